Background: an optimization exercise with open tools, aiming at small area. Do not read the settings as production practice. Where RTL was checked, it was by simulation tests only, not by an equivalence proof against the original. The runs stand in the order in which they began. Some may have run side by side, so a run need not build on the results above it, and the first need not be the original design. The series may have gaps, and a smaller design here may also do less where the tests do not look. For runs 2 and 3, only the layout was checked, not whether the RTL still works. The clock port is modelled as an ideal driver; clocking choices that lean on that would not hold on a real chip. Power is estimated from default activity; no workload was simulated.

$ cat flow/config.mk
export PLATFORM = sky130hd
export DESIGN_NAME = blackjack
export DESIGN_NICKNAME = blackjack
export VERILOG_FILES = /design/flow/design.v
export SDC_FILE = /design/flow/constraint.sdc
export NUM_CORES = 4
export LEC_CHECK = 0
export CAP_MARGIN = 20
export CORE_MARGIN = 2
export CORE_UTILIZATION = 40
export SLEW_MARGIN = 20
$ cat flow/constraint.sdc
create_clock -name core_clock -period 10.0 [get_ports {clk}]
set_input_delay 2.0000 -clock core_clock [delete_from_list [all_inputs] [get_ports {clk}]]
set_output_delay 2.0000 -clock core_clock [all_outputs]
set_load 0.01 [all_outputs]
$ cat flow/design.v
`timescale 1ns / 1ps
module dbc(
input clk,
input rst,
input signal_i,
output reg signal_o
    );
    parameter clock_freq = 100000000,
              debounce_time = 1000,
              initial_value = 1'b0;
    localparam timerlim = clock_freq / debounce_time;
		localparam s_initial = 3'b000,
				   s_zero = 3'b001,
				   s_zero_to_one = 3'b010,
				   s_one = 3'b011,
				   s_one_to_zero = 3'b100;				   
		reg [2:0] state;		
    localparam timerw = $clog2(timerlim);
    reg [timerw-1:0] timer;
	reg timer_en, timer_tick;
    always@ (posedge clk or posedge rst) begin
      if (rst) begin
        state <= s_initial;
        signal_o <= 1'b0;
        timer <= 0;
        timer_en <= 1'b0;
        timer_tick <= 1'b0;
      end
      else begin
        case (state)
            s_initial: begin
                if (initial_value == 1'b0)
                    state <= s_zero;
                else
                    state <= s_one;
            end
            s_zero: begin
                signal_o <= 1'b0;
                if (signal_i == 1'b1)
                    state <= s_zero_to_one;
            end
            s_zero_to_one: begin
                signal_o <= 1'b0;
                timer_en <= 1'b1;
                if (timer_tick == 1'b1) begin
                    state <= s_one;
                    timer_en <= 1'b0;
                end
                if (signal_i == 1'b0) begin
                    state <= s_zero;
                    timer_en <= 1'b0;
                end
            end
            s_one: begin
                signal_o <= 1'b1;
                if (signal_i == 1'b0)
                    state <= s_one_to_zero;
            end
            s_one_to_zero: begin
                signal_o <= 1'b1;
                timer_en <= 1'b1;
                if (timer_tick == 1'b1) begin
                    state <= s_zero;
                    timer_en <= 1'b0;
                end
                if (signal_i == 1'b1) begin
                    state <= s_one;
                    timer_en <= 1'b0;
                end
            end
        endcase
        if (timer_en == 1'b1) begin
            if (timer == (timerlim - 1)) begin
                timer_tick <= 1'b1;
                timer <= 0;
            end    
            else begin
                timer_tick <= 1'b0;
                timer <= timer + 1'b1;
            end
        end       
        else begin
            timer <= 0;
            timer_tick <= 1'b0;
        end    
      end
    end 
endmodule
`timescale 1ns / 1ps
module edge_detector(
input clk, input rst, input in,
output reg out,
output rise
    );
	reg [1:0] state;
	assign rise = (state == 2);
	always @ (posedge clk or posedge rst) begin
	if (rst) begin
		state<=0;
		out<=0;
	end
	else
	case (state)
		0: begin
		out<=0;
		if(in) 
			state<=0;
		else 
			state<=1;
		end
		1: begin
		out<=0;
		if(in) 
			state<=2;
		else 
			state<=1;
		end
		2: begin
		out<=1;
		if(in) 
			state<=0;
		else 
			state<=1;
		end
		default: begin 
		state<=0;
		out<=0;
		end
	endcase
	end
endmodule
`timescale 1ns / 1ps
module card_generator(input hit, input clk, input rst, output reg [3:0] card, output reg [3:0] prev_card);
reg [3:0] counter;
always@(posedge clk or posedge rst) begin
if(rst)
counter<=2;
else begin
counter<=counter+1'b1;
if(counter==11)
counter<=2;
end
end
always@(posedge clk or posedge rst) begin
if(rst) begin
card<=0;
prev_card<=0;
end
else if(hit) begin
card<=counter;
prev_card<= card;
end
end
endmodule
`timescale 1ns / 1ps
module lfsr (out, clk, rst);
  output reg [3:0] out;
  reg [3:0] number;
  input clk, rst;
  wire feedback;
  assign feedback = ~(number[3] ^ number[2]);
always @(posedge clk, posedge rst)
  begin
    if (rst)
      number <= 4'b0;
    else
      number <= {number[2:0],feedback};
  end
  always @(*) begin
  case(number)
  0: out=5;
  1: out=11;
  14: out=8;
  13: out=3;
  12: out=10;
  default: out=number;
  endcase
  end
endmodule
`timescale 1ns / 1ps
module bin2bcd_5b(
   input [4:0] bin,
   output reg [15:0] bcd
   );
integer i;
always @(bin) begin
    bcd=0;		 	
    for (i=0;i<5;i=i+1) begin					 
        if (bcd[3:0] >= 5) bcd[3:0] = bcd[3:0] + 3;		 
	if (bcd[7:4] >= 5) bcd[7:4] = bcd[7:4] + 3;
	if (bcd[11:8] >= 5) bcd[11:8] = bcd[11:8] + 3;
	if (bcd[15:12] >= 5) bcd[15:12] = bcd[15:12] + 3;
	bcd = {bcd[14:0],bin[4-i]};				 
    end
end
endmodule
`timescale 1ns / 1ps
module bin2bcd_8b(
   input [7:0] bin,
   output reg [15:0] bcd
   );
integer i;
always @(bin) begin
    bcd=0;		 	
    for (i=0;i<8;i=i+1) begin					 
        if (bcd[3:0] >= 5) bcd[3:0] = bcd[3:0] + 3;		 
	if (bcd[7:4] >= 5) bcd[7:4] = bcd[7:4] + 3;
	if (bcd[11:8] >= 5) bcd[11:8] = bcd[11:8] + 3;
	if (bcd[15:12] >= 5) bcd[15:12] = bcd[15:12] + 3;
	bcd = {bcd[14:0],bin[7-i]};				 
    end
end
endmodule
`timescale 1ns / 1ps
module lcd( clk, p_score_bcd, d_score_bcd, p_fh_bcd, p_sh_bcd, d_fh_bcd, d_sh_bcd,
 bet_bcd, sf_e, e, rs, rw, d, c, b, a, trigger, rst );
	 parameter CW = 27;
	 input trigger;
	 input rst;
	 input [15:0] p_score_bcd, d_score_bcd, p_fh_bcd, p_sh_bcd, d_fh_bcd, d_sh_bcd, bet_bcd;
	 input clk;  
	 output reg sf_e;  
	 output reg e;  
	 output reg rs;  
	 output reg rw;  
	 output reg d;  
	 output reg c;  
	 output reg b;  
	 output reg a;  
	reg [ CW-1 : 0 ] count;	 
	reg [ 5 : 0 ] code;			 
	reg refresh;					 
	reg st;
	always @ (posedge clk or posedge rst) begin
	if (rst) begin
		count <= 0;
		code <= 0;
		refresh <= 0;
		st <= 0;
		{ sf_e, e, rs, rw, d, c, b, a } <= 0;
	end
	else
	case(st)
	0: begin
		count <= count +1;
		case ( count[ CW-1 : CW-7 ] )	 
			0: code <= 6'h03;			 
			1: code <= 6'h03;			 
			2: code <= 6'h03;			 
			3: code <= 6'h02;			 
			4: code <= 6'h02;			 
			5: code <= 6'h08;			 
			6: code <= 6'h00; 		 
			7: code <= 6'h06;			 
			8: code <= 6'h00;			 
			9: code <= 6'h0C;			 
			10: code <= 6'h00;		 
			11: code <= 6'h01;		 
			12: code <= 6'h25;		 
			13: code <= 6'h20;		 
			14: code <= 6'h23;		 
			15: code <= 6'h2A;
			16: code <= 6'h23;		 
			17: code <= {2'h2,p_score_bcd[7:4]};
			18: code <= 6'h23;		 
			19: code <= {2'h2,p_score_bcd[3:0]};
			20: code <= 6'h22;		 
			21: code <= 6'h20;
			22: code <= 6'h24;		 
			23: code <= 6'h24;
			24: code <= 6'h23;		 
			25: code <= 6'h2A;
			26: code <= 6'h23;		 
			27: code <= {2'h2,d_score_bcd[7:4]};
			28: code <= 6'h23;		 
			29: code <= {2'h2,d_score_bcd[3:0]};
			30: code <= 6'h22;		 
			31: code <= 6'h20;	
			32: code <= 6'h24;		 
			33: code <= 6'h22;	
			34: code <= 6'h23;		 
			35: code <= 6'h2A;	
			36: code <= 6'h23;		 
			37: code <= {2'h2,bet_bcd[11:8]};
			38: code <= 6'h23;		 
			39: code <= {2'h2,bet_bcd[7:4]};
			40: code <= 6'h23;		 
			41: code <= {2'h2,bet_bcd[3:0]};
			42: code <= 6'b001100;	 
			43: code <= 6'b000000;	 
			44: code <= 6'h25;		 
			45: code <= 6'h20;		 
			46: code <= 6'h23;		 
			47: code <= 6'h2A;
			48: code <= 6'h23;		 
			49: code <= {2'h2,p_fh_bcd[7:4]};
			50: code <= 6'h23;		 
			51: code <= {2'h2,p_fh_bcd[3:0]};
			52: code <= 6'h22;		 
			53: code <= 6'h20;
			54: code <= 6'h23;		 
			55: code <= {2'h2,p_sh_bcd[7:4]};
			56: code <= 6'h23;		 
			57: code <= {2'h2,p_sh_bcd[3:0]};
			58: code <= 6'h22;		 
			59: code <= 6'h20;
			60: code <= 6'h24;		 
			61: code <= 6'h24;
			62: code <= 6'h23;		 
			63: code <= 6'h2A;
			64: code <= 6'h23;		 
			65: code <= {2'h2,d_fh_bcd[7:4]};
			66: code <= 6'h23;		 
			67: code <= {2'h2,d_fh_bcd[3:0]};
			68: code <= 6'h22;		 
			69: code <= 6'h20;
			70: code <= 6'h23;		 
			71: code <= {2'h2,d_sh_bcd[7:4]};
			72: code <= 6'h23;		 
			73: code <= {2'h2,d_sh_bcd[3:0]};			
			default: code <= 6'h10;
		endcase
			refresh <= count[ CW-8 ];  
			sf_e <= 1;
			{ e, rs, rw, d, c, b, a } <= { refresh, code };
			if(count[CW-1:CW-7]==127)
			st<=1;
			end
			1: begin
			if(trigger)
			st<=0;
			end
		endcase
	end  
endmodule
`timescale 1ns / 1ps
module blackjack(
	input reset,
	input clk,
	input hit,
	input stay,
	input double_down,
	input split,
	output reg win,
	output reg tie,
	output reg lose,
	output sf_e, e, rs, rw, d, c, b, a
    );
wire[3:0] card;  
wire [3:0] prev_card;	
wire hit_sp, stay_sp, double_down_sp, split_sp;	
wire hit_out, stay_out, dd_out, split_out;
wire [3:0] d_card;
wire hit_rise;
localparam DBC_TIME = 6250000;    
localparam LCD_CW = 11;
dbc #(.debounce_time(DBC_TIME)) hit_debounce(.signal_i(hit),.clk(clk), .rst(reset), .signal_o(hit_out));
dbc #(.debounce_time(DBC_TIME)) stay_debounce(.signal_i(stay),.clk(clk), .rst(reset), .signal_o(stay_out));
dbc #(.debounce_time(DBC_TIME)) dd_debounce(.signal_i(double_down),.clk(clk), .rst(reset), .signal_o(dd_out));
dbc #(.debounce_time(DBC_TIME)) split_debounce(.signal_i(split),.clk(clk), .rst(reset), .signal_o(split_out));
card_generator new_card(.hit(hit_rise), .clk(clk), .rst(reset), .card(card), .prev_card(prev_card));
lfsr d_new_card(.clk(clk), .rst(reset), .out(d_card));
edge_detector hit_button(.clk(clk), .rst(reset), .in(hit_out), .out(hit_sp), .rise(hit_rise));
edge_detector stay_button(.clk(clk), .rst(reset), .in(stay_out), .out(stay_sp), .rise());
edge_detector double_down_button(.clk(clk), .rst(reset), .in(dd_out), .out(double_down_sp), .rise());
edge_detector split_button(.clk(clk), .rst(reset), .in(split_out), .out(split_sp), .rise());
reg [3:0] state;    
reg [4:0] player_score;
reg [4:0] dealer_score;
reg [4:0] number_of_cards_player;
reg [4:0] number_of_cards_dealer;
reg [4:0] split_fh_p_score;
reg [4:0] split_sh_p_score;
reg [4:0] split_fh_d_score;
reg [4:0] split_sh_d_score;
reg [7:0] bet;  
reg dd_flag;		 
reg split_flag;      
reg result_flag;
reg splitted;
reg hit_d;
localparam state_initial = 0;
localparam state_player = 1;
localparam state_dealer = 2;
localparam state_game_result = 3;
localparam state_player_dd = 4;
localparam state_player_split_fh = 5;
localparam state_player_split_sh = 6;
localparam state_dealer_split_fh = 7;
localparam state_dealer_split_sh = 8;
wire [15:0] p_score_bcd, d_score_bcd, p_fh_bcd, p_sh_bcd, d_fh_bcd, d_sh_bcd;
wire [15:0] bet_bcd;
bin2bcd_5b bcd_p_score(.bin(player_score), .bcd(p_score_bcd));
bin2bcd_5b bcd_d_score(.bin(dealer_score), .bcd(d_score_bcd));
bin2bcd_5b bcd_p_score_fh(.bin(split_fh_p_score), .bcd(p_fh_bcd));
bin2bcd_5b bcd_p_score_sh(.bin(split_sh_p_score), .bcd(p_sh_bcd));
bin2bcd_5b bcd_d_score_fh(.bin(split_fh_d_score), .bcd(d_fh_bcd));
bin2bcd_5b bcd_d_score_sh(.bin(split_sh_d_score), .bcd(d_sh_bcd));
bin2bcd_8b bcd_bet(.bin(bet), .bcd(bet_bcd));
wire trigger;
assign trigger=(hit_out || stay_out || dd_out || split_out || reset)?1:0;
lcd #(.CW(LCD_CW)) lcdTest( .clk(clk), .rst(reset), .p_score_bcd(p_score_bcd), .d_score_bcd(d_score_bcd), .p_fh_bcd(p_fh_bcd), .p_sh_bcd(p_sh_bcd), .d_fh_bcd(d_fh_bcd), .d_sh_bcd(d_sh_bcd),
 .bet_bcd(bet_bcd), .sf_e(sf_e), .e(e), .rs(rs), .rw(rw), .d(d), .c(c), .b(b), .a(a), .trigger(trigger));
always @(posedge clk or posedge reset)
begin
	if(reset) begin 
	win = 0;
	tie = 0;
	lose = 0;
	number_of_cards_player = 0;
	number_of_cards_dealer = 0;
	player_score = 0;
	dealer_score = 0;
	dd_flag = 1;
	split_flag = 1;
	result_flag = 1;
	splitted = 1;
	hit_d=1;
	split_fh_p_score = 0;
	split_sh_p_score = 0;
	split_fh_d_score = 0;
	split_sh_d_score = 0;
	bet = 100;
	state <= state_initial;
	end
	else begin
	case(state)
		state_initial:
			begin
				state <= state_player;
			end
		state_player:   
		if(bet >= 10) 
		begin
				begin
				if(hit_sp == 1) begin
					if(card == 11 && player_score > 10)  								 
						begin
						player_score = player_score + 1'b1;
						number_of_cards_player = number_of_cards_player + 1'b1;
						end
				else 
					begin                                                      			 
					player_score = player_score + card;
					number_of_cards_player = number_of_cards_player + 1'b1;
					end
				end
				if((stay_sp == 1 && number_of_cards_player >=2 ) || player_score >= 21)	 
					begin																 
						state <= state_dealer;
					end
				if(double_down_sp == 1 && number_of_cards_player==2 && (player_score==9 || player_score==10 || player_score==11 ) && bet >= 20) 
					begin
						state <= state_player_dd;										 
					end																	 
				if(split_sp == 1 && number_of_cards_player == 2 && card==prev_card)		 
					begin																 
						split_fh_p_score = card;
						split_sh_p_score = card;
						splitted = 0;
						state <= state_player_split_fh;
					end
				end
			end
		state_player_dd:    
			begin
				if(hit_sp == 1 && dd_flag == 1) begin										
					if(card == 11 && player_score > 10)  								 
						begin
						player_score = player_score + 1'b1;
						number_of_cards_player = number_of_cards_player + 1'b1;
						dd_flag = 0;													 
						end
				else 
					begin                                                      			 
					player_score = player_score + card;
					number_of_cards_player = number_of_cards_player + 1'b1;
					dd_flag = 0;														 
					end
				end
				if(stay_sp == 1 && dd_flag == 0 )											 
					begin																
						state <= state_dealer;
					end
			end
		state_player_split_fh:    
			begin
			if(hit_sp == 1) begin
					if(card == 11 && split_fh_p_score > 10)  								
						begin
						split_fh_p_score = split_fh_p_score + 1'b1;
						split_flag = 0;
						end
				else 
					begin                                                      			
					split_fh_p_score = split_fh_p_score + card;
					split_flag = 0;
					end
				end
				if((stay_sp == 1 && split_flag==0) || split_fh_p_score >= 21)										
					begin																
						state <= state_dealer_split_fh;
						split_flag=1;
					end
			end
		state_dealer_split_fh:    
		begin
				if(hit_d == 1) begin
				split_fh_d_score = split_fh_d_score + d_card;
				number_of_cards_dealer = number_of_cards_dealer + 1'b1;
					if(number_of_cards_dealer >=2 && split_fh_d_score >= 17) 												 
						hit_d=0;		
				end
				else      
					begin
						hit_d=1;
						state <= state_player_split_sh;
					end
			end
		state_player_split_sh:    
			begin
			if(hit_sp == 1) begin
					if(card == 11 && split_sh_p_score > 10)  								
						begin
						split_sh_p_score = split_sh_p_score + 1'b1;
						split_flag = 0;
						end
				else 
					begin                                                      			
					split_sh_p_score = split_sh_p_score + card;
					split_flag = 0;
					end
				end
				if((stay_sp == 1 && split_flag==0) || split_sh_p_score >= 21)										
					begin																
						state <= state_dealer_split_sh;
						split_flag = 1;
					end
			end
			state_dealer_split_sh:    
			begin
				if(hit_d == 1) begin
				split_sh_d_score = split_sh_d_score + d_card;
				number_of_cards_dealer = number_of_cards_dealer + 1'b1;
					if(number_of_cards_dealer >=2 && split_sh_d_score >= 17) 												 
						hit_d=0;		
				end
				else      
					begin
						hit_d=1;
						state <= state_game_result;
					end
			end
		state_dealer:    
			begin
				if(hit_d == 1) begin
				dealer_score = dealer_score + d_card;
				number_of_cards_dealer = number_of_cards_dealer + 1'b1;
					if(number_of_cards_dealer >=2 && dealer_score >= 17) 												 
						hit_d=0;		
				end
				else      
					begin
						hit_d=1;
						state <= state_game_result;
					end
			end
		state_game_result:     
		begin
		if(result_flag) begin
		result_flag = 0;
		if(splitted) begin
				if((player_score > 21) && (dealer_score > 21))	 						 
					tie = 1;
				else if(player_score > 21)	begin											 
					lose = 1;
					bet = bet - 10;
					end
				else if(dealer_score > 21)	begin											 
					win = 1;
						if(dd_flag == 0) begin
						bet = bet + 20;
						end
						else begin
							if(player_score==21)
							bet = bet + 15;
							else bet = bet + 10;
						end
					end
				else if (dealer_score > player_score) begin									 
					lose = 1;
						if(dd_flag == 0)
						bet = bet - 20;
						else
						bet = bet - 10;
					end
				else if (dealer_score < player_score) begin									 
					win = 1;
					if(dd_flag == 0) begin
						bet = bet + 20;
					end
					else begin
						if(player_score==21)
						bet = bet + 15;
						else bet = bet + 10;
						end
					end
				else if (dealer_score == player_score)									 
					tie = 1;
			end
			else begin
				if((split_fh_p_score > 21) && (split_fh_d_score > 21))	 						
					tie = 1;
				else if(split_fh_p_score > 21) begin													
					lose = 1;
					bet = bet - 10;
					end
				else if(split_fh_d_score > 21) begin												
					win = 1;
					bet = bet + 10;
					end
				else if (split_fh_d_score > split_fh_p_score) begin							
					lose = 1;
					bet = bet - 10;
					end
				else if (split_fh_d_score < split_fh_p_score) begin									
					win = 1;
					bet = bet + 10;
					end
				else if (split_fh_d_score == split_fh_p_score && split_fh_p_score != 0 && split_fh_d_score != 0)									
					tie = 1;
				if((split_sh_p_score > 21) && (split_sh_d_score > 21))  						
					tie = 1;
				else if(split_sh_p_score > 21)	begin													
					lose = 1;
					bet = bet - 10;
					end
				else if(split_sh_d_score > 21) begin														
					win = 1;
					bet = bet + 10;
					end
				else if (split_sh_d_score > split_sh_p_score) begin								
					lose = 1;
					bet = bet - 10;
					end
				else if (split_sh_d_score < split_sh_p_score) begin									
					win = 1;
					bet = bet + 10;
					end
				else if (split_sh_d_score == split_sh_p_score && split_sh_p_score != 0 && split_sh_d_score != 0)									
					tie = 1;
			end
			end
				if (split_sp == 1) begin
					state <= state_initial;
					win = 0;
					tie = 0;
					lose = 0;
					number_of_cards_player = 0;
					number_of_cards_dealer = 0;
					player_score = 0;
					dealer_score = 0;
					dd_flag = 1;
					split_flag = 1;
					result_flag = 1;
					splitted = 1;
					split_fh_p_score = 0;
					split_sh_p_score = 0;
					split_fh_d_score = 0;
					split_sh_d_score = 0;
					end
			end
	endcase
	end
end
endmodule					
$ cat flow/run.sh
#!/bin/bash
# synth_recipe.tcl (not shown) runs the flow's synth.tcl, then flattens the netlist and writes it again
# the make line also repeats each setting of config.mk as NAME=value (left out here)
make -C /OpenROAD-flow-scripts/flow DESIGN_CONFIG=/design/flow/config.mk WORK_HOME=/design/flow/orfs CLKGATE_MAP_FILE= SYNTH_SCRIPT=/design/flow/synth_recipe.tcl finish
==> results of run 1 <==
## cell type report
type | count | area, sq um | share of cell area [%]
Timing Repair Buffer | 27 | 263 | 1.81
Inverter | 87 | 332 | 2.29
Sequential cell | 155 | 3890 | 26.8
Clock inverter | 14 | 131 | 0.906
Clock buffer | 18 | 439 | 3.03
Multi-Input combinational cell | 1311 | 8880 | 61.3
Tap cell | 448 | 561 | 3.87
## cells by family after synthesis
logic type               count (synthesis)  share of synthesized area (%)
AND/OR/NAND/NOR                        537                           19.5
AO/OA/AOI/OAI                          529                           26.0
buffers and inverters                  171                           4.95
flip-flops                             155                           29.0
adder cells (fa/ha/maj)                116                           11.1
XOR/XNOR                                77                           5.19
multiplexers                            52                           4.20
## metal layers
layer / routed length (microns) / global-route usage, % / up-vias / share of wire [%]
li1: - / - / 5902 / -
met1: 16700 / 28.0 / 5797 / 47
met2: 16500 / 34.0 / 298 / 46
met3: 1660 / 3.36 / 50 / 4.7
met4: 729 / 6.41 / 0 / 2.1
met5: 0 / 0 / - / 0
## registers in the layout, summed over array words and instances (netlist names), 5 cells and up
register / cells
player_score: 5
bet: 8
dealer_score: 5
split_sh_p_score: 5
split_fh_p_score: 5
number_of_cards_player: 5
split_fh_d_score: 5
lcdTest.code: 6
number_of_cards_dealer: 5
lcdTest.count: 11
split_sh_d_score: 5
## worst max-delay path: stages, from the launching register on
cell	delay (ps)
dfstp_2	700
inv_1	220
ha_1	270
inv_1	60
ha_1	280
a21oi_1	150
xnor2_1	300
ha_1	310
nor2b_1	260
nor2_1	100
a221oi_4	450
inv_2	90
ha_1	210
nor2b_1	160
o221ai_1	180
a21oi_1	160
o31ai_1	540
o21ai_2	180
o21ai_4	150
xor2_2	250
inv_2	70
ha_1	210
nor4_2	270
o21ai_1	100
a221o_1	330
## stage by stage
stage          hold slack [ps]  instances  cell area, sq um  utilization [%]
3_3_place_gp               425       2027             13900             41.8
5_1_grt                    463       2060             14500             43.6
3_5_place_dp               425       2027             13900             41.8
2_1_floorplan              399       1637             13400                -
4_1_cts                    437       2059             14500             43.5
6_report                   435       2060             14500             43.6
## power by group through the flow
stage | Sequential (mW) | Clock (mW) | Combinational [mW]
3_3_place_gp | 0.941 | 0 | 0.472
4_1_cts | 0.933 | 0.660 | 0.487
6_report | 0.936 | 0.642 | 0.485
5_1_grt | 0.965 | 0.687 | 0.554
2_1_floorplan | 0.838 | 0 | 0.461
3_5_place_dp | 0.944 | 0 | 0.485
## final timing paths
kind,to,cells after the start
setup / recovery,lcdTest.code[2],24
hold / removal,d_new_card.number[3],0
setup reg to reg,lcdTest.code[2],24
hold reg to reg,d_new_card.number[3],0
max in group asynchronous,lcdTest.code[0],4
min in group asynchronous,dd_debounce.state[2],2
## cells in the final DEF, fill, tap and decap left out, types with 11 or more instances in the layout
| cell type | n |
|---|---|
| dfrtp_1 | 146 |
| o21ai_0 | 144 |
| nor2_1 | 142 |
| nand2_1 | 132 |
| a21oi_1 | 121 |
| ha_1 | 110 |
| inv_1 | 81 |
| nand3_1 | 62 |
| nor3_1 | 51 |
| xnor2_1 | 49 |
| nor2b_1 | 47 |
| mux2i_1 | 29 |
| a21o_1 | 28 |
| nand2b_1 | 26 |
| xor2_1 | 25 |
| mux2_2 | 22 |
| o21a_1 | 18 |
| o211ai_1 | 18 |
| o22ai_1 | 17 |
| clkbuf_16 | 17 |
| a31oi_1 | 16 |
| clkdlybuf4s50_1 | 16 |
| o31ai_1 | 14 |
| and2_1 | 14 |
| a22oi_1 | 11 |
==> qor.yml, run 1 <==
clock_skew_ps: 20.9
dr_total_vias: 12000
grt_pass1_vias: 11500
synth-edff-count: 0
avgSynthCellArea_sq_um: 8.21
worstSkewPairLatency_ps: 450
setup_viol: 0
dieArea_sq_um: 35100
numCtsBuffers: 17
status: "complete, no violations"
async_reset_ff_share_pct: 100
tns_ps: 0
ys_types: 95
post_cts_buffers: 0
port_buffers: 16
crit_path_end_kind: "register"
sw_frac_of_total_pct: 35.8
cts_resized: 0
clock_path_buffers: 2
power.density_nw_per_um2: 142
rsz0062_at_grt: "false"
antenna_left: 0
p_leak_nw: 6.13
hold_violations: 0
syn_inst: 1637
worstPathArrival_ps: 6470
hp-start: "d_new_card.number[2]"
post-place-ws_ps: 3920
cts_sinks: 155
first_pass_iters: 5
power.switching_mw: 0.739
cp_data_required_time_ps: 10310
p_int_mw: 1.32
p_total_mw: 2.06
rr_startpoint: "bet[5]"
final_max_slew_viol_count: 0
criticalPathCategory: "reg2reg"
grt_pass1_wl_mm: 59.4
dr.first_iter.drc_count: 962
track_usage_pct: 20.7
slew_headroom_pct: 32.7
synth.top_cell.area_share_pct: 27.2
wl_per_cell_microns: 17.2
path_clk_slew_ps: 80
syn-num-nets: 1759
drc: 0
syn_to_final_growth_pct: 7.89
drive_above_1_share_pct: 6.33
synth_top_area_cell: "dfrtp_1"
synth_common_cells: "dfrtp_1, o21ai_0, nor2_1, nand2_1, a21oi_1"
start_kind: "register"
netlist_top_cells_area: "dfrtp_1, ha_1, o21ai_0"
path_max_fanout: 15
cts_hold_buf: 0
seq_power_share_pct: 45.4
n_antenna_cell: 0
crit_start: "bet[5]"
dp_hpwl_mm: 26.2
cts-root-buf: "clkbuf_16"
ys_seq_elements: 155
ir_drop_mv: 0.122
ys_seq_area_share_pct: 29.0
die_h_microns: 187
row_count: 67
yosysWarnings: 8
dieWidth_microns: 187
grt_max_degree: 82
synth_most_common_cell: "dfrtp_1"
post-route-period-util_pct: 61.6
layout.nets: 1721
max_freq_mhz: 162
place_congestion: 0.890
max_cap_viol_count: 0
combinationalPowerShare_pct: 23.5
antenna_found_initial: 0
io_pins: 17
fillers: 3378
wirelength_mm: 35.5
worst-slew-pin-transition_ps: 1010
core_sq_um: 33300
grt-ovfl-total: 0
vias_per_cell: 5.85
post-route-worst-setup-slack_ps: 3840
r2r_slack_ps: 3840
tritoncts: "yes"
p_clk_share_pct: 31.1
worstHoldPathType: "reg2reg"
start_util_pct: 40.4
synth_flop_cell: "dfrtp_1"
netlist_area_sq_um: 13400
finalCriticalPeriod_ps: 6160
cts_max_level: 4
==> inputs of run 2 (changes only) <==
==> flow/design.v (replaced) <==
module dbc(input clk, input rst, input signal_i, output reg signal_o, output rise, output reg pulse);
  reg [4:0] cnt; reg s1, s2;
  function [4:0] L; input [4:0] x; L = {x[3:0], x[4] ^ x[2]}; endfunction
  localparam [4:0] Z = 5'b00001;
  wire [4:0] T19, RST;
  assign T19 = L(L(L(L(L(L(L(L(L(L(L(L(L(L(L(L(L(L(L(Z)))))))))))))))))));
  wire flip = (cnt == T19);
  wire s = signal_o ^ flip;
  wire diff = signal_i ^ s;
  assign rise = s2;
  always @(posedge clk or posedge rst)
    if (rst) begin signal_o <= 0; cnt <= 5'b10000; s1 <= 0; s2 <= 0; pulse <= 0; end
    else begin
      signal_o <= s;
      cnt <= (diff & ~flip) ? L(cnt) : (diff ? L(Z) : Z);
      s1 <= ~signal_o; s2 <= signal_o & s1; pulse <= s2;
    end
endmodule
module card_generator(input hit, input clk, input rst, input [3:0] lstate,
                      output reg [3:0] card, output reg same);
reg par;
reg [3:0] v;
always @(*) begin
    case ({par, lstate})
        5'd0: v = 4'd2;
        5'd1: v = 4'd8;
        5'd2: v = 4'd2;
        5'd3: v = 4'd4;
        5'd4: v = 4'd10;
        5'd5: v = 4'd8;
        5'd6: v = 4'd4;
        5'd7: v = 4'd10;
        5'd8: v = 4'd6;
        5'd9: v = 4'd6;
        5'd10: v = 4'd4;
        5'd11: v = 4'd8;
        5'd12: v = 4'd10;
        5'd13: v = 4'd2;
        5'd14: v = 4'd6;
        5'd16: v = 4'd7;
        5'd17: v = 4'd3;
        5'd18: v = 4'd7;
        5'd19: v = 4'd9;
        5'd20: v = 4'd5;
        5'd21: v = 4'd3;
        5'd22: v = 4'd9;
        5'd23: v = 4'd5;
        5'd24: v = 4'd11;
        5'd25: v = 4'd11;
        5'd26: v = 4'd9;
        5'd27: v = 4'd3;
        5'd28: v = 4'd5;
        5'd29: v = 4'd7;
        5'd30: v = 4'd11;
        default: v = {par, 3'd0};
    endcase
end
always @(posedge clk or posedge rst) begin
    if (rst) begin
        par <= 1'b0;
        card <= 4'd0;
        same <= 1'b1;
    end else begin
        par <= ~par;
        if (hit) begin
            card <= v;
            same <= (v == card);
        end
    end
end
endmodule
module lfsr (out, state, clk, rst);
  output reg [3:0] out;
  output [3:0] state;
  input clk, rst;
  reg [3:0] number;
  assign state = number;
  wire feedback = ~(number[3] ^ number[2]);
  always @(posedge clk, posedge rst)
  begin
    if (rst)
      number <= 4'b0;
    else
      number <= {number[2:0], feedback};
  end
  always @(*) begin
    case (number)
      0: out = 5;
      1: out = 11;
      14: out = 8;
      13: out = 3;
      12: out = 10;
      default: out = number;
    endcase
  end
endmodule
module bin2bcd_8b(
   input [7:0] bin,
   output reg [11:0] bcd
   );
integer i;
always @(bin) begin
    bcd = 0;
    for (i = 0; i < 8; i = i + 1) begin
        if (bcd[3:0] >= 5) bcd[3:0] = bcd[3:0] + 3;
        if (bcd[7:4] >= 5) bcd[7:4] = bcd[7:4] + 3;
        bcd = {bcd[10:0], bin[7-i]};
    end
end
endmodule
module lcd(clk, rst, trigger, ps, ds, fhp, shp, fhd, shd, bet_bcd,
           sf_e, e, rs, rw, d, c, b, a);
    parameter CW = 11;
    input clk, rst, trigger;
    input [4:0] ps, ds, fhp, shp, fhd, shd;
    input [11:0] bet_bcd;
    output reg sf_e, e, rs, rw, d, c, b, a;
    reg [CW-1:0] count;
    reg [5:0] code;
    reg refresh;
    reg st;
    wire [6:0] idx = count[CW-1:CW-7];
    reg [4:0] sc;
    always @(*) begin
        case (idx)
            7'd17, 7'd19: sc = ps;
            7'd27, 7'd29: sc = ds;
            7'd49, 7'd51: sc = fhp;
            7'd55, 7'd57: sc = shp;
            7'd65, 7'd67: sc = fhd;
            default:      sc = shd;
        endcase
    end
    wire [1:0] tens = (sc >= 5'd30) ? 2'd3 : (sc >= 5'd20) ? 2'd2 : (sc >= 5'd10) ? 2'd1 : 2'd0;
    wire [4:0] ones5 = sc - tens * 4'd10;
    reg [5:0] code_n;
    always @(*) begin
        case (idx)
            7'd0: code_n = 6'h03;
            7'd1: code_n = 6'h03;
            7'd2: code_n = 6'h03;
            7'd3: code_n = 6'h02;
            7'd4: code_n = 6'h02;
            7'd5: code_n = 6'h08;
            7'd6: code_n = 6'h00;
            7'd7: code_n = 6'h06;
            7'd8: code_n = 6'h00;
            7'd9: code_n = 6'h0C;
            7'd10: code_n = 6'h00;
            7'd11: code_n = 6'h01;
            7'd12: code_n = 6'h25;
            7'd13: code_n = 6'h20;
            7'd14: code_n = 6'h23;
            7'd15: code_n = 6'h2A;
            7'd16: code_n = 6'h23;
            7'd17: code_n = {4'h8, tens};
            7'd18: code_n = 6'h23;
            7'd19: code_n = {2'h2, ones5[3:0]};
            7'd20: code_n = 6'h22;
            7'd21: code_n = 6'h20;
            7'd22: code_n = 6'h24;
            7'd23: code_n = 6'h24;
            7'd24: code_n = 6'h23;
            7'd25: code_n = 6'h2A;
            7'd26: code_n = 6'h23;
            7'd27: code_n = {4'h8, tens};
            7'd28: code_n = 6'h23;
            7'd29: code_n = {2'h2, ones5[3:0]};
            7'd30: code_n = 6'h22;
            7'd31: code_n = 6'h20;
            7'd32: code_n = 6'h24;
            7'd33: code_n = 6'h22;
            7'd34: code_n = 6'h23;
            7'd35: code_n = 6'h2A;
            7'd36: code_n = 6'h23;
            7'd37: code_n = {2'h2, bet_bcd[11:8]};
            7'd38: code_n = 6'h23;
            7'd39: code_n = {2'h2, bet_bcd[7:4]};
            7'd40: code_n = 6'h23;
            7'd41: code_n = {2'h2, bet_bcd[3:0]};
            7'd42: code_n = 6'h0C;
            7'd43: code_n = 6'h00;
            7'd44: code_n = 6'h25;
            7'd45: code_n = 6'h20;
            7'd46: code_n = 6'h23;
            7'd47: code_n = 6'h2A;
            7'd48: code_n = 6'h23;
            7'd49: code_n = {4'h8, tens};
            7'd50: code_n = 6'h23;
            7'd51: code_n = {2'h2, ones5[3:0]};
            7'd52: code_n = 6'h22;
            7'd53: code_n = 6'h20;
            7'd54: code_n = 6'h23;
            7'd55: code_n = {4'h8, tens};
            7'd56: code_n = 6'h23;
            7'd57: code_n = {2'h2, ones5[3:0]};
            7'd58: code_n = 6'h22;
            7'd59: code_n = 6'h20;
            7'd60: code_n = 6'h24;
            7'd61: code_n = 6'h24;
            7'd62: code_n = 6'h23;
            7'd63: code_n = 6'h2A;
            7'd64: code_n = 6'h23;
            7'd65: code_n = {4'h8, tens};
            7'd66: code_n = 6'h23;
            7'd67: code_n = {2'h2, ones5[3:0]};
            7'd68: code_n = 6'h22;
            7'd69: code_n = 6'h20;
            7'd70: code_n = 6'h23;
            7'd71: code_n = {4'h8, tens};
            7'd72: code_n = 6'h23;
            7'd73: code_n = {2'h2, ones5[3:0]};
            default: code_n = 6'h10;
        endcase
    end
    always @(posedge clk or posedge rst) begin
        if (rst) begin
            count <= 0;
            code <= 0;
            refresh <= 0;
            st <= 0;
            {sf_e, e, rs, rw, d, c, b, a} <= 0;
        end else if (!st) begin
            count <= count + 1'b1;
            code <= code_n;
            refresh <= count[CW-8];
            sf_e <= 1'b1;
            {e, rs, rw, d, c, b, a} <= {refresh, code};
            if (idx == 7'd127)
                st <= 1'b1;
        end else if (trigger)
            st <= 1'b0;
    end
endmodule
`timescale 1ns / 1ps
module blackjack(
	input reset,
	input clk,
	input hit,
	input stay,
	input double_down,
	input split,
	output reg win,
	output reg tie,
	output reg lose,
	output sf_e, e, rs, rw, d, c, b, a
    );
wire hit_out, stay_out, dd_out, split_out;
wire hit_rise, hit_sp, stay_sp, double_down_sp, split_sp;
dbc hit_debounce(.clk(clk), .rst(reset), .signal_i(hit), .signal_o(hit_out), .rise(hit_rise), .pulse(hit_sp));
dbc stay_debounce(.clk(clk), .rst(reset), .signal_i(stay), .signal_o(stay_out), .rise(), .pulse(stay_sp));
dbc dd_debounce(.clk(clk), .rst(reset), .signal_i(double_down), .signal_o(dd_out), .rise(), .pulse(double_down_sp));
dbc split_debounce(.clk(clk), .rst(reset), .signal_i(split), .signal_o(split_out), .rise(), .pulse(split_sp));
wire [3:0] d_card, lstate;
lfsr d_new_card(.clk(clk), .rst(reset), .out(d_card), .state(lstate));
wire [3:0] card;
wire same;
card_generator new_card(.hit(hit_rise), .clk(clk), .rst(reset), .lstate(lstate), .card(card), .same(same));
reg [4:0] ps, X, fhp, shp, shd;
reg [7:0] bet;
reg [4:0] state;
localparam [4:0] S_INIT = 0,
                 S_P0 = 1, S_P1 = 2, S_P2 = 3, S_P3 = 4,
                 S_DDA = 5, S_DDB = 6,
                 S_DL1 = 7, S_DLN = 8, S_DLS = 9,
                 S_DL1D = 10, S_DLND = 11, S_DLSD = 12,
                 S_RES = 13, S_RESD = 14, S_DONE = 15,
                 S_SFHA = 16, S_SFHB = 17, S_DFH1 = 18, S_DFHN = 19, S_DFHS = 20,
                 S_SSHA = 21, S_SSHB = 22, S_DSH = 23, S_DSHS = 24;
wire splitted = |fhp;    
wire [15:0] bet_bcd;
bin2bcd_8b bcd_bet(.bin(bet), .bcd(bet_bcd[11:0]));
assign bet_bcd[15:12] = 4'd0;
wire trigger = hit_out | stay_out | dd_out | split_out;
lcd lcdTest(.clk(clk), .rst(reset), .trigger(trigger),
    .ps(ps), .ds(splitted ? 5'd0 : X), .fhp(fhp), .shp(shp), .fhd(splitted ? X : 5'd0), .shd(shd),
    .bet_bcd(bet_bcd[11:0]), .sf_e(sf_e), .e(e), .rs(rs), .rw(rw), .d(d), .c(c), .b(b), .a(a));
wire in_sfh = (state == S_SFHA) || (state == S_SFHB);
wire in_ssh = (state == S_SSHA) || (state == S_SSHB);
wire [4:0] P = in_sfh ? fhp : in_ssh ? shp : ps;
wire [4:0] padd = (card == 4'd11 && P > 5'd10) ? 5'd1 : {1'b0, card};
wire [4:0] psum = P + padd;
wire [4:0] np = hit_sp ? psum : P;
wire in_dsh = (state == S_DSH);
wire [4:0] D = in_dsh ? shd : X;
wire [4:0] dsum = D + {1'b0, d_card};
wire d17 = dsum >= 5'd17;
function [2:0] hand;
    input [4:0] p, dl;
    input chk0;
    begin
        if (p > 21 && dl > 21) hand = 3'b010;
        else if (p > 21) hand = 3'b001;
        else if (dl > 21) hand = 3'b100;
        else if (dl > p) hand = 3'b001;
        else if (dl < p) hand = 3'b100;
        else if (!chk0 || (p != 0 && dl != 0)) hand = 3'b010;
        else hand = 3'b000;
    end
endfunction
wire [4:0] p1 = splitted ? fhp : ps;
wire [2:0] h1 = hand(p1, X, splitted);
wire [2:0] h2 = hand(shp, shd, 1'b1);
wire ddg = (state == S_RESD);
reg [7:0] delta;
always @(*) begin
    if (splitted) begin
        delta = (h1[2] ? 8'd10 : h1[0] ? -8'd10 : 8'd0) + (h2[2] ? 8'd10 : h2[0] ? -8'd10 : 8'd0);
    end else begin
        if (h1[2]) delta = ddg ? 8'd20 : (ps == 5'd21) ? 8'd15 : 8'd10;
        else if (h1[0]) delta = (ddg && !(ps > 21)) ? -8'd20 : -8'd10;
        else delta = 8'd0;
    end
end
wire [2:0] res = splitted ? (h1 | h2) : h1;
wire [1:0] ncp = state[1:0] - 2'd1;    
wire [1:0] ncp1 = hit_sp ? ((ncp == 2'd3) ? 2'd3 : ncp + 2'd1) : ncp;
always @(posedge clk or posedge reset) begin
    if (reset) begin
        win <= 0; tie <= 0; lose <= 0;
        ps <= 0; X <= 0; fhp <= 0; shp <= 0; shd <= 0;
        bet <= 8'd100;
        state <= S_INIT;
    end else begin
        case (state)
            S_INIT: state <= S_P0;
            S_P0, S_P1, S_P2, S_P3:
                if (bet >= 10) begin
                    ps <= np;
                    state <= S_P0 + ncp1;
                    if ((stay_sp && ncp1 >= 2) || np >= 21)
                        state <= S_DL1;
                    if (double_down_sp && ncp1 == 2 && (np == 9 || np == 10 || np == 11) && bet >= 20)
                        state <= S_DDA;
                    if (split_sp && ncp1 == 2 && same) begin
                        fhp <= card;
                        shp <= card;
                        state <= S_SFHA;
                    end
                end
            S_DDA: if (hit_sp) begin
                    ps <= psum;
                    state <= stay_sp ? S_DL1D : S_DDB;
                end
            S_DDB: if (stay_sp) state <= S_DL1D;
            S_DL1, S_DL1D: begin
                    X <= dsum;
                    state <= state + 1'b1;
                end
            S_DLN, S_DLND, S_DFHN: begin
                    X <= dsum;
                    if (d17) state <= state + 1'b1;
                end
            S_DLS: state <= S_RES;
            S_DLSD: state <= S_RESD;
            S_SFHA, S_SFHB: begin
                    fhp <= np;
                    if (hit_sp) state <= S_SFHB;
                    if ((stay_sp && (hit_sp || state == S_SFHB)) || np >= 21)
                        state <= S_DFH1;
                end
            S_DFH1: begin
                    X <= dsum;
                    state <= S_DFHN;
                end
            S_DFHS: state <= S_SSHA;
            S_SSHA, S_SSHB: begin
                    shp <= np;
                    if (hit_sp) state <= S_SSHB;
                    if ((stay_sp && (hit_sp || state == S_SSHB)) || np >= 21)
                        state <= S_DSH;
                end
            S_DSH: begin
                    shd <= dsum;
                    if (d17) state <= S_DSHS;
                end
            S_DSHS: state <= S_RES;
            default: ;
        endcase
        if (state == S_RES || state == S_RESD) begin
            {win, tie, lose} <= res;
            bet <= bet + delta;
            state <= S_DONE;
        end
        if ((state == S_RES || state == S_RESD || state == S_DONE) && split_sp) begin
            win <= 0; tie <= 0; lose <= 0;
            ps <= 0; X <= 0; fhp <= 0; shp <= 0; shd <= 0;
            state <= S_INIT;
        end
    end
end
endmodule
==> qor.yml, run 2 <==
status: "complete, no violations"  # unchanged
grt_pass1_wl_mm: 38.5  # was 59.4 mm
drc: 0  # unchanged
worst-slew-pin-transition_ps: 1200  # was 1010 ps
synth-edff-count: 0  # unchanged
ys_types: 94  # was 95
r2r_slack_ps: 3810  # was 3840 ps
n_antenna_cell: 0  # unchanged
ys_seq_elements: 114  # was 155
max_cap_viol_count: 0  # unchanged
cp_slowest_cell: "dfstp_2"  # unchanged
async_reset_ff_share_pct: 100  # unchanged
port_buffers: 16  # unchanged
hold_violations: 0  # unchanged
cp_data_required_time_ps: 10290  # was 10310 ps
synthXorXnorAreaFrac_pct: 4.81  # was 5.19%
wirelength_mm: 23.2  # was 35.5 mm
row_count: 55  # was 67
yosysWarnings: 6  # was 8
place_congestion: 0.879  # was 0.890
first_pass_iters: 6  # was 5
crit_top_cell: "ha_1"  # unchanged
post-route-period-util_pct: 61.9  # was 61.6%
dr.first_iter.drc_count: 553  # was 962
grt_max_degree: 70  # was 82
synth_most_common_cell: "nand2_1"  # was dfrtp_1
synth_top_area_cell: "dfrtp_1"  # unchanged
drive_above_1_share_pct: 8.05  # was 6.33%
track_usage_pct: 19.5  # was 20.7%
synth_top_family_by_area: "compound AO/OA/AOI/OAI gates"  # unchanged
die_h_microns: 156  # was 187 microns
cts-root-buf: "clkbuf_16"  # unchanged
syn-num-nets: 1186  # was 1759
start_util_pct: 40.8  # was 40.4%
power.density_nw_per_um2: 141  # was 142 nW/um^2
path_clk_slew_ps: 60  # was 80 ps
grt_pass1_vias: 7596  # was 11500
fin_area_sq_um: 10100  # was 14500 sq um
cts_sinks: 114  # was 155
final_common_cell: "nand2_1"  # was dfrtp_1
grt-ovfl-total: 0  # unchanged
regMostFlops: "lcdTest.count"  # unchanged
largest_reg_flops: 11  # unchanged
start_kind: "register"  # unchanged
final_cell_mix: "nand2_1, dfrtp_1, nor2_1"  # was dfrtp_1, o21ai_0, nor2_1
tns_ps: 0  # unchanged
place_area_sq_um: 9560  # was 13900 sq um
rsz0062_at_grt: "false"  # unchanged
netlist_top_cells_area: "dfrtp_1, ha_1, nand2_1"  # was dfrtp_1, ha_1, o21ai_0
layout.nets: 1176  # was 1721
synthMuxAreaShare_pct: 4.99  # was 4.20%
antenna_left: 0  # unchanged
p_leak_nw: 4.40  # was 6.13 nW
synth_common_cells: "nand2_1, dfrtp_1, nor2_1, a21oi_1, o21ai_0"  # was dfrtp_1, o21ai_0, nor2_1, nand2_1, a21oi_1
clock_skew_ps: 9.73  # was 20.9 ps
p_total_mw: 1.43  # was 2.06 mW
cts_max_level: 4  # unchanged
synth_fa_ha_area_share_pct: 9.25  # was 11.1%
clock_path_buffers: 2  # unchanged
ys_seq_area_share_pct: 31.0  # was 29.0%
finalCriticalPeriod_ps: 6190  # was 6160 ps
max_freq_mhz: 162  # about the same
worstPathArrival_ps: 6480  # was 6470 ps
synth_flop_cell: "dfrtp_1"  # unchanged
path_max_fanout: 7  # was 15
ir_drop_mv: 0.130  # was 0.122 mV
synthSimpleGateAreaFrac_pct: 20.3  # was 19.5%
crit_buf_inv: 4  # unchanged
crit_path_end_kind: "register"  # unchanged
vias_per_cell: 5.78  # was 5.85
dieArea_sq_um: 24300  # was 35100 sq um
synth-compound-area-share_pct: 24.3  # was 26.0%
final_max_slew_viol_count: 0  # unchanged
synth.top_cell.area_share_pct: 28.7  # was 27.2%
io_pins: 17  # unchanged
cts_resized: 0  # unchanged
cts_hold_buf: 0  # unchanged
syn_to_final_growth_pct: 9.61  # was 7.89%
criticalPathCategory: "reg2reg"  # unchanged
avgSynthCellArea_sq_um: 8.28  # was 8.21 sq um
antenna_found_initial: 0  # unchanged
critPathMaxStageDelay_ps: 590  # was 700 ps
numCtsBuffers: 17  # unchanged
syn_inst: 1115  # was 1637
tritoncts: "yes"  # unchanged
dp_hpwl_mm: 16.8  # was 26.2 mm
netlist_area_sq_um: 9230  # was 13400 sq um
dieWidth_microns: 156  # was 187 microns
post_cts_buffers: 0  # unchanged
worstSkewPairLatency_ps: 420  # was 450 ps
slew_headroom_pct: 19.4  # was 32.7%
critPathTopFamily: "adder cells"  # was compound AO/OA/AOI/OAI gates
core_sq_um: 22600  # was 33300 sq um
dr_total_vias: 8105  # was 12000
worstHoldPathType: "reg2reg"  # unchanged
wl_per_cell_microns: 16.6  # was 17.2 microns
setup_viol: 0  # unchanged
## run 2: kinds of logic after synthesis
| logic type | Yosys count |
|---|---|
| xor+xnor | 49 |
| buf+inv | 122 |
| simple gates | 395 |
| mux | 43 |
| compound gates | 326 |
| fa+ha+maj | 66 |
| flops | 114 |
## run 2: path summary, 6_finish.rpt
| kind | start | to | cells after the start |
|---|---|---|---|
| setup / recovery | bet[5] | lcdTest.code[2] | 27 |
| hold / removal | dd_debounce.s2 | dd_debounce.pulse | 0 |
| setup reg to reg | bet[5] | lcdTest.code[2] | 27 |
| hold reg to reg | dd_debounce.s2 | dd_debounce.pulse | 0 |
| max in group asynchronous | reset | win | 3 |
| min in group asynchronous | reset | split_debounce.cnt[2] | 2 |
## run 2: area by class of cell
cell class	count	area, sq um
clock buffer	21	450
clock inverter	11	105
fill	2209	12500
inverter	73	278
multi-input combinational	879	5870
sequential	114	2860
tap	285	357
timing repair buffer	20	190
## run 2: worst reg2reg max path: stages, from the launching register on
cell      delay, ps
dfstp_2         590
inv_1            80
ha_1            190
inv_1            50
ha_1            240
a21o_1          190
xnor2_1         170
ha_1            280
nor2b_1         170
a211oi_1        300
nor2_1          120
xnor2_2         270
ha_1            240
nor2b_1         230
nor2_1           60
mux2i_1         340
ha_1            220
inv_1            40
ha_1            210
a21oi_1         220
xor2_1          320
inv_1           110
ha_1            220
nor2b_1         150
o21ai_0         280
mux2_2          380
a221oi_1        290
o21ai_0         110
## run 2: where the power goes
| group | total (mW) | internal, mW | switching, mW |
|---|---|---|---|
| clock network | 0.576 | 0.348 | 0.228 |
| registers | 0.622 | 0.532 | 0.0902 |
| logic | 0.232 | 0.0979 | 0.134 |
## run 2: per-stage QoR
stage,hold slack [ps],cells,setup slack (ps),util [%]
global route,354,1403,3210,44.7
detailed placement,335,1371,3890,42.2
CTS,347,1403,3860,44.7
floorplan,331,1115,4510,-
global placement,335,1371,4110,42.2
finish,346,1403,3810,44.7
## run 2: layer usage
layer | global-route usage, % | vias to the layer above | share of wire (%) | routed length [microns]
met5 | 0 | - | 0 | 0
met4 | 5.64 | 0 | 1.8 | 416
met3 | 3.81 | 28 | 5.1 | 1190
met2 | 30.3 | 200 | 45 | 10400
met1 | 27.8 | 3876 | 49 | 11300
li1 | - | 4001 | - | -
==> inputs of run 3 (changes only) <==
--- a/flow/config.mk
+++ b/flow/config.mk
@@ -9,3 +9,5 @@
 export CORE_MARGIN = 2
 export CORE_UTILIZATION = 40
+export CTS_BUF_LIST = sky130_fd_sc_hd__clkbuf_4
+export HOLD_SLACK_MARGIN = 0
 export SLEW_MARGIN = 20
==> qor.yml, run 3 <==
status: "complete, no violations"  # unchanged
final_common_cell: "nand2_1"  # unchanged
ir_drop_mv: 0.125  # was 0.130 mV
synth-edff-count: 0  # unchanged
wirelength_mm: 23.2  # about the same
tns_ps: 0  # unchanged
drive_above_1_share_pct: 8.23  # was 8.05%
p_total_mw: 1.18  # was 1.43 mW
place_congestion: 0.879  # unchanged
post_cts_buffers: 0  # unchanged
antenna_found_initial: 1  # was 0
cp_slowest_cell: "dfstp_2"  # unchanged
die_h_microns: 156  # unchanged
power.density_nw_per_um2: 120  # was 141 nW/um^2
numCtsBuffers: 17  # unchanged
final_max_slew_viol_count: 0  # unchanged
synth_common_cells: "nand2_1, dfrtp_1, nor2_1, a21oi_1, o21ai_0"  # unchanged
async_reset_ff_share_pct: 100  # unchanged
dp_hpwl_mm: 16.8  # unchanged
synth.top_cell.area_share_pct: 28.7  # unchanged
crit_path_end_kind: "register"  # unchanged
cts_resized: 0  # unchanged
crit_buf_inv: 4  # unchanged
start_util_pct: 40.8  # unchanged
avgSynthCellArea_sq_um: 8.28  # unchanged
fin_area_sq_um: 9820  # was 10100 sq um
post-route-period-util_pct: 62.0  # was 61.9%
setup_viol: 0  # unchanged
critPathTopFamily: "adder cells"  # unchanged
clock_skew_ps: 18.1  # was 9.73 ps
vias_per_cell: 5.79  # was 5.78
ys_seq_elements: 114  # unchanged
ys_types: 94  # unchanged
largest_reg_flops: 11  # unchanged
start_kind: "register"  # unchanged
tritoncts: "yes"  # unchanged
final_cell_mix: "nand2_1, dfrtp_1, nor2_1"  # unchanged
grt-ovfl-total: 0  # unchanged
regMostFlops: "lcdTest.count"  # unchanged
ys_seq_area_share_pct: 31.0  # unchanged
path_max_fanout: 7  # unchanged
cp_data_required_time_ps: 10430  # was 10290 ps
place_inst: 1371  # unchanged
criticalPathCategory: "reg2reg"  # unchanged
slew_headroom_pct: 17.4  # was 19.4%
io_pins: 17  # unchanged
grt_max_degree: 70  # unchanged
worstHoldPathType: "reg2reg"  # unchanged
netlist_area_sq_um: 9230  # unchanged
syn-num-nets: 1186  # unchanged
max_cap_viol_count: 0  # unchanged
cts-root-buf: "clkbuf_4"  # was clkbuf_16
wl_per_cell_microns: 16.5  # was 16.6 microns
netlist_top_cells_area: "dfrtp_1, ha_1, nand2_1"  # unchanged
rsz0062_at_grt: "false"  # unchanged
path_clk_slew_ps: 110  # was 60 ps
synth_top_area_cell: "dfrtp_1"  # unchanged
synth_flop_cell: "dfrtp_1"  # unchanged
dr.first_iter.drc_count: 543  # was 553
dr_total_vias: 8123  # was 8105
yosysWarnings: 6  # unchanged
crit_top_cell: "ha_1"  # unchanged
p_leak_nw: 4.28  # was 4.40 nW
hold_violations: 0  # unchanged
max_freq_mhz: 161  # was 162 MHz
place_area_sq_um: 9560  # unchanged
worstSkewPairLatency_ps: 540  # was 420 ps
cts_hold_buf: 0  # unchanged
antenna_left: 0  # unchanged
clock_path_buffers: 2  # unchanged
dieWidth_microns: 156  # unchanged
grt_pass1_vias: 7572  # was 7596
syn_inst: 1115  # unchanged
grt_pass1_wl_mm: 38.4  # was 38.5 mm
track_usage_pct: 19.5  # about the same
synth_most_common_cell: "nand2_1"  # unchanged
cts_sinks: 114  # unchanged
drc: 0  # unchanged
syn_to_final_growth_pct: 6.43  # was 9.61%
worstPathArrival_ps: 6630  # was 6480 ps
holdWs_ps: 359  # was 346 ps
multi_input_area_sq_um: 5870  # unchanged
fillers: 2249  # was 2209
regArea_sq_um: 2860  # unchanged
port_buffers: 16  # unchanged
fin_cells: 1404  # was 1403
critPathMaxStageDelay_ps: 610  # was 590 ps
row_count: 55  # unchanged
finalCriticalPeriod_ps: 6200  # was 6190 ps
layout.nets: 1176  # unchanged
core_sq_um: 22600  # unchanged
dieArea_sq_um: 24300  # unchanged
worst-slew-pin-transition_ps: 1230  # was 1200 ps
cts_max_level: 4  # unchanged
first_pass_iters: 5  # was 6
==> run 3: cell counts after synthesis <==
No cell type changed its count.
==> run 3: final timing paths <==
| kind | startpoint | end | slack, ps | cells past startpoint |
|---|---|---|---|---|
| setup / recovery | bet[5] | lcdTest.code[2] | 3800 | 27 |
| setup reg to reg | bet[5] | lcdTest.code[2] | 3800 | 27 |
| hold / removal | dd_debounce.s2 | dd_debounce.pulse | 360 | 0 |
| min in group asynchronous | reset | split_debounce.cnt[2] | 1850 | 2 |
| hold reg to reg | dd_debounce.s2 | dd_debounce.pulse | 360 | 0 |
| max in group asynchronous | reset | bet[7] | 6830 | 3 |
==> run 3: kinds of logic after synthesis <==
group	count (synthesis)	synth area share [%]
muxes	43	4.99
AOI/OAI and AO/OA	326	24.3
and+or+nand+nor	395	20.3
adders and majority gates	66	9.25
xor gates and xnor gates	49	4.81
buffers and inverters	122	5.34
DFF	114	31.0
==> run 3: report_power, final <==
part           switching, mW  internal (mW)  total, mW
clock network          0.194          0.131      0.325
registers             0.0901          0.531      0.621
logic                  0.135         0.0979      0.233
total                  0.419          0.759       1.18
==> run 3: final cells by class <==
cell class,instances,share of cell area (%)
Clock inverter,12,1.11
Antenna cell,1,0.0255
Inverter,73,2.83
Tap cell,285,3.63
Clock buffer,20,1.53
Sequential cell,114,29.2
Multi-Input combinational cell,879,59.8
Timing Repair Buffer,20,1.94
==> run 3: per-layer routing <==
| layer | share of wire (%) | routed length, microns | global-route usage (%) | up-vias |
|---|---|---|---|---|
| met4 | 1.8 | 421 | 5.29 | 0 |
| met3 | 6.0 | 1380 | 4.17 | 29 |
| met5 | 0 | 0 | 0 | - |
| met2 | 44 | 10200 | 30.0 | 227 |
| li1 | - | - | - | 4000 |
| met1 | 48 | 11100 | 27.8 | 3867 |
==> run 3: worst reg2reg max path, cell delays in order, from the launching register on <==
cell and delay, ps:
dfstp_2 610, inv_1 80, ha_1 190, inv_1 50, ha_1 240, a21o_1 180
xnor2_1 170, ha_1 280, nor2b_1 160, a211oi_1 300, nor2_1 120, xnor2_2 270
ha_1 240, nor2b_1 230, nor2_1 70, mux2i_1 330, ha_1 220, inv_1 40
ha_1 210, a21oi_1 220, xor2_1 320, inv_1 110, ha_1 220, nor2b_1 150
o21ai_0 280, mux2_2 380, a221oi_1 290, o21ai_0 110
==> run 3: per-stage QoR <==
stage,worst slack [ps],util [%]
after floorplan,4510,-
after detailed placement,3890,42.2
final,3800,43.4
after CTS,3850,43.4
after global routing,3200,43.4
after global placement,4110,42.2
==> inputs of run 4 (changes only) <==
--- a/flow/design.v
+++ b/flow/design.v
@@ -276,14 +276,31 @@
     .ps(ps), .ds(splitted ? 5'd0 : X), .fhp(fhp), .shp(shp), .fhd(splitted ? X : 5'd0), .shd(shd),
     .bet_bcd(bet_bcd[11:0]), .sf_e(sf_e), .e(e), .rs(rs), .rw(rw), .d(d), .c(c), .b(b), .a(a));
+wire isP   = (state == S_P0) || (state == S_P1) || (state == S_P2) || (state == S_P3);
+wire isDDA = (state == S_DDA);
 wire in_sfh = (state == S_SFHA) || (state == S_SFHB);
 wire in_ssh = (state == S_SSHA) || (state == S_SSHB);
-wire [4:0] P = in_sfh ? fhp : in_ssh ? shp : ps;
-wire [4:0] padd = (card == 4'd11 && P > 5'd10) ? 5'd1 : {1'b0, card};
+wire in_dsh = (state == S_DSH);
+wire dl_add = (state == S_DL1) || (state == S_DLN) || (state == S_DL1D) || (state == S_DLND)
+           || (state == S_DFH1) || (state == S_DFHN);
+wire resf = (state == S_RES) || (state == S_RESD);
+wire clr = (resf || state == S_DONE) && split_sp;    
+wire betok = bet >= 8'd10;
+wire pl = isP && betok;
+wire [1:0] ncp = state[1:0] - 2'd1;    
+wire [1:0] ncp1 = hit_sp ? ((ncp == 2'd3) ? 2'd3 : ncp + 2'd1) : ncp;
+wire split_ev = pl && split_sp && ncp1 == 2'd2 && same;
+wire [4:0] P = clr ? 5'd0 : in_sfh ? fhp : in_ssh ? shp : ps;
+wire [4:0] padd = clr ? 5'd0 : (card == 4'd11 && P > 5'd10) ? 5'd1 : {1'b0, card};
 wire [4:0] psum = P + padd;
 wire [4:0] np = hit_sp ? psum : P;
-wire in_dsh = (state == S_DSH);
-wire [4:0] D = in_dsh ? shd : X;
-wire [4:0] dsum = D + {1'b0, d_card};
+wire ge21 = np >= 5'd21;
+wire [4:0] D = clr ? 5'd0 : in_dsh ? shd : X;
+wire [4:0] dsum = D + (clr ? 5'd0 : {1'b0, d_card});
 wire d17 = dsum >= 5'd17;
+wire we_ps = clr || (hit_sp && (pl || isDDA));
+wire we_fh = clr || (hit_sp && in_sfh);
+wire we_sh = clr || (hit_sp && in_ssh);
+wire we_x  = clr || dl_add;
+wire we_sd = clr || in_dsh;
 function [2:0] hand;
     input [4:0] p, dl;
@@ -313,7 +330,44 @@
     end
 end
-wire [2:0] res = splitted ? (h1 | h2) : h1;
-wire [1:0] ncp = state[1:0] - 2'd1;    
-wire [1:0] ncp1 = hit_sp ? ((ncp == 2'd3) ? 2'd3 : ncp + 2'd1) : ncp;
+wire [2:0] res = h1 | h2;
+reg [4:0] nstate;
+always @(*) begin
+    nstate = state;
+    case (state)
+        S_INIT: nstate = S_P0;
+        S_P0, S_P1, S_P2, S_P3:
+            if (betok) begin
+                nstate = S_P0 + ncp1;
+                if ((stay_sp && ncp1 >= 2) || ge21)
+                    nstate = S_DL1;
+                if (double_down_sp && ncp1 == 2 && (np == 9 || np == 10 || np == 11) && bet >= 20)
+                    nstate = S_DDA;
+                if (split_ev)
+                    nstate = S_SFHA;
+            end
+        S_DDA: if (hit_sp) nstate = stay_sp ? S_DL1D : S_DDB;
+        S_DDB: if (stay_sp) nstate = S_DL1D;
+        S_DL1, S_DL1D, S_DFH1: nstate = state + 1'b1;
+        S_DLN, S_DLND, S_DFHN: if (d17) nstate = state + 1'b1;
+        S_DLS: nstate = S_RES;
+        S_DLSD: nstate = S_RESD;
+        S_SFHA, S_SFHB: begin
+                if (hit_sp) nstate = S_SFHB;
+                if ((stay_sp && (hit_sp || state == S_SFHB)) || ge21)
+                    nstate = S_DFH1;
+            end
+        S_DFHS: nstate = S_SSHA;
+        S_SSHA, S_SSHB: begin
+                if (hit_sp) nstate = S_SSHB;
+                if ((stay_sp && (hit_sp || state == S_SSHB)) || ge21)
+                    nstate = S_DSH;
+            end
+        S_DSH: if (d17) nstate = S_DSHS;
+        S_DSHS: nstate = S_RES;
+        S_RES, S_RESD: nstate = S_DONE;
+        default: ;
+    endcase
+    if (clr) nstate = S_INIT;
+end
 always @(posedge clk or posedge reset) begin
     if (reset) begin
@@ -323,69 +377,18 @@
         state <= S_INIT;
     end else begin
-        case (state)
-            S_INIT: state <= S_P0;
-            S_P0, S_P1, S_P2, S_P3:
-                if (bet >= 10) begin
-                    ps <= np;
-                    state <= S_P0 + ncp1;
-                    if ((stay_sp && ncp1 >= 2) || np >= 21)
-                        state <= S_DL1;
-                    if (double_down_sp && ncp1 == 2 && (np == 9 || np == 10 || np == 11) && bet >= 20)
-                        state <= S_DDA;
-                    if (split_sp && ncp1 == 2 && same) begin
-                        fhp <= card;
-                        shp <= card;
-                        state <= S_SFHA;
-                    end
-                end
-            S_DDA: if (hit_sp) begin
-                    ps <= psum;
-                    state <= stay_sp ? S_DL1D : S_DDB;
-                end
-            S_DDB: if (stay_sp) state <= S_DL1D;
-            S_DL1, S_DL1D: begin
-                    X <= dsum;
-                    state <= state + 1'b1;
-                end
-            S_DLN, S_DLND, S_DFHN: begin
-                    X <= dsum;
-                    if (d17) state <= state + 1'b1;
-                end
-            S_DLS: state <= S_RES;
-            S_DLSD: state <= S_RESD;
-            S_SFHA, S_SFHB: begin
-                    fhp <= np;
-                    if (hit_sp) state <= S_SFHB;
-                    if ((stay_sp && (hit_sp || state == S_SFHB)) || np >= 21)
-                        state <= S_DFH1;
-                end
-            S_DFH1: begin
-                    X <= dsum;
-                    state <= S_DFHN;
-                end
-            S_DFHS: state <= S_SSHA;
-            S_SSHA, S_SSHB: begin
-                    shp <= np;
-                    if (hit_sp) state <= S_SSHB;
-                    if ((stay_sp && (hit_sp || state == S_SSHB)) || np >= 21)
-                        state <= S_DSH;
-                end
-            S_DSH: begin
-                    shd <= dsum;
-                    if (d17) state <= S_DSHS;
-                end
-            S_DSHS: state <= S_RES;
-            default: ;
-        endcase
-        if (state == S_RES || state == S_RESD) begin
-            {win, tie, lose} <= res;
-            bet <= bet + delta;
-            state <= S_DONE;
-        end
-        if ((state == S_RES || state == S_RESD || state == S_DONE) && split_sp) begin
-            win <= 0; tie <= 0; lose <= 0;
-            ps <= 0; X <= 0; fhp <= 0; shp <= 0; shd <= 0;
-            state <= S_INIT;
+        state <= nstate;
+        if (we_ps) ps <= psum;
+        if (split_ev) begin
+            fhp <= {1'b0, card};
+            shp <= {1'b0, card};
+        end else begin
+            if (we_fh) fhp <= psum;
+            if (we_sh) shp <= psum;
         end
+        if (we_x) X <= dsum;
+        if (we_sd) shd <= dsum;
+        if (resf) bet <= bet + delta;
+        if (clr) {win, tie, lose} <= 3'b000;
+        else if (resf) {win, tie, lose} <= res;
     end
 end
==> flow/flow/run.sh (new file) <==
#!/bin/bash
# Layout flow: the standard synthesis, then the combinational logic between
# the (unchanged) registers is re-optimised for area with ABC, then the standard flow's
# standard layout from floorplan to finish. Each tool writes its own log here.
set -uo pipefail
W=$(pwd)
R=$W/orfs/results/${FLOW_PLATFORM}/blackjack/base
LIB=$FLOW_HOME/platforms/${FLOW_PLATFORM}/lib/sky130_fd_sc_hd__tt_025C_1v80.lib

bash standard.sh synth > $W/log_1_std_synth.txt 2>&1 || exit 1
cp $R/1_2_yosys.v $W/std_netlist.v

# don't-use cells of the platform
python3 - "$FLOW_HOME/platforms/${FLOW_PLATFORM}/config.mk" > $W/dont_use.txt <<'PY'
import re, sys
txt = open(sys.argv[1]).read().replace("\\\n", " ")
cells = set()
for m in re.finditer(r"DONT_USE_CELLS\s*\+?=([^\n]*)", txt):
    cells.update(re.findall(r"sky130_fd_sc_hd__\w+", m.group(1)))
print(" ".join(f"-dont_use {c}" for c in sorted(cells)))
PY
DU=$(cat $W/dont_use.txt)

best=""
bestarea=""
for s in $W/flow/abc_*.script; do
  n=$(basename $s .script)
  cat > $W/resynth_$n.ys <<EOS
read_liberty -ignore_miss_func $LIB
blackbox sky130_fd_sc_hd__df*
read_verilog $W/std_netlist.v
hierarchy -top $FLOW_TOP
flatten
opt_clean -purge
abc -script $s -liberty $LIB $DU
opt_clean -purge
hilomap -singleton -hicell sky130_fd_sc_hd__conb_1 HI -locell sky130_fd_sc_hd__conb_1 LO
opt_clean -purge
tee -o $W/stat_$n.txt stat -liberty $LIB
write_verilog -noattr -nohex -nodec $W/netlist_$n.v
EOS
  ( timeout 1200 yosys -s $W/resynth_$n.ys > $W/log_2_resynth_$n.txt 2>&1 ) &
done
wait
for s in $W/flow/abc_*.script; do
  n=$(basename $s .script)
  a=$(grep -o "Chip area for module.*: [0-9.]*" $W/stat_$n.txt 2>/dev/null | awk '{print $NF}')
  [[ -z "$a" || ! -s $W/netlist_$n.v ]] && continue
  grep -o "sky130_fd_sc_hd__df[a-z0-9_]* [^ ]*" $W/std_netlist.v | sort > $W/regs_std.txt
  grep -o "sky130_fd_sc_hd__df[a-z0-9_]* [^ ]*" $W/netlist_$n.v | sort > $W/regs_$n.txt
  cmp -s $W/regs_std.txt $W/regs_$n.txt || continue
  if [[ -z "$best" ]] || python3 -c "import sys; sys.exit(0 if $a < $bestarea else 1)"; then
    best=$n; bestarea=$a
  fi
done
echo "chosen: ${best:-standard} ${bestarea}" > $W/log_2_resynth_choice.txt
if [[ -n "$best" ]]; then
  cp $W/netlist_$best.v $R/1_2_yosys.v
  touch $R/1_2_yosys.v
fi

bash standard.sh "BUFFER_PORTS_ARGS=-buffer_cell sky130_fd_sc_hd__buf_1" finish > $W/log_3_std_layout.txt 2>&1 || exit 1
==> flow/flow/abc_a.script (new file) <==
strash
&get -n
&deepsyn -T 30
&put
dch -f
amap
topo
==> flow/flow/abc_b.script (new file) <==
strash
&get -n
&deepsyn -T 30
&put
&get -n
&dch -f
&nf -R 1000
&put
topo
==> flow/flow/abc_c.script (new file) <==
strash
dch -f
map -a
topo
==> flow/standard.sh (new file) <==
#!/bin/bash
# synth_recipe.tcl (not shown) runs the flow's synth.tcl, then flattens the netlist and writes it again
# the make line also repeats each setting of config.mk as NAME=value (left out here)
make -C /OpenROAD-flow-scripts/flow DESIGN_CONFIG=/design/flow/config.mk WORK_HOME=/design/flow/orfs CLKGATE_MAP_FILE= SYNTH_SCRIPT=/design/flow/synth_recipe.tcl "${@:-finish}"
removed: flow/run.sh
==> qor.yml, run 4 <==
final_cell_mix: "nor2_1, clkinv_1, dfrtp_1"  # was nand2_1, dfrtp_1, nor2_1
drive_above_1_share_pct: 4.27  # was 8.23%
worst-slew-pin-transition_ps: 890  # was 1230 ps
post-route-worst-setup-slack_ps: 4070  # was 3800 ps
syn-num-nets: 894  # was 1186
post-route-period-util_pct: 59.3  # was 62.0%
antenna_found_initial: 1  # unchanged
ir_drop_mv: 0.0892  # was 0.125 mV
syn_to_final_growth_pct: 9.93  # was 6.43%
start_kind: "register"  # unchanged
tns_ps: 0  # unchanged
cts_max_level: 4  # unchanged
wl_per_cell_microns: 15.2  # was 16.5 microns
largest_reg_flops: 11  # unchanged
crit_top_cell: "nor2_1"  # was ha_1
p_leak_nw: 2.89  # was 4.28 nW
rr_endpoint: "state[2]"  # was lcdTest.code[2]
r2r_slack_ps: 4070  # was 3800 ps
first_pass_iters: 10  # was 5
place_congestion: 0.923  # was 0.879
track_usage_pct: 20.7  # was 19.5%
start_util_pct: 40.6  # was 40.8%
clock_path_buffers: 2  # unchanged
fin_cells: 1157  # was 1404
cts_resized: 0  # unchanged
rsz0062_at_grt: "false"  # unchanged
io_pins: 17  # unchanged
yosysWarnings: 6  # unchanged
syn_inst: 888  # was 1115
final_max_slew_viol_count: 0  # unchanged
worstHoldPathType: "reg2reg"  # unchanged
ff2ff_path_depth: 25  # was 27
numCtsBuffers: 17  # unchanged
die_h_microns: 133  # was 156 microns
cts-root-buf: "clkbuf_4"  # unchanged
post-place-ws_ps: 4310  # was 3890 ps
grt-ovfl-total: 0  # unchanged
row_count: 47  # was 55
max_freq_mhz: 169  # was 161 MHz
slew_headroom_pct: 40.7  # was 17.4%
grt_pass1_wl_mm: 29.7  # was 38.4 mm
worstSkewPairLatency_ps: 540  # about the same
dieArea_sq_um: 17800  # was 24300 sq um
place_inst: 1125  # was 1371
path_max_fanout: 7  # unchanged
max_cap_viol_count: 0  # unchanged
critPathMaxStageDelay_ps: 570  # was 610 ps
criticalPathCategory: "reg2reg"  # unchanged
p_total_mw: 1.13  # was 1.18 mW
worstSetupEndpoint: "state[2]"  # was lcdTest.code[2]
grt_max_degree: 71  # was 70
vias_per_cell: 5.64  # was 5.79
final_common_cell: "nor2_1"  # was nand2_1
rr_startpoint: "state[4]"  # was bet[5]
core_sq_um: 16500  # was 22600 sq um
setup_viol: 0  # unchanged
netlist_area_sq_um: 6690  # was 9230 sq um
cp_slowest_cell: "o21ai_0"  # was dfstp_2
worstPathArrival_ps: 6340  # was 6630 ps
cts_hold_buf: 0  # unchanged
dr.first_iter.drc_count: 693  # was 543
crit_path_end_kind: "register"  # unchanged
finalCriticalPeriod_ps: 5930  # was 6200 ps
drc: 0  # unchanged
layout.nets: 930  # was 1176
cp_data_required_time_ps: 10410  # was 10430 ps
wirelength_mm: 17.6  # was 23.2 mm
holdWs_ps: 361  # was 359 ps
status: "complete, no violations"  # unchanged
clock_skew_ps: 23.0  # was 18.1 ps
dieWidth_microns: 133  # was 156 microns
regMostFlops: "lcdTest.count"  # unchanged
antenna_left: 0  # unchanged
crit_start: "state[4]"  # was bet[5]
cts_sinks: 114  # unchanged
avgSynthCellArea_sq_um: 7.53  # was 8.28 sq um
tritoncts: "yes"  # unchanged
power.density_nw_per_um2: 153  # was 120 nW/um^2
hold_violations: 0  # unchanged
post_cts_buffers: 0  # unchanged
dr_total_vias: 6529  # was 8123
path_clk_slew_ps: 120  # was 110 ps
dp_hpwl_mm: 13.2  # was 16.8 mm
grt_pass1_vias: 6133  # was 7572
port_buffers: 16  # unchanged
run 4: worst min-delay path by stage:
stage | start | to | cells past startpoint
after global routing | split_debounce.s2 | split_debounce.pulse | 0
after detailed placement | stay_debounce.s2 | stay_debounce.pulse | 0
after global placement | stay_debounce.s2 | stay_debounce.pulse | 0
after floorplan | dd_debounce.s2 | dd_debounce.pulse | 0
final | split_debounce.s2 | split_debounce.pulse | 0
after CTS | split_debounce.s2 | split_debounce.pulse | 0
run 4: metrics by stage:
step                      cell area [sq um]  util (%)
final                                  7350      44.7
after detailed placement               7030      42.7
after CTS                              7350      44.6
after floorplan                        6690         -
after global routing                   7350      44.7
after global placement                 7030      42.7
run 4: area by class of cell:
cell class	instances	area [sq um]
repair buffers	17	67.6
multi-input cells	636	3310
clock inverters	14	189
clock buffers	17	128
well taps	220	275
diodes	1	2.50
flip-flops and latches	114	2860
inverters	138	520
fillers	1709	9110
run 4: per-layer routing:
metal | track usage (%) | wire length (microns) | vias to the layer above
li1 | - | - | 3221
met1 | 28.7 | 8210 | 3008
met2 | 32.0 | 7870 | 263
met3 | 4.45 | 1130 | 37
met4 | 7.74 | 392 | 0
met5 | 0 | 0 | -
run 4: critical path: cells and delay by family (launching register included):
family | cells | cell delay (ps)
flops | 1 | 410
buf+inv | 4 | 550
simple gates | 12 | 2250
compound gates | 9 | 2590
run 4: where the power goes:
| group | switching (mW) | leakage, nW | internal (mW) |
|---|---|---|---|
| sequential | 0.0455 | 1.45 | 0.527 |
| clock | 0.189 | 0.165 | 0.196 |
| combinational | 0.108 | 1.28 | 0.0616 |
==> inputs of run 5 (changes only) <==
--- a/flow/flow/run.sh
+++ b/flow/flow/run.sh
@@ -60,3 +60,8 @@
 fi
 
-bash standard.sh "BUFFER_PORTS_ARGS=-buffer_cell sky130_fd_sc_hd__buf_1" finish > $W/log_3_std_layout.txt 2>&1 || exit 1
+# extra make settings for the layout, one per line
+ARGS=()
+if [[ -f $W/flow/layout_args.txt ]]; then
+  while IFS= read -r line; do [[ -n "$line" ]] && ARGS+=("$line"); done < $W/flow/layout_args.txt
+fi
+bash standard.sh "${ARGS[@]}" finish > $W/log_3_std_layout.txt 2>&1 || exit 1
==> flow/flow/layout_args.txt (new file) <==
BUFFER_PORTS_ARGS=-buffer_cell sky130_fd_sc_hd__buf_1
CTS_ARGS=-sink_clustering_enable -repair_clock_nets -buf_list sky130_fd_sc_hd__clkbuf_8 -dont_use_dummy_load -sink_clustering_size 30 -sink_clustering_max_diameter 100
==> qor.yml, run 5 <==
clock_skew_ps: 25.5  # was 23.0 ps
finalCriticalPeriod_ps: 5920  # was 5930 ps
worstHoldPathType: "reg2reg"  # unchanged
max_freq_mhz: 169  # about the same
start_kind: "register"  # unchanged
track_usage_pct: 20.6  # was 20.7%
hold_violations: 0  # unchanged
crit_top_cell: "nor2_1"  # unchanged
power.density_nw_per_um2: 145  # was 153 nW/um^2
criticalPathCategory: "reg2reg"  # unchanged
cts-root-buf: "clkbuf_8"  # was clkbuf_4
layout.nets: 930  # unchanged
path_clk_slew_ps: 70  # was 120 ps
final_max_slew_viol_count: 0  # unchanged
final_common_cell: "nor2_1"  # unchanged
numCtsBuffers: 17  # unchanged
cts_sinks: 114  # unchanged
setup_viol: 0  # unchanged
avgSynthCellArea_sq_um: 7.53  # unchanged
tritoncts: "yes"  # unchanged
cts_resized: 0  # unchanged
yosysWarnings: 6  # unchanged
regMostFlops: "lcdTest.count"  # unchanged
path_max_fanout: 7  # unchanged
n_antenna_cell: 0  # was 1
holdWs_ps: 342  # was 361 ps
dr_total_vias: 6409  # was 6529
port_buffers: 16  # unchanged
cts_max_level: 4  # unchanged
antenna_found_initial: 0  # was 1
first_pass_iters: 6  # was 10
dieWidth_microns: 133  # unchanged
wl_per_cell_microns: 15.3  # was 15.2 microns
clock_path_buffers: 2  # unchanged
grtUsageMet2_pct: 31.4  # was 32.0%
worstSkewPairLatency_ps: 440  # was 540 ps
min_to: "dd_debounce.pulse"  # was split_debounce.pulse
status: "complete, no violations"  # unchanged
ff2ff_path_depth: 25  # unchanged
p_total_mw: 1.05  # was 1.13 mW
die_h_microns: 133  # unchanged
grt-ovfl-total: 0  # unchanged
top_usage_layer: "met2"  # unchanged
fillers: 1715  # was 1709
dr.first_iter.drc_count: 708  # was 693
dp_hpwl_mm: 13.2  # unchanged
p_leak_nw: 2.85  # was 2.89 nW
post-route-worst-setup-slack_ps: 4080  # was 4070 ps
antenna_left: 0  # unchanged
syn_inst: 888  # unchanged
r2r_slack_ps: 4080  # was 4070 ps
dieArea_sq_um: 17800  # unchanged
rr_startpoint: "state[4]"  # unchanged
ir_drop_mv: 0.0782  # was 0.0892 mV
critPathMaxStageDelay_ps: 580  # was 570 ps
row_count: 47  # unchanged
post-route-period-util_pct: 59.2  # was 59.3%
worstPathArrival_ps: 6210  # was 6340 ps
met3_usage_pct: 4.30  # was 4.45%
cp_slowest_cell: "o21ai_0"  # unchanged
grt_pass1_vias: 6065  # was 6133
post-place-ws_ps: 4310  # unchanged
wirelength_mm: 17.5  # was 17.6 mm
grt_use_met1_pct: 28.8  # was 28.7%
vias_per_cell: 5.61  # was 5.64
post_cts_buffers: 0  # unchanged
start_util_pct: 40.6  # unchanged
tns_ps: 0  # unchanged
final_util_pct: 44.1  # was 44.7%
cts_hold_buf: 0  # unchanged
max_cap_viol_count: 0  # unchanged
largest_reg_flops: 11  # unchanged
core_sq_um: 16500  # unchanged
io_pins: 17  # unchanged
critPathTopFamily: "compound AO/OA/AOI/OAI gates"  # unchanged
final_cell_mix: "nor2_1, clkinv_1, dfrtp_1"  # unchanged
crit_path_end_kind: "register"  # unchanged
syn-num-nets: 894  # unchanged
crit_buf_inv: 4  # unchanged
place_congestion: 0.923  # unchanged
worst-slew-pin-transition_ps: 903  # was 890 ps
drc: 0  # unchanged
drive_above_1_share_pct: 2.93  # was 4.27%
rr_endpoint: "state[2]"  # unchanged
rsz0062_at_grt: "false"  # unchanged
holdPathStages: 0  # unchanged
netlist_area_sq_um: 6690  # unchanged
grt_pass1_wl_mm: 29.5  # was 29.7 mm
grt_max_degree: 71  # unchanged
cp_data_required_time_ps: 10290  # was 10410 ps
hp-start: "dd_debounce.s2"  # was split_debounce.s2
slew_headroom_pct: 39.8  # was 40.7%
syn_to_final_growth_pct: 8.66  # was 9.93%
## run 5: worst reg2reg max path, stage by stage (launching register included)
cell and delay [ps]:
dfrtp_1 380, clkinv_1 160, nor2_1 230, clkinv_1 230, nor3_1 510, nor2_1 210
a222oi_1 560, nor2_1 120, nor2_1 110, nor2_1 50, o211ai_1 220, o211ai_1 130
or2_0 260, o21ai_0 110, nand2_1 110, clkinv_1 50, o21ai_0 90, nor2_1 180
nor2_1 70, a21oi_1 360, o22ai_1 140, and2_0 200, o21ai_0 580, nor3_1 190
a222oi_1 400, clkinv_1 110
## run 5: power breakdown
group	leakage, nW	switching, mW	internal, mW
logic	1.28	0.108	0.0616
clock network	0.122	0.160	0.149
registers	1.45	0.0452	0.529
total	2.85	0.313	0.739
## run 5: worst max path at each step
stage | start | end | slack, ps | cells after the start
after CTS | state[4] | state[2] | 4230 | 25
final | state[4] | state[2] | 4080 | 25
after floorplan | state[4] | state[2] | 5280 | 25
after detailed placement | state[4] | state[2] | 4310 | 25
after global placement | state[4] | state[2] | 4240 | 25
after global routing | state[4] | state[2] | 3400 | 25
## run 5: metrics by stage
step,std cells,instance area (sq um)
after floorplan,888,6690
after global routing,1142,7270
after detailed placement,1125,7030
final,1142,7270
after CTS,1142,7270
after global placement,1125,7030
## run 5: routing by layer
layer  part of all wire, %  vias up
li1                      -     3214
met1                    48     2930
met2                    44      231
met3                   6.0       34
met4                   2.6        0
met5                     0        -
## run 5: area by class of cell
class,instances,area (sq um),area share (%)
Tap cell,220,275,3.79
Sequential cell,114,2860,39.4
Inverter,138,520,7.16
Multi-Input combinational cell,636,3310,45.5
Clock buffer,17,234,3.22
Timing Repair Buffer,17,67.6,0.930
==> inputs of run 6 (changes only) <==
==> flow/flow/layout_args.txt (replaced) <==
BUFFER_PORTS_ARGS=-buffer_cell sky130_fd_sc_hd__buf_1
CTS_ARGS=-sink_clustering_enable -repair_clock_nets -buf_list sky130_fd_sc_hd__clkbuf_8 -dont_use_dummy_load -sink_clustering_size 60 -sink_clustering_max_diameter 400 -sink_clustering_levels 1
==> qor.yml, run 6 <==
status: "complete, no violations"  # unchanged
port_buffers: 16  # unchanged
hold_violations: 0  # unchanged
finalCriticalPeriod_ps: 5920  # unchanged
worstSkewPairLatency_ps: 440  # about the same
rr_startpoint: "state[4]"  # unchanged
wl_per_cell_microns: 15.3  # unchanged
criticalPathCategory: "reg2reg"  # unchanged
seq_power_share_pct: 54.6  # about the same
slew_headroom_pct: 39.8  # unchanged
path_clk_slew_ps: 70  # about the same
die_h_microns: 133  # unchanged
worst-slew-pin-transition_ps: 903  # unchanged
cts_max_level: 4  # unchanged
dieWidth_microns: 133  # unchanged
regArea_sq_um: 2860  # unchanged
wirelength_mm: 17.5  # unchanged
p_leak_nw: 2.85  # unchanged
max_cap_viol_count: 0  # unchanged
clock_path_buffers: 2  # unchanged
tritoncts: "yes"  # unchanged
dp_hpwl_mm: 13.2  # unchanged
largest_reg_flops: 11  # unchanged
grt_pass1_vias: 6065  # unchanged
m1WireLength_mm: 8.32  # unchanged
r2r_slack_ps: 4080  # about the same
cts_hold_buf: 0  # unchanged
n_antenna_cell: 0  # unchanged
setup_viol: 0  # unchanged
layout.nets: 930  # unchanged
power.density_nw_per_um2: 145  # unchanged
clock_skew_ps: 25.5  # unchanged
regMostFlops: "lcdTest.count"  # unchanged
io_pins: 17  # unchanged
cts_resized: 0  # unchanged
final_cell_mix: "nor2_1, clkinv_1, dfrtp_1"  # unchanged
rr_endpoint: "state[2]"  # unchanged
ff2ff_path_depth: 25  # unchanged
syn-num-nets: 894  # unchanged
sw_frac_of_total_pct: 29.8  # unchanged
core_sq_um: 16500  # unchanged
rsz0062_at_grt: "false"  # unchanged
yosysWarnings: 6  # unchanged
place_congestion: 0.923  # unchanged
dr.first_iter.drc_count: 708  # unchanged
post-route-period-util_pct: 59.2  # unchanged
final_common_cell: "nor2_1"  # unchanged
p_int_mw: 0.739  # unchanged
netlist_area_sq_um: 6690  # unchanged
crit_start: "state[4]"  # unchanged
ir_drop_mv: 0.0782  # unchanged
grt-ovfl-total: 0  # unchanged
top_layer_used: "met4"  # unchanged
cts_sinks: 114  # unchanged
dieArea_sq_um: 17800  # unchanged
first_pass_iters: 6  # unchanged
track_usage_pct: 20.6  # unchanged
antenna_left: 0  # unchanged
drive_above_1_share_pct: 2.93  # unchanged
power.switching_mw: 0.313  # unchanged
grt_pass1_wl_mm: 29.5  # unchanged
dr_total_vias: 6409  # unchanged
max_freq_mhz: 169  # unchanged
syn_to_final_growth_pct: 8.66  # unchanged
fillers: 1715  # unchanged
worstPathArrival_ps: 6210  # about the same
cp_data_required_time_ps: 10290  # about the same
p_clk_share_pct: 29.3  # about the same
vias_per_cell: 5.61  # unchanged
worstSetupEndpoint: "state[2]"  # unchanged
worstHoldPathType: "reg2reg"  # unchanged
grt_max_degree: 71  # unchanged
combinationalPowerShare_pct: 16.1  # about the same
cts-root-buf: "clkbuf_8"  # unchanged
dr_wl_met3_mm: 1.04  # unchanged
numCtsBuffers: 17  # unchanged
final_max_slew_viol_count: 0  # unchanged
final_util_pct: 44.1  # unchanged
syn_inst: 888  # unchanged
drc: 0  # unchanged
tns_ps: 0  # unchanged
start_util_pct: 40.6  # unchanged
met2WireLength_mm: 7.66  # unchanged
row_count: 47  # unchanged
fin_cells: 1142  # unchanged
multi_input_area_sq_um: 3310  # unchanged
path_max_fanout: 7  # unchanged
crit_path_end_kind: "register"  # unchanged
post_cts_buffers: 0  # unchanged
antenna_found_initial: 0  # unchanged
start_kind: "register"  # unchanged
avgSynthCellArea_sq_um: 7.53  # unchanged
place_inst: 1125  # unchanged
==> run 6: cell counts in the layout (fill, tap and decap cells not counted) <==
Identical to the previous run, type by type.
==> run 6: worst min-delay path by stage <==
stage / from / end / slack [ps] / depth (start not counted)
detailed placement: stay_debounce.s2 / stay_debounce.pulse / 330 / 0
global route: split_debounce.s2 / split_debounce.pulse / 360 / 0
finish: dd_debounce.s2 / dd_debounce.pulse / 340 / 0
global placement: stay_debounce.s2 / stay_debounce.pulse / 330 / 0
floorplan: dd_debounce.s2 / dd_debounce.pulse / 330 / 0
CTS: dd_debounce.s2 / dd_debounce.pulse / 350 / 0
==> run 6: through the flow <==
| step | area [sq um] | hold WS, ps | total power [mW] | setup slack, ps |
|---|---|---|---|---|
| floorplan | 6690 | 331 | 0.700 | 5280 |
| global placement | 7030 | 334 | 0.753 | 4240 |
| detailed placement | 7030 | 335 | 0.753 | 4310 |
| CTS | 7270 | 348 | 1.07 | 4230 |
| global route | 7270 | 359 | 1.12 | 3400 |
| finish | 7270 | 342 | 1.05 | 4080 |
==> run 6: layout make-up <==
type	instances	area share, %
Tap cell	220	3.79
Timing Repair Buffer	17	0.930
Clock buffer	17	3.22
Sequential cell	114	39.4
Multi-Input combinational cell	636	45.5
Inverter	138	7.16
==> run 6: critical path, stage by stage (launching register included) <==
cell and delay (ps):
dfrtp_1 380, clkinv_1 160, nor2_1 230, clkinv_1 230, nor3_1 510, nor2_1 200
a222oi_1 560, nor2_1 120, nor2_1 110, nor2_1 50, o211ai_1 220, o211ai_1 130
or2_0 260, o21ai_0 110, nand2_1 110, clkinv_1 50, o21ai_0 90, nor2_1 180
nor2_1 70, a21oi_1 360, o22ai_1 140, and2_0 200, o21ai_0 580, nor3_1 190
a222oi_1 400, clkinv_1 110
==> run 6: power groups by stage <==
stage               sequential, mW  combinational (mW)  clock [mW]
finish                       0.574               0.170       0.308
global route                 0.582               0.196       0.340
CTS                          0.573               0.172       0.320
detailed placement           0.581               0.172           0
global placement             0.582               0.171           0
floorplan                    0.566               0.135           0
==> run 6: per-layer routing <==
layer	GRT usage (%)	up-vias
met2	31.4	231
met5	0	-
met3	4.30	34
met1	28.8	2930
met4	8.27	0
li1	-	3214
==> inputs of run 7 (changes only) <==
==> flow/flow/layout_args.txt (replaced) <==
BUFFER_PORTS_ARGS=-buffer_cell sky130_fd_sc_hd__buf_1
CTS_ARGS=-repair_clock_nets -buf_list sky130_fd_sc_hd__clkbuf_16 -dont_use_dummy_load
==> qor.yml, run 7 <==
status: "complete, no violations"  # unchanged
cp_slowest_cell: "o21ai_0"  # unchanged
cts_resized: 0  # unchanged
core_sq_um: 16500  # unchanged
drive_above_1_share_pct: 2.93  # unchanged
row_count: 47  # unchanged
regMostFlops: "lcdTest.count"  # unchanged
first_pass_iters: 5  # was 6
met2WireLength_mm: 7.71  # was 7.66 mm
port_buffers: 16  # unchanged
sw_frac_of_total_pct: 27.3  # was 29.8%
setup_viol: 0  # unchanged
post-route-worst-setup-slack_ps: 4110  # was 4080 ps
fillers: 1695  # was 1715
crit_top_cell: "nor2_1"  # unchanged
netlist_area_sq_um: 6690  # unchanged
slew_headroom_pct: 39.9  # was 39.8%
cp_data_required_time_ps: 10270  # was 10290 ps
wl_per_cell_microns: 15.4  # was 15.3 microns
syn-num-nets: 894  # unchanged
vias_per_cell: 5.67  # was 5.61
crit_path_end_kind: "register"  # unchanged
drc: 0  # unchanged
clock_path_buffers: 2  # unchanged
critPathTopFamily: "compound AO/OA/AOI/OAI gates"  # unchanged
io_pins: 17  # unchanged
grt-ovfl-total: 0  # unchanged
dieWidth_microns: 133  # unchanged
p_total_mw: 1.22  # was 1.05 mW
criticalPathCategory: "reg2reg"  # unchanged
place_congestion: 0.923  # unchanged
largest_reg_flops: 11  # unchanged
crit_buf_inv: 4  # unchanged
numCtsBuffers: 17  # unchanged
hold_violations: 0  # unchanged
ir_drop_mv: 0.112  # was 0.0782 mV
top_layer_used: "met4"  # unchanged
holdWs_ps: 348  # was 342 ps
yosysWarnings: 6  # unchanged
syn_inst: 888  # unchanged
p_clk_share_pct: 38.7  # was 29.3%
post-route-period-util_pct: 58.9  # was 59.2%
finalCriticalPeriod_ps: 5890  # was 5920 ps
path_clk_slew_ps: 60  # was 70 ps
p_leak_nw: 2.94  # was 2.85 nW
max_cap_viol_count: 0  # unchanged
worst-slew-pin-transition_ps: 901  # was 903 ps
track_usage_pct: 20.7  # was 20.6%
final_common_cell: "nor2_1"  # unchanged
final_cell_mix: "nor2_1, clkinv_1, dfrtp_1"  # unchanged
post_cts_buffers: 0  # unchanged
start_kind: "register"  # unchanged
rsz0062_at_grt: "false"  # unchanged
tns_ps: 0  # unchanged
antenna_found_initial: 0  # unchanged
critPathMaxStageDelay_ps: 590  # was 580 ps
cts_sinks: 114  # unchanged
power.density_nw_per_um2: 163  # was 145 nW/um^2
dr_total_vias: 6471  # was 6409
post-place-ws_ps: 4310  # unchanged
combinationalPowerShare_pct: 13.9  # was 16.1%
power.switching_mw: 0.332  # was 0.313 mW
seq_power_share_pct: 47.3  # was 54.6%
dr.first_iter.drc_count: 667  # was 708
grt_pass1_vias: 6091  # was 6065
dr_wl_met3_mm: 1.09  # was 1.04 mm
worstHoldPathType: "reg2reg"  # unchanged
tritoncts: "yes"  # unchanged
die_h_microns: 133  # unchanged
dieArea_sq_um: 17800  # unchanged
avgSynthCellArea_sq_um: 7.53  # unchanged
m1WireLength_mm: 8.36  # was 8.32 mm
worstSkewPairLatency_ps: 410  # was 440 ps
dp_hpwl_mm: 13.2  # unchanged
antenna_left: 0  # unchanged
layout.nets: 930  # unchanged
final_max_slew_viol_count: 0  # unchanged
p_int_mw: 0.883  # was 0.739 mW
worstPathArrival_ps: 6170  # was 6210 ps
cts_hold_buf: 0  # unchanged
clock_skew_ps: 20.1  # was 25.5 ps
grt_max_degree: 71  # unchanged
cts_max_level: 4  # unchanged
grt_pass1_wl_mm: 29.8  # was 29.5 mm
wirelength_mm: 17.6  # was 17.5 mm
n_antenna_cell: 0  # unchanged
cts-root-buf: "clkbuf_16"  # was clkbuf_8
start_util_pct: 40.6  # unchanged
path_max_fanout: 7  # unchanged
syn_to_final_growth_pct: 11.5  # was 8.66%
max_freq_mhz: 170  # was 169 MHz
[run 7: final cells by class]
| cell class | instances | area, sq um | area share [%] |
|---|---|---|---|
| Sequential cell | 114 | 2860 | 38.4 |
| Clock buffer | 17 | 425 | 5.70 |
| Multi-Input combinational cell | 636 | 3310 | 44.3 |
| Tap cell | 220 | 275 | 3.69 |
| Inverter | 138 | 520 | 6.98 |
| Timing Repair Buffer | 17 | 67.6 | 0.906 |
[run 7: path summary, 6_finish.rpt]
path / depth (start not counted) / from / slack (ps) / to
max in group asynchronous: 3 / reset / 7050 / lose
worst min register to register: 0 / split_debounce.s2 / 350 / split_debounce.pulse
worst max-delay path: 25 / state[4] / 4110 / state[2]
worst min-delay path: 0 / split_debounce.s2 / 350 / split_debounce.pulse
worst max register to register: 25 / state[4] / 4110 / state[2]
min in group asynchronous: 2 / reset / 1650 / split_debounce.signal_o
[run 7: power groups by stage]
| stage | Sequential, mW | Combinational, mW | Clock, mW |
|---|---|---|---|
| after global placement | 0.582 | 0.171 | 0 |
| after floorplan | 0.566 | 0.135 | 0 |
| after detailed placement | 0.581 | 0.172 | 0 |
| after global routing | 0.583 | 0.196 | 0.505 |
| after CTS | 0.574 | 0.172 | 0.483 |
| final | 0.575 | 0.169 | 0.471 |
[run 7: routing by layer]
metal	GRT usage, %	up-vias
li1	-	3216
met5	0	-
met4	8.45	0
met1	29.3	2969
met3	3.81	39
met2	31.5	247
[run 7: worst register-to-register path, stage by stage, from the launching register on]
cell and delay [ps]:
dfrtp_1 380, clkinv_1 160, nor2_1 230, clkinv_1 230, nor3_1 520, nor2_1 210, a222oi_1 560, nor2_1 120
nor2_1 110, nor2_1 50, o211ai_1 220, o211ai_1 130, or2_0 260, o21ai_0 110, nand2_1 110, clkinv_1 50
o21ai_0 90, nor2_1 180, nor2_1 70, a21oi_1 360, o22ai_1 140, and2_0 200, o21ai_0 590, nor3_1 190
a222oi_1 380, clkinv_1 110
[run 7: through the flow]
step	instances	cell area [sq um]	utilization [%]
finish	1142	7460	45.3
global route	1142	7460	45.3
CTS	1142	7460	45.3
detailed placement	1125	7030	42.7
global placement	1125	7030	42.7
floorplan	888	6690	-
==> inputs of run 8 (changes only) <==
==> flow/flow/layout_args.txt (replaced) <==
BUFFER_PORTS_ARGS=-buffer_cell sky130_fd_sc_hd__buf_1
CTS_ARGS=-sink_clustering_enable -repair_clock_nets -buf_list sky130_fd_sc_hd__clkbuf_4 -dont_use_dummy_load
==> qor.yml, run 8 <==
die_h_microns: 133  # unchanged
place_area_sq_um: 7030  # unchanged
rsz0062_at_grt: "false"  # unchanged
drive_above_1_share_pct: 2.93  # unchanged
crit_path_end_kind: "register"  # unchanged
p_total_mw: 0.970  # was 1.22 mW
post-route-worst-setup-slack_ps: 4040  # was 4110 ps
grt_pass1_vias: 6087  # was 6091
holdWs_ps: 340  # was 348 ps
final_util_pct: 43.5  # was 45.3%
dp_hpwl_mm: 13.2  # unchanged
worst-slew-pin-transition_ps: 906  # was 901 ps
hold_violations: 0  # unchanged
clock_skew_ps: 39.0  # was 20.1 ps
grt_pass1_wl_mm: 29.5  # was 29.8 mm
fin_cells: 1143  # was 1142
met3_usage_pct: 4.83  # was 3.81%
row_count: 47  # unchanged
yosysWarnings: 6  # unchanged
syn_to_final_growth_pct: 7.11  # was 11.5%
worstHoldPathType: "reg2reg"  # unchanged
regMostFlops: "lcdTest.count"  # unchanged
cts_resized: 0  # unchanged
power.density_nw_per_um2: 135  # was 163 nW/um^2
numCtsBuffers: 17  # unchanged
grtUsageMet2_pct: 31.3  # was 31.5%
port_buffers: 16  # unchanged
max_freq_mhz: 168  # was 170 MHz
top_usage_layer: "met2"  # unchanged
criticalPathCategory: "reg2reg"  # unchanged
vias_per_cell: 5.64  # was 5.67
io_pins: 17  # unchanged
post-route-period-util_pct: 59.6  # was 58.9%
cp_data_required_time_ps: 10380  # was 10270 ps
cts_max_level: 4  # unchanged
final_max_slew_viol_count: 0  # unchanged
ir_drop_mv: 0.0953  # was 0.112 mV
start_kind: "register"  # unchanged
avgSynthCellArea_sq_um: 7.53  # unchanged
critPathMaxStageDelay_ps: 600  # was 590 ps
crit_top_cell: "nor2_1"  # unchanged
largest_reg_flops: 11  # unchanged
post_cts_buffers: 0  # unchanged
tns_ps: 0  # unchanged
dr.first_iter.drc_count: 700  # was 667
status: "complete, no violations"  # unchanged
grt_use_met1_pct: 28.7  # was 29.3%
post-place-ws_ps: 4310  # unchanged
fin_area_sq_um: 7160  # was 7460 sq um
start_util_pct: 40.6  # unchanged
final_cell_mix: "nor2_1, clkinv_1, dfrtp_1"  # unchanged
antenna_left: 0  # unchanged
path_clk_slew_ps: 110  # was 60 ps
sw_frac_of_total_pct: 31.3  # was 27.3%
final_common_cell: "nor2_1"  # unchanged
setup_viol: 0  # unchanged
combinationalPowerShare_pct: 17.5  # was 13.9%
p_int_mw: 0.666  # was 0.883 mW
syn-num-nets: 894  # unchanged
place_inst: 1125  # unchanged
dieWidth_microns: 133  # unchanged
clock_path_buffers: 2  # unchanged
worstPathArrival_ps: 6340  # was 6170 ps
power.switching_mw: 0.303  # was 0.332 mW
wirelength_mm: 17.5  # was 17.6 mm
core_sq_um: 16500  # unchanged
slew_headroom_pct: 39.6  # was 39.9%
p_leak_nw: 2.81  # was 2.94 nW
path_max_fanout: 7  # unchanged
cp_slowest_cell: "o21ai_0"  # unchanged
grt_max_degree: 71  # unchanged
worstSkewPairLatency_ps: 540  # was 410 ps
critPathTopFamily: "compound AO/OA/AOI/OAI gates"  # unchanged
layout.nets: 930  # unchanged
crit_buf_inv: 4  # unchanged
seq_power_share_pct: 59.1  # was 47.3%
syn_inst: 888  # unchanged
antenna_found_initial: 1  # was 0
cts-root-buf: "clkbuf_4"  # was clkbuf_16
track_usage_pct: 20.7  # about the same
netlist_area_sq_um: 6690  # unchanged
finalCriticalPeriod_ps: 5960  # was 5890 ps
grt-ovfl-total: 0  # unchanged
max_cap_viol_count: 0  # unchanged
dr_total_vias: 6450  # was 6471
cts_hold_buf: 0  # unchanged
wl_per_cell_microns: 15.3  # was 15.4 microns
p_clk_share_pct: 23.4  # was 38.7%
first_pass_iters: 6  # was 5
tritoncts: "yes"  # unchanged
drc: 0  # unchanged
place_congestion: 0.923  # unchanged
dieArea_sq_um: 17800  # unchanged
cts_sinks: 114  # unchanged
## run 8: path summary, 6_finish.rpt
path	startpoint	endpoint	slack, ps	depth (start not counted)
worst max-delay path	state[4]	state[2]	4040	25
worst min-delay path	dd_debounce.s2	dd_debounce.pulse	340	0
worst max register to register	state[4]	state[2]	4040	25
worst min register to register	dd_debounce.s2	dd_debounce.pulse	340	0
max in group asynchronous	reset	state[1]	7160	3
min in group asynchronous	reset	dd_debounce.cnt[0]	1500	2
## run 8: area by class of cell
type,instances,area [sq um]
clock buffers,17,128
flip-flops and latches,114,2860
multi-input cells,636,3310
diodes,1,2.50
well taps,220,275
inverters,138,520
repair buffers,17,67.6
fillers,1727,9300
## run 8: routing by layer
metal	part of all wire, %	wire length (microns)
met5	0	0
met4	2.7	477
met3	5.8	1010
met2	44	7630
met1	48	8400
## run 8: worst register-to-register path, cell delays in order (launching register included)
cell,delay [ps]
dfrtp_1,400
clkinv_1,160
nor2_1,240
clkinv_1,230
nor3_1,530
nor2_1,220
a222oi_1,540
nor2_1,120
nor2_1,110
nor2_1,50
o211ai_1,220
o211ai_1,130
or2_0,260
o21ai_0,110
nand2_1,110
clkinv_1,50
o21ai_0,90
nor2_1,180
nor2_1,70
a21oi_1,370
o22ai_1,140
and2_0,200
o21ai_0,600
nor3_1,190
a222oi_1,380
clkinv_1,110
## run 8: power by group through the flow
stage                     clock (mW)  combinational, mW  sequential [mW]
after CTS                      0.238              0.172            0.573
final                          0.226              0.170            0.573
after global placement             0              0.171            0.582
after detailed placement           0              0.172            0.581
after global routing           0.257              0.197            0.581
after floorplan                    0              0.135            0.566
==> inputs of run 9 (changes only) <==
--- a/flow/design.v
+++ b/flow/design.v
@@ -1,18 +1,36 @@
-module dbc(input clk, input rst, input signal_i, output reg signal_o, output rise, output reg pulse);
-  reg [4:0] cnt; reg s1, s2;
-  function [4:0] L; input [4:0] x; L = {x[3:0], x[4] ^ x[2]}; endfunction
-  localparam [4:0] Z = 5'b00001;
-  wire [4:0] T19, RST;
-  assign T19 = L(L(L(L(L(L(L(L(L(L(L(L(L(L(L(L(L(L(L(Z)))))))))))))))))));
-  wire flip = (cnt == T19);
-  wire s = signal_o ^ flip;
-  wire diff = signal_i ^ s;
-  assign rise = s2;
-  always @(posedge clk or posedge rst)
-    if (rst) begin signal_o <= 0; cnt <= 5'b10000; s1 <= 0; s2 <= 0; pulse <= 0; end
-    else begin
-      signal_o <= s;
-      cnt <= (diff & ~flip) ? L(cnt) : (diff ? L(Z) : Z);
-      s1 <= ~signal_o; s2 <= signal_o & s1; pulse <= s2;
+module dbc(
+input clk,
+input rst,
+input signal_i,
+output reg signal_o,
+output rise,       
+output pulse,      
+output started     
+    );
+    function [4:0] L;
+        input [4:0] x;
+        L = {x[3:0], x[4] ^ x[2]};
+    endfunction
+    localparam [4:0] Z   = 5'b00001;   
+    localparam [4:0] T19 = 5'b00110;   
+    localparam [4:0] R   = 5'b10000;   
+    reg [4:0] cnt;
+    reg [1:0] ph;
+    wire flip = (cnt == T19);
+    wire s = signal_o ^ flip;
+    wire diff = signal_i ^ s;
+    assign rise = signal_o & (ph == 2'd2);
+    assign pulse = signal_o & (ph == 2'd3);
+    assign started = (cnt != R);
+    always @(posedge clk or posedge rst) begin
+        if (rst) begin
+            signal_o <= 1'b0;
+            cnt <= R;
+            ph <= 2'd0;
+        end else begin
+            signal_o <= s;
+            cnt <= (diff & ~flip) ? L(cnt) : (diff ? L(Z) : Z);
+            ph <= flip ? 2'd1 : ph + {1'b0, ph != 2'd0};
+        end
     end
 endmodule
@@ -109,16 +127,18 @@
 end
 endmodule
-module lcd(clk, rst, trigger, ps, ds, fhp, shp, fhd, shd, bet_bcd,
+module lcd(clk, rst, trigger, started, ps, ds, fhp, shp, fhd, shd, bet_bcd,
            sf_e, e, rs, rw, d, c, b, a);
     parameter CW = 11;
-    input clk, rst, trigger;
+    input clk, rst, trigger, started;
     input [4:0] ps, ds, fhp, shp, fhd, shd;
     input [11:0] bet_bcd;
-    output reg sf_e, e, rs, rw, d, c, b, a;
+    output sf_e;
+    output reg e, rs, rw, d, c, b, a;
     reg [CW-1:0] count;
     reg [5:0] code;
-    reg refresh;
     reg st;
     wire [6:0] idx = count[CW-1:CW-7];
+    assign sf_e = started;
+    wire refresh = started & (count[CW-8] ^ (count[CW-9:CW-11] == 3'd0));
     reg [4:0] sc;
     always @(*) begin
@@ -218,12 +238,9 @@
             count <= 0;
             code <= 0;
-            refresh <= 0;
             st <= 0;
-            {sf_e, e, rs, rw, d, c, b, a} <= 0;
+            {e, rs, rw, d, c, b, a} <= 0;
         end else if (!st) begin
             count <= count + 1'b1;
             code <= code_n;
-            refresh <= count[CW-8];
-            sf_e <= 1'b1;
             {e, rs, rw, d, c, b, a} <= {refresh, code};
             if (idx == 7'd127)
@@ -241,15 +258,16 @@
 	input double_down,
 	input split,
-	output reg win,
-	output reg tie,
-	output reg lose,
+	output win,
+	output tie,
+	output lose,
 	output sf_e, e, rs, rw, d, c, b, a
     );
 wire hit_out, stay_out, dd_out, split_out;
 wire hit_rise, hit_sp, stay_sp, double_down_sp, split_sp;
-dbc hit_debounce(.clk(clk), .rst(reset), .signal_i(hit), .signal_o(hit_out), .rise(hit_rise), .pulse(hit_sp));
-dbc stay_debounce(.clk(clk), .rst(reset), .signal_i(stay), .signal_o(stay_out), .rise(), .pulse(stay_sp));
-dbc dd_debounce(.clk(clk), .rst(reset), .signal_i(double_down), .signal_o(dd_out), .rise(), .pulse(double_down_sp));
-dbc split_debounce(.clk(clk), .rst(reset), .signal_i(split), .signal_o(split_out), .rise(), .pulse(split_sp));
+wire started;
+dbc hit_debounce(.clk(clk), .rst(reset), .signal_i(hit), .signal_o(hit_out), .rise(hit_rise), .pulse(hit_sp), .started(started));
+dbc stay_debounce(.clk(clk), .rst(reset), .signal_i(stay), .signal_o(stay_out), .rise(), .pulse(stay_sp), .started());
+dbc dd_debounce(.clk(clk), .rst(reset), .signal_i(double_down), .signal_o(dd_out), .rise(), .pulse(double_down_sp), .started());
+dbc split_debounce(.clk(clk), .rst(reset), .signal_i(split), .signal_o(split_out), .rise(), .pulse(split_sp), .started());
 wire [3:0] d_card, lstate;
 lfsr d_new_card(.clk(clk), .rst(reset), .out(d_card), .state(lstate));
@@ -273,5 +291,5 @@
 assign bet_bcd[15:12] = 4'd0;
 wire trigger = hit_out | stay_out | dd_out | split_out;
-lcd lcdTest(.clk(clk), .rst(reset), .trigger(trigger),
+lcd lcdTest(.clk(clk), .rst(reset), .trigger(trigger), .started(started),
     .ps(ps), .ds(splitted ? 5'd0 : X), .fhp(fhp), .shp(shp), .fhd(splitted ? X : 5'd0), .shd(shd),
     .bet_bcd(bet_bcd[11:0]), .sf_e(sf_e), .e(e), .rs(rs), .rw(rw), .d(d), .c(c), .b(b), .a(a));
@@ -331,4 +349,5 @@
 end
 wire [2:0] res = h1 | h2;
+assign {win, tie, lose} = (state == S_DONE) ? res : 3'b000;
 reg [4:0] nstate;
 always @(*) begin
@@ -372,5 +391,4 @@
 always @(posedge clk or posedge reset) begin
     if (reset) begin
-        win <= 0; tie <= 0; lose <= 0;
         ps <= 0; X <= 0; fhp <= 0; shp <= 0; shd <= 0;
         bet <= 8'd100;
@@ -389,6 +407,4 @@
         if (we_sd) shd <= dsum;
         if (resf) bet <= bet + delta;
-        if (clr) {win, tie, lose} <= 3'b000;
-        else if (resf) {win, tie, lose} <= res;
     end
 end
==> flow/flow/layout_args.txt (replaced) <==
BUFFER_PORTS_ARGS=-buffer_cell sky130_fd_sc_hd__buf_1
CTS_ARGS=-sink_clustering_enable -repair_clock_nets -buf_list sky130_fd_sc_hd__clkbuf_8 -dont_use_dummy_load
--- a/flow/config.mk
+++ b/flow/config.mk
@@ -9,5 +9,5 @@
 export CORE_MARGIN = 2
 export CORE_UTILIZATION = 40
-export CTS_BUF_LIST = sky130_fd_sc_hd__clkbuf_4
+export CTS_BUF_LIST = sky130_fd_sc_hd__clkbuf_8
 export HOLD_SLACK_MARGIN = 0
 export SLEW_MARGIN = 20
==> qor.yml, run 9 <==
status: "complete, no violations"  # unchanged
ir_drop_mv: 0.106  # was 0.0953 mV
yosysWarnings: 6  # unchanged
track_usage_pct: 20.8  # was 20.7%
cts_max_level: 3  # was 4
dieArea_sq_um: 17400  # was 17800 sq um
path_max_fanout: 9  # was 7
place_area_sq_um: 6880  # was 7030 sq um
drc: 0  # unchanged
worstHoldPathType: "reg2reg"  # unchanged
hold_violations: 0  # unchanged
post_cts_buffers: 0  # unchanged
path_clk_slew_ps: 90  # was 110 ps
rr_endpoint: "state[3]"  # was state[2]
dr.first_iter.drc_count: 642  # was 700
slew_headroom_pct: 44.4  # was 39.6%
fin_area_sq_um: 7010  # was 7160 sq um
avgSynthCellArea_sq_um: 7.33  # was 7.53 sq um
rr_startpoint: "state[1]"  # was state[4]
crit_path_end_kind: "register"  # unchanged
final_max_slew_viol_count: 0  # unchanged
combinationalPowerShare_pct: 19.6  # was 17.5%
clock_path_buffers: 2  # unchanged
grt_max_degree: 67  # was 71
final_cell_mix: "nor2_1, clkinv_1, dfrtp_1"  # unchanged
r2r_slack_ps: 4010  # was 4040 ps
die_h_microns: 132  # was 133 microns
largest_reg_flops: 11  # unchanged
fillers: 1673  # was 1727
worst-slew-pin-transition_ps: 834  # was 906 ps
grt_pass1_wl_mm: 29.4  # was 29.5 mm
dp_hpwl_mm: 13.5  # was 13.2 mm
p_total_mw: 0.929  # was 0.970 mW
dieWidth_microns: 132  # was 133 microns
io_pins: 17  # unchanged
first_pass_iters: 7  # was 6
post-route-worst-setup-slack_ps: 4010  # was 4040 ps
regMostFlops: "lcdTest.count"  # unchanged
final_util_pct: 44.0  # was 43.5%
layout.nets: 927  # was 930
post-route-period-util_pct: 59.9  # was 59.6%
row_count: 46  # was 47
dr_total_vias: 6461  # was 6450
antenna_found_initial: 0  # was 1
n_antenna_cell: 0  # was 1
worstSkewPairLatency_ps: 390  # was 540 ps
numCtsBuffers: 9  # was 17
core_sq_um: 15900  # was 16500 sq um
wirelength_mm: 17.5  # about the same
netlist_area_sq_um: 6530  # was 6690 sq um
max_freq_mhz: 167  # was 168 MHz
max_cap_viol_count: 0  # unchanged
p_int_mw: 0.630  # was 0.666 mW
holdPathStages: 0  # unchanged
drive_above_1_share_pct: 2.29  # was 2.93%
cts-root-buf: "clkbuf_8"  # was clkbuf_4
power.density_nw_per_um2: 133  # was 135 nW/um^2
cts_sinks: 105  # was 114
clock_skew_ps: 18.7  # was 39.0 ps
cp_data_required_time_ps: 10280  # was 10380 ps
cts_resized: 0  # unchanged
grt_pass1_vias: 5992  # was 6087
vias_per_cell: 5.69  # was 5.64
start_kind: "register"  # unchanged
worstPathArrival_ps: 6270  # was 6340 ps
min_to: "d_new_card.number[3]"  # was dd_debounce.pulse
antenna_left: 0  # unchanged
start_util_pct: 41.0  # was 40.6%
criticalPathCategory: "reg2reg"  # unchanged
finalCriticalPeriod_ps: 5990  # was 5960 ps
wl_per_cell_microns: 15.4  # was 15.3 microns
place_inst: 1126  # was 1125
final_common_cell: "nor2_1"  # unchanged
setup_viol: 0  # unchanged
syn-num-nets: 897  # was 894
hp-start: "d_new_card.number[2]"  # was dd_debounce.s2
grt-ovfl-total: 0  # unchanged
rsz0062_at_grt: "false"  # unchanged
sw_frac_of_total_pct: 32.2  # was 31.3%
port_buffers: 16  # unchanged
holdWs_ps: 413  # was 340 ps
post-place-ws_ps: 4200  # was 4310 ps
tns_ps: 0  # unchanged
p_clk_share_pct: 23.6  # was 23.4%
cts_hold_buf: 0  # unchanged
ff2ff_path_depth: 26  # was 25
place_congestion: 0.962  # was 0.923
syn_inst: 891  # was 888
seq_power_share_pct: 56.8  # was 59.1%
syn_to_final_growth_pct: 7.34  # was 7.11%
fin_cells: 1135  # was 1143
tritoncts: "yes"  # unchanged
p_leak_nw: 2.62  # was 2.81 nW
power.switching_mw: 0.299  # was 0.303 mW
-- run 9: final cells by class --
cell class | count | area [sq um] | share of cell area, %
Sequential cell | 105 | 2640 | 37.6
Inverter | 156 | 588 | 8.39
Tap cell | 216 | 270 | 3.86
Clock buffer | 9 | 124 | 1.77
Timing Repair Buffer | 19 | 82.6 | 1.18
Multi-Input combinational cell | 630 | 3310 | 47.2
-- run 9: power by group through the flow --
| stage | logic, mW | registers [mW] | clock network (mW) |
|---|---|---|---|
| detailed placement | 0.185 | 0.535 | 0 |
| global placement | 0.183 | 0.535 | 0 |
| global route | 0.213 | 0.536 | 0.245 |
| finish | 0.182 | 0.528 | 0.219 |
| floorplan | 0.143 | 0.524 | 0 |
| CTS | 0.184 | 0.528 | 0.230 |
-- run 9: worst max-delay path: stages, from the launching register on --
cell and delay [ps]:
dfrtp_1 520, clkinv_1 260, nor2_1 200, clkinv_1 90
o21ai_0 140, o21ai_0 140, nor2_1 440, nor2_1 210
a222oi_1 450, clkinv_1 230, a21oi_1 190, o211ai_1 140
o21ai_0 290, nor2_1 70, a21oi_1 210, nand2_1 120
o21ai_0 120, nand2_1 90, o21ai_0 110, o21ai_0 230
o21a_1 180, o32ai_1 540, nor2b_1 120, nor2_1 120
o21ai_0 110, or2_0 290, o32ai_1 250
-- run 9: layer usage --
metal / share of wire (%) / vias up / global-route usage (%)
met5: 0 / - / 0
met4: 3.1 / 0 / 9.06
met3: 5.9 / 44 / 4.42
met2: 45 / 232 / 32.0
met1: 46 / 2956 / 28.3
li1: - / 3229 / -
-- run 9: worst max-delay path by stage --
stage	start	depth (start not counted)	to
2_1_floorplan	state[1]	26	state[3]
3_3_place_gp	state[1]	21	state[3]
3_5_place_dp	state[1]	26	state[3]
4_1_cts	state[1]	26	state[3]
5_1_grt	state[1]	26	state[3]
6_report	state[1]	26	state[3]
==> inputs of run 10 (changes only) <==
--- a/flow/design.v
+++ b/flow/design.v
@@ -127,10 +127,10 @@
 end
 endmodule
-module lcd(clk, rst, trigger, started, ps, ds, fhp, shp, fhd, shd, bet_bcd,
+module lcd(clk, rst, trigger, started, ps, ds, fhp, shp, fhd, shd, bet,
            sf_e, e, rs, rw, d, c, b, a);
     parameter CW = 11;
     input clk, rst, trigger, started;
     input [4:0] ps, ds, fhp, shp, fhd, shd;
-    input [11:0] bet_bcd;
+    input [7:0] bet;
     output sf_e;
     output reg e, rs, rw, d, c, b, a;
@@ -141,17 +141,20 @@
     assign sf_e = started;
     wire refresh = started & (count[CW-8] ^ (count[CW-9:CW-11] == 3'd0));
-    reg [4:0] sc;
+    reg [7:0] sc;
     always @(*) begin
         case (idx)
-            7'd17, 7'd19: sc = ps;
-            7'd27, 7'd29: sc = ds;
-            7'd49, 7'd51: sc = fhp;
-            7'd55, 7'd57: sc = shp;
-            7'd65, 7'd67: sc = fhd;
-            default:      sc = shd;
+            7'd17, 7'd19: sc = {3'b000, ps};
+            7'd27, 7'd29: sc = {3'b000, ds};
+            7'd37, 7'd39, 7'd41: sc = bet;
+            7'd49, 7'd51: sc = {3'b000, fhp};
+            7'd55, 7'd57: sc = {3'b000, shp};
+            7'd65, 7'd67: sc = {3'b000, fhd};
+            default:      sc = {3'b000, shd};
         endcase
     end
-    wire [1:0] tens = (sc >= 5'd30) ? 2'd3 : (sc >= 5'd20) ? 2'd2 : (sc >= 5'd10) ? 2'd1 : 2'd0;
-    wire [4:0] ones5 = sc - tens * 4'd10;
+    wire [11:0] dg;
+    bin2bcd_8b conv(.bin(sc), .bcd(dg));
+    wire [1:0] tens = dg[5:4];
+    wire [4:0] ones5 = {1'b0, dg[3:0]};
     reg [5:0] code_n;
     always @(*) begin
@@ -194,9 +197,9 @@
             7'd35: code_n = 6'h2A;
             7'd36: code_n = 6'h23;
-            7'd37: code_n = {2'h2, bet_bcd[11:8]};
+            7'd37: code_n = {2'h2, dg[11:8]};
             7'd38: code_n = 6'h23;
-            7'd39: code_n = {2'h2, bet_bcd[7:4]};
+            7'd39: code_n = {2'h2, dg[7:4]};
             7'd40: code_n = 6'h23;
-            7'd41: code_n = {2'h2, bet_bcd[3:0]};
+            7'd41: code_n = {2'h2, dg[3:0]};
             7'd42: code_n = 6'h0C;
             7'd43: code_n = 6'h00;
@@ -287,11 +290,8 @@
                  S_SSHA = 21, S_SSHB = 22, S_DSH = 23, S_DSHS = 24;
 wire splitted = |fhp;    
-wire [15:0] bet_bcd;
-bin2bcd_8b bcd_bet(.bin(bet), .bcd(bet_bcd[11:0]));
-assign bet_bcd[15:12] = 4'd0;
 wire trigger = hit_out | stay_out | dd_out | split_out;
 lcd lcdTest(.clk(clk), .rst(reset), .trigger(trigger), .started(started),
     .ps(ps), .ds(splitted ? 5'd0 : X), .fhp(fhp), .shp(shp), .fhd(splitted ? X : 5'd0), .shd(shd),
-    .bet_bcd(bet_bcd[11:0]), .sf_e(sf_e), .e(e), .rs(rs), .rw(rw), .d(d), .c(c), .b(b), .a(a));
+    .bet(bet), .sf_e(sf_e), .e(e), .rs(rs), .rw(rw), .d(d), .c(c), .b(b), .a(a));
 wire isP   = (state == S_P0) || (state == S_P1) || (state == S_P2) || (state == S_P3);
 wire isDDA = (state == S_DDA);
@@ -308,12 +308,14 @@
 wire [1:0] ncp1 = hit_sp ? ((ncp == 2'd3) ? 2'd3 : ncp + 2'd1) : ncp;
 wire split_ev = pl && split_sp && ncp1 == 2'd2 && same;
-wire [4:0] P = clr ? 5'd0 : in_sfh ? fhp : in_ssh ? shp : ps;
-wire [4:0] padd = clr ? 5'd0 : (card == 4'd11 && P > 5'd10) ? 5'd1 : {1'b0, card};
-wire [4:0] psum = P + padd;
-wire [4:0] np = hit_sp ? psum : P;
+wire dealer_turn = dl_add || in_dsh;
+wire [4:0] A = clr ? 5'd0 : in_sfh ? fhp : in_ssh ? shp : dl_add ? X : in_dsh ? shd : ps;
+wire [4:0] padd = (card == 4'd11 && A > 5'd10) ? 5'd1 : {1'b0, card};
+wire [4:0] B = clr ? 5'd0 : dealer_turn ? {1'b0, d_card} : padd;
+wire [4:0] sum = A + B;
+wire [4:0] psum = sum;
+wire [4:0] dsum = sum;
+wire [4:0] np = hit_sp ? sum : A;
 wire ge21 = np >= 5'd21;
-wire [4:0] D = clr ? 5'd0 : in_dsh ? shd : X;
-wire [4:0] dsum = D + (clr ? 5'd0 : {1'b0, d_card});
-wire d17 = dsum >= 5'd17;
+wire d17 = sum >= 5'd17;
 wire we_ps = clr || (hit_sp && (pl || isDDA));
 wire we_fh = clr || (hit_sp && in_sfh);
--- a/flow/flow/run.sh
+++ b/flow/flow/run.sh
@@ -41,4 +41,6 @@
 EOS
   ( timeout 1200 yosys -s $W/resynth_$n.ys > $W/log_2_resynth_$n.txt 2>&1 ) &
+  # at most NUM_CORES at once
+  while (( $(jobs -rp | wc -l) >= ${NUM_CORES:-4} )); do sleep 1; done
 done
 wait
==> flow/flow/abc_s1.script (new file) <==
strash
&get -n
&deepsyn -T 60 -S 1
&put
dch -f
amap
topo
==> flow/flow/abc_s2.script (new file) <==
strash
&get -n
&deepsyn -T 60 -S 2
&put
dch -f
amap
topo
==> flow/flow/abc_s3.script (new file) <==
strash
&get -n
&deepsyn -T 60 -S 3
&put
dch -f
amap
topo
==> flow/flow/abc_s4.script (new file) <==
strash
&get -n
&deepsyn -T 60 -S 4
&put
dch -f
amap
topo
==> flow/flow/abc_s5.script (new file) <==
strash
&get -n
&deepsyn -T 60 -S 5
&put
dch -f
amap
topo
==> flow/flow/abc_s6.script (new file) <==
strash
&get -n
&deepsyn -T 60 -S 6
&put
dch -f
amap
topo
==> flow/flow/abc_s7.script (new file) <==
strash
&get -n
&deepsyn -T 60 -S 7
&put
dch -f
amap
topo
==> flow/flow/abc_s8.script (new file) <==
strash
&get -n
&deepsyn -T 60 -S 8
&put
dch -f
amap
topo
--- a/flow/config.mk
+++ b/flow/config.mk
@@ -6,4 +6,5 @@
 export NUM_CORES = 4
 export LEC_CHECK = 0
+export ABC_AREA = 1
 export CAP_MARGIN = 20
 export CORE_MARGIN = 2
removed: flow/flow/abc_a.script
removed: flow/flow/abc_b.script
removed: flow/flow/abc_c.script
==> qor.yml, run 10 <==
cts_max_level: 3  # unchanged
port_buffers: 16  # unchanged
row_count: 45  # was 46
setup_viol: 0  # unchanged
final_cell_mix: "nor2_1, clkinv_1, dfrtp_1"  # unchanged
grt_pass1_vias: 5592  # was 5992
wirelength_mm: 17.3  # was 17.5 mm
first_pass_iters: 5  # was 7
tns_ps: 0  # unchanged
netlist_area_sq_um: 6240  # was 6530 sq um
avgSynthCellArea_sq_um: 7.57  # was 7.33 sq um
wl_per_cell_microns: 16.7  # was 15.4 microns
final_common_cell: "nor2_1"  # unchanged
post_cts_buffers: 0  # unchanged
p_clk_share_pct: 22.9  # was 23.6%
regMostFlops: "lcdTest.count"  # unchanged
regArea_sq_um: 2640  # unchanged
status: "complete, no violations"  # unchanged
combinationalPowerShare_pct: 22.4  # was 19.6%
n_antenna_cell: 0  # unchanged
syn_inst: 824  # was 891
antenna_found_initial: 0  # unchanged
antenna_left: 0  # unchanged
criticalPathCategory: "reg2reg"  # unchanged
cp_data_required_time_ps: 10270  # was 10280 ps
p_int_mw: 0.640  # was 0.630 mW
holdPathStages: 2  # was 0
path_clk_slew_ps: 100  # was 90 ps
io_pins: 17  # unchanged
drc: 0  # unchanged
numCtsBuffers: 9  # unchanged
largest_reg_flops: 11  # unchanged
clock_skew_ps: 22.6  # was 18.7 ps
tritoncts: "yes"  # unchanged
grt_pass1_wl_mm: 28.7  # was 29.4 mm
post-place-ws_ps: 3540  # was 4200 ps
cts_resized: 0  # unchanged
ff2ff_path_depth: 24  # was 26
final_util_pct: 43.9  # was 44.0%
cts_sinks: 105  # unchanged
drive_above_1_share_pct: 2.35  # was 2.29%
syn-num-nets: 830  # was 897
final_max_slew_viol_count: 0  # unchanged
rsz0062_at_grt: "false"  # unchanged
power.density_nw_per_um2: 144  # was 133 nW/um^2
dr_total_vias: 6072  # was 6461
slew_headroom_pct: 34.4  # was 44.4%
sw_frac_of_total_pct: 33.4  # was 32.2%
post-route-worst-setup-slack_ps: 3510  # was 4010 ps
place_congestion: 0.933  # was 0.962
finalCriticalPeriod_ps: 6490  # was 5990 ps
dr.first_iter.drc_count: 517  # was 642
track_usage_pct: 21.9  # was 20.8%
grt-ovfl-total: 0  # unchanged
max_cap_viol_count: 0  # unchanged
dp_hpwl_mm: 13.2  # was 13.5 mm
worstSkewPairLatency_ps: 390  # about the same
cts-root-buf: "clkbuf_8"  # unchanged
start_util_pct: 41.0  # about the same
path_max_fanout: 7  # was 9
crit_path_end_kind: "register"  # unchanged
ir_drop_mv: 0.124  # was 0.106 mV
p_leak_nw: 2.52  # was 2.62 nW
worstHoldPathType: "reg2reg"  # unchanged
multi_input_area_sq_um: 3110  # was 3310 sq um
worst-slew-pin-transition_ps: 976  # was 834 ps
die_h_microns: 129  # was 132 microns
cts_hold_buf: 0  # unchanged
layout.nets: 859  # was 927
seq_power_share_pct: 54.7  # was 56.8%
clock_path_buffers: 2  # unchanged
dieArea_sq_um: 16600  # was 17400 sq um
worstPathArrival_ps: 6760  # was 6270 ps
max_freq_mhz: 154  # was 167 MHz
hold_violations: 0  # unchanged
dieWidth_microns: 129  # was 132 microns
yosysWarnings: 6  # unchanged
grt_max_degree: 81  # was 67
power.switching_mw: 0.320  # was 0.299 mW
post-route-period-util_pct: 64.9  # was 59.9%
vias_per_cell: 5.84  # was 5.69
fillers: 1587  # was 1673
syn_to_final_growth_pct: 7.08  # was 7.34%
core_sq_um: 15200  # was 15900 sq um
start_kind: "register"  # unchanged
run 10: routing by layer:
layer | vias up | share of wire (%) | GRT usage [%]
li1 | 3008 | - | -
met1 | 2824 | 47 | 29.9
met2 | 194 | 44 | 33.7
met3 | 46 | 5.7 | 5.41
met4 | 0 | 3.1 | 8.63
met5 | - | 0 | 0
run 10: stage by stage:
stage / std cells / hold slack, ps / area [sq um] / power [mW]
global route: 1039 / 492 / 6680 / 1.02
CTS: 1039 / 454 / 6670 / 0.969
detailed placement: 1030 / 441 / 6550 / 0.748
finish: 1039 / 453 / 6680 / 0.960
global placement: 1030 / 440 / 6550 / 0.747
floorplan: 824 / 422 / 6240 / 0.687
run 10: area by class of cell:
class                   instances  share of cell area (%)
repair buffers                 18                    1.18
flip-flops and latches        105                    39.5
clock buffers                   9                    1.85
multi-input cells             589                    46.6
well taps                     188                    3.52
inverters                     130                    7.34
run 10: critical path, stage by stage, from the launching register on:
cell	delay (ps)
dfrtp_1	470
clkinv_1	210
nor2_1	260
clkinv_1	180
nor2_1	200
clkinv_1	150
nor2_1	290
nor2_1	200
a2111oi_1	900
a21o_1	130
a21boi_0	80
o41ai_1	370
a211oi_1	140
o21ai_0	300
o22ai_1	150
o21ai_0	490
or2_0	280
o21ai_0	170
o21ai_0	300
nor2b_1	240
nor2_1	50
a2111oi_0	420
nand2_1	110
a31oi_1	180
o22ai_1	90
run 10: power by group through the flow:
stage / logic [mW] / registers, mW / clock network (mW)
2_1_floorplan: 0.164 / 0.523 / 0
3_3_place_gp: 0.214 / 0.533 / 0
3_5_place_dp: 0.214 / 0.533 / 0
4_1_cts: 0.215 / 0.525 / 0.230
5_1_grt: 0.247 / 0.533 / 0.244
6_report: 0.215 / 0.525 / 0.220
run 10: worst paths after layout:
path                                      from  slack [ps]             endpoint
setup / recovery                      state[0]        3510             state[1]
hold / removal             hit_debounce.cnt[3]         450  hit_debounce.cnt[4]
setup reg to reg                      state[0]        3510             state[1]
hold reg to reg            hit_debounce.cnt[3]         450  hit_debounce.cnt[4]
max in group asynchronous                reset        7420               shp[1]
min in group asynchronous                reset        1570            lcdTest.e
==> inputs of run 11 (changes only) <==
--- a/flow/design.v
+++ b/flow/design.v
@@ -281,12 +281,29 @@
 reg [7:0] bet;
 reg [4:0] state;
-localparam [4:0] S_INIT = 0,
-                 S_P0 = 1, S_P1 = 2, S_P2 = 3, S_P3 = 4,
-                 S_DDA = 5, S_DDB = 6,
-                 S_DL1 = 7, S_DLN = 8, S_DLS = 9,
-                 S_DL1D = 10, S_DLND = 11, S_DLSD = 12,
-                 S_RES = 13, S_RESD = 14, S_DONE = 15,
-                 S_SFHA = 16, S_SFHB = 17, S_DFH1 = 18, S_DFHN = 19, S_DFHS = 20,
-                 S_SSHA = 21, S_SSHB = 22, S_DSH = 23, S_DSHS = 24;
+localparam [4:0] S_INIT = 5'b00000,
+                 S_DDA = 5'b00010,
+                 S_DDB = 5'b00011,
+                 S_P0 = 5'b00100,
+                 S_P1 = 5'b00101,
+                 S_P2 = 5'b00110,
+                 S_P3 = 5'b00111,
+                 S_DL1 = 5'b01000,
+                 S_DLN = 5'b01001,
+                 S_DLS = 5'b01010,
+                 S_DL1D = 5'b01100,
+                 S_DLND = 5'b01101,
+                 S_DLSD = 5'b01110,
+                 S_SFHA = 5'b10000,
+                 S_SFHB = 5'b10001,
+                 S_SSHA = 5'b10100,
+                 S_SSHB = 5'b10101,
+                 S_RES = 5'b10010,
+                 S_RESD = 5'b10011,
+                 S_DONE = 5'b10110,
+                 S_DFH1 = 5'b11000,
+                 S_DFHN = 5'b11001,
+                 S_DFHS = 5'b11010,
+                 S_DSH = 5'b11101,
+                 S_DSHS = 5'b11110;
 wire splitted = |fhp;    
 wire trigger = hit_out | stay_out | dd_out | split_out;
@@ -305,5 +322,13 @@
 wire betok = bet >= 8'd10;
 wire pl = isP && betok;
-wire [1:0] ncp = state[1:0] - 2'd1;    
+reg [1:0] ncp;    
+always @(*) begin
+    case (state)
+        S_P1: ncp = 2'd1;
+        S_P2: ncp = 2'd2;
+        S_P3: ncp = 2'd3;
+        default: ncp = 2'd0;
+    endcase
+end
 wire [1:0] ncp1 = hit_sp ? ((ncp == 2'd3) ? 2'd3 : ncp + 2'd1) : ncp;
 wire split_ev = pl && split_sp && ncp1 == 2'd2 && same;
@@ -359,5 +384,5 @@
         S_P0, S_P1, S_P2, S_P3:
             if (betok) begin
-                nstate = S_P0 + ncp1;
+                nstate = (ncp1 == 2'd0) ? S_P0 : (ncp1 == 2'd1) ? S_P1 : (ncp1 == 2'd2) ? S_P2 : S_P3;
                 if ((stay_sp && ncp1 >= 2) || ge21)
                     nstate = S_DL1;
@@ -369,6 +394,10 @@
         S_DDA: if (hit_sp) nstate = stay_sp ? S_DL1D : S_DDB;
         S_DDB: if (stay_sp) nstate = S_DL1D;
-        S_DL1, S_DL1D, S_DFH1: nstate = state + 1'b1;
-        S_DLN, S_DLND, S_DFHN: if (d17) nstate = state + 1'b1;
+        S_DL1: nstate = S_DLN;
+        S_DL1D: nstate = S_DLND;
+        S_DFH1: nstate = S_DFHN;
+        S_DLN: if (d17) nstate = S_DLS;
+        S_DLND: if (d17) nstate = S_DLSD;
+        S_DFHN: if (d17) nstate = S_DFHS;
         S_DLS: nstate = S_RES;
         S_DLSD: nstate = S_RESD;
==> flow/flow/abc_s5.script (replaced) <==
strash
&get -n
&deepsyn -T 60 -S 5
&put
dch -f
amap -m
topo
==> flow/flow/abc_s6.script (replaced) <==
strash
&get -n
&deepsyn -T 60 -S 6
&put
dch -f
amap -m
topo
==> flow/flow/abc_s7.script (replaced) <==
strash
&get -n
&deepsyn -T 60 -S 7
&put
dch -f
amap -m
topo
==> flow/flow/abc_s8.script (replaced) <==
strash
&get -n
&deepsyn -T 60 -S 8
&put
dch -f
amap -m
topo
==> qor.yml, run 11 <==
critPathMaxStageDelay_ps: 640  # was 900 ps
wirelength_mm: 16.9  # was 17.3 mm
drc: 0  # unchanged
grt_pass1_wl_mm: 28.2  # was 28.7 mm
grt-ovfl-total: 0  # unchanged
place_area_sq_um: 6460  # was 6550 sq um
wl_per_cell_microns: 16.7  # about the same
ir_drop_mv: 0.126  # was 0.124 mV
dr.first_iter.drc_count: 636  # was 517
dieArea_sq_um: 16300  # was 16600 sq um
syn_to_final_growth_pct: 7.24  # was 7.08%
layout.nets: 827  # was 859
max_cap_viol_count: 0  # unchanged
netlist_area_sq_um: 6140  # was 6240 sq um
grtUsageMet2_pct: 33.1  # was 33.7%
grt_max_degree: 69  # was 81
fin_cells: 1007  # was 1039
hold_violations: 0  # unchanged
rsz0062_at_grt: "false"  # unchanged
holdWs_ps: 479  # was 453 ps
tritoncts: "yes"  # unchanged
critPathTopFamily: "compound AO/OA/AOI/OAI gates"  # unchanged
criticalPathCategory: "reg2reg"  # unchanged
ff2ff_path_depth: 25  # was 24
avgSynthCellArea_sq_um: 7.76  # was 7.57 sq um
worstPathArrival_ps: 6450  # was 6760 ps
status: "complete, no violations"  # unchanged
grt_use_met1_pct: 30.2  # was 29.9%
worst-slew-pin-transition_ps: 830  # was 976 ps
dr_total_vias: 5937  # was 6072
final_cell_mix: "nor2_1, clkinv_1, dfrtp_1"  # unchanged
io_pins: 17  # unchanged
cts_resized: 0  # unchanged
worstSkewPairLatency_ps: 400  # was 390 ps
fillers: 1523  # was 1587
core_sq_um: 15100  # was 15200 sq um
crit_path_end_kind: "register"  # unchanged
syn-num-nets: 797  # was 830
top_usage_layer: "met2"  # unchanged
multi_input_area_sq_um: 3010  # was 3110 sq um
cp_data_required_time_ps: 10310  # was 10270 ps
setup_viol: 0  # unchanged
regMostFlops: "lcdTest.count"  # unchanged
holdPathStages: 1  # was 2
post-place-ws_ps: 4080  # was 3540 ps
numCtsBuffers: 9  # unchanged
drive_above_1_share_pct: 2.56  # was 2.35%
path_clk_slew_ps: 120  # was 100 ps
met3_usage_pct: 4.59  # was 5.41%
worstHoldPathType: "reg2reg"  # unchanged
slew_headroom_pct: 44.7  # was 34.4%
cts_max_level: 3  # unchanged
regArea_sq_um: 2640  # unchanged
antenna_found_initial: 0  # unchanged
row_count: 45  # unchanged
final_util_pct: 43.6  # was 43.9%
final_common_cell: "nor2_1"  # unchanged
crit_buf_inv: 4  # was 3
max_freq_mhz: 163  # was 154 MHz
largest_reg_flops: 11  # unchanged
post-route-worst-setup-slack_ps: 3860  # was 3510 ps
power.density_nw_per_um2: 145  # was 144 nW/um^2
path_max_fanout: 8  # was 7
cp.depth: 25  # was 24
first_pass_iters: 10  # was 5
post_cts_buffers: 0  # unchanged
final_max_slew_viol_count: 0  # unchanged
n_antenna_cell: 0  # unchanged
cts_sinks: 105  # unchanged
syn_inst: 791  # was 824
port_buffers: 16  # unchanged
place_congestion: 0.971  # was 0.933
post-route-period-util_pct: 61.4  # was 64.9%
antenna_left: 0  # unchanged
dieWidth_microns: 128  # was 129 microns
fin_area_sq_um: 6580  # was 6680 sq um
cts_hold_buf: 0  # unchanged
start_util_pct: 40.7  # was 41.0%
place_inst: 998  # was 1030
finalCriticalPeriod_ps: 6140  # was 6490 ps
dp_hpwl_mm: 12.9  # was 13.2 mm
clock_path_buffers: 2  # unchanged
grt_pass1_vias: 5505  # was 5592
track_usage_pct: 21.8  # was 21.9%
clock_skew_ps: 40.7  # was 22.6 ps
cts-root-buf: "clkbuf_8"  # unchanged
p_total_mw: 0.952  # was 0.960 mW
vias_per_cell: 5.90  # was 5.84
die_h_microns: 128  # was 129 microns
p_leak_nw: 2.53  # was 2.52 nW
start_kind: "register"  # unchanged
cp_slowest_cell: "o21ai_0"  # was a2111oi_1
yosysWarnings: 6  # unchanged
tns_ps: 0  # unchanged
run 11: per-layer routing:
layer	share of wire, %	up-vias
met5	0	-
met4	3.5	0
met3	6.6	42
met2	44	228
met1	46	2739
li1	-	2928
run 11: path summary, 6_finish.rpt:
| path | startpoint | end | slack, ps |
|---|---|---|---|
| max reg2reg | state[2] | state[0] | 3860 |
| min in group asynchronous | reset | stay_debounce.cnt[3] | 1600 |
| min reg2reg | dd_debounce.ph[0] | dd_debounce.ph[0] | 480 |
| min | dd_debounce.ph[0] | dd_debounce.ph[0] | 480 |
| max | state[2] | state[0] | 3860 |
| max in group asynchronous | reset | bet[1] | 7150 |
run 11: report_power, final:
part / switching (mW) / total [mW] / internal, mW / leakage (nW)
clock network: 0.135 / 0.216 / 0.0812 / 0.0647
logic: 0.135 / 0.207 / 0.0725 / 1.13
registers: 0.0422 / 0.529 / 0.487 / 1.33
total: 0.312 / 0.952 / 0.640 / 2.53
run 11: final cells by class:
class | instances | share of cell area, %
clock buffers | 9 | 1.88
flip-flops and latches | 105 | 40.1
well taps | 188 | 3.57
repair buffers | 19 | 1.25
inverters | 129 | 7.40
multi-input cells | 557 | 45.8
run 11: worst register-to-register path, cell delays in order, from the launching register on:
cell and delay, ps:
dfrtp_1 490, clkinv_1 230, nor2_1 440, clkinv_1 200
nor3_1 330, o21ai_0 330, clkinv_1 270, nor2_1 100
a221oi_1 390, o21a_1 160, o21ai_0 110, o22ai_1 210
o22ai_1 160, nor2b_1 160, nor3_1 290, o22ai_1 140
o21ai_0 640, o22ai_1 210, clkinv_1 130, nor2_1 60
nor3_1 210, nand2_1 110, o21ai_0 250, nor2_1 90
o2111ai_1 180, a21boi_0 200
==> inputs of run 12 (changes only) <==
--- a/flow/design.v
+++ b/flow/design.v
@@ -150,5 +150,6 @@
             7'd55, 7'd57: sc = {3'b000, shp};
             7'd65, 7'd67: sc = {3'b000, fhd};
-            default:      sc = {3'b000, shd};
+            7'd71, 7'd73: sc = {3'b000, shd};
+            default:      sc = 8'bx;    
         endcase
     end
==> qor.yml, run 12 <==
status: "complete, no violations"  # unchanged
cts_sinks: 105  # unchanged
drc: 0  # unchanged
top_usage_layer: "met2"  # unchanged
worst-slew-pin-transition_ps: 963  # was 830 ps
dr_total_vias: 5979  # was 5937
track_usage_pct: 21.8  # unchanged
antenna_found_initial: 1  # was 0
post-route-period-util_pct: 56.1  # was 61.4%
wl_per_cell_microns: 16.9  # was 16.7 microns
die_h_microns: 128  # about the same
vias_per_cell: 5.82  # was 5.90
syn-num-nets: 818  # was 797
worstSkewPairLatency_ps: 410  # was 400 ps
final_common_cell: "nor2_1"  # unchanged
row_count: 45  # unchanged
dieWidth_microns: 128  # about the same
clock_path_buffers: 2  # unchanged
io_pins: 17  # unchanged
path_max_fanout: 8  # unchanged
criticalPathCategory: "reg2out"  # was reg2reg
grt_pass1_wl_mm: 28.2  # about the same
cp_data_required_time_ps: 8000  # was 10310 ps
cp.depth: 12  # was 25
ff2ff_path_depth: 24  # was 25
hp-start: "hit_debounce.cnt[3]"  # was dd_debounce.ph[0]
fin_cells: 1028  # was 1007
dr.first_iter.drc_count: 827  # was 636
grt_use_met1_pct: 29.6  # was 30.2%
clock_skew_ps: 39.7  # was 40.7 ps
antenna_left: 0  # unchanged
worstHoldPathType: "reg2reg"  # unchanged
p_leak_nw: 2.56  # was 2.53 nW
wirelength_mm: 17.3  # was 16.9 mm
crit_path_end_kind: "primary output"  # was register
place_congestion: 1.01  # was 0.971
cts-root-buf: "clkbuf_8"  # unchanged
holdPathStages: 2  # was 1
numCtsBuffers: 9  # unchanged
holdWs_ps: 463  # was 479 ps
rsz0062_at_grt: "false"  # unchanged
grtUsageMet2_pct: 33.3  # was 33.1%
cts_max_level: 3  # unchanged
tritoncts: "yes"  # unchanged
power.density_nw_per_um2: 145  # about the same
crit_chain: "clkinv_1 -> nand3_1 -> clkinv_1 -> a21oi_1 -> a221oi_1 -> a221oi_1 -> clkinv_1 -> o21ai_0 -> nor2_1 -> nor4_1 -> nor3b_1 -> buf_1"
largest_reg_flops: 11  # unchanged
final_max_slew_viol_count: 0  # unchanged
setup_viol: 0  # unchanged
avgSynthCellArea_sq_um: 7.60  # was 7.76 sq um
grt_max_degree: 61  # was 69
tns_ps: 0  # unchanged
met3_usage_pct: 5.68  # was 4.59%
grt_pass1_vias: 5544  # was 5505
ir_drop_mv: 0.116  # was 0.126 mV
critPathMaxStageDelay_ps: 480  # was 640 ps
netlist_area_sq_um: 6170  # was 6140 sq um
port_buffers: 16  # unchanged
max_freq_mhz: 178  # was 163 MHz
crit_buf_inv: 4  # unchanged
start_util_pct: 40.7  # about the same
fillers: 1522  # was 1523
slew_headroom_pct: 35.1  # was 44.7%
max_cap_viol_count: 0  # unchanged
hold_violations: 0  # unchanged
start_kind: "register"  # unchanged
dp_hpwl_mm: 13.1  # was 12.9 mm
dieArea_sq_um: 16400  # was 16300 sq um
post_cts_buffers: 0  # unchanged
yosysWarnings: 6  # unchanged
first_pass_iters: 6  # was 10
rr_startpoint: "state[3]"  # was state[2]
worstPathArrival_ps: 3610  # was 6450 ps
path_clk_slew_ps: 120  # about the same
grt-ovfl-total: 0  # unchanged
layout.nets: 847  # was 827
syn_to_final_growth_pct: 7.43  # was 7.24%
syn_inst: 812  # was 791
drive_above_1_share_pct: 2.74  # was 2.56%
cts_resized: 0  # unchanged
cp_slowest_cell: "a221oi_1"  # was o21ai_0
cts_hold_buf: 0  # unchanged
critPathTopFamily: "compound AO/OA/AOI/OAI gates"  # unchanged
final_cell_mix: "nor2_1, clkinv_1, dfrtp_1"  # unchanged
place_area_sq_um: 6480  # was 6460 sq um
core_sq_um: 15100  # about the same
place_inst: 1018  # was 998
crit_start: "fhp[0]"  # was state[2]
finalCriticalPeriod_ps: 5610  # was 6140 ps
fin_area_sq_um: 6630  # was 6580 sq um
regMostFlops: "lcdTest.count"  # unchanged
crit_top_cell: "clkinv_1"
run 12: layout make-up:
| type | instances | area [sq um] | area share, % |
|---|---|---|---|
| multi-input combinational | 581 | 3080 | 46.4 |
| sequential | 105 | 2640 | 39.8 |
| inverter | 126 | 475 | 7.18 |
| tap | 188 | 235 | 3.55 |
| clock buffer | 9 | 124 | 1.87 |
| timing repair buffer | 18 | 75.1 | 1.13 |
| antenna | 1 | 2.50 | 0.0378 |
run 12: worst reg2reg max path, stage by stage (launching register included):
cell and delay [ps]:
dfrtp_1 630, clkinv_1 390, nor2_1 250, clkinv_1 190, nor2_1 310, a21oi_1 120
o211ai_1 230, a21oi_1 120, o21ai_0 250, nor3_1 90, nor2_1 140, nor2_1 80
nor2_1 100, nor2_1 60, nor2_1 120, nor2_1 60, o21ai_0 750, o21ai_0 220
o21ai_0 200, nor3b_1 410, nor2_1 70, o22ai_1 230, o21bai_1 230, a211oi_1 90
a22oi_1 170
run 12: report_power, final:
part	leakage (nW)	switching [mW]	total [mW]	internal, mW
Sequential	1.33	0.0480	0.535	0.487
Clock	0.0647	0.140	0.221	0.0813
Combinational	1.16	0.133	0.207	0.0740
run 12: path summary, 6_finish.rpt:
check                      slack [ps]                     end
min reg2reg                       460     hit_debounce.cnt[4]
max                              4390                     tie
min                               460     hit_debounce.cnt[4]
max in group asynchronous        7130  stay_debounce.signal_o
max reg2reg                      4390                state[0]
min in group asynchronous        1670    d_new_card.number[2]
run 12: per-stage QoR:
stage               utilization (%)  total power, mW  worst slack, ps
finish                         43.7            0.963             4390
global route                   43.7             1.02             3800
CTS                            43.6            0.967             4440
detailed placement             42.8            0.746             4680
global placement               42.8            0.744             4730
floorplan                         -            0.686             5580
run 12: per-layer routing:
layer	vias up	share of wire, %
li1	2958	-
met1	2741	46
met2	244	44
met3	36	7.6
met4	0	3.0
met5	-	0
==> inputs of run 13 (changes only) <==
--- a/flow/design.v
+++ b/flow/design.v
@@ -75,14 +75,13 @@
 end
 always @(posedge clk or posedge rst) begin
-    if (rst) begin
+    if (rst)
         par <= 1'b0;
-        card <= 4'd0;
-        same <= 1'b1;
-    end else begin
+    else
         par <= ~par;
-        if (hit) begin
-            card <= v;
-            same <= (v == card);
-        end
+end
+always @(posedge clk) begin
+    if (hit) begin
+        card <= v;
+        same <= (v == card);
     end
 end
--- a/flow/flow/run.sh
+++ b/flow/flow/run.sh
@@ -67,3 +67,5 @@
   while IFS= read -r line; do [[ -n "$line" ]] && ARGS+=("$line"); done < $W/flow/layout_args.txt
 fi
+# upsize slow clock buffers after CTS
+ARGS+=("POST_CTS_TCL=$W/flow/post_cts.tcl")
 bash standard.sh "${ARGS[@]}" finish > $W/log_3_std_layout.txt 2>&1 || exit 1
==> flow/flow/post_cts.tcl (new file) <==
# Upsize the clock buffers that drive a register clock pin with a slow slew.
estimate_parasitics -placement
set thr 120.0
set big [[ord::get_db] findMaster sky130_fd_sc_hd__clkbuf_16]
set drivers [dict create]
foreach pin [get_pins -hierarchical */CLK] {
  set s 0
  foreach a {slew_max_rise slew_max_fall} {
    set v [get_property $pin $a]
    if {[string is double -strict $v] && $v > $s} { set s $v }
  }
  if {[sta::time_sta_ui $s] * 1000.0 > $thr} {
    set iterm [[ord::get_db_block] findITerm [get_full_name $pin]]
    if {$iterm == "NULL"} continue
    set net [$iterm getNet]
    foreach it [$net getITerms] {
      if {[$it isOutputSignal]} { dict set drivers [[$it getInst] getName] 1 }
    }
  }
}
set n 0
foreach name [dict keys $drivers] {
  set inst [[ord::get_db_block] findInst $name]
  set m [[$inst getMaster] getName]
  if {[string match "sky130_fd_sc_hd__clkbuf_*" $m] && $m != "sky130_fd_sc_hd__clkbuf_16"} {
    $inst swapMaster $big
    incr n
  }
}
puts "post-cts: upsized $n clock buffers (slew over $thr ps)"
if {$n > 0} {
  detailed_placement
  estimate_parasitics -placement
}
==> qor.yml, run 13 <==
status: "aborted with a tool error"  # was complete, no violations
haltStage: "netlist read-in after synthesis"
firstError: "[ERROR STA-0171] /design/flow/orfs/results/sky130hd/blackjack/base/1_2_yosys.v line 805, syntax error"
yosysWarnings: 6  # unchanged
==> inputs of run 14 (changes only) <==
--- a/flow/design.v
+++ b/flow/design.v
@@ -416,5 +416,6 @@
         S_DSHS: nstate = S_RES;
         S_RES, S_RESD: nstate = S_DONE;
-        default: ;
+        S_DONE: ;
+        default: nstate = 5'bx;    
     endcase
     if (clr) nstate = S_INIT;
--- a/flow/flow/run.sh
+++ b/flow/flow/run.sh
@@ -28,5 +28,5 @@
   cat > $W/resynth_$n.ys <<EOS
 read_liberty -ignore_miss_func $LIB
-blackbox sky130_fd_sc_hd__df*
+blackbox sky130_fd_sc_hd__*df* sky130_fd_sc_hd__dl*
 read_verilog $W/std_netlist.v
 hierarchy -top $FLOW_TOP
@@ -49,6 +49,8 @@
   a=$(grep -o "Chip area for module.*: [0-9.]*" $W/stat_$n.txt 2>/dev/null | awk '{print $NF}')
   [[ -z "$a" || ! -s $W/netlist_$n.v ]] && continue
-  grep -o "sky130_fd_sc_hd__df[a-z0-9_]* [^ ]*" $W/std_netlist.v | sort > $W/regs_std.txt
-  grep -o "sky130_fd_sc_hd__df[a-z0-9_]* [^ ]*" $W/netlist_$n.v | sort > $W/regs_$n.txt
+  # only cell instances (no behavioural registers) may come out
+  grep -qE "^\s*(reg|always)\b" $W/netlist_$n.v && continue
+  grep -oE "sky130_fd_sc_hd__[a-z]*(df|dl)[a-z0-9_]* [^ ]*" $W/std_netlist.v | sort > $W/regs_std.txt
+  grep -oE "sky130_fd_sc_hd__[a-z]*(df|dl)[a-z0-9_]* [^ ]*" $W/netlist_$n.v | sort > $W/regs_$n.txt
   cmp -s $W/regs_std.txt $W/regs_$n.txt || continue
   if [[ -z "$best" ]] || python3 -c "import sys; sys.exit(0 if $a < $bestarea else 1)"; then
==> qor.yml, run 14 <==
final_max_slew_viol_count: 0
criticalPathCategory: "reg2reg"
io_pins: 17
start_util_pct: 40.5
top_usage_layer: "met2"
syn-num-nets: 795
place_congestion: 0.946
p_leak_nw: 2.47
wirelength_mm: 17.0
netlist_area_sq_um: 6110
post-route-worst-setup-slack_ps: 4730
final_cell_mix: "nor2_1, clkinv_1, dfrtp_1"
grt_pass1_wl_mm: 28.1
power.density_nw_per_um2: 144
met3_usage_pct: 4.56
dieArea_sq_um: 16300
n_antenna_cell: 0
grtUsageMet2_pct: 33.1
wl_per_cell_microns: 16.9
tns_ps: 0
clock_skew_ps: 34.2
dr.first_iter.drc_count: 553
p_total_mw: 0.953
worstHoldPathType: "reg2reg"
largest_reg_flops: 11
syn_to_final_growth_pct: 8.25
fin_cells: 1004
dr_total_vias: 5860
fin_area_sq_um: 6620
cts_sinks: 105
regMostFlops: "lcdTest.count"
post-place-ws_ps: 4880
first_pass_iters: 6
avgSynthCellArea_sq_um: 7.75
grt-ovfl-total: 0
antenna_found_initial: 0
max_freq_mhz: 190
holdWs_ps: 443
crit_path_end_kind: "register"
start_kind: "register"
syn_inst: 789
path_max_fanout: 9
max_cap_viol_count: 0
grt_use_met1_pct: 31.3
setup_viol: 0
post-route-period-util_pct: 52.7
vias_per_cell: 5.84
drc: 0
place_area_sq_um: 6430
worstSkewPairLatency_ps: 410
drive_above_1_share_pct: 2.33
antenna_left: 0
port_buffers: 16
tritoncts: "yes"
track_usage_pct: 21.8
core_sq_um: 15100
status: "complete, no violations"  # was aborted with a tool error
path_clk_slew_ps: 70
final_util_pct: 43.9
layout.nets: 824
hold_violations: 0
ir_drop_mv: 0.125
cp_data_required_time_ps: 10280
place_inst: 995
dp_hpwl_mm: 13.0
row_count: 45
finalCriticalPeriod_ps: 5270
rsz0062_at_grt: "false"
worst-slew-pin-transition_ps: 842
yosysWarnings: 6  # unchanged
worstPathArrival_ps: 5550
die_h_microns: 128
grt_pass1_vias: 5419
grt_max_degree: 64
slew_headroom_pct: 43.3
final_common_cell: "nor2_1"
dieWidth_microns: 128
run 14: final timing paths:
kind / slack (ps) / from / endpoint / depth (start not counted)
max reg2reg: 4730 / state[2] / state[1] / 25
max in group asynchronous: 7230 / reset / lcdTest.code[5] / 3
max: 4730 / state[2] / state[1] / 25
min: 440 / d_new_card.number[0] / d_new_card.number[1] / 0
min reg2reg: 440 / d_new_card.number[0] / d_new_card.number[1] / 0
min in group asynchronous: 1610 / reset / hit_debounce.cnt[2] / 2
run 14: where the power goes:
group          switching (mW)  internal (mW)
clock                   0.144          0.132
combinational          0.0966         0.0528
sequential             0.0405          0.487
run 14: worst max-delay path: stages, from the launching register on:
cell,delay (ps)
dfrtp_1,510
clkinv_1,200
nor2_1,390
clkinv_1,300
nand2_1,210
o221ai_1,130
o221ai_1,160
nand2_1,120
a21o_1,170
a21oi_1,130
nor2_1,60
o21a_1,120
nor2_1,140
nor2_1,80
o21bai_1,220
o22ai_1,130
a21oi_1,540
o22ai_1,180
o21ai_0,160
nor3b_1,370
a211oi_1,160
o21ai_0,190
clkinv_1,190
nand2_1,120
a41o_1,90
o21ai_0,70
run 14: per-layer routing:
layer	vias to the layer above	routed length, microns
met3	33	1160
li1	2906	-
met4	0	410
met1	2706	7950
met2	215	7490
met5	-	0
run 14: layout make-up:
cell class                 instances  area [sq um]
tap                              188           235
multi-input combinational        550          2950
fill                            1543          8470
sequential                       105          2660
inverter                         134           505
clock buffer                       9           191
timing repair buffer              18          75.1
==> inputs of run 15 (changes only) <==
--- a/flow/design.v
+++ b/flow/design.v
@@ -416,6 +416,5 @@
         S_DSHS: nstate = S_RES;
         S_RES, S_RESD: nstate = S_DONE;
-        S_DONE: ;
-        default: nstate = 5'bx;    
+        default: ;
     endcase
     if (clr) nstate = S_INIT;
==> qor.yml, run 15 <==
avgSynthCellArea_sq_um: 7.74  # was 7.75 sq um
final_cell_mix: "nor2_1, clkinv_1, dfrtp_1"  # unchanged
dr_total_vias: 5861  # was 5860
grt-ovfl-total: 0  # unchanged
drc: 0  # unchanged
yosysWarnings: 6  # unchanged
die_h_microns: 128  # about the same
ir_drop_mv: 0.160  # was 0.125 mV
layout.nets: 825  # was 824
p_leak_nw: 2.42  # was 2.47 nW
r2r_slack_ps: 3460  # was 4730 ps
tritoncts: "yes"  # unchanged
rsz0062_at_grt: "false"  # unchanged
rr_startpoint: "state[3]"  # was state[2]
slew_headroom_pct: 31.9  # was 43.3%
post-route-period-util_pct: 65.4  # was 52.7%
criticalPathCategory: "reg2reg"  # unchanged
min_to: "hit_debounce.cnt[4]"  # was d_new_card.number[1]
setup_viol: 0  # unchanged
track_usage_pct: 21.7  # was 21.8%
antenna_found_initial: 0  # unchanged
final_common_cell: "nor2_1"  # unchanged
worstPathArrival_ps: 6870  # was 5550 ps
start_util_pct: 40.6  # was 40.5%
place_congestion: 1.00  # was 0.946
max_cap_viol_count: 0  # unchanged
row_count: 45  # unchanged
cp_slowest_cell: "o21ai_0"  # was a21oi_1
hp-start: "hit_debounce.cnt[3]"  # was d_new_card.number[0]
vias_per_cell: 5.83  # was 5.84
critPathMaxStageDelay_ps: 610  # was 540 ps
start_kind: "register"  # unchanged
crit_top_cell: "nor2_1"  # unchanged
first_pass_iters: 5  # was 6
drive_above_1_share_pct: 2.20  # was 2.33%
crit_start: "state[3]"  # was state[2]
wirelength_mm: 16.7  # was 17.0 mm
rr_endpoint: "state[2]"  # was state[1]
n_antenna_cell: 0  # unchanged
grt_max_degree: 77  # was 64
max_freq_mhz: 153  # was 190 MHz
dieWidth_microns: 128  # about the same
holdPathStages: 2  # was 0
path_clk_slew_ps: 80  # was 70 ps
power.density_nw_per_um2: 139  # was 144 nW/um^2
syn_to_final_growth_pct: 7.95  # was 8.25%
status: "complete, no violations"  # unchanged
core_sq_um: 15100  # unchanged
p_total_mw: 0.919  # was 0.953 mW
wl_per_cell_microns: 16.6  # was 16.9 microns
path_max_fanout: 11  # was 9
cts_sinks: 105  # unchanged
dieArea_sq_um: 16300  # about the same
grt_pass1_vias: 5475  # was 5419
regMostFlops: "lcdTest.count"  # unchanged
clock_skew_ps: 24.9  # was 34.2 ps
final_max_slew_viol_count: 0  # unchanged
netlist_area_sq_um: 6120  # was 6110 sq um
worstHoldPathType: "reg2reg"  # unchanged
crit_path_end_kind: "register"  # unchanged
finalCriticalPeriod_ps: 6540  # was 5270 ps
syn-num-nets: 797  # was 795
hold_violations: 0  # unchanged
tns_ps: 0  # unchanged
worst-slew-pin-transition_ps: 1010  # was 842 ps
cp_data_required_time_ps: 10330  # was 10280 ps
ff2ff_path_depth: 32  # was 25
largest_reg_flops: 11  # unchanged
grt_pass1_wl_mm: 28.2  # was 28.1 mm
io_pins: 17  # unchanged
syn_inst: 791  # was 789
dr.first_iter.drc_count: 491  # was 553
worstSkewPairLatency_ps: 420  # was 410 ps
port_buffers: 16  # unchanged
dp_hpwl_mm: 12.4  # was 13.0 mm
antenna_left: 0  # unchanged
run 15: cell count changes in the layout (fill, tap and decap cells not counted), sizes merged, moves of 4 or more:
cell	before	now
nor2b	10	6
nor3	34	41
clkinv	133	124
nor2	140	161
nand3	17	8
a21oi	56	61
o21a	11	7
o21ai	60	52
a222oi	5	0
nand2	53	46
a22o	0	6
run 15: worst max path at each step:
stage | end | cells past startpoint
6_report | state[2] | 32
5_1_grt | state[2] | 33
3_5_place_dp | state[2] | 32
3_3_place_gp | state[2] | 32
2_1_floorplan | state[2] | 32
run 15: through the flow:
| stage | area, sq um | setup slack (ps) | instances | util, % | hold slack, ps |
|---|---|---|---|---|---|
| 2_1_floorplan | 6120 | 4910 | 791 | - | 431 |
| 3_3_place_gp | 6430 | 3810 | 996 | 42.6 | 445 |
| 3_5_place_dp | 6430 | 3590 | 996 | 42.6 | 452 |
| 5_1_grt | 6610 | 2590 | 1005 | 43.8 | 479 |
| 6_report | 6610 | 3460 | 1005 | 43.8 | 461 |
run 15: worst max-delay path: cells and delay by family, from the launching register on:
kind / cells / cell delay (ps)
AOI/OAI and AO/OA: 10 / 2630
buffers and inverters: 3 / 960
and+or+nand+nor: 19 / 2370
DFF: 1 / 510
run 15: power breakdown:
| part | internal [mW] | switching, mW |
|---|---|---|
| clock network | 0.124 | 0.142 |
| logic | 0.0489 | 0.0888 |
| registers | 0.482 | 0.0335 |
run 15: final cells by class:
class / instances / area (sq um)
Fill cell: 1517 / 8480
Multi-Input combinational cell: 561 / 3000
Sequential cell: 105 / 2660
Inverter: 125 / 472
Tap cell: 188 / 235
Clock buffer: 9 / 180
Timing Repair Buffer: 17 / 67.6
run 15: layer usage:
metal	global-route usage (%)	part of all wire, %	vias up
li1	-	-	2895
met1	30.3	47	2718
met2	33.0	44	202
met3	4.34	6.2	46
met4	8.99	2.8	0
met5	0	0	-
==> inputs of run 16 (changes only) <==
--- a/flow/design.v
+++ b/flow/design.v
@@ -71,5 +71,5 @@
         5'd29: v = 4'd7;
         5'd30: v = 4'd11;
-        default: v = {par, 3'd0};
+        default: v = 4'bx;    
     endcase
 end
@@ -108,4 +108,5 @@
       13: out = 3;
       12: out = 10;
+      15: out = 4'bx;    
       default: out = number;
     endcase
@@ -416,5 +417,6 @@
         S_DSHS: nstate = S_RES;
         S_RES, S_RESD: nstate = S_DONE;
-        default: ;
+        S_DONE: ;
+        default: nstate = 5'bx;    
     endcase
     if (clr) nstate = S_INIT;
==> flow/flow/abc_s10.script (new file) <==
strash
&get -n
&deepsyn -T 60 -S 10
&put
dch -f
amap
topo
==> flow/flow/abc_s11.script (new file) <==
strash
&get -n
&deepsyn -T 60 -S 11
&put
dch -f
amap
topo
==> flow/flow/abc_s12.script (new file) <==
strash
&get -n
&deepsyn -T 60 -S 12
&put
dch -f
amap
topo
==> flow/flow/abc_s13.script (new file) <==
strash
&get -n
&deepsyn -T 60 -S 13
&put
dch -f
amap -m
topo
==> flow/flow/abc_s14.script (new file) <==
strash
&get -n
&deepsyn -T 60 -S 14
&put
dch -f
amap -m
topo
==> flow/flow/abc_s15.script (new file) <==
strash
&get -n
&deepsyn -T 60 -S 15
&put
dch -f
amap -m
topo
==> flow/flow/abc_s16.script (new file) <==
strash
&get -n
&deepsyn -T 60 -S 16
&put
dch -f
amap -m
topo
==> flow/flow/abc_s9.script (new file) <==
strash
&get -n
&deepsyn -T 60 -S 9
&put
dch -f
amap
topo
--- a/flow/flow/post_cts.tcl
+++ b/flow/flow/post_cts.tcl
@@ -1,5 +1,5 @@
 # Upsize the clock buffers that drive a register clock pin with a slow slew.
 estimate_parasitics -placement
-set thr 120.0
+set thr 126.0
 set big [[ord::get_db] findMaster sky130_fd_sc_hd__clkbuf_16]
 set drivers [dict create]
==> qor.yml, run 16 <==
syn-num-nets: 816  # was 797
clock_skew_ps: 26.0  # was 24.9 ps
dieArea_sq_um: 16300  # about the same
crit_path_end_kind: "register"  # unchanged
wl_per_cell_microns: 16.3  # was 16.6 microns
worstSkewPairLatency_ps: 410  # was 420 ps
syn_to_final_growth_pct: 8.04  # was 7.95%
vias_per_cell: 5.77  # was 5.83
finalCriticalPeriod_ps: 6360  # was 6540 ps
syn_inst: 810  # was 791
tns_ps: 0  # unchanged
fin_area_sq_um: 6620  # was 6610 sq um
wirelength_mm: 16.7  # about the same
cts_sinks: 105  # unchanged
dr.first_iter.drc_count: 443  # was 491
antenna_left: 0  # unchanged
n_antenna_cell: 0  # unchanged
status: "complete, no violations"  # unchanged
netlist_area_sq_um: 6130  # was 6120 sq um
worst-slew-pin-transition_ps: 1010  # about the same
place_area_sq_um: 6440  # was 6430 sq um
die_h_microns: 128  # about the same
post-route-period-util_pct: 63.6  # was 65.4%
start_kind: "register"  # unchanged
drc: 0  # unchanged
cp_data_required_time_ps: 10350  # was 10330 ps
path_clk_slew_ps: 90  # was 80 ps
antenna_found_initial: 0  # unchanged
worstPathArrival_ps: 6710  # was 6870 ps
final_common_cell: "nor2_1"  # unchanged
p_leak_nw: 2.53  # was 2.42 nW
largest_reg_flops: 11  # unchanged
grt-ovfl-total: 0  # unchanged
p_total_mw: 0.921  # was 0.919 mW
slew_headroom_pct: 32.0  # was 31.9%
track_usage_pct: 21.7  # about the same
rsz0062_at_grt: "false"  # unchanged
dieWidth_microns: 128  # about the same
io_pins: 17  # unchanged
dp_hpwl_mm: 13.0  # was 12.4 mm
tritoncts: "yes"  # unchanged
port_buffers: 16  # unchanged
avgSynthCellArea_sq_um: 7.57  # was 7.74 sq um
worstHoldPathType: "reg2reg"  # unchanged
ir_drop_mv: 0.114  # was 0.160 mV
max_freq_mhz: 157  # was 153 MHz
regMostFlops: "lcdTest.count"  # unchanged
final_cell_mix: "nor2_1, clkinv_1, dfrtp_1"  # unchanged
drive_above_1_share_pct: 2.27  # was 2.20%
final_max_slew_viol_count: 0  # unchanged
grt_pass1_vias: 5633  # was 5475
first_pass_iters: 5  # unchanged
path_max_fanout: 17  # was 11
core_sq_um: 15100  # unchanged
criticalPathCategory: "reg2reg"  # unchanged
dr_total_vias: 5910  # was 5861
hold_violations: 0  # unchanged
row_count: 45  # unchanged
grt_pass1_wl_mm: 28.2  # about the same
place_congestion: 0.950  # was 1.00
grt_max_degree: 56  # was 77
power.density_nw_per_um2: 139  # about the same
setup_viol: 0  # unchanged
layout.nets: 845  # was 825
yosysWarnings: 6  # unchanged
start_util_pct: 40.6  # about the same
max_cap_viol_count: 0  # unchanged
==> run 16: cell count changes in the layout (fill, tap and decap cells not counted), moves of 4 or more <==
cell / previous run / this run
o32a_1: 4 / 0
nand2_1: 46 / 65
o32ai_1: 9 / 4
a22o_1: 6 / 2
or2_0: 9 / 1
o21ai_0: 52 / 60
nand3_1: 8 / 16
o211ai_1: 6 / 1
clkinv_1: 124 / 129
o21a_1: 7 / 11
==> run 16: final timing paths <==
path | startpoint | end | slack [ps] | cells past startpoint
min in group asynchronous | reset | hit_debounce.cnt[2] | 1640 | 2
max in group asynchronous | reset | shp[2] | 7210 | 3
hold reg to reg | hit_debounce.cnt[3] | hit_debounce.cnt[4] | 460 | 2
setup reg to reg | state[3] | state[1] | 3640 | 25
hold / removal | hit_debounce.cnt[3] | hit_debounce.cnt[4] | 460 | 2
setup / recovery | state[3] | state[1] | 3640 | 25
==> run 16: worst max-delay path: stages (launching register included) <==
cell,delay (ps)
dfrtp_1,640
clkinv_1,550
nor3_1,380
clkinv_1,180
nor2_1,390
clkinv_1,240
nand2_1,170
o21ai_0,120
a21oi_1,290
nor2_1,70
nor2_1,100
o21ai_0,100
nand2_1,80
o41ai_1,70
a2111oi_0,700
o22ai_1,180
nand2_1,130
and2_0,170
nor2_1,70
a21oi_1,430
o22ai_1,150
o21ai_0,230
o21ai_0,190
nor2b_1,190
o311ai_0,310
o21a_1,170
==> run 16: report_power, final <==
part | internal (mW) | switching, mW
Combinational | 0.0507 | 0.0919
Sequential | 0.482 | 0.0323
Clock | 0.124 | 0.141
==> run 16: layer usage <==
layer | wire (microns) | GRT usage [%] | up-vias
li1 | - | - | 2931
met1 | 7530 | 29.2 | 2700
met2 | 7510 | 33.9 | 233
met3 | 1120 | 4.97 | 46
met4 | 548 | 8.86 | 0
met5 | 0 | 0 | -
==> run 16: area by class of cell <==
class / count / area, sq um
sequential: 105 / 2660
multi-input combinational: 575 / 2980
clock buffer: 9 / 180
timing repair buffer: 18 / 75.1
fill: 1556 / 8470
inverter: 130 / 490
tap: 188 / 235
==> run 16: metrics by stage <==
stage	cells	utilization [%]	setup slack, ps	hold WS, ps
final	1025	43.9	3640	462
after global placement	1016	42.7	4270	455
after detailed placement	1016	42.7	3950	459
after global routing	1025	43.9	3000	498
after floorplan	810	-	5220	431
==> inputs of run 17 (changes only) <==
--- a/flow/design.v
+++ b/flow/design.v
@@ -113,24 +113,11 @@
   end
 endmodule
-module bin2bcd_8b(
-   input [7:0] bin,
-   output reg [11:0] bcd
-   );
-integer i;
-always @(bin) begin
-    bcd = 0;
-    for (i = 0; i < 8; i = i + 1) begin
-        if (bcd[3:0] >= 5) bcd[3:0] = bcd[3:0] + 3;
-        if (bcd[7:4] >= 5) bcd[7:4] = bcd[7:4] + 3;
-        bcd = {bcd[10:0], bin[7-i]};
-    end
-end
-endmodule
-module lcd(clk, rst, trigger, started, ps, ds, fhp, shp, fhd, shd, bet,
+module lcd(clk, rst, trigger, started, ps, ds, fhp, shp, fhd, shd, bq, br,
            sf_e, e, rs, rw, d, c, b, a);
     parameter CW = 11;
     input clk, rst, trigger, started;
     input [4:0] ps, ds, fhp, shp, fhd, shd;
-    input [7:0] bet;
+    input [4:0] bq;    
+    input [3:0] br;
     output sf_e;
     output reg e, rs, rw, d, c, b, a;
@@ -141,21 +128,19 @@
     assign sf_e = started;
     wire refresh = started & (count[CW-8] ^ (count[CW-9:CW-11] == 3'd0));
-    reg [7:0] sc;
+    reg [4:0] sc;
     always @(*) begin
         case (idx)
-            7'd17, 7'd19: sc = {3'b000, ps};
-            7'd27, 7'd29: sc = {3'b000, ds};
-            7'd37, 7'd39, 7'd41: sc = bet;
-            7'd49, 7'd51: sc = {3'b000, fhp};
-            7'd55, 7'd57: sc = {3'b000, shp};
-            7'd65, 7'd67: sc = {3'b000, fhd};
-            7'd71, 7'd73: sc = {3'b000, shd};
-            default:      sc = 8'bx;    
+            7'd17, 7'd19: sc = ps;
+            7'd27, 7'd29: sc = ds;
+            7'd37, 7'd39: sc = bq;    
+            7'd49, 7'd51: sc = fhp;
+            7'd55, 7'd57: sc = shp;
+            7'd65, 7'd67: sc = fhd;
+            7'd71, 7'd73: sc = shd;
+            default:      sc = 5'bx;    
         endcase
     end
-    wire [11:0] dg;
-    bin2bcd_8b conv(.bin(sc), .bcd(dg));
-    wire [1:0] tens = dg[5:4];
-    wire [4:0] ones5 = {1'b0, dg[3:0]};
+    wire [1:0] tens = (sc >= 5'd30) ? 2'd3 : (sc >= 5'd20) ? 2'd2 : (sc >= 5'd10) ? 2'd1 : 2'd0;
+    wire [4:0] ones5 = sc - tens * 4'd10;
     reg [5:0] code_n;
     always @(*) begin
@@ -198,9 +183,9 @@
             7'd35: code_n = 6'h2A;
             7'd36: code_n = 6'h23;
-            7'd37: code_n = {2'h2, dg[11:8]};
+            7'd37: code_n = {4'h8, tens};
             7'd38: code_n = 6'h23;
-            7'd39: code_n = {2'h2, dg[7:4]};
+            7'd39: code_n = {2'h2, ones5[3:0]};
             7'd40: code_n = 6'h23;
-            7'd41: code_n = {2'h2, dg[3:0]};
+            7'd41: code_n = {2'h2, br};
             7'd42: code_n = 6'h0C;
             7'd43: code_n = 6'h00;
@@ -280,5 +265,6 @@
 card_generator new_card(.hit(hit_rise), .clk(clk), .rst(reset), .lstate(lstate), .card(card), .same(same));
 reg [4:0] ps, X, fhp, shp, shd;
-reg [7:0] bet;
+reg [4:0] bq;
+reg [3:0] br;
 reg [4:0] state;
 localparam [4:0] S_INIT = 5'b00000,
@@ -311,5 +297,5 @@
 lcd lcdTest(.clk(clk), .rst(reset), .trigger(trigger), .started(started),
     .ps(ps), .ds(splitted ? 5'd0 : X), .fhp(fhp), .shp(shp), .fhd(splitted ? X : 5'd0), .shd(shd),
-    .bet(bet), .sf_e(sf_e), .e(e), .rs(rs), .rw(rw), .d(d), .c(c), .b(b), .a(a));
+    .bq(bq), .br(br), .sf_e(sf_e), .e(e), .rs(rs), .rw(rw), .d(d), .c(c), .b(b), .a(a));
 wire isP   = (state == S_P0) || (state == S_P1) || (state == S_P2) || (state == S_P3);
 wire isDDA = (state == S_DDA);
@@ -321,5 +307,6 @@
 wire resf = (state == S_RES) || (state == S_RESD);
 wire clr = (resf || state == S_DONE) && split_sp;    
-wire betok = bet >= 8'd10;
+wire betok = bq != 5'd0;
+wire bet20 = bq >= 5'd2;
 wire pl = isP && betok;
 reg [1:0] ncp;    
@@ -366,12 +353,36 @@
 wire [2:0] h2 = hand(shp, shd, 1'b1);
 wire ddg = (state == S_RESD);
-reg [7:0] delta;
+reg [2:0] dt2;
+reg five;
 always @(*) begin
+    five = 1'b0;
     if (splitted) begin
-        delta = (h1[2] ? 8'd10 : h1[0] ? -8'd10 : 8'd0) + (h2[2] ? 8'd10 : h2[0] ? -8'd10 : 8'd0);
+        dt2 = (h1[2] ? 3'd2 : h1[0] ? 3'd0 : 3'd1) + (h2[2] ? 3'd2 : h2[0] ? 3'd0 : 3'd1);
+    end else begin
+        if (h1[2]) begin
+            dt2 = ddg ? 3'd4 : 3'd3;
+            five = !ddg && (ps == 5'd21);
+        end
+        else if (h1[0]) dt2 = (ddg && !(ps > 21)) ? 3'd0 : 3'd1;
+        else dt2 = 3'd2;
+    end
+end
+wire [4:0] r1 = {1'b0, br} + (five ? 5'd5 : 5'd0);
+wire rc = r1 >= 5'd10;
+wire [3:0] r2 = rc ? r1 - 5'd10 : r1[3:0];
+wire [5:0] q2 = {1'b0, bq} + {3'b000, dt2} + {5'b00000, rc};
+wire wrap_hi = (q2 > 6'd27) || (q2 == 6'd27 && r2 >= 4'd6);
+wire wrap_lo = q2 < 6'd2;
+reg [4:0] nbq;
+reg [3:0] nbr;
+always @(*) begin
+    if (wrap_hi) begin
+        if (r2 >= 4'd6) begin nbq = q2 - 6'd27; nbr = r2 - 4'd6; end
+        else begin nbq = q2 - 6'd28; nbr = r2 + 4'd4; end
+    end else if (wrap_lo) begin
+        if (r2 >= 4'd4) begin nbq = q2 + 6'd24; nbr = r2 - 4'd4; end
+        else begin nbq = q2 + 6'd23; nbr = r2 + 4'd6; end
     end else begin
-        if (h1[2]) delta = ddg ? 8'd20 : (ps == 5'd21) ? 8'd15 : 8'd10;
-        else if (h1[0]) delta = (ddg && !(ps > 21)) ? -8'd20 : -8'd10;
-        else delta = 8'd0;
+        nbq = q2 - 6'd2; nbr = r2;
     end
 end
@@ -388,5 +399,5 @@
                 if ((stay_sp && ncp1 >= 2) || ge21)
                     nstate = S_DL1;
-                if (double_down_sp && ncp1 == 2 && (np == 9 || np == 10 || np == 11) && bet >= 20)
+                if (double_down_sp && ncp1 == 2 && (np == 9 || np == 10 || np == 11) && bet20)
                     nstate = S_DDA;
                 if (split_ev)
@@ -425,5 +436,5 @@
     if (reset) begin
         ps <= 0; X <= 0; fhp <= 0; shp <= 0; shd <= 0;
-        bet <= 8'd100;
+        bq <= 5'd10; br <= 4'd0;
         state <= S_INIT;
     end else begin
@@ -439,5 +450,5 @@
         if (we_x) X <= dsum;
         if (we_sd) shd <= dsum;
-        if (resf) bet <= bet + delta;
+        if (resf) begin bq <= nbq; br <= nbr; end
     end
 end
--- a/flow/flow/post_cts.tcl
+++ b/flow/flow/post_cts.tcl
@@ -1,5 +1,5 @@
 # Upsize the clock buffers that drive a register clock pin with a slow slew.
 estimate_parasitics -placement
-set thr 126.0
+set thr 128.0
 set big [[ord::get_db] findMaster sky130_fd_sc_hd__clkbuf_16]
 set drivers [dict create]
@@ -10,5 +10,7 @@
     if {[string is double -strict $v] && $v > $s} { set s $v }
   }
-  if {[sta::time_sta_ui $s] * 1000.0 > $thr} {
+  set ps_ [expr {[sta::time_sta_ui $s] * 1000.0}]
+  if {$ps_ > 100.0} { puts "post-cts: [get_full_name $pin] slew $ps_ ps" }
+  if {$ps_ > $thr} {
     set iterm [[ord::get_db_block] findITerm [get_full_name $pin]]
     if {$iterm == "NULL"} continue
==> qor.yml, run 17 <==
core_sq_um: 15200  # was 15100 sq um
p_leak_nw: 2.55  # was 2.53 nW
crit_top_cell: "clkinv_1"
ir_drop_mv: 0.105  # was 0.114 mV
grt_pass1_vias: 5598  # was 5633
start_util_pct: 40.9  # was 40.6%
rr_startpoint: "fhp[1]"  # was state[3]
grt_max_degree: 76  # was 56
dp_hpwl_mm: 12.7  # was 13.0 mm
clock_skew_ps: 26.1  # was 26.0 ps
r2r_slack_ps: 3770  # was 3640 ps
power.density_nw_per_um2: 136  # was 139 nW/um^2
finalCriticalPeriod_ps: 6230  # was 6360 ps
worstSkewPairLatency_ps: 400  # was 410 ps
criticalPathCategory: "reg2reg"  # unchanged
min_to: "hit_debounce.cnt[4]"  # unchanged
grt-ovfl-total: 0  # unchanged
worst-slew-pin-transition_ps: 973  # was 1010 ps
syn_to_final_growth_pct: 7.85  # was 8.04%
first_pass_iters: 6  # was 5
fin_area_sq_um: 6700  # was 6620 sq um
syn-num-nets: 815  # was 816
tns_ps: 0  # unchanged
antenna_found_initial: 0  # unchanged
start_kind: "register"  # unchanged
n_antenna_cell: 0  # unchanged
final_cell_mix: "nor2_1, clkinv_1, dfrtp_1"  # unchanged
dieArea_sq_um: 16500  # was 16300 sq um
drc: 0  # unchanged
cts_sinks: 106  # was 105
io_pins: 17  # unchanged
final_common_cell: "nor2_1"  # unchanged
slew_headroom_pct: 34.5  # was 32.0%
dr_total_vias: 6035  # was 5910
hold_violations: 0  # unchanged
port_buffers: 16  # unchanged
place_congestion: 0.934  # was 0.950
place_inst: 1015  # was 1016
cp_data_required_time_ps: 10310  # was 10350 ps
regMostFlops: "lcdTest.count"  # unchanged
dieWidth_microns: 129  # was 128 microns
worstPathArrival_ps: 6550  # was 6710 ps
post-route-worst-setup-slack_ps: 3770  # was 3640 ps
holdPathStages: 2  # unchanged
avgSynthCellArea_sq_um: 7.68  # was 7.57 sq um
status: "complete, no violations"  # unchanged
rsz0062_at_grt: "false"  # unchanged
path_max_fanout: 8  # was 17
row_count: 45  # unchanged
crit_buf_inv: 5  # was 3
yosysWarnings: 5  # was 6
final_util_pct: 44.1  # was 43.9%
netlist_area_sq_um: 6210  # was 6130 sq um
critPathMaxStageDelay_ps: 450  # was 700 ps
fin_cells: 1024  # was 1025
path_clk_slew_ps: 90  # about the same
die_h_microns: 129  # was 128 microns
antenna_left: 0  # unchanged
place_area_sq_um: 6530  # was 6440 sq um
setup_viol: 0  # unchanged
track_usage_pct: 21.5  # was 21.7%
critPathTopFamily: "compound AO/OA/AOI/OAI gates"  # unchanged
post-place-ws_ps: 3990  # was 3950 ps
layout.nets: 844  # was 845
vias_per_cell: 5.89  # was 5.77
final_max_slew_viol_count: 0  # unchanged
max_cap_viol_count: 0  # unchanged
rr_endpoint: "br[2]"  # was state[1]
grt_pass1_wl_mm: 28.4  # was 28.2 mm
crit_path_end_kind: "register"  # unchanged
hp-start: "hit_debounce.cnt[3]"  # unchanged
wirelength_mm: 16.9  # was 16.7 mm
syn_inst: 809  # was 810
cp_slowest_cell: "nor4_1"  # was a2111oi_0
largest_reg_flops: 11  # unchanged
wl_per_cell_microns: 16.5  # was 16.3 microns
dr.first_iter.drc_count: 626  # was 443
drive_above_1_share_pct: 2.27  # about the same
fillers: 1577  # was 1556
ff2ff_path_depth: 28  # was 25
tritoncts: "yes"  # unchanged
max_freq_mhz: 160  # was 157 MHz
worstHoldPathType: "reg2reg"  # unchanged
post-route-period-util_pct: 62.3  # was 63.6%
## run 17: layout make-up
| cell class | count | area, sq um | share of cell area, % |
|---|---|---|---|
| flip-flops and latches | 106 | 2690 | 40.1 |
| repair buffers | 18 | 75.1 | 1.12 |
| multi-input cells | 569 | 3030 | 45.2 |
| inverters | 134 | 505 | 7.54 |
| well taps | 188 | 235 | 3.51 |
| clock buffers | 9 | 169 | 2.52 |
## run 17: worst min-delay path, stage by stage (launching register included)
cell      delay [ps]
dfrtp_1          380
clkinv_1          60
nor2_1            40
## run 17: routing by layer
metal  part of all wire (%)  track usage (%)
met5                      0                0
met3                    7.1             4.74
met2                     45             33.2
met4                    3.3             7.99
met1                     45             30.0
## run 17: stage by stage
step	hold WS (ps)	total power [mW]
floorplan	431	0.629
global placement	446	0.664
detailed placement	460	0.666
global route	494	0.976
finish	465	0.912
## run 17: worst max-delay path by stage
stage	from	end	slack, ps	depth (start not counted)
2_1_floorplan	fhp[1]	br[2]	4770	28
3_3_place_gp	fhp[1]	br[2]	4220	28
3_5_place_dp	fhp[1]	br[2]	3990	28
5_1_grt	fhp[1]	br[2]	2900	28
6_report	fhp[1]	br[2]	3770	28
## run 17: power by group
part           switching (mW)  leakage, nW  total (mW)  internal, mW
Combinational          0.0876         1.13       0.138        0.0504
Clock                   0.140       0.0852       0.256         0.115
Sequential             0.0328         1.34       0.519         0.486
Total                   0.261         2.55       0.912         0.652
==> inputs of run 18 (changes only) <==
--- a/flow/flow/run.sh
+++ b/flow/flow/run.sh
@@ -71,3 +71,5 @@
 # upsize slow clock buffers after CTS
 ARGS+=("POST_CTS_TCL=$W/flow/post_cts.tcl")
+# build a two-level clock tree of our own before CTS (CTS_ARGS then leaves it alone)
+[[ -f $W/flow/pre_cts.tcl ]] && ARGS+=("PRE_CTS_TCL=$W/flow/pre_cts.tcl")
 bash standard.sh "${ARGS[@]}" finish > $W/log_3_std_layout.txt 2>&1 || exit 1
==> flow/flow/layout_args.txt (replaced) <==
BUFFER_PORTS_ARGS=-buffer_cell sky130_fd_sc_hd__buf_1
CTS_ARGS=-clk_nets clk -dont_use_dummy_load
==> flow/flow/pre_cts.tcl (new file) <==
# A two-level clock tree: the registers are split into K groups by location
# (k-means); each group is driven by one leaf buffer at its centre, and the
# leaves by one root buffer.
set K 7
set leafm [[ord::get_db] findMaster sky130_fd_sc_hd__clkbuf_8]
set rootm [[ord::get_db] findMaster sky130_fd_sc_hd__clkbuf_8]
set block [ord::get_db_block]
set clknet [$block findNet clk]
set pts {}
set its {}
foreach iterm [$clknet getITerms] {
  set bb [[$iterm getInst] getBBox]
  lappend pts [list [expr {([$bb xMin] + [$bb xMax]) / 2.0}] [expr {([$bb yMin] + [$bb yMax]) / 2.0}]]
  lappend its $iterm
}
set n [llength $pts]
# k-means, started from points spread along the sorted x order
set order [lsort -real -index 0 $pts]
set cs {}
for {set k 0} {$k < $K} {incr k} { lappend cs [lindex $order [expr {int(($k + 0.5) * $n / $K)}]] }
for {set it 0} {$it < 30} {incr it} {
  set asg {}
  foreach p $pts {
    set best 0; set bd 1e30
    for {set k 0} {$k < $K} {incr k} {
      set c [lindex $cs $k]
      set d [expr {abs([lindex $p 0] - [lindex $c 0]) + abs([lindex $p 1] - [lindex $c 1])}]
      if {$d < $bd} { set bd $d; set best $k }
    }
    lappend asg $best
  }
  set ncs {}
  for {set k 0} {$k < $K} {incr k} {
    set sx 0; set sy 0; set m 0
    foreach p $pts a $asg { if {$a == $k} { set sx [expr {$sx + [lindex $p 0]}]; set sy [expr {$sy + [lindex $p 1]}]; incr m } }
    if {$m > 0} { lappend ncs [list [expr {$sx / $m}] [expr {$sy / $m}]] } else { lappend ncs [lindex $cs $k] }
  }
  set cs $ncs
}
set root [odb::dbInst_create $block $rootm clkroot_buf]
set rnet [odb::dbNet_create $block clk_root]
$rnet setSigType CLOCK
set rx 0; set ry 0
for {set k 0} {$k < $K} {incr k} {
  set leaf [odb::dbInst_create $block $leafm clkleaf_buf_$k]
  set lnet [odb::dbNet_create $block clk_leaf_$k]
  $lnet setSigType CLOCK
  [$leaf findITerm A] connect $rnet
  [$leaf findITerm X] connect $lnet
  set c [lindex $cs $k]
  $leaf setLocation [expr {int([lindex $c 0])}] [expr {int([lindex $c 1])}]
  $leaf setPlacementStatus PLACED
  set rx [expr {$rx + [lindex $c 0]}]; set ry [expr {$ry + [lindex $c 1]}]
  set cnt 0
  foreach iterm $its a $asg { if {$a == $k} { $iterm disconnect; $iterm connect $lnet; incr cnt } }
  puts "clock leaf $k: $cnt registers"
}
[$root findITerm A] connect $clknet
[$root findITerm X] connect $rnet
$root setLocation [expr {int($rx / $K)}] [expr {int($ry / $K)}]
$root setPlacementStatus PLACED
removed: flow/flow/abc_s10.script
removed: flow/flow/abc_s11.script
removed: flow/flow/abc_s12.script
removed: flow/flow/abc_s13.script
removed: flow/flow/abc_s14.script
removed: flow/flow/abc_s15.script
removed: flow/flow/abc_s16.script
removed: flow/flow/abc_s5.script
removed: flow/flow/abc_s6.script
removed: flow/flow/abc_s7.script
removed: flow/flow/abc_s8.script
removed: flow/flow/abc_s9.script
==> qor.yml, run 18 <==
max_cap_viol_count: 0  # unchanged
netlist_area_sq_um: 6210  # unchanged
criticalPathCategory: "reg2reg"  # unchanged
path_max_fanout: 8  # unchanged
worstPathArrival_ps: 6300  # was 6550 ps
place_area_sq_um: 6530  # unchanged
yosysWarnings: 5  # unchanged
wirelength_mm: 17.2  # was 16.9 mm
track_usage_pct: 20.6  # was 21.5%
dr.first_iter.drc_count: 609  # was 626
place_congestion: 0.990  # was 0.934
die_h_microns: 129  # unchanged
drc: 0  # unchanged
antenna_found_initial: 0  # unchanged
crit_top_cell: "clkinv_1"  # unchanged
layout.nets: 856  # was 844
worstHoldPathType: "reg2reg"  # unchanged
max_freq_mhz: 168  # was 160 MHz
grt_pass1_wl_mm: 28.1  # was 28.4 mm
status: "complete, no violations"  # unchanged
grt_max_degree: 68  # was 76
grt_pass1_vias: 5433  # was 5598
r2r_slack_ps: 4050  # was 3770 ps
final_max_slew_viol_count: 0  # unchanged
crit_path_end_kind: "register"  # unchanged
finalCriticalPeriod_ps: 5950  # was 6230 ps
cp_data_required_time_ps: 10350  # was 10310 ps
syn_inst: 822  # was 809
worst-slew-pin-transition_ps: 1010  # was 973 ps
syn_to_final_growth_pct: 7.71  # was 7.85%
rsz0062_at_grt: "false"  # unchanged
dieWidth_microns: 129  # unchanged
avgSynthCellArea_sq_um: 7.56  # was 7.68 sq um
wl_per_cell_microns: 16.6  # was 16.5 microns
antenna_left: 0  # unchanged
post-route-period-util_pct: 59.5  # was 62.3%
syn-num-nets: 828  # was 815
largest_reg_flops: 11  # unchanged
dr_total_vias: 6070  # was 6035
cp_slowest_cell: "dfrtp_1"  # was nor4_1
final_util_pct: 44.0  # was 44.1%
place_inst: 1028  # was 1015
ff2ff_path_depth: 30  # was 28
path_clk_slew_ps: 100  # was 90 ps
first_pass_iters: 8  # was 6
row_count: 45  # unchanged
power.density_nw_per_um2: 136  # about the same
grt-ovfl-total: 0  # unchanged
setup_viol: 0  # unchanged
clock_skew_ps: 28.8  # was 26.1 ps
final_cell_mix: "nor2_1, clkinv_1, dfrtp_1"  # unchanged
hold_violations: 0  # unchanged
n_antenna_cell: 0  # unchanged
p_leak_nw: 2.55  # about the same
port_buffers: 16  # unchanged
io_pins: 17  # unchanged
regMostFlops: "lcdTest.count"  # unchanged
start_util_pct: 40.9  # unchanged
dieArea_sq_um: 16500  # unchanged
fin_cells: 1036  # was 1024
final_common_cell: "nor2_1"  # unchanged
tns_ps: 0  # unchanged
start_kind: "register"  # unchanged
core_sq_um: 15200  # unchanged
worstSkewPairLatency_ps: 420  # was 400 ps
vias_per_cell: 5.86  # was 5.89
holdPathStages: 2  # unchanged
p_total_mw: 0.913  # was 0.912 mW
slew_headroom_pct: 32.4  # was 34.5%
drive_above_1_share_pct: 2.00  # was 2.27%
ir_drop_mv: 0.0884  # was 0.105 mV
fin_area_sq_um: 6690  # was 6700 sq um
dp_hpwl_mm: 13.0  # was 12.7 mm
critPathMaxStageDelay_ps: 430  # was 450 ps
[run 18: metrics by stage]
| step | hold WS [ps] | setup WS (ps) |
|---|---|---|
| finish | 461 | 4050 |
| global placement | 436 | 4130 |
| global route | 498 | 3410 |
| floorplan | 431 | 5310 |
| detailed placement | 443 | 4160 |
[run 18: power breakdown]
group | total (mW) | switching [mW] | internal (mW)
clock network | 0.254 | 0.139 | 0.115
registers | 0.520 | 0.0337 | 0.486
logic | 0.140 | 0.0894 | 0.0504
total | 0.913 | 0.262 | 0.652
[run 18: area by class of cell]
cell class / instances / area (sq um)
Sequential cell: 106 / 2690
Buffer: 8 / 166
Fill cell: 1533 / 8510
Timing Repair Buffer: 18 / 75.1
Tap cell: 188 / 235
Multi-Input combinational cell: 586 / 3040
Inverter: 130 / 490
[run 18: routing by layer]
metal / GRT usage (%) / up-vias / share of wire, %
met5: 0 / - / 0
met4: 4.35 / 0 / 2.3
met3: 2.95 / 39 / 7.2
met2: 33.9 / 214 / 45
met1: 29.2 / 2835 / 45
li1: - / 2982 / -
[run 18: final timing paths]
kind / start / to
min reg2reg: hit_debounce.cnt[3] / hit_debounce.cnt[4]
min: hit_debounce.cnt[3] / hit_debounce.cnt[4]
min in group asynchronous: reset / split_debounce.cnt[3]
max reg2reg: fhp[0] / bq[1]
max in group asynchronous: reset / bq[4]
max: fhp[0] / bq[1]
[run 18: worst max-delay path, delay by kind of cell (launching register included)]
family                 cells  cell delay [ps]
AO/OA/AOI/OAI             13             3040
AND/OR/NAND/NOR           11             1420
buffers and inverters      6              980
flip-flops                 1              430
==> inputs of run 19 (changes only) <==
==> flow/design.v: back to that of run 16 <==
==> flow/flow/layout_args.txt (replaced) <==
BUFFER_PORTS_ARGS=-buffer_cell sky130_fd_sc_hd__buf_1
CTS_ARGS=-sink_clustering_enable -repair_clock_nets -buf_list sky130_fd_sc_hd__clkbuf_8 -dont_use_dummy_load
--- a/flow/flow/post_cts.tcl
+++ b/flow/flow/post_cts.tcl
@@ -1,5 +1,5 @@
 # Upsize the clock buffers that drive a register clock pin with a slow slew.
 estimate_parasitics -placement
-set thr 128.0
+set thr 1000.0
 set big [[ord::get_db] findMaster sky130_fd_sc_hd__clkbuf_16]
 set drivers [dict create]
removed: flow/flow/pre_cts.tcl
==> qor.yml, run 19 <==
fin_area_sq_um: 6620  # was 6690 sq um
regArea_sq_um: 2660  # was 2690 sq um
start_util_pct: 40.7  # was 40.9%
final_common_cell: "nor2_1"  # unchanged
first_pass_iters: 7  # was 8
yosysWarnings: 6  # was 5
avgSynthCellArea_sq_um: 7.58  # was 7.56 sq um
power.switching_mw: 0.266  # was 0.262 mW
worstHoldPathType: "reg2reg"  # unchanged
crit_buf_inv: 6  # unchanged
grt_max_degree: 59  # was 68
power.density_nw_per_um2: 139  # was 136 nW/um^2
final_util_pct: 43.8  # was 44.0%
ff2ff_path_depth: 32  # was 30
tns_ps: 0  # unchanged
holdWs_ps: 462  # was 461 ps
tritoncts: "yes"
syn-num-nets: 815  # was 828
ir_drop_mv: 0.0969  # was 0.0884 mV
layout.nets: 844  # was 856
syn_inst: 809  # was 822
syn_to_final_growth_pct: 7.85  # was 7.71%
start_kind: "register"  # unchanged
rr_endpoint: "state[0]"  # was bq[1]
place_congestion: 0.983  # was 0.990
max_cap_viol_count: 0  # unchanged
dr_total_vias: 5944  # was 6070
worstSkewPairLatency_ps: 400  # was 420 ps
track_usage_pct: 22.2  # was 20.6%
dieArea_sq_um: 16300  # was 16500 sq um
place_area_sq_um: 6450  # was 6530 sq um
p_leak_nw: 2.58  # was 2.55 nW
critPathTopFamily: "compound AO/OA/AOI/OAI gates"  # unchanged
combinationalPowerShare_pct: 16.1  # was 15.3%
hp-start: "d_new_card.number[1]"  # was hit_debounce.cnt[3]
cts_sinks: 105
clock_skew_ps: 15.7  # was 28.8 ps
hold_violations: 0  # unchanged
finalCriticalPeriod_ps: 6040  # was 5950 ps
setup_viol: 0  # unchanged
grt-ovfl-total: 0  # unchanged
drc: 0  # unchanged
critPathMaxStageDelay_ps: 510  # was 430 ps
criticalPathCategory: "reg2reg"  # unchanged
crit_path_end_kind: "register"  # unchanged
wirelength_mm: 17.3  # was 17.2 mm
core_sq_um: 15100  # was 15200 sq um
cp_slowest_cell: "a2111oi_0"  # was dfrtp_1
r2r_slack_ps: 3960  # was 4050 ps
port_buffers: 16  # unchanged
p_total_mw: 0.918  # was 0.913 mW
path_max_fanout: 8  # unchanged
crit_top_cell: "nor2_1"  # was clkinv_1
post-route-period-util_pct: 60.4  # was 59.5%
n_antenna_cell: 0  # unchanged
post-place-ws_ps: 4120  # was 4160 ps
p_int_mw: 0.652  # about the same
grt_pass1_wl_mm: 28.7  # was 28.1 mm
row_count: 45  # unchanged
grt_pass1_vias: 5667  # was 5433
largest_reg_flops: 11  # unchanged
multi_input_area_sq_um: 2970  # was 3040 sq um
cp_data_required_time_ps: 10280  # was 10350 ps
drive_above_1_share_pct: 2.27  # was 2.00%
antenna_left: 0  # unchanged
io_pins: 17  # unchanged
netlist_area_sq_um: 6130  # was 6210 sq um
holdPathStages: 0  # was 2
final_cell_mix: "nor2_1, clkinv_1, dfrtp_1"  # unchanged
die_h_microns: 128  # was 129 microns
antenna_found_initial: 0  # unchanged
fillers: 1510  # was 1533
dp_hpwl_mm: 13.4  # was 13.0 mm
wl_per_cell_microns: 16.9  # was 16.6 microns
status: "complete, no violations"  # unchanged
post-route-worst-setup-slack_ps: 3960  # was 4050 ps
fin_cells: 1024  # was 1036
worst-slew-pin-transition_ps: 939  # was 1010 ps
slew_headroom_pct: 36.9  # was 32.4%
rsz0062_at_grt: "false"  # unchanged
p_clk_share_pct: 27.4  # was 27.8%
sw_frac_of_total_pct: 28.9  # was 28.7%
final_max_slew_viol_count: 0  # unchanged
place_inst: 1015  # was 1028
min_to: "d_new_card.number[2]"  # was hit_debounce.cnt[4]
worstPathArrival_ps: 6320  # was 6300 ps
path_clk_slew_ps: 70  # was 100 ps
dieWidth_microns: 128  # was 129 microns
vias_per_cell: 5.80  # was 5.86
rr_startpoint: "state[2]"  # was fhp[0]
max_freq_mhz: 166  # was 168 MHz
dr.first_iter.drc_count: 569  # was 609
seq_power_share_pct: 56.5  # was 56.9%
regMostFlops: "lcdTest.count"  # unchanged
-- run 19: power by group through the flow --
stage | clock network (mW) | registers, mW | logic [mW]
final | 0.252 | 0.518 | 0.148
after global routing | 0.279 | 0.526 | 0.173
after detailed placement | 0 | 0.527 | 0.150
after floorplan | 0 | 0.518 | 0.118
after global placement | 0 | 0.526 | 0.149
-- run 19: per-layer routing --
metal	GRT usage [%]	part of all wire [%]
met5	0	0
met2	35.2	46
met1	29.9	45
met3	5.09	6.7
met4	7.95	2.7
-- run 19: area by class of cell --
| type | count | area share [%] |
|---|---|---|
| inverter | 133 | 7.58 |
| tap | 188 | 3.56 |
| multi-input combinational | 571 | 45.0 |
| sequential | 105 | 40.2 |
| timing repair buffer | 18 | 1.13 |
| clock buffer | 9 | 2.55 |
-- run 19: how the worst max path moves through the flow --
stage | start | endpoint | slack, ps | depth (start not counted)
2_1_floorplan | state[2] | state[0] | 5110 | 32
3_3_place_gp | state[2] | state[0] | 4290 | 32
3_5_place_dp | state[2] | state[0] | 4120 | 32
5_1_grt | state[2] | state[0] | 3080 | 32
6_report | state[2] | state[0] | 3960 | 32
-- run 19: worst register-to-register path: cells and delay by family, from the launching register on --
| family | cells | cell delay (ps) |
|---|---|---|
| compound gates | 13 | 2540 |
| simple gates | 13 | 2150 |
| buf+inv | 6 | 790 |
| flops | 1 | 440 |
==> inputs of run 20 (changes only) <==
==> flow/flow/layout_args.txt (replaced) <==
BUFFER_PORTS_ARGS=-buffer_cell sky130_fd_sc_hd__buf_1
CTS_ARGS=-clk_nets clk -dont_use_dummy_load
==> flow/flow/pre_cts.tcl (new file) <==
# A two-level clock tree: the registers are split into K groups by location
# (k-means); each group is driven by one leaf buffer at its centre, and the
# leaves by one root buffer.
set K 7
set leafm [[ord::get_db] findMaster sky130_fd_sc_hd__clkbuf_8]
set rootm [[ord::get_db] findMaster sky130_fd_sc_hd__clkbuf_8]
set block [ord::get_db_block]
set clknet [$block findNet clk]
set pts {}
set its {}
foreach iterm [$clknet getITerms] {
  set bb [[$iterm getInst] getBBox]
  lappend pts [list [expr {([$bb xMin] + [$bb xMax]) / 2.0}] [expr {([$bb yMin] + [$bb yMax]) / 2.0}]]
  lappend its $iterm
}
set n [llength $pts]
# k-means, started from points spread along the sorted x order
set order [lsort -real -index 0 $pts]
set cs {}
for {set k 0} {$k < $K} {incr k} { lappend cs [lindex $order [expr {int(($k + 0.5) * $n / $K)}]] }
for {set it 0} {$it < 30} {incr it} {
  set asg {}
  foreach p $pts {
    set best 0; set bd 1e30
    for {set k 0} {$k < $K} {incr k} {
      set c [lindex $cs $k]
      set d [expr {abs([lindex $p 0] - [lindex $c 0]) + abs([lindex $p 1] - [lindex $c 1])}]
      if {$d < $bd} { set bd $d; set best $k }
    }
    lappend asg $best
  }
  set ncs {}
  for {set k 0} {$k < $K} {incr k} {
    set sx 0; set sy 0; set m 0
    foreach p $pts a $asg { if {$a == $k} { set sx [expr {$sx + [lindex $p 0]}]; set sy [expr {$sy + [lindex $p 1]}]; incr m } }
    if {$m > 0} { lappend ncs [list [expr {$sx / $m}] [expr {$sy / $m}]] } else { lappend ncs [lindex $cs $k] }
  }
  set cs $ncs
}
set root [odb::dbInst_create $block $rootm clkroot_buf]
set rnet [odb::dbNet_create $block clk_root]
$rnet setSigType CLOCK
set rx 0; set ry 0
for {set k 0} {$k < $K} {incr k} {
  set leaf [odb::dbInst_create $block $leafm clkleaf_buf_$k]
  set lnet [odb::dbNet_create $block clk_leaf_$k]
  $lnet setSigType CLOCK
  [$leaf findITerm A] connect $rnet
  [$leaf findITerm X] connect $lnet
  set c [lindex $cs $k]
  $leaf setLocation [expr {int([lindex $c 0])}] [expr {int([lindex $c 1])}]
  $leaf setPlacementStatus PLACED
  set rx [expr {$rx + [lindex $c 0]}]; set ry [expr {$ry + [lindex $c 1]}]
  set cnt 0
  foreach iterm $its a $asg { if {$a == $k} { $iterm disconnect; $iterm connect $lnet; incr cnt } }
  puts "clock leaf $k: $cnt registers"
}
[$root findITerm A] connect $clknet
[$root findITerm X] connect $rnet
$root setLocation [expr {int($rx / $K)}] [expr {int($ry / $K)}]
$root setPlacementStatus PLACED
==> qor.yml, run 20 <==
fin_cells: 1023  # was 1024
cp_data_required_time_ps: 10290  # was 10280 ps
die_h_microns: 128  # unchanged
n_antenna_cell: 0  # unchanged
final_max_slew_viol_count: 0  # unchanged
yosysWarnings: 6  # unchanged
worstPathArrival_ps: 6360  # was 6320 ps
finalCriticalPeriod_ps: 6070  # was 6040 ps
dp_hpwl_mm: 13.4  # unchanged
drive_above_1_share_pct: 2.16  # was 2.27%
tns_ps: 0  # unchanged
place_inst: 1015  # unchanged
crit_path_end_kind: "register"  # unchanged
worst-slew-pin-transition_ps: 935  # was 939 ps
avgSynthCellArea_sq_um: 7.58  # unchanged
grt_max_degree: 59  # unchanged
final_common_cell: "nor2_1"  # unchanged
max_cap_viol_count: 0  # unchanged
dieWidth_microns: 128  # unchanged
grt_pass1_vias: 5632  # was 5667
wl_per_cell_microns: 16.8  # was 16.9 microns
start_kind: "register"  # unchanged
critPathMaxStageDelay_ps: 510  # about the same
final_util_pct: 43.8  # about the same
port_buffers: 16  # unchanged
layout.nets: 843  # was 844
grt_pass1_wl_mm: 28.6  # was 28.7 mm
syn_to_final_growth_pct: 7.63  # was 7.85%
setup_viol: 0  # unchanged
worstHoldPathType: "reg2reg"  # unchanged
crit_buf_inv: 6  # unchanged
wirelength_mm: 17.2  # was 17.3 mm
path_max_fanout: 8  # unchanged
largest_reg_flops: 11  # unchanged
dr_total_vias: 5922  # was 5944
dr_wl_met3_mm: 1.13  # was 1.16 mm
cp_slowest_cell: "a2111oi_0"  # unchanged
io_pins: 17  # unchanged
critPathTopFamily: "compound AO/OA/AOI/OAI gates"  # unchanged
slew_headroom_pct: 37.2  # was 36.9%
core_sq_um: 15100  # unchanged
track_usage_pct: 21.2  # was 22.2%
syn_inst: 809  # unchanged
ir_drop_mv: 0.128  # was 0.0969 mV
first_pass_iters: 7  # unchanged
antenna_found_initial: 0  # unchanged
crit_top_cell: "nor2_1"  # unchanged
regMostFlops: "lcdTest.count"  # unchanged
grt-ovfl-total: 0  # unchanged
syn-num-nets: 815  # unchanged
hp-start: "d_new_card.number[0]"  # was d_new_card.number[1]
row_count: 45  # unchanged
start_util_pct: 40.7  # unchanged
power.density_nw_per_um2: 137  # was 139 nW/um^2
worstSkewPairLatency_ps: 420  # was 400 ps
rsz0062_at_grt: "false"  # unchanged
met2WireLength_mm: 7.77  # was 7.87 mm
status: "complete, no violations"  # unchanged
rr_startpoint: "state[2]"  # unchanged
netlist_area_sq_um: 6130  # unchanged
antenna_left: 0  # unchanged
p_leak_nw: 2.57  # was 2.58 nW
dr.first_iter.drc_count: 520  # was 569
top_layer_used: "met4"  # unchanged
fillers: 1513  # was 1510
post-route-period-util_pct: 60.7  # was 60.4%
path_clk_slew_ps: 90  # was 70 ps
hold_violations: 0  # unchanged
vias_per_cell: 5.79  # was 5.80
crit_start: "state[2]"  # unchanged
max_freq_mhz: 165  # was 166 MHz
drc: 0  # unchanged
dieArea_sq_um: 16300  # unchanged
criticalPathCategory: "reg2reg"  # unchanged
final_cell_mix: "nor2_1, clkinv_1, dfrtp_1"  # unchanged
place_congestion: 0.983  # unchanged
clock_skew_ps: 48.5  # was 15.7 ps
m1WireLength_mm: 7.84  # was 7.79 mm
## run 20: final timing paths
check	cells after the start	endpoint	slack, ps
max in group asynchronous	3	lcdTest.rw	7250
min in group asynchronous	2	hit_debounce.cnt[1]	1610
worst max-delay path	32	state[0]	3930
worst min-delay path	0	d_new_card.number[1]	450
worst max register to register	32	state[0]	3930
worst min register to register	0	d_new_card.number[1]	450
## run 20: layer usage
metal | GRT usage, % | up-vias
met5 | 0 | -
met4 | 5.04 | 0
met3 | 2.17 | 36
met2 | 35.0 | 197
met1 | 30.0 | 2766
li1 | - | 2923
## run 20: cell type report
cell class                      count  area (sq um)  share of cell area, %
Multi-Input combinational cell    571          2970                   45.0
Sequential cell                   105          2660                   40.3
Inverter                          133           502                   7.60
Tap cell                          188           235                   3.56
Buffer                              8           155                   2.35
Timing Repair Buffer               18          75.1                   1.14
## run 20: through the flow
| step | power (mW) | cell area (sq um) | setup slack [ps] | hold WS (ps) |
|---|---|---|---|---|
| 6_report | 0.908 | 6600 | 3930 | 448 |
| 5_1_grt | 0.965 | 6600 | 3050 | 457 |
| 3_5_place_dp | 0.677 | 6450 | 4120 | 442 |
| 3_3_place_gp | 0.675 | 6450 | 4290 | 450 |
| 2_1_floorplan | 0.636 | 6130 | 5110 | 396 |
## run 20: power by group
group / internal [mW] / switching, mW / leakage [nW]
Combinational: 0.0541 / 0.0941 / 1.17
Clock: 0.106 / 0.135 / 0.0781
Sequential: 0.483 / 0.0351 / 1.32
Total: 0.644 / 0.264 / 2.57
==> inputs of run 21 (changes only) <==
--- a/flow/design.v
+++ b/flow/design.v
@@ -27,11 +27,11 @@
             signal_o <= 1'b0;
             cnt <= R;
-            ph <= 2'd0;
         end else begin
             signal_o <= s;
             cnt <= (diff & ~flip) ? L(cnt) : (diff ? L(Z) : Z);
-            ph <= flip ? 2'd1 : ph + {1'b0, ph != 2'd0};
         end
     end
+    always @(posedge clk)
+        ph <= flip ? 2'd1 : ph + {1'b0, ph != 2'd0};
 endmodule
 module card_generator(input hit, input clk, input rst, input [3:0] lstate,
==> flow/flow/abc_s1.script (replaced) <==
strash
&get -n
&deepsyn -T 120 -S 21
&put
dch -f
amap
topo
==> flow/flow/abc_s2.script (replaced) <==
strash
&get -n
&deepsyn -T 120 -S 22
&put
dch -f
amap
topo
==> flow/flow/abc_s3.script (replaced) <==
strash
&get -n
&deepsyn -T 120 -S 23
&put
dch -f
amap
topo
==> flow/flow/abc_s4.script (replaced) <==
strash
&get -n
&deepsyn -T 120 -S 24
&put
dch -f
amap
topo
==> flow/flow/abc_s5.script (new file) <==
strash
&get -n
&deepsyn -T 120 -S 25
&put
dch -f
amap -m
topo
==> flow/flow/abc_s6.script (new file) <==
strash
&get -n
&deepsyn -T 120 -S 26
&put
dch -f
amap -m
topo
==> flow/flow/abc_s7.script (new file) <==
strash
&get -n
&deepsyn -T 120 -S 27
&put
dch -f
amap -m
topo
==> flow/flow/abc_s8.script (new file) <==
strash
&get -n
&deepsyn -T 120 -S 28
&put
dch -f
amap -m
topo
==> flow/flow/layout_args.txt (replaced) <==
BUFFER_PORTS_ARGS=-buffer_cell sky130_fd_sc_hd__buf_1
CTS_ARGS=-sink_clustering_enable -repair_clock_nets -buf_list sky130_fd_sc_hd__clkbuf_8 -dont_use_dummy_load
--- a/flow/flow/post_cts.tcl
+++ b/flow/flow/post_cts.tcl
@@ -1,5 +1,5 @@
 # Upsize the clock buffers that drive a register clock pin with a slow slew.
 estimate_parasitics -placement
-set thr 1000.0
+set thr 120.0
 set big [[ord::get_db] findMaster sky130_fd_sc_hd__clkbuf_16]
 set drivers [dict create]
@@ -10,6 +10,6 @@
     if {[string is double -strict $v] && $v > $s} { set s $v }
   }
-  set ps_ [expr {[sta::time_sta_ui $s] * 1000.0}]
-  if {$ps_ > 100.0} { puts "post-cts: [get_full_name $pin] slew $ps_ ps" }
+  set ps_ [expr {[sta::time_ui_sta $s] * 1e12}]
+  if {$ps_ > 90.0} { puts "post-cts: [get_full_name $pin] slew $ps_ ps" }
   if {$ps_ > $thr} {
     set iterm [[ord::get_db_block] findITerm [get_full_name $pin]]
removed: flow/flow/pre_cts.tcl
==> qor.yml, run 21 <==
status: "complete, no violations"  # unchanged
cts_sinks: 105
slew_headroom_pct: 35.6  # was 37.2%
post-route-period-util_pct: 57.9  # was 60.7%
regMostFlops: "lcdTest.count"  # unchanged
antenna_left: 0  # unchanged
antenna_found_initial: 0  # unchanged
p_leak_nw: 2.46  # was 2.57 nW
crit_buf_inv: 2  # was 6
vias_per_cell: 5.93  # was 5.79
finalCriticalPeriod_ps: 5790  # was 6070 ps
sw_frac_of_total_pct: 30.0  # was 29.1%
die_h_microns: 127  # was 128 microns
grt_pass1_vias: 5498  # was 5632
cp_data_required_time_ps: 10300  # was 10290 ps
avgSynthCellArea_sq_um: 7.59  # was 7.58 sq um
crit_top_cell: "o21ai_0"  # was nor2_1
rsz0062_at_grt: "false"  # unchanged
grt-ovfl-total: 0  # unchanged
criticalPathCategory: "reg2reg"  # unchanged
setup_viol: 0  # unchanged
dr_total_vias: 5937  # was 5922
grt_max_degree: 61  # was 59
max_freq_mhz: 173  # was 165 MHz
n_antenna_cell: 0  # unchanged
wirelength_mm: 17.4  # was 17.2 mm
wl_per_cell_microns: 17.4  # was 16.8 microns
seq_power_share_pct: 59.0  # was 57.1%
cp_slowest_cell: "o21ai_0"  # was a2111oi_0
dieWidth_microns: 127  # was 128 microns
final_max_slew_viol_count: 0  # unchanged
syn_to_final_growth_pct: 7.27  # was 7.63%
path_clk_slew_ps: 100  # was 90 ps
power.density_nw_per_um2: 137  # about the same
dieArea_sq_um: 16000  # was 16300 sq um
critPathTopFamily: "compound AO/OA/AOI/OAI gates"  # unchanged
yosysWarnings: 6  # unchanged
final_common_cell: "nor2_1"  # unchanged
worstSkewPairLatency_ps: 390  # was 420 ps
largest_reg_flops: 11  # unchanged
netlist_area_sq_um: 6010  # was 6130 sq um
core_sq_um: 14600  # was 15100 sq um
critPathMaxStageDelay_ps: 470  # was 510 ps
max_cap_viol_count: 0  # unchanged
worstHoldPathType: "reg2reg"  # unchanged
dr.first_iter.drc_count: 587  # was 520
tns_ps: 0  # unchanged
first_pass_iters: 8  # was 7
drive_above_1_share_pct: 2.44  # was 2.16%
start_util_pct: 41.2  # was 40.7%
drc: 0  # unchanged
start_kind: "register"  # unchanged
tritoncts: "yes"
io_pins: 17  # unchanged
worst-slew-pin-transition_ps: 958  # was 935 ps
row_count: 44  # was 45
clock_skew_ps: 27.8  # was 48.5 ps
power.switching_mw: 0.264  # about the same
track_usage_pct: 22.1  # was 21.2%
path_max_fanout: 7  # was 8
p_clk_share_pct: 24.5  # was 26.6%
grt_pass1_wl_mm: 28.2  # was 28.6 mm
fillers: 1486  # was 1513
ir_drop_mv: 0.0917  # was 0.128 mV
final_cell_mix: "nor2_1, clkinv_1, dfrtp_1"  # unchanged
crit_path_end_kind: "register"  # unchanged
final_util_pct: 44.2  # was 43.8%
port_buffers: 16  # unchanged
worstPathArrival_ps: 6090  # was 6360 ps
hold_violations: 0  # unchanged
syn_inst: 791  # was 809
combinationalPowerShare_pct: 16.4  # was 16.3%
p_int_mw: 0.618  # was 0.644 mW
layout.nets: 826  # was 843
place_congestion: 0.961  # was 0.983
syn-num-nets: 797  # was 815
dp_hpwl_mm: 13.5  # was 13.4 mm
==> run 21: final cells by class <==
cell class / count / area (sq um) / share of cell area (%)
tap: 184 / 230 / 3.57
clock buffer: 9 / 124 / 1.92
multi-input combinational: 558 / 2910 / 45.2
inverter: 128 / 482 / 7.48
sequential: 105 / 2620 / 40.7
timing repair buffer: 18 / 75.1 / 1.17
==> run 21: stage by stage <==
stage	total power [mW]	setup WS, ps	hold slack (ps)	instance area [sq um]	instances
after floorplan	0.633	5490	422	6010	791
after global placement	0.669	4560	441	6320	993
final	0.882	4210	472	6440	1002
after detailed placement	0.675	4490	450	6320	993
after global routing	0.934	3600	500	6440	1002
==> run 21: power groups by stage <==
stage	Sequential (mW)	Clock (mW)	Combinational (mW)
2_1_floorplan	0.518	0	0.115
3_3_place_gp	0.527	0	0.143
3_5_place_dp	0.529	0	0.147
5_1_grt	0.528	0.238	0.168
6_report	0.521	0.216	0.145
==> run 21: metal layers <==
metal / wire [microns] / track usage, % / vias to the layer above / share of wire (%)
li1: - / - / 2873 / -
met1: 7520 / 28.3 / 2806 / 43
met2: 8600 / 38.3 / 224 / 49
met3: 929 / 3.75 / 34 / 5.3
met4: 371 / 6.27 / 0 / 2.1
met5: 0 / 0 / - / 0
==> run 21: worst paths after layout <==
kind / depth (start not counted) / slack (ps) / endpoint / start
max: 27 / 4210 / bet[7] / fhp[2]
min: 1 / 470 / dd_debounce.ph[0] / dd_debounce.ph[0]
max reg2reg: 27 / 4210 / bet[7] / fhp[2]
min reg2reg: 1 / 470 / dd_debounce.ph[0] / dd_debounce.ph[0]
max in group asynchronous: 3 / 7190 / bet[1] / reset
min in group asynchronous: 2 / 1610 / lcdTest.e / reset
==> inputs of run 22 (changes only) <==
==> flow/flow/abc_s1.script (replaced) <==
strash
&get -n
&deepsyn -T 60 -S 1
&put
dch -f
amap
topo
==> flow/flow/abc_s10.script (new file) <==
strash
&get -n
&deepsyn -T 60 -S 10
&put
dch -f
amap
topo
==> flow/flow/abc_s11.script (new file) <==
strash
&get -n
&deepsyn -T 60 -S 11
&put
dch -f
amap
topo
==> flow/flow/abc_s12.script (new file) <==
strash
&get -n
&deepsyn -T 60 -S 12
&put
dch -f
amap
topo
==> flow/flow/abc_s13.script (new file) <==
strash
&get -n
&deepsyn -T 60 -S 13
&put
dch -f
amap -m
topo
==> flow/flow/abc_s14.script (new file) <==
strash
&get -n
&deepsyn -T 60 -S 14
&put
dch -f
amap -m
topo
==> flow/flow/abc_s15.script (new file) <==
strash
&get -n
&deepsyn -T 60 -S 15
&put
dch -f
amap -m
topo
==> flow/flow/abc_s16.script (new file) <==
strash
&get -n
&deepsyn -T 60 -S 16
&put
dch -f
amap -m
topo
==> flow/flow/abc_s2.script (replaced) <==
strash
&get -n
&deepsyn -T 60 -S 2
&put
dch -f
amap
topo
==> flow/flow/abc_s3.script (replaced) <==
strash
&get -n
&deepsyn -T 60 -S 3
&put
dch -f
amap
topo
==> flow/flow/abc_s4.script (replaced) <==
strash
&get -n
&deepsyn -T 60 -S 4
&put
dch -f
amap
topo
==> flow/flow/abc_s5.script (replaced) <==
strash
&get -n
&deepsyn -T 60 -S 5
&put
dch -f
amap -m
topo
==> flow/flow/abc_s6.script (replaced) <==
strash
&get -n
&deepsyn -T 60 -S 6
&put
dch -f
amap -m
topo
==> flow/flow/abc_s7.script (replaced) <==
strash
&get -n
&deepsyn -T 60 -S 7
&put
dch -f
amap -m
topo
==> flow/flow/abc_s8.script (replaced) <==
strash
&get -n
&deepsyn -T 60 -S 8
&put
dch -f
amap -m
topo
==> flow/flow/abc_s9.script (new file) <==
strash
&get -n
&deepsyn -T 60 -S 9
&put
dch -f
amap
topo
==> qor.yml, run 22 <==
core_sq_um: 14600  # about the same
dieWidth_microns: 127  # about the same
post-place-ws_ps: 4770  # was 4490 ps
dr_total_vias: 5763  # was 5937
tritoncts: "yes"  # unchanged
avgSynthCellArea_sq_um: 7.54  # was 7.59 sq um
crit_buf_inv: 4  # was 2
setup_viol: 0  # unchanged
worstSkewPairLatency_ps: 390  # about the same
syn_to_final_growth_pct: 7.19  # was 7.27%
finalCriticalPeriod_ps: 5390  # was 5790 ps
critPathMaxStageDelay_ps: 410  # was 470 ps
path_max_fanout: 9  # was 7
syn_inst: 803  # was 791
seq_power_share_pct: 59.9  # was 59.0%
antenna_found_initial: 0  # unchanged
power.switching_mw: 0.254  # was 0.264 mW
start_util_pct: 41.3  # was 41.2%
dr.first_iter.drc_count: 488  # was 587
grt_max_degree: 83  # was 61
io_pins: 17  # unchanged
grt-ovfl-total: 0  # unchanged
power.density_nw_per_um2: 134  # was 137 nW/um^2
fillers: 1514  # was 1486
worstHoldPathType: "reg2reg"  # unchanged
final_util_pct: 44.3  # was 44.2%
rr_startpoint: "fhp[0]"  # was fhp[2]
largest_reg_flops: 11  # unchanged
cts_sinks: 105  # unchanged
path_clk_slew_ps: 100  # about the same
post-route-worst-setup-slack_ps: 4610  # was 4210 ps
ir_drop_mv: 0.0664  # was 0.0917 mV
hold_violations: 0  # unchanged
criticalPathCategory: "reg2reg"  # unchanged
cp_data_required_time_ps: 10250  # was 10300 ps
multi_input_area_sq_um: 2910  # about the same
grt_pass1_vias: 5325  # was 5498
final_common_cell: "nor2_1"  # unchanged
fin_area_sq_um: 6490  # was 6440 sq um
regMostFlops: "lcdTest.count"  # unchanged
worstPathArrival_ps: 5640  # was 6090 ps
layout.nets: 838  # was 826
post-route-period-util_pct: 53.9  # was 57.9%
sw_frac_of_total_pct: 29.3  # was 30.0%
clock_skew_ps: 32.1  # was 27.8 ps
place_congestion: 0.938  # was 0.961
dp_hpwl_mm: 12.1  # was 13.5 mm
die_h_microns: 127  # about the same
worst-slew-pin-transition_ps: 756  # was 958 ps
combinationalPowerShare_pct: 15.8  # was 16.4%
holdWs_ps: 457  # was 472 ps
row_count: 44  # unchanged
track_usage_pct: 20.4  # was 22.1%
drc: 0  # unchanged
dieArea_sq_um: 16100  # was 16000 sq um
max_freq_mhz: 186  # was 173 MHz
netlist_area_sq_um: 6050  # was 6010 sq um
wirelength_mm: 15.9  # was 17.4 mm
wl_per_cell_microns: 15.7  # was 17.4 microns
p_clk_share_pct: 24.3  # was 24.5%
place_area_sq_um: 6360  # was 6320 sq um
start_kind: "register"  # unchanged
cp_slowest_cell: "a221oi_1"  # was o21ai_0
hp-start: "d_new_card.number[0]"  # was dd_debounce.ph[0]
p_total_mw: 0.868  # was 0.882 mW
first_pass_iters: 5  # was 8
max_cap_viol_count: 0  # unchanged
place_inst: 1005  # was 993
slew_headroom_pct: 49.1  # was 35.6%
port_buffers: 16  # unchanged
grt_pass1_wl_mm: 26.5  # was 28.2 mm
crit_path_end_kind: "register"  # unchanged
n_antenna_cell: 0  # unchanged
syn-num-nets: 809  # was 797
fin_cells: 1014  # was 1002
crit_start: "fhp[0]"  # was fhp[2]
p_leak_nw: 2.42  # was 2.46 nW
p_int_mw: 0.614  # was 0.618 mW
tns_ps: 0  # unchanged
regArea_sq_um: 2620  # unchanged
final_max_slew_viol_count: 0  # unchanged
drive_above_1_share_pct: 2.29  # was 2.44%
rsz0062_at_grt: "false"  # unchanged
antenna_left: 0  # unchanged
yosysWarnings: 6  # unchanged
vias_per_cell: 5.68  # was 5.93
status: "complete, no violations"  # unchanged
final_cell_mix: "nor2_1, clkinv_1, dfrtp_1"  # unchanged
crit_top_cell: "nor2_1"  # was o21ai_0
critPathTopFamily: "compound AO/OA/AOI/OAI gates"  # unchanged
run 22: cell type report:
| cell class | count | area share [%] |
|---|---|---|
| timing repair buffer | 18 | 1.22 |
| sequential | 105 | 40.4 |
| clock buffer | 9 | 1.91 |
| inverter | 138 | 8.02 |
| tap | 184 | 3.55 |
| multi-input combinational | 560 | 44.9 |
run 22: power by group through the flow:
| stage | Clock [mW] | Sequential [mW] | Combinational, mW |
|---|---|---|---|
| 3_3_place_gp | 0 | 0.528 | 0.136 |
| 2_1_floorplan | 0 | 0.517 | 0.108 |
| 6_report | 0.211 | 0.520 | 0.137 |
| 5_1_grt | 0.237 | 0.528 | 0.157 |
| 3_5_place_dp | 0 | 0.529 | 0.139 |
run 22: path summary, 6_finish.rpt:
check                                   endpoint  slack, ps  cells after the start
max                                       bet[7]       4610                     28
max in group asynchronous                 bet[4]       7500                      3
max reg2reg                               bet[7]       4610                     28
min in group asynchronous  split_debounce.cnt[2]       1490                      2
min                         d_new_card.number[1]        460                      0
min reg2reg                 d_new_card.number[1]        460                      0
run 22: per-layer routing:
metal	track usage [%]	up-vias	wire [microns]
met3	4.10	24	823
met2	33.1	152	7420
li1	-	2911	-
met5	0	-	0
met4	6.92	0	392
met1	27.5	2676	7290
==> inputs of run 23 (changes only) <==
==> flow/flow/abc_s1.script (replaced) <==
strash
&get -n
&deepsyn -T 120 -S 21
&put
dch -f
amap
topo
==> flow/flow/abc_s10.script (replaced) <==
strash
&get -n
&deepsyn -T 120 -S 30
&put
dch -f
amap -m
topo
==> flow/flow/abc_s11.script (replaced) <==
strash
&get -n
&deepsyn -T 120 -S 31
&put
dch -f
amap
topo
==> flow/flow/abc_s12.script (replaced) <==
strash
&get -n
&deepsyn -T 120 -S 32
&put
dch -f
amap -m
topo
==> flow/flow/abc_s13.script (replaced) <==
strash
&get -n
&deepsyn -T 120 -S 33
&put
dch -f
amap
topo
==> flow/flow/abc_s14.script (replaced) <==
strash
&get -n
&deepsyn -T 120 -S 34
&put
dch -f
amap -m
topo
==> flow/flow/abc_s15.script (replaced) <==
strash
&get -n
&deepsyn -T 120 -S 35
&put
dch -f
amap
topo
==> flow/flow/abc_s16.script (replaced) <==
strash
&get -n
&deepsyn -T 120 -S 36
&put
dch -f
amap -m
topo
==> flow/flow/abc_s2.script (replaced) <==
strash
&get -n
&deepsyn -T 120 -S 22
&put
dch -f
amap
topo
==> flow/flow/abc_s3.script (replaced) <==
strash
&get -n
&deepsyn -T 120 -S 23
&put
dch -f
amap
topo
==> flow/flow/abc_s4.script (replaced) <==
strash
&get -n
&deepsyn -T 120 -S 24
&put
dch -f
amap
topo
==> flow/flow/abc_s5.script (replaced) <==
strash
&get -n
&deepsyn -T 120 -S 25
&put
dch -f
amap -m
topo
==> flow/flow/abc_s6.script (replaced) <==
strash
&get -n
&deepsyn -T 120 -S 26
&put
dch -f
amap -m
topo
==> flow/flow/abc_s7.script (replaced) <==
strash
&get -n
&deepsyn -T 120 -S 27
&put
dch -f
amap -m
topo
==> flow/flow/abc_s8.script (replaced) <==
strash
&get -n
&deepsyn -T 120 -S 28
&put
dch -f
amap -m
topo
==> flow/flow/abc_s9.script (replaced) <==
strash
&get -n
&deepsyn -T 120 -S 29
&put
dch -f
amap
topo
==> qor.yml, run 23 <==
final_util_pct: 44.2  # was 44.3%
p_int_mw: 0.618  # was 0.614 mW
criticalPathCategory: "reg2reg"  # unchanged
path_clk_slew_ps: 100  # about the same
vias_per_cell: 5.93  # was 5.68
hold_violations: 0  # unchanged
place_congestion: 0.961  # was 0.938
drive_above_1_share_pct: 2.44  # was 2.29%
cts_sinks: 105  # unchanged
tns_ps: 0  # unchanged
place_area_sq_um: 6320  # was 6360 sq um
finalCriticalPeriod_ps: 5790  # was 5390 ps
tritoncts: "yes"  # unchanged
syn_to_final_growth_pct: 7.27  # was 7.19%
place_inst: 993  # was 1005
start_kind: "register"  # unchanged
port_buffers: 16  # unchanged
grt_pass1_vias: 5498  # was 5325
post-route-period-util_pct: 57.9  # was 53.9%
first_pass_iters: 8  # was 5
worstSkewPairLatency_ps: 390  # about the same
crit_path_end_kind: "register"  # unchanged
p_clk_share_pct: 24.5  # was 24.3%
core_sq_um: 14600  # about the same
post-route-worst-setup-slack_ps: 4210  # was 4610 ps
crit_start: "fhp[2]"  # was fhp[0]
post-place-ws_ps: 4490  # was 4770 ps
r2r_slack_ps: 4210  # was 4610 ps
max_cap_viol_count: 0  # unchanged
p_leak_nw: 2.46  # was 2.42 nW
status: "complete, no violations"  # unchanged
p_total_mw: 0.882  # was 0.868 mW
layout.nets: 826  # was 838
seq_power_share_pct: 59.0  # was 59.9%
holdWs_ps: 472  # was 457 ps
final_cell_mix: "nor2_1, clkinv_1, dfrtp_1"  # unchanged
ir_drop_mv: 0.0917  # was 0.0664 mV
cp_data_required_time_ps: 10300  # was 10250 ps
die_h_microns: 127  # about the same
dr_total_vias: 5937  # was 5763
grt_pass1_wl_mm: 28.2  # was 26.5 mm
worst-slew-pin-transition_ps: 958  # was 756 ps
regMostFlops: "lcdTest.count"  # unchanged
syn_inst: 791  # was 803
n_antenna_cell: 0  # unchanged
netlist_area_sq_um: 6010  # was 6050 sq um
fin_area_sq_um: 6440  # was 6490 sq um
antenna_left: 0  # unchanged
final_common_cell: "nor2_1"  # unchanged
clock_skew_ps: 27.8  # was 32.1 ps
yosysWarnings: 6  # unchanged
avgSynthCellArea_sq_um: 7.59  # was 7.54 sq um
sw_frac_of_total_pct: 30.0  # was 29.3%
setup_viol: 0  # unchanged
max_freq_mhz: 173  # was 186 MHz
wirelength_mm: 17.4  # was 15.9 mm
io_pins: 17  # unchanged
fin_cells: 1002  # was 1014
row_count: 44  # unchanged
path_max_fanout: 7  # was 9
dieWidth_microns: 127  # about the same
dieArea_sq_um: 16000  # was 16100 sq um
worstSetupEndpoint: "bet[7]"  # unchanged
track_usage_pct: 22.1  # was 20.4%
dr.first_iter.drc_count: 587  # was 488
slew_headroom_pct: 35.6  # was 49.1%
worstHoldPathType: "reg2reg"  # unchanged
antenna_found_initial: 0  # unchanged
rr_endpoint: "bet[7]"  # unchanged
start_util_pct: 41.2  # was 41.3%
power.density_nw_per_um2: 137  # was 134 nW/um^2
grt-ovfl-total: 0  # unchanged
power.switching_mw: 0.264  # was 0.254 mW
worstPathArrival_ps: 6090  # was 5640 ps
largest_reg_flops: 11  # unchanged
combinationalPowerShare_pct: 16.4  # was 15.8%
final_max_slew_viol_count: 0  # unchanged
ff2ff_path_depth: 27  # was 28
drc: 0  # unchanged
syn-num-nets: 797  # was 809
wl_per_cell_microns: 17.4  # was 15.7 microns
rsz0062_at_grt: "false"  # unchanged
rr_startpoint: "fhp[2]"  # was fhp[0]
dp_hpwl_mm: 13.5  # was 12.1 mm
grt_max_degree: 61  # was 83
-- run 23: cell types whose count changed in the layout (fill, tap and decap cells not counted), moves of 5 or more --
cell and delta:
a31oi_1 -5, a21oi_1 +19, clkinv_1 -10, nand3_1 -6
o22ai_1 -13, nor3_1 -12, nor2_1 +6
-- run 23: worst min-delay path by stage --
stage / start / slack, ps / cells after the start / to
after floorplan: d_new_card.number[1] / 420 / 0 / d_new_card.number[2]
after global placement: dd_debounce.ph[0] / 440 / 1 / dd_debounce.ph[0]
after detailed placement: d_new_card.number[1] / 450 / 0 / d_new_card.number[2]
after global routing: d_new_card.number[1] / 500 / 0 / d_new_card.number[2]
final: dd_debounce.ph[0] / 470 / 1 / dd_debounce.ph[0]
-- run 23: power groups by stage --
stage | registers (mW) | clock network (mW) | logic, mW
6_report | 0.521 | 0.216 | 0.145
3_3_place_gp | 0.527 | 0 | 0.143
2_1_floorplan | 0.518 | 0 | 0.115
5_1_grt | 0.528 | 0.238 | 0.168
3_5_place_dp | 0.529 | 0 | 0.147
-- run 23: layout make-up --
type                       count  area [sq um]
multi-input combinational    558          2910
fill                        1486          8150
sequential                   105          2620
timing repair buffer          18          75.1
clock buffer                   9           124
tap                          184           230
inverter                     128           482
-- run 23: per-layer routing --
metal	GRT usage, %	part of all wire, %	up-vias
met4	6.27	2.1	0
met5	0	0	-
met1	28.3	43	2806
met3	3.75	5.3	34
met2	38.3	49	224
li1	-	-	2873
-- run 23: critical path, stage by stage (launching register included) --
cell and delay, ps:
dfrtp_1 420, nor3_1 200, nand3_1 230, o21ai_0 350
nor2_1 70, a21oi_1 200, o221ai_1 190, o21ai_0 340
o21ai_0 250, nor2_1 190, a21oi_1 110, o32ai_1 410
a21oi_1 230, o22ai_1 260, clkinv_1 120, nand3_1 110
nor2_1 60, o21ai_0 470, clkinv_1 180, nor3_1 250
nor2_1 90, a21oi_1 140, o21ai_0 140, a211oi_1 300
nand2_1 110, o21ai_0 130, nor2_1 70, a21oi_1 110
==> inputs of run 24 (changes only) <==
--- a/flow/design.v
+++ b/flow/design.v
@@ -342,5 +342,5 @@
 wire [4:0] dsum = sum;
 wire [4:0] np = hit_sp ? sum : A;
-wire ge21 = np >= 5'd21;
+wire ge21 = hit_sp && (sum >= 5'd21);
 wire d17 = sum >= 5'd17;
 wire we_ps = clr || (hit_sp && (pl || isDDA));
@@ -363,6 +363,6 @@
 endfunction
 wire [4:0] p1 = splitted ? fhp : ps;
-wire [2:0] h1 = hand(p1, X, splitted);
-wire [2:0] h2 = hand(shp, shd, 1'b1);
+wire [2:0] h1 = hand(p1, X, 1'b0);
+wire [2:0] h2 = (shp != 5'd0) ? hand(shp, shd, 1'b0) : 3'b000;
 wire ddg = (state == S_RESD);
 reg [7:0] delta;
==> qor.yml, run 24 <==
tritoncts: "yes"  # unchanged
syn_to_final_growth_pct: 7.18  # was 7.27%
path_max_fanout: 8  # was 7
clock_skew_ps: 27.7  # was 27.8 ps
start_util_pct: 41.2  # about the same
worstHoldPathType: "reg2reg"  # unchanged
drive_above_1_share_pct: 2.35  # was 2.44%
criticalPathCategory: "reg2reg"  # unchanged
ff2ff_path_depth: 31  # was 27
avgSynthCellArea_sq_um: 7.70  # was 7.59 sq um
wl_per_cell_microns: 16.7  # was 17.4 microns
dr.first_iter.drc_count: 639  # was 587
final_common_cell: "nor2_1"  # unchanged
wirelength_mm: 16.6  # was 17.4 mm
hold_violations: 0  # unchanged
io_pins: 17  # unchanged
first_pass_iters: 5  # was 8
dp_hpwl_mm: 12.7  # was 13.5 mm
die_h_microns: 127  # about the same
power.density_nw_per_um2: 136  # was 137 nW/um^2
post-place-ws_ps: 3970  # was 4490 ps
slew_headroom_pct: 39.6  # was 35.6%
start_kind: "register"  # unchanged
final_cell_mix: "nor2_1, clkinv_1, dfrtp_1"  # unchanged
dr_total_vias: 5878  # was 5937
holdPathStages: 0  # was 1
cp_data_required_time_ps: 10310  # was 10300 ps
row_count: 44  # unchanged
setup_viol: 0  # unchanged
place_inst: 983  # was 993
crit_buf_inv: 2  # unchanged
n_antenna_cell: 0  # unchanged
antenna_found_initial: 0  # unchanged
core_sq_um: 14600  # unchanged
grt_max_degree: 55  # was 61
fillers: 1475  # was 1486
dieWidth_microns: 127  # about the same
finalCriticalPeriod_ps: 6210  # was 5790 ps
place_congestion: 0.964  # was 0.961
worstPathArrival_ps: 6510  # was 6090 ps
critPathMaxStageDelay_ps: 470  # about the same
port_buffers: 16  # unchanged
rsz0062_at_grt: "false"  # unchanged
ir_drop_mv: 0.0641  # was 0.0917 mV
largest_reg_flops: 11  # unchanged
syn_inst: 781  # was 791
layout.nets: 816  # was 826
worstSkewPairLatency_ps: 400  # was 390 ps
crit_top_cell: "a21oi_1"  # was o21ai_0
track_usage_pct: 21.5  # was 22.1%
tns_ps: 0  # unchanged
cts_sinks: 105  # unchanged
final_max_slew_viol_count: 0  # unchanged
drc: 0  # unchanged
path_clk_slew_ps: 90  # was 100 ps
syn-num-nets: 787  # was 797
vias_per_cell: 5.93  # about the same
regMostFlops: "lcdTest.count"  # unchanged
grt_pass1_vias: 5708  # was 5498
post-route-worst-setup-slack_ps: 3790  # was 4210 ps
antenna_left: 0  # unchanged
dieArea_sq_um: 16000  # about the same
yosysWarnings: 6  # unchanged
p_leak_nw: 2.51  # was 2.46 nW
cp.depth: 31  # was 27
grt_pass1_wl_mm: 27.9  # was 28.2 mm
worst-slew-pin-transition_ps: 899  # was 958 ps
max_cap_viol_count: 0  # unchanged
grt-ovfl-total: 0  # unchanged
post-route-period-util_pct: 62.1  # was 57.9%
cp_slowest_cell: "dfrtp_1"  # was o21ai_0
status: "complete, no violations"  # unchanged
critPathTopFamily: "compound AO/OA/AOI/OAI gates"  # unchanged
holdWs_ps: 477  # was 472 ps
max_freq_mhz: 161  # was 173 MHz
fin_cells: 992  # was 1002
netlist_area_sq_um: 6010  # about the same
crit_path_end_kind: "register"  # unchanged
-- run 24: cell type report --
class | instances | area, sq um | area share [%]
Clock buffer | 9 | 124 | 1.92
Tap cell | 184 | 230 | 3.57
Sequential cell | 105 | 2620 | 40.7
Timing Repair Buffer | 18 | 75.1 | 1.16
Multi-Input combinational cell | 553 | 2930 | 45.5
Inverter | 123 | 463 | 7.18
-- run 24: final timing paths --
| check | startpoint | slack [ps] | end |
|---|---|---|---|
| max | fhp[4] | 3790 | bet[7] |
| min | d_new_card.number[2] | 480 | d_new_card.number[3] |
| max reg2reg | fhp[4] | 3790 | bet[7] |
| min reg2reg | d_new_card.number[2] | 480 | d_new_card.number[3] |
| max in group asynchronous | reset | 7200 | bet[1] |
| min in group asynchronous | reset | 1640 | lcdTest.count[6] |
-- run 24: power by group --
part           leakage (nW)  internal [mW]  switching [mW]
logic                  1.16         0.0509          0.0907
clock network        0.0647         0.0812           0.138
registers              1.29          0.483          0.0314
total                  2.51          0.616           0.260
-- run 24: metrics by stage --
stage | util (%) | area (sq um) | power, mW
3_3_place_gp | 43.3 | 6320 | 0.658
5_1_grt | 44.2 | 6450 | 0.928
6_report | 44.2 | 6450 | 0.876
2_1_floorplan | - | 6010 | 0.627
3_5_place_dp | 43.3 | 6320 | 0.667
-- run 24: metal layers --
metal  vias up  global-route usage [%]  share of wire [%]
met4         0                    10.7                3.1
met5         -                       0                  0
met1      2765                    28.4                 44
li1       2848                       -                  -
met2       227                    34.6                 47
met3        38                    3.08                5.4
==> inputs of run 25 (changes only) <==
--- a/flow/design.v
+++ b/flow/design.v
@@ -342,5 +342,5 @@
 wire [4:0] dsum = sum;
 wire [4:0] np = hit_sp ? sum : A;
-wire ge21 = hit_sp && (sum >= 5'd21);
+wire ge21 = np >= 5'd21;
 wire d17 = sum >= 5'd17;
 wire we_ps = clr || (hit_sp && (pl || isDDA));
@@ -363,6 +363,6 @@
 endfunction
 wire [4:0] p1 = splitted ? fhp : ps;
-wire [2:0] h1 = hand(p1, X, 1'b0);
-wire [2:0] h2 = (shp != 5'd0) ? hand(shp, shd, 1'b0) : 3'b000;
+wire [2:0] h1 = hand(p1, X, splitted);
+wire [2:0] h2 = hand(shp, shd, 1'b1);
 wire ddg = (state == S_RESD);
 reg [7:0] delta;
==> flow/flow/abc_s17.script (new file) <==
strash
&get -n
&deepsyn -T 120 -S 37
&put
dch -f
amap
topo
==> flow/flow/abc_s18.script (new file) <==
strash
&get -n
&deepsyn -T 120 -S 38
&put
dch -f
amap -m
topo
==> flow/flow/abc_s19.script (new file) <==
strash
&get -n
&deepsyn -T 120 -S 39
&put
dch -f
amap
topo
==> flow/flow/abc_s20.script (new file) <==
strash
&get -n
&deepsyn -T 120 -S 40
&put
dch -f
amap -m
topo
==> flow/flow/abc_s21.script (new file) <==
strash
&get -n
&deepsyn -T 120 -S 41
&put
dch -f
amap
topo
==> flow/flow/abc_s22.script (new file) <==
strash
&get -n
&deepsyn -T 120 -S 42
&put
dch -f
amap -m
topo
==> flow/flow/abc_s23.script (new file) <==
strash
&get -n
&deepsyn -T 120 -S 43
&put
dch -f
amap
topo
==> flow/flow/abc_s24.script (new file) <==
strash
&get -n
&deepsyn -T 120 -S 44
&put
dch -f
amap -m
topo
==> qor.yml, run 25 <==
setup_viol: 0  # unchanged
rsz0062_at_grt: "false"  # unchanged
regMostFlops: "lcdTest.count"  # unchanged
r2r_slack_ps: 4210  # was 3790 ps
path_clk_slew_ps: 100  # was 90 ps
avgSynthCellArea_sq_um: 7.59  # was 7.70 sq um
grt-ovfl-total: 0  # unchanged
drive_above_1_share_pct: 2.44  # was 2.35%
antenna_found_initial: 0  # unchanged
slew_headroom_pct: 35.6  # was 39.6%
crit_start: "fhp[2]"  # was fhp[4]
max_cap_viol_count: 0  # unchanged
dieWidth_microns: 127  # about the same
hp-start: "dd_debounce.ph[0]"  # was d_new_card.number[2]
syn_inst: 791  # was 781
worstSkewPairLatency_ps: 390  # was 400 ps
largest_reg_flops: 11  # unchanged
netlist_area_sq_um: 6010  # about the same
crit_buf_inv: 2  # unchanged
p_leak_nw: 2.46  # was 2.51 nW
die_h_microns: 127  # about the same
clock_skew_ps: 27.8  # was 27.7 ps
power.switching_mw: 0.264  # was 0.260 mW
sw_frac_of_total_pct: 30.0  # was 29.7%
final_max_slew_viol_count: 0  # unchanged
combinationalPowerShare_pct: 16.4  # was 16.2%
wl_per_cell_microns: 17.4  # was 16.7 microns
syn-num-nets: 797  # was 787
dp_hpwl_mm: 13.5  # was 12.7 mm
first_pass_iters: 8  # was 5
yosysWarnings: 6  # unchanged
vias_per_cell: 5.93  # about the same
rr_startpoint: "fhp[2]"  # was fhp[4]
start_kind: "register"  # unchanged
dr.first_iter.drc_count: 587  # was 639
crit_path_end_kind: "register"  # unchanged
ir_drop_mv: 0.0917  # was 0.0641 mV
status: "complete, no violations"  # unchanged
worst-slew-pin-transition_ps: 958  # was 899 ps
track_usage_pct: 22.1  # was 21.5%
wirelength_mm: 17.4  # was 16.6 mm
criticalPathCategory: "reg2reg"  # unchanged
tritoncts: "yes"  # unchanged
place_congestion: 0.961  # was 0.964
final_common_cell: "nor2_1"  # unchanged
drc: 0  # unchanged
io_pins: 17  # unchanged
p_clk_share_pct: 24.5  # was 25.1%
holdPathStages: 1  # was 0
port_buffers: 16  # unchanged
crit_top_cell: "o21ai_0"  # was a21oi_1
final_cell_mix: "nor2_1, clkinv_1, dfrtp_1"  # unchanged
rr_endpoint: "bet[7]"  # unchanged
core_sq_um: 14600  # unchanged
critPathMaxStageDelay_ps: 470  # about the same
critPathTopFamily: "compound AO/OA/AOI/OAI gates"  # unchanged
layout.nets: 826  # was 816
p_total_mw: 0.882  # was 0.876 mW
hold_violations: 0  # unchanged
grt_pass1_vias: 5498  # was 5708
start_util_pct: 41.2  # about the same
grt_max_degree: 61  # was 55
syn_to_final_growth_pct: 7.27  # was 7.18%
cts_sinks: 105  # unchanged
grt_pass1_wl_mm: 28.2  # was 27.9 mm
seq_power_share_pct: 59.0  # was 58.8%
final_util_pct: 44.2  # about the same
p_int_mw: 0.618  # was 0.616 mW
n_antenna_cell: 0  # unchanged
min_to: "dd_debounce.ph[0]"  # was d_new_card.number[3]
post-route-period-util_pct: 57.9  # was 62.1%
dr_total_vias: 5937  # was 5878
power.density_nw_per_um2: 137  # was 136 nW/um^2
path_max_fanout: 7  # was 8
finalCriticalPeriod_ps: 5790  # was 6210 ps
worstPathArrival_ps: 6090  # was 6510 ps
tns_ps: 0  # unchanged
worstHoldPathType: "reg2reg"  # unchanged
row_count: 44  # unchanged
cp_data_required_time_ps: 10300  # was 10310 ps
dieArea_sq_um: 16000  # about the same
antenna_left: 0  # unchanged
ff2ff_path_depth: 27  # was 31
cp_slowest_cell: "o21ai_0"  # was dfrtp_1
max_freq_mhz: 173  # was 161 MHz
run 25: cell count changes in the layout (fill, tap and decap cells not counted), moves of 5 or more:
cell / delta
nor2_1: +20
a21oi_1: +12
nand2_1: -8
nor4_1: -7
o21a_1: -7
a22o_1: -5
a22oi_1: +5
clkinv_1: +5
nor2b_1: -5
o22ai_1: -5
run 25: how the worst max path moves through the flow:
stage / to / slack [ps] / cells past startpoint
floorplan: bet[7] / 5490 / 27
global placement: bet[7] / 4560 / 27
detailed placement: bet[7] / 4490 / 27
global route: bet[7] / 3600 / 27
finish: bet[7] / 4210 / 27
run 25: final cells by class:
cell class	count	area, sq um
fillers	1486	8150
multi-input cells	558	2910
flip-flops and latches	105	2620
inverters	128	482
well taps	184	230
clock buffers	9	124
repair buffers	18	75.1
run 25: metrics by stage:
stage	hold WS [ps]	cells	setup WS, ps	cell area (sq um)
6_report	472	1002	4210	6440
5_1_grt	500	1002	3600	6440
3_5_place_dp	450	993	4490	6320
3_3_place_gp	441	993	4560	6320
2_1_floorplan	422	791	5490	6010
run 25: power groups by stage:
stage | Sequential, mW | Clock (mW) | Combinational, mW
final | 0.521 | 0.216 | 0.145
after global routing | 0.528 | 0.238 | 0.168
after detailed placement | 0.529 | 0 | 0.147
after global placement | 0.527 | 0 | 0.143
after floorplan | 0.518 | 0 | 0.115
run 25: per-layer routing:
| metal | GRT usage, % | up-vias | wire length, microns |
|---|---|---|---|
| li1 | - | 2873 | - |
| met1 | 28.3 | 2806 | 7520 |
| met2 | 38.3 | 224 | 8600 |
| met3 | 3.75 | 34 | 929 |
| met4 | 6.27 | 0 | 371 |
| met5 | 0 | - | 0 |
run 25: worst reg2reg max path, delay by kind of cell, from the launching register on:
family	cells	cell delay, ps
flops	1	420
compound gates	15	3630
simple gates	10	1390
buf+inv	2	300
==> inputs of run 26 (changes only) <==
--- a/flow/design.v
+++ b/flow/design.v
@@ -342,5 +342,5 @@
 wire [4:0] dsum = sum;
 wire [4:0] np = hit_sp ? sum : A;
-wire ge21 = np >= 5'd21;
+wire ge21 = hit_sp && (sum >= 5'd21);
 wire d17 = sum >= 5'd17;
 wire we_ps = clr || (hit_sp && (pl || isDDA));
@@ -363,6 +363,6 @@
 endfunction
 wire [4:0] p1 = splitted ? fhp : ps;
-wire [2:0] h1 = hand(p1, X, splitted);
-wire [2:0] h2 = hand(shp, shd, 1'b1);
+wire [2:0] h1 = hand(p1, X, 1'b0);
+wire [2:0] h2 = (shp != 5'd0) ? hand(shp, shd, 1'b0) : 3'b000;
 wire ddg = (state == S_RESD);
 reg [7:0] delta;
==> qor.yml, run 26 <==
p_total_mw: 0.876  # was 0.882 mW
final_cell_mix: "nor2_1, clkinv_1, dfrtp_1"  # unchanged
holdWs_ps: 477  # was 472 ps
row_count: 44  # unchanged
io_pins: 17  # unchanged
slew_headroom_pct: 39.6  # was 35.6%
place_congestion: 0.964  # was 0.961
rsz0062_at_grt: "false"  # unchanged
finalCriticalPeriod_ps: 6210  # was 5790 ps
netlist_area_sq_um: 6010  # about the same
worstSkewPairLatency_ps: 400  # was 390 ps
fin_area_sq_um: 6450  # was 6440 sq um
dieWidth_microns: 127  # about the same
worst-slew-pin-transition_ps: 899  # was 958 ps
grt_max_degree: 55  # was 61
worstHoldPathType: "reg2reg"  # unchanged
dieArea_sq_um: 16000  # about the same
fillers: 1475  # was 1486
core_sq_um: 14600  # unchanged
grt_pass1_vias: 5708  # was 5498
avgSynthCellArea_sq_um: 7.70  # was 7.59 sq um
crit_top_cell: "a21oi_1"  # was o21ai_0
ir_drop_mv: 0.0641  # was 0.0917 mV
max_cap_viol_count: 0  # unchanged
clock_skew_ps: 27.7  # was 27.8 ps
tritoncts: "yes"  # unchanged
cp_slowest_cell: "dfrtp_1"  # was o21ai_0
layout.nets: 816  # was 826
power.density_nw_per_um2: 136  # was 137 nW/um^2
drive_above_1_share_pct: 2.35  # was 2.44%
port_buffers: 16  # unchanged
first_pass_iters: 5  # was 8
crit_path_end_kind: "register"  # unchanged
die_h_microns: 127  # about the same
syn-num-nets: 787  # was 797
hold_violations: 0  # unchanged
cts_sinks: 105  # unchanged
syn_inst: 781  # was 791
cp_data_required_time_ps: 10310  # was 10300 ps
wl_per_cell_microns: 16.7  # was 17.4 microns
grt-ovfl-total: 0  # unchanged
crit_buf_inv: 2  # unchanged
track_usage_pct: 21.5  # was 22.1%
setup_viol: 0  # unchanged
p_leak_nw: 2.51  # was 2.46 nW
final_common_cell: "nor2_1"  # unchanged
dr.first_iter.drc_count: 639  # was 587
antenna_found_initial: 0  # unchanged
n_antenna_cell: 0  # unchanged
criticalPathCategory: "reg2reg"  # unchanged
path_clk_slew_ps: 90  # was 100 ps
grt_pass1_wl_mm: 27.9  # was 28.2 mm
wirelength_mm: 16.6  # was 17.4 mm
post-route-period-util_pct: 62.1  # was 57.9%
critPathMaxStageDelay_ps: 470  # about the same
dp_hpwl_mm: 12.7  # was 13.5 mm
status: "complete, no violations"  # unchanged
final_max_slew_viol_count: 0  # unchanged
vias_per_cell: 5.93  # about the same
yosysWarnings: 6  # unchanged
place_area_sq_um: 6320  # about the same
start_util_pct: 41.2  # about the same
path_max_fanout: 8  # was 7
regMostFlops: "lcdTest.count"  # unchanged
antenna_left: 0  # unchanged
tns_ps: 0  # unchanged
critPathTopFamily: "compound AO/OA/AOI/OAI gates"  # unchanged
dr_total_vias: 5878  # was 5937
largest_reg_flops: 11  # unchanged
max_freq_mhz: 161  # was 173 MHz
drc: 0  # unchanged
start_kind: "register"  # unchanged
worstPathArrival_ps: 6510  # was 6090 ps
syn_to_final_growth_pct: 7.18  # was 7.27%
[run 26: path summary, 6_finish.rpt]
| kind | from | end | slack [ps] | depth (start not counted) |
|---|---|---|---|---|
| worst max-delay path | fhp[4] | bet[7] | 3790 | 31 |
| min in group asynchronous | reset | lcdTest.count[6] | 1640 | 2 |
| worst min register to register | d_new_card.number[2] | d_new_card.number[3] | 480 | 0 |
| max in group asynchronous | reset | bet[1] | 7200 | 3 |
| worst max register to register | fhp[4] | bet[7] | 3790 | 31 |
| worst min-delay path | d_new_card.number[2] | d_new_card.number[3] | 480 | 0 |
[run 26: final cells by class]
class | instances | area, sq um | area share, %
clock buffers | 9 | 124 | 1.92
multi-input cells | 553 | 2930 | 45.5
inverters | 123 | 463 | 7.18
flip-flops and latches | 105 | 2620 | 40.7
well taps | 184 | 230 | 3.57
repair buffers | 18 | 75.1 | 1.16
[run 26: through the flow]
stage	instances	utilization (%)	worst slack, ps
after floorplan	781	-	5060
after global placement	983	43.3	4010
after detailed placement	983	43.3	3970
after global routing	992	44.2	3110
final	992	44.2	3790
[run 26: where the power goes]
group	leakage [nW]	total [mW]	internal, mW	switching, mW
registers	1.29	0.515	0.483	0.0314
clock network	0.0647	0.219	0.0812	0.138
logic	1.16	0.142	0.0509	0.0907
[run 26: metal layers]
metal	global-route usage [%]	vias up	wire length, microns
li1	-	2848	-
met1	28.4	2765	7360
met2	34.6	227	7820
met3	3.08	38	887
met4	10.7	0	509
met5	0	-	0

[afterwards: timing with drivers on the ports]
The flow's constraints put no driver on any port. The routed layouts listed below were extracted and timed again, unchanged, in two steps.
Step 1, drivers: a clkbuf_16 drives clk and a buf_2 each remaining input, both assumed.
Step 2 also shifts input and output timing later by t, the mid clock arrival at the registers, as if the neighbouring blocks saw the same clock.
Slacks: ideal / step 1 / step 2; pairs: ideal / step 1.
run | t (ns) | slack for setup (ns) | latest minus earliest clock arrival (ns) | worst data-port slew with drivers (ns)
run 1 | 0.489 | 3.842 / 3.842 / 3.842 | 0.022 / 0.021 | 0.04
run 2 | 0.460 | 3.810 / 3.810 / 3.810 | 0.011 / 0.012 | 0.03
run 3 | 0.573 | 3.804 / 3.804 / 3.804 | 0.022 / 0.022 | 0.03
run 4 | 0.570 | 4.067 / 4.067 / 4.067 | 0.023 / 0.023 | 0.03
run 5 | 0.464 | 4.078 / 4.078 / 4.078 | 0.028 / 0.028 | 0.03
run 6 | 0.464 | 4.078 / 4.078 / 4.078 | 0.028 / 0.028 | 0.03
run 7 | 0.439 | 4.105 / 4.105 / 4.105 | 0.024 / 0.024 | 0.03
run 8 | 0.555 | 4.040 / 4.040 / 4.040 | 0.040 / 0.040 | 0.03
run 9 | 0.417 | 4.011 / 4.011 / 4.011 | 0.019 / 0.018 | 0.03
run 10 | 0.416 | 3.506 / 3.506 / 3.506 | 0.023 / 0.024 | 0.03
run 11 | 0.420 | 3.856 / 3.856 / 3.856 | 0.042 / 0.042 | 0.03
run 12 | 0.423 | 4.386 / 4.348 / 4.392 | 0.041 / 0.041 | 0.04
run 14 | 0.433 | 4.734 / 4.734 / 4.734 | 0.035 / 0.034 | 0.03
run 15 | 0.440 | 3.458 / 3.458 / 3.458 | 0.026 / 0.025 | 0.03
run 16 | 0.431 | 3.638 / 3.638 / 3.638 | 0.026 / 0.026 | 0.03
run 17 | 0.428 | 3.765 / 3.765 / 3.765 | 0.027 / 0.027 | 0.03
run 18 | 0.449 | 4.049 / 4.049 / 4.049 | 0.029 / 0.029 | 0.03
run 19 | 0.432 | 3.962 / 3.962 / 3.962 | 0.016 / 0.016 | 0.03
run 20 | 0.431 | 3.925 / 3.925 / 3.925 | 0.051 / 0.051 | 0.03
run 21 | 0.419 | 4.206 / 4.206 / 4.206 | 0.029 / 0.029 | 0.04
run 22 | 0.409 | 4.610 / 4.607 / 4.610 | 0.032 / 0.032 | 0.03
run 23 | 0.419 | 4.206 / 4.206 / 4.206 | 0.029 / 0.029 | 0.04
run 24 | 0.420 | 3.794 / 3.794 / 3.794 | 0.028 / 0.028 | 0.03
run 25 | 0.419 | 4.206 / 4.206 / 4.206 | 0.029 / 0.029 | 0.04
run 26 | 0.420 | 3.794 / 3.794 / 3.794 | 0.028 / 0.028 | 0.03
After both steps every run listed still meets setup and hold.
